This is an optimization exercise on Yosys and OpenROAD, whose aim is small area, not a production implementation.
RTL that was checked went through simulation tests only; none was proved equivalent to the original.
The runs stand in the order in which they began. Some may have run side by side, so a run need not build on the results above it, and the first need not be the original design.
Not every run is shown, and edits may drop behaviour that the tests do not exercise.
The RTL of runs 4 and 5 was laid out without a check of its function.
No activity file was given, so power comes from the tool's default toggle rates. The flow treats the clock pin as an ideal source, which a real chip does not have.

File: design.v
`timescale 1ns / 1ps
module lte_hw_acc_scrambler #(
    parameter IN_DATA_WIDTH = 1
)
(
    input  logic                         clk,
    input  logic                         ce,
    input  logic                         rstn,
    input  logic [3:0]                   sfn,         
    input [IN_DATA_WIDTH - 1 : 0]        s_data,      
    input                                s_valid,
    output                               s_ready,
    input                                in_sof,      
    input [7:0]                          in_lof,      
    input [4:0]                          cfg_addr,
    input [30:0]                         cfg_data,
    input                                cfg_wr,
    output [IN_DATA_WIDTH - 1 : 0]       m_data,
    output                               m_valid,
    input                                m_ready,
    output                               out_sof,     
    output [7:0]                         out_lof      
);
    logic [30:0]                    x_data_1;
    logic [30:0]                    x_data_2;
    logic [19:0] [30:0]             cfg_reg;         
    logic [7:0]                     counter;
    logic                           processing;      
    logic                           transfer;
    logic [30:0]                    effective_x1;
    logic [30:0]                    effective_x2;
    assign effective_x1 = (transfer && in_sof) ? cfg_reg[2 * sfn] : x_data_1;
    assign effective_x2 = (transfer && in_sof) ? cfg_reg[2 * sfn + 1] : x_data_2;
    always @(posedge clk) begin
        if(!rstn) begin
            for (int i = 0; i < 20; i++) begin
                if (i % 2 == 0) begin
                    cfg_reg[i] <= {30'b0, 1'b1};
                end
                else if (i % 2 == 1) begin
                    cfg_reg[i] <= (i >> 2) << 9;
                end
            end
        end
        if(cfg_wr && !processing) begin
            cfg_reg[cfg_addr] <= cfg_data;
        end
    end
    always_ff @(posedge clk) begin
        if (!rstn) begin
            x_data_1    <= 31'b0;
            x_data_2    <= 31'b0;
            processing  <= 1'b0;
            counter     <= 8'b0;
        end else if(ce) begin
            if (transfer) begin
                if (in_sof) begin
                    x_data_1 <= {effective_x1[0] ^ effective_x1[3], effective_x1[30:1]};
                    x_data_2 <= {effective_x2[0] ^ effective_x2[1] ^ effective_x2[2] ^ effective_x2[3], effective_x2[30:1]};
                    counter <= in_lof - 8'd1;
                    processing <= 1'b1;
                end else if (processing) begin
                    x_data_1 <= {x_data_1[0] ^ x_data_1[3], x_data_1[30:1]};
                    x_data_2 <= {x_data_2[0] ^ x_data_2[1] ^ x_data_2[2] ^ x_data_2[3], x_data_2[30:1]};
                    counter <= counter - 8'd1;
                    if (counter == 8'd1) begin 
                        processing <= 1'b0;
                    end
                end
            end
        end
    end
    assign m_data   = s_data ^ (effective_x1[0] ^ effective_x2[0]);
    assign transfer = s_valid && s_ready;
    assign s_ready  = m_ready;
    assign m_valid  = s_valid;
    assign out_lof  = in_lof;
    assign out_sof  = in_sof;
endmodule
File: run.sh
#!/bin/bash
# synth_recipe.tcl (not shown) runs the flow's synth.tcl, then flattens the netlist and writes it again
# the make line also repeats each setting of config.mk as NAME=value (left out here)
make -C /OpenROAD-flow-scripts/flow DESIGN_CONFIG=/design/flow/config.mk WORK_HOME=/design/flow/orfs CLKGATE_MAP_FILE= SYNTH_SCRIPT=/design/flow/synth_recipe.tcl finish
File: config.mk
export PLATFORM = sky130hd
export DESIGN_NAME = lte_hw_acc_scrambler
export DESIGN_NICKNAME = lte_hw_acc_scrambler
export VERILOG_FILES = /design/flow/design.v
export SDC_FILE = /design/flow/constraint.sdc
export NUM_CORES = 4
export LEC_CHECK = 0
export CAP_MARGIN = 20
export CORE_MARGIN = 2
export CORE_UTILIZATION = 45
export SLEW_MARGIN = 20
File: constraint.sdc
create_clock -name core_clock -period 3.6 [get_ports {clk}]
set_input_delay 0.7200 -clock core_clock [delete_from_list [all_inputs] [get_ports {clk}]]
set_output_delay 0.7200 -clock core_clock [all_outputs]
set_load 0.01 [all_outputs]
==> results.cfg, run 1 <==
[worst_setup_path]
path_max_fanout = 3
cp.depth = 7
slowest_stage = or3b_2
setup.worst_path.class = input pin to output pin
crit_path_end_kind = output pin
critPathTopFamily = simple AND/OR/NAND/NOR gates
cp.arrival_ps = 2480
crit_chain = clkdlybuf4s50_1 > or3b_2 > nor3_1 > a221oi_2 > xor2_1 > xnor2_1 > dlymetal6s2s_1
cpPeakStageDelay_ps = 490
worstSetupStartpointType = input pin
ff2ff_path_depth = 6
critical_path_required_ps = 2880
crit_buf_inv = 2

[yosys]
synth.area.top_cells = dfxtp_1 (48%), nand2_1 (9.5%), mux4_2 (9.0%), a32o_1 (6.4%), o21ai_0 (5.4%)
synthSimpleGateAreaFrac_pct = 12.11
synth_fa_ha_area_share_pct = 0.2598
postSynthCellCount = 3073
synth_compound_area_share_pct = 21.89
yosysTopAreaCellShare_pct = 47.87
ys_types = 54
synth.ff_latch_count = 691
synthMuxAreaShare_pct = 11.95
avgSynthCellArea_um2 = 9.403
synth_top_family_by_area = compound AO/OA/AOI/OAI gates
syn_area_um2 = 28900
synth_edf_count = 0
synth_area_leader_cell = dfxtp_1
synthArstFlopShare_pct = 0
synthesis.yosys.warnings = 1
synth_xor_xnor_area_share_pct = 0.5586
synth.most_common_cell = nand2_1
synth_seq_area_share_pct = 47.87
synth_flop_cell = dfxtp_1
synth_commonest_cells = nand2_1 (732), dfxtp_1 (691), o21ai_0 (313), clkbuf_1 (262), a32o_1 (185)

[clock_tree]
htree_levels = 3
cts.clk_slew.worst_paths_ps = 60
clk-insertion-delay-late_ps = 610
cts_root_buf = clkbuf_16
cts_tree = built
cts_sinks = 691
cts_buffer_depth = 3
cts_made_buffers = 73

[grt]
grt_use_total_pct = 25.30
grt_max_degree = 207
antenna_found_initial = 1
grt_pass1_wl_um = 132700
overflow = 0
first_global_vias = 23010

[pwr]
power.density_nw_per_um2 = 499.6
ir_drop_mv = 0.3627
power.share.sequential_pct = 47.8
comb_power_share_pct = 7.8
p_clk_share_pct = 44.4
p_int_mw = 12.46
p_switching_mw = 3.964
swShare_pct = 24.13
finalPower_mw = 16.43
p_leak_nw = 11.07

[sta]
fmax_mhz = 312.1
finalHoldViolCount = 0
slew_headroom_pct = 21.66
report.final.slew_viol_count = 0
post-route-period-util_pct = 89.01
tightest_slew_ps = 1173
rsz0062_at_grt = no
fin_crit_ps = 3204
hold_ws_ps = 455.0
finalSetupTns_ps = 0
setup_violations = 0
skew_ps = 18.36

[finish]
drive_gt1_share_pct = 12.60
largest_reg_flops = 620
nets = 3023
area_delta_synth_final_pct = 13.79
final_util_pct = 51.94
stdcell_count = 3855

[placement]
hpwlAfterDp_um = 48420
place_inst = 3732
gp_congestion = 0.8223
port_buffers = 67

[die]
rows = 92
die_area_um2 = 66260
ios = 68
start_util_pct = 45.64
die_w_um = 257.4
core_area_um2 = 63310
die_y_um = 257.4

[detailed_routing]
dr_total_vias = 23340
avgRoutedWirePerCell_um = 21.98
drt-total-wl_um = 84720
final_antenna_net_count = 0
drt_iter0_drc = 1890
drt_pass1_iterations = 5
post-route-drc-count = 0
avgViaCountPerCell = 6.055

[hold_path]
hold_path.class = flip-flop to flip-flop
whs_path_depth = 2

[status]
outcome = complete, no violations

[run]
maxCapViolCount = 0
==> layer usage <==
metal / track usage (%) / routed length, um / up-vias
met3: 4.433 / 6030 / 143
met1: 34.59 / 37290 / 11540
li1: - / - / 10830
met4: 7.370 / 2127 / 0
met2: 41.08 / 39270 / 828
met5: 0 / 0 / -
==> layout by cell type (no fill, tap or decap), drive strengths merged, types with 2 or more instances in the layout <==
cell type      netlist  layout
nor2b                4       4
a221oi              10      10
xnor2                7       7
o22ai                4       4
clkdlybuf4s50        0      62
buf                 93     106
nand3b               2       2
xor2                 8       8
a32o               185     185
and3                 4       4
clkinv               1      17
a22oi                5       5
nor3                25      25
diode                0       2
o21bai               2       2
clkbuf             264     103
nand2              732     732
a21oi              129     129
mux2i               83      83
and2                 2       2
mux4               116     116
a22o               118     118
o21ai              314     314
a21bo                4       4
ha                   6       6
o211ai             112     112
nand3               14      14
nor3b                2       2
a31oi               12      12
nor2                92      92
bufinv               0       2
dfxtp              691     691
or3                  2       2
a2bb2oi              2       2
a211oi               4       4
nand2b               4       4
inv                  9       9
o21a                 2       2
==> tightest hold or removal path: cells and delay by family, from the launching register on <==
kind / cells / cell delay [ps]
and+or+nand+nor: 1 / 50
AOI/OAI and AO/OA: 1 / 50
DFF: 1 / 310
==> power by group through the flow <==
stage	logic, mW	registers (mW)	clock network (mW)
6_report	1.28	7.85	7.30
5_1_grt	1.36	7.86	7.74
3_5_place_dp	1.27	8.01	0
2_1_floorplan	0.781	7.99	0
4_1_cts	1.27	7.84	7.43
3_3_place_gp	1.25	8.00	0
==> final cells by class <==
class / count / area [um2]
Sequential cell: 691 / 13830
Timing Repair Buffer: 170 / 1827
Antenna cell: 2 / 5.005
Clock buffer: 102 / 2132
Multi-Input combinational cell: 2015 / 13820
Fill cell: 5650 / 30430
Clock inverter: 19 / 162.7
Inverter: 10 / 40.04
Tap cell: 846 / 1059
==> timing repair <==
| action | 4_1_cts | 5_1_grt |
|---|---|---|
| gates resized for setup | 0 | 3 |
| setup buffers | 0 | 0 |
| setup endpoints to repair | 0 | 1 |
| hold buffers | 0 | 0 |
==> kinds of logic after synthesis <==
group                      Yosys count
AOI/OAI and AO/OA                  907
and+or+nand+nor                    886
DFF                                691
buffers and inverters              367
muxes                              200
xor gates and xnor gates            16
adders and majority gates            6
==> worst paths after layout <==
kind | from | slack (ps) | to
hold / removal | x_data_1[6] | 460 | x_data_1[6]
hold reg to reg | x_data_1[6] | 460 | x_data_1[6]
setup reg to reg | processing | 1050 | cfg_reg[175]
setup / recovery | sfn[3] | 400 | m_data[0]
==> metrics by stage <==
stage,instance area [um2],worst slack (ps)
2_1_floorplan,28900,664.9
3_3_place_gp,30570,-60.65
3_5_place_dp,30570,19.80
4_1_cts,32860,12.50
5_1_grt,32880,312.2
6_report,32880,395.6
==> inputs of run 2 (changes only) <==
==> design.v (replaced) <==
`timescale 1ns / 1ps
module lte_scr_ao22 (
    input  logic a1, b1, a2, b2,
    output logic y
);
    assign y = (a1 & b1) | (a2 & b2);
endmodule
module lte_scr_aoi222 (
    input  logic a1, b1, a2, b2, a3, b3,
    output logic y
);
    assign y = !((a1 & b1) | (a2 & b2) | (a3 & b3));
endmodule
module lte_scr_aoi22 (
    input  logic a1, b1, a2, b2,
    output logic y
);
    assign y = !((a1 & b1) | (a2 & b2));
endmodule
module lte_scr_nand4 (
    input  logic a, b, c, d,
    output logic y
);
    assign y = !(a & b & c & d);
endmodule
module lte_scr_or12 (
    input  logic [11:0] s,
    input  logic [11:0] d,
    output logic        y
);
    logic [3:0] t;
    for (genvar g = 0; g < 4; g++) begin : g_t
        lte_scr_aoi222 u (.a1(s[3*g]), .b1(d[3*g]), .a2(s[3*g+1]), .b2(d[3*g+1]),
                          .a3(s[3*g+2]), .b3(d[3*g+2]), .y(t[g]));
    end
    lte_scr_nand4 u_o (.a(t[0]), .b(t[1]), .c(t[2]), .d(t[3]), .y(y));
endmodule
module lte_scr_or10 (
    input  logic [9:0] s,
    input  logic [9:0] d,
    output logic       y
);
    logic [3:0] t;
    for (genvar g = 0; g < 3; g++) begin : g_t
        lte_scr_aoi222 u (.a1(s[3*g]), .b1(d[3*g]), .a2(s[3*g+1]), .b2(d[3*g+1]),
                          .a3(s[3*g+2]), .b3(d[3*g+2]), .y(t[g]));
    end
    lte_scr_aoi22 u_3 (.a1(s[9]), .b1(d[9]), .a2(1'b0), .b2(1'b0), .y(t[3]));
    lte_scr_nand4 u_o (.a(t[0]), .b(t[1]), .c(t[2]), .d(t[3]), .y(y));
endmodule
module lte_hw_acc_scrambler #(
    parameter IN_DATA_WIDTH = 1
)
(
    input  logic                         clk,
    input  logic                         ce,
    input  logic                         rstn,
    input  logic [3:0]                   sfn,
    input [IN_DATA_WIDTH - 1 : 0]        s_data,
    input                                s_valid,
    output                               s_ready,
    input                                in_sof,
    input [7:0]                          in_lof,
    input [4:0]                          cfg_addr,
    input [30:0]                         cfg_data,
    input                                cfg_wr,
    output [IN_DATA_WIDTH - 1 : 0]       m_data,
    output                               m_valid,
    input                                m_ready,
    output                               out_sof,
    output [7:0]                         out_lof
);
    logic [19:0][30:0] cfg_reg;
    logic [30:0] x_data_1, x_data_2;
    logic [7:0]  counter;
    logic        processing;
    wire transfer = s_valid & m_ready;
    wire load     = transfer & in_sof;
    logic [9:0] dec;
    always_comb begin
        for (int k = 0; k < 8; k++)
            dec[k] = !sfn[3] && (sfn[2:0] == k[2:0]);
        dec[8] = sfn[3] & !sfn[0];
        dec[9] = sfn[3] &  sfn[0];
    end
    function automatic logic [30:0] rst_val(input int i);
        rst_val = (i % 2 == 0) ? 31'd1 : 31'((i >> 2) << 9);
    endfunction
    wire [30:0] dz = cfg_data & {31{rstn}};     
    wire [30:0] d1 = cfg_data | {31{!rstn}};    
    logic [19:0] we, keep;
    logic [19:0][30:0] cfg_nxt;
    always_comb begin
        for (int i = 0; i < 20; i++) begin
            we[i]   = !rstn || (cfg_wr && !processing && cfg_addr == i[4:0]);
            keep[i] = rstn && !(cfg_wr && !processing && cfg_addr == i[4:0]);
        end
    end
    for (genvar i = 0; i < 20; i++) begin : g_cfg
        localparam logic [30:0] RV = rst_val(i);
        for (genvar b = 0; b < 31; b++) begin : g_b
            lte_scr_ao22 u_hold (
                .a1(RV[b] ? d1[b] : dz[b]), .b1(we[i]),
                .a2(cfg_reg[i][b]), .b2(keep[i]),
                .y(cfg_nxt[i][b]));
        end
    end
    always_ff @(posedge clk)
        cfg_reg <= cfg_nxt;
    wire        go    = rstn & ce & transfer;
    wire        sel_a = go & in_sof;
    wire [9:0]  sel_l = dec & {10{sel_a}};
    wire        sel_s = go & !in_sof & processing;
    wire        sel_h = rstn & !(ce & transfer & (in_sof | processing));
    logic [3:0] rd1, rd2;
    for (genvar b = 0; b < 4; b++) begin : g_rd
        logic [9:0] c1, c2;
        for (genvar k = 0; k < 10; k++) begin : g_k
            assign c1[k] = cfg_reg[2*k][b];
            assign c2[k] = cfg_reg[2*k+1][b];
        end
        lte_scr_or10 u_r1 (.s(dec), .d(c1), .y(rd1[b]));
        lte_scr_or10 u_r2 (.s(dec), .d(c2), .y(rd2[b]));
    end
    wire [30:0] nx1, nx2;
    for (genvar b = 0; b < 3; b++) begin : g_lo
        logic t1, t2;
        lte_scr_aoi222 u_1 (.a1(sel_a), .b1(rd1[b+1]), .a2(sel_s), .b2(x_data_1[b+1]),
                            .a3(sel_h), .b3(x_data_1[b]), .y(t1));
        lte_scr_aoi222 u_2 (.a1(sel_a), .b1(rd2[b+1]), .a2(sel_s), .b2(x_data_2[b+1]),
                            .a3(sel_h), .b3(x_data_2[b]), .y(t2));
        assign nx1[b] = !t1;
        assign nx2[b] = !t2;
    end
    for (genvar b = 3; b < 30; b++) begin : g_hi
        logic [11:0] c1, c2;
        for (genvar k = 0; k < 10; k++) begin : g_k
            assign c1[k] = cfg_reg[2*k][b+1];
            assign c2[k] = cfg_reg[2*k+1][b+1];
        end
        assign c1[10] = x_data_1[b+1];
        assign c2[10] = x_data_2[b+1];
        assign c1[11] = x_data_1[b];
        assign c2[11] = x_data_2[b];
        lte_scr_or12 u_1 (.s({sel_h, sel_s, sel_l}), .d(c1), .y(nx1[b]));
        lte_scr_or12 u_2 (.s({sel_h, sel_s, sel_l}), .d(c2), .y(nx2[b]));
    end
    wire fb1_l = rd1[0] ^ rd1[3];
    wire fb2_l = rd2[0] ^ rd2[1] ^ rd2[2] ^ rd2[3];
    wire fb1_s = x_data_1[0] ^ x_data_1[3];
    wire fb2_s = x_data_2[0] ^ x_data_2[1] ^ x_data_2[2] ^ x_data_2[3];
    logic f1, f2;
    lte_scr_aoi222 u_f1 (.a1(sel_a), .b1(fb1_l), .a2(sel_s), .b2(fb1_s),
                         .a3(sel_h), .b3(x_data_1[30]), .y(f1));
    lte_scr_aoi222 u_f2 (.a1(sel_a), .b1(fb2_l), .a2(sel_s), .b2(fb2_s),
                         .a3(sel_h), .b3(x_data_2[30]), .y(f2));
    assign nx1[30] = !f1;
    assign nx2[30] = !f2;
    always_ff @(posedge clk) begin
        x_data_1 <= nx1;
        x_data_2 <= nx2;
    end
    always_ff @(posedge clk) begin
        if (ce && transfer) begin
            if (in_sof)
                counter <= in_lof - 8'd1;
            else if (processing)
                counter <= counter - 8'd1;
        end
    end
    always_ff @(posedge clk) begin
        if (!rstn)
            processing <= 1'b0;
        else if (ce && transfer) begin
            if (in_sof)
                processing <= 1'b1;
            else if (processing && counter == 8'd1)
                processing <= 1'b0;
        end
    end
    wire e0 = load ? (rd1[0] ^ rd2[0]) : (x_data_1[0] ^ x_data_2[0]);
    assign m_data   = s_data ^ e0;
    assign s_ready  = m_ready;
    assign m_valid  = s_valid;
    assign out_lof  = in_lof;
    assign out_sof  = in_sof;
endmodule
--- a/config.mk
+++ b/config.mk
@@ -10,2 +10,4 @@
 export CORE_UTILIZATION = 45
 export SLEW_MARGIN = 20
+export SYNTH_HIERARCHICAL = 1
+export SYNTH_MINIMUM_KEEP_SIZE = 0
==> run 2 against run 1 <==
Against the previous run: maximum frequency fell by 5.8%; via count down 14%; sequential power grew 9.7%; register-to-register slack better by 240 ps; sequential share of layout area increased by 6.3 points; sequential cell count is the same; highest routed layer unchanged; synthesized cell count shrank 40%; setup slack worse by 200 ps; largest power group unchanged; critical path depth up 3; first-iteration DRC count increased by 61%; still clean on timing, DRC and antenna; hold slack improved by 18 ps; non-clock buffer count rose by 25.
==> results.cfg, run 2 <==
[status]
outcome = complete, no violations

[yosys]
synthesis.yosys.warnings = 7
synth_commonest_cells = dfxtp_1 (683), a22o_1 (620), a222oi_1 (248), nand4_1 (62), and2_1 (34)
synth_flop_cell = dfxtp_1
ys_types = 35
syn_area_um2 = 23600
yosysTopAreaCellShare_pct = 57.93
avgSynthCellArea_um2 = 12.78
synth_area_leader_cell = dfxtp_1
synth_seq_area_share_pct = 58.95
synth.ff_latch_count = 691
postSynthCellCount = 1847
synth.most_common_cell = dfxtp_1
synthArstFlopShare_pct = 0
synth.area.top_cells = dfxtp_1 (58%), a22o_1 (23%), a222oi_1 (11%), nand4_1 (1.6%), edfxtp_1 (1.0%)
synth_edf_count = 8

[sta]
layout_setup_ws_ps = 197.3
skew_ps = 15.82
setup_violations = 0
finalSetupTns_ps = 0
tightest_slew_ps = 1058
fmax_mhz = 293.9
fin_crit_ps = 3403
post-route-period-util_pct = 94.52
finalHoldViolCount = 0
rsz0062_at_grt = no
hold_ws_ps = 473.0
report.final.slew_viol_count = 0
slew_headroom_pct = 29.46

[detailed_routing]
drt_pass1_iterations = 9
avgRoutedWirePerCell_um = 29.31
final_antenna_net_count = 0
drt-total-wl_um = 83050
avgViaCountPerCell = 7.091
post-route-drc-count = 0
dr_total_vias = 20090
drt_iter0_drc = 3045

[grt]
antenna_found_initial = 0
first_global_vias = 19860
grt_max_degree = 63
grt_use_total_pct = 30.30
overflow = 0
grt_pass1_wl_um = 125600

[worst_setup_path]
critical_path_required_ps = 2880
ff2ff_path_depth = 6
r2r_slack_ps = 1290
path_max_fanout = 5
reg2reg_from = processing
setup.worst_path.class = input pin to output pin
r2r-end = cfg_reg[247]
crit_path_end_kind = output pin
worstSetupStartpointType = input pin
cp.arrival_ps = 2680

[finish]
num_antenna_cells = 0
nets = 2163
multi_input_area_um2 = 9851
area_delta_synth_final_pct = 21.75
ff_latch_area_um2 = 13910
stdcell_count = 2833
largest_reg_flops = 620
final_cell_mix = dfxtp_1 (683), a22o_1 (620), a222oi_1 (248)
drive_gt1_share_pct = 13.33
final_area_um2 = 28740
fill_cells = 4243
final_util_pct = 55.68
layout_commonest_cell = dfxtp_1

[pwr]
power.density_nw_per_um2 = 597.5
ir_drop_mv = 0.4552
finalPower_mw = 17.17
p_leak_nw = 11.37

[placement]
port_buffers = 67
place_area_um2 = 26440
gp_congestion = 0.8294
dp_worst_setup_slack_ps = -505.9
hpwlAfterDp_um = 44880
place_inst = 2708

[clock_tree]
cts.clk_slew.worst_paths_ps = 60
cts_root_buf = clkbuf_16
htree_levels = 3
cts_hold_buf = 0
cts_made_buffers = 71
clk-insertion-delay-late_ps = 610
cts_sinks = 691
cts_buffer_depth = 3
cts_tree = built

[die]
die_w_um = 233.0
die_area_um2 = 54300
core_area_um2 = 51610
die_y_um = 233.0
ios = 68
rows = 83
start_util_pct = 45.73

[run]
maxCapViolCount = 0

[hold_path]
hold_path.class = flip-flop to flip-flop
hold_start = cfg_reg[423]
min_to = cfg_reg[423]
whs_path_depth = 1
-- run 2: cell count changes in the layout (fill, tap and decap cells not counted), moves of 26 or more --
cell / before / now
and2_1: 2 / 32
buf_4: 73 / 114
mux4_2: 116 / 0
o211ai_1: 112 / 0
a222oi_1: 0 / 248
a21oi_1: 127 / 2
inv_1: 7 / 33
nor2_1: 83 / 11
o21ai_0: 313 / 2
nand2_1: 732 / 11
a22o_1: 118 / 620
mux2i_1: 83 / 5
nand4_1: 0 / 62
a32o_1: 185 / 0
-- run 2: logic make-up (layout without fill, tap and decap cells) --
group / Yosys count / in the layout / synth area share [%]
simple gates: 164 / 164 / 4.198
compound gates: 901 / 901 / 34.48
mux: 5 / 5 / 0.2121
buf+inv: 52 / 350 / 1.023
flops: 691 / 691 / 58.95
xor+xnor: 23 / 23 / 0.8535
other cells: 8 / 16 / 0.1272
fa+ha+maj: 3 / 3 / 0.1591
-- run 2: area by class of cell --
class / instances / share of cell area (%)
well taps: 680 / 2.961
inverters: 33 / 0.4311
repair buffers: 195 / 6.252
multi-input cells: 1112 / 34.28
flip-flops and latches: 691 / 48.42
clock inverters: 15 / 0.4354
clock buffers: 107 / 7.223
-- run 2: what timing repair did --
| item | CTS | global route |
|---|---|---|
| gates cloned | 0 | 0 |
| buffers inserted | 2 | 1 |
| endpoints found under the setup margin | 1 | 1 |
| pin swaps | 6 | 3 |
| gates resized for setup | 16 | 6 |
-- run 2: per-layer routing --
| layer | vias up | track usage [%] | share of wire (%) |
|---|---|---|---|
| met5 | - | 0 | 0 |
| met4 | 0 | 11.66 | 3.8 |
| met3 | 235 | 4.828 | 8.9 |
| met2 | 1178 | 47.50 | 45 |
| met1 | 10120 | 41.91 | 43 |
| li1 | 8558 | - | - |
-- run 2: how the worst max path moves through the flow --
stage | from | endpoint | slack, ps | cells after the start
floorplan | cfg_addr[4] | cfg_reg[248] | -590 | 5
global placement | sfn[0] | m_data[0] | -410 | 10
detailed placement | sfn[0] | m_data[0] | -510 | 10
CTS | sfn[2] | m_data[0] | 0.5 | 10
global route | sfn[1] | m_data[0] | 120 | 10
finish | sfn[1] | m_data[0] | 200 | 10
-- run 2: power breakdown --
group | leakage [nW] | total, mW | internal (mW) | switching [mW]
combinational | 4.55 | 1.49 | 0.663 | 0.825
clock | 1.08 | 7.08 | 4.05 | 3.02
sequential | 5.74 | 8.61 | 8.27 | 0.334
total | 11.4 | 17.2 | 13.0 | 4.18
-- run 2: modules after synthesis, one instance, submodules excluded, excerpt --
module	flip-flops and latches	cell area [um2]
lte_scr_aoi22	0	12.51
lte_scr_aoi222	0	10.01
lte_hw_acc_scrambler	691	15170
lte_scr_nand4	0	6.256
lte_scr_or10	0	3.754
lte_scr_ao22	0	8.758
-- run 2: worst max-delay path, stage by stage --
cell	delay [ps]
dlygate4sd2_1	340
buf_4	200
nor3_2	80
a222oi_1	370
nand4_1	270
xnor2_2	240
nor2_1	70
a21oi_2	120
xnor2_1	120
buf_2	140
==> inputs of run 3 (changes only) <==
--- a/config.mk
+++ b/config.mk
@@ -6,8 +6,8 @@
 export NUM_CORES = 4
 export LEC_CHECK = 0
-export CAP_MARGIN = 20
+export CAP_MARGIN = 0
 export CORE_MARGIN = 2
-export CORE_UTILIZATION = 45
-export SLEW_MARGIN = 20
+export CORE_UTILIZATION = 60
+export SLEW_MARGIN = 0
 export SYNTH_HIERARCHICAL = 1
 export SYNTH_MINIMUM_KEEP_SIZE = 0
==> run 3 against run 2 <==
Against the previous run: still clean; synthesized area unchanged; maximum frequency decreased by 3.3%; clock skew about the same; sequential cell count is the same; critical path type unchanged.
==> results.cfg, run 3 <==
[status]
outcome = complete, no violations

[yosys]
synthesis.yosys.warnings = 7
synth.area.top_cells = dfxtp_1 (58%), a22o_1 (23%), a222oi_1 (11%), nand4_1 (1.6%), edfxtp_1 (1.0%)
ys_types = 35
avgSynthCellArea_um2 = 12.78
synth.ff_latch_count = 691
yosysTopAreaCellShare_pct = 57.93
synth_edf_count = 8
synth_area_leader_cell = dfxtp_1
synth_seq_area_share_pct = 58.95
synth_flop_cell = dfxtp_1
synthArstFlopShare_pct = 0
synth_commonest_cells = dfxtp_1 (683), a22o_1 (620), a222oi_1 (248), nand4_1 (62), and2_1 (34)
syn_area_um2 = 23600
synth.most_common_cell = dfxtp_1
postSynthCellCount = 1847

[die]
die_w_um = 202.3
start_util_pct = 60.93
ios = 68
core_area_um2 = 38740
die_area_um2 = 40940
die_y_um = 202.3
rows = 72

[clock_tree]
cts_sinks = 691
cts_made_buffers = 68
htree_levels = 3
clk-insertion-delay-late_ps = 590
cts_root_buf = clkbuf_16
cts_buffer_depth = 3
cts.clk_slew.worst_paths_ps = 60
cts_hold_buf = 0
cts_tree = built

[grt]
grt.met2_usage_pct = 58.06
grt_pass1_wl_um = 121900
antenna_found_initial = 0
grt_use_total_pct = 38.31
top_usage_layer = met2
overflow = 0
grt_max_degree = 63
first_global_vias = 20100
use_met3_pct = 6.965
grt_use_met1_pct = 53.08

[sta]
layout_setup_ws_ps = 82.73
slew_headroom_pct = 31.36
finalHoldViolCount = 0
tightest_slew_ps = 1030
fin_crit_ps = 3517
finalSetupTns_ps = 0
report.final.slew_viol_count = 0
post-route-period-util_pct = 97.70
skew_ps = 16.08
setup_violations = 0
fmax_mhz = 284.3

[worst_setup_path]
critical_path_required_ps = 2880
ff2ff_path_depth = 6
setup.worst_path.class = input pin to output pin
worstSetupStartpointType = input pin
path_max_fanout = 7
cp.arrival_ps = 2800
crit_path_end_kind = output pin

[placement]
hpwlAfterDp_um = 43330
dp_worst_setup_slack_ps = -469.9
gp_congestion = 0.8701
port_buffers = 67

[run]
maxCapViolCount = 0

[detailed_routing]
drt-total-wl_um = 79860
dr_total_vias = 20360
avgRoutedWirePerCell_um = 29.93
final_antenna_net_count = 0
drt_iter0_drc = 3354
post-route-drc-count = 0
avgViaCountPerCell = 7.632
drt_pass1_iterations = 10

[finish]
largest_reg_flops = 620
layout_commonest_cell = dfxtp_1
drive_gt1_share_pct = 13.54
final_cell_mix = dfxtp_1 (683), a22o_1 (620), a222oi_1 (248)
area_delta_synth_final_pct = 21.80
nets = 2159

[pwr]
ir_drop_mv = 0.4736
power.density_nw_per_um2 = 609.8
p_leak_nw = 11.45

[hold_path]
whs_path_depth = 1
hold_path.class = flip-flop to flip-flop
run 3: cell counts after synthesis:
No cell type changed its count.
run 3: Yosys stat by module (local to each module, per instance), excerpt:
module	cells inside	flip-flops and latches
lte_scr_ao22	1	0
lte_scr_aoi222	1	0
lte_scr_or10	1	0
lte_scr_aoi22	1	0
lte_hw_acc_scrambler	901	691
lte_scr_nand4	1	0
run 3: final timing paths:
| path | slack [ps] | start | end |
|---|---|---|---|
| max | 80 | sfn[3] | m_data[0] |
| min | 470 | cfg_reg[112] | cfg_reg[112] |
| max reg2reg | 1330 | processing | cfg_reg[464] |
| min reg2reg | 470 | cfg_reg[112] | cfg_reg[112] |
run 3: final cells by class:
| class | count | area, um2 |
|---|---|---|
| multi-input combinational | 1112 | 9801 |
| antenna | 1 | 2.502 |
| timing repair buffer | 194 | 1898 |
| inverter | 33 | 123.9 |
| sequential | 691 | 13910 |
| clock buffer | 103 | 2120 |
| clock inverter | 16 | 242.7 |
| fill | 2606 | 9988 |
| tap | 518 | 648.1 |
run 3: through the flow:
stage / power, mW / cell area, um2 / hold slack, ps / util [%] / std cells
floorplan: 9.533 / 23650 / 432.8 / - / 1855
global route: 18.00 / 28750 / 481.0 / 74.21 / 2667
detailed placement: 10.17 / 26320 / 453.2 / 67.94 / 2545
global placement: 10.11 / 26320 / 444.5 / 67.94 / 2545
CTS: 17.50 / 28730 / 473.9 / 74.18 / 2666
finish: 17.53 / 28750 / 472.9 / 74.22 / 2668
run 3: worst max-delay path, stage by stage:
cell and delay (ps):
clkdlybuf4s50_1 440, buf_4 180, nor2b_1 190, a222oi_1 320, nand4_1 230, xnor2_2 240, nor2_1 70, a21oi_2 120
xnor2_1 130, buf_2 150
run 3: timing repair:
item | in CTS | in global routing
pin swaps | 4 | 4
gates resized for setup | 12 | 3
setup endpoints to repair | 1 | 1
setup buffers | 2 | 1
run 3: per-layer routing:
layer / vias up / wire [um]
met5: - / 0
met4: 0 / 3605
met3: 273 / 9236
met2: 1517 / 34930
met1: 10040 / 32090
li1: 8538 / -
run 3: power breakdown:
group / switching, mW / internal, mW / total, mW
Clock: 2.95 / 4.49 / 7.44
Combinational: 0.813 / 0.661 / 1.47
Sequential: 0.343 / 8.27 / 8.61
run 3: cell families (layout without fill, tap and decap cells):
logic type,count (synthesis),in the layout,synth area share (%)
adder cells (fa/ha/maj),3,3,0.1591
buffers and inverters,52,346,1.023
multiplexers,5,5,0.2121
AO/OA/AOI/OAI,901,901,34.48
XOR/XNOR,23,23,0.8535
flip-flops,691,691,58.95
AND/OR/NAND/NOR,164,164,4.198
other,8,17,0.1272
==> inputs of run 4 (changes only) <==
--- a/design.v
+++ b/design.v
@@ -12,9 +12,9 @@
     assign y = !((a1 & b1) | (a2 & b2) | (a3 & b3));
 endmodule
-module lte_scr_aoi22 (
-    input  logic a1, b1, a2, b2,
+module lte_scr_nand2 (
+    input  logic a, b,
     output logic y
 );
-    assign y = !((a1 & b1) | (a2 & b2));
+    assign y = !(a & b);
 endmodule
 module lte_scr_nand4 (
@@ -46,5 +46,5 @@
                           .a3(s[3*g+2]), .b3(d[3*g+2]), .y(t[g]));
     end
-    lte_scr_aoi22 u_3 (.a1(s[9]), .b1(d[9]), .a2(1'b0), .b2(1'b0), .y(t[3]));
+    lte_scr_nand2 u_3 (.a(s[9]), .b(d[9]), .y(t[3]));
     lte_scr_nand4 u_o (.a(t[0]), .b(t[1]), .c(t[2]), .d(t[3]), .y(y));
 endmodule
@@ -164,5 +164,5 @@
         if (ce && transfer) begin
             if (in_sof)
-                counter <= in_lof - 8'd1;
+                counter <= in_lof;
             else if (processing)
                 counter <= counter - 8'd1;
@@ -175,5 +175,5 @@
             if (in_sof)
                 processing <= 1'b1;
-            else if (processing && counter == 8'd1)
+            else if (processing && counter == 8'd2)
                 processing <= 1'b0;
         end
--- a/config.mk
+++ b/config.mk
@@ -6,8 +6,11 @@
 export NUM_CORES = 4
 export LEC_CHECK = 0
-export CAP_MARGIN = 0
+export CAP_MARGIN = 20
 export CORE_MARGIN = 2
-export CORE_UTILIZATION = 60
-export SLEW_MARGIN = 0
+export CORE_UTILIZATION = 45
+export CTS_BUF_LIST = sky130_fd_sc_hd__clkbuf_16
+export CTS_CLUSTER_DIAMETER = 60
+export CTS_CLUSTER_SIZE = 30
+export SLEW_MARGIN = 20
 export SYNTH_HIERARCHICAL = 1
 export SYNTH_MINIMUM_KEEP_SIZE = 0
==> run 4 against run 3 <==
Against the previous run: power down 11%; first-iteration DRC count is 1.1% higher; hold slack improved by 5.4 ps; non-clock buffer count grew 6; final area fell by 1.9%; routed wire length is 4.2% higher; synthesized area is 0.48% lower; setup slack improved by 110 ps; sequential cell count stayed put; critical endpoint unchanged; largest power group unchanged; highest routed layer unchanged.
==> results.cfg, run 4 <==
[sta]
hold_ws_ps = 478.4
report.final.slew_viol_count = 0
layout_setup_ws_ps = 195.2
setup_violations = 0
skew_ps = 39.56
fin_crit_ps = 3405
tightest_slew_ps = 1124
finalHoldViolCount = 0
rsz0062_at_grt = no
slew_headroom_pct = 24.93
post-route-period-util_pct = 94.58
fmax_mhz = 293.7

[yosys]
synth_commonest_cells = dfxtp_1 (683), a22o_1 (620), a222oi_1 (248), nand4_1 (62), and2_1 (32)
yosysTopAreaCellShare_pct = 58.21
synthArstFlopShare_pct = 0
ys_types = 40
synth.most_common_cell = dfxtp_1
synth_edf_count = 8
synth.ff_latch_count = 691
avgSynthCellArea_um2 = 12.79
synth_flop_cell = dfxtp_1
synth_area_leader_cell = dfxtp_1
synth.area.top_cells = dfxtp_1 (58%), a22o_1 (23%), a222oi_1 (11%), nand4_1 (1.7%), edfxtp_1 (1.0%)
synthesis.yosys.warnings = 7
postSynthCellCount = 1836
syn_area_um2 = 23490
synth_seq_area_share_pct = 59.23

[detailed_routing]
final_antenna_net_count = 0
dr_total_vias = 19830
avgViaCountPerCell = 7.159
drt-total-wl_um = 83230
drt_iter0_drc = 3392
post-route-drc-count = 0
avgRoutedWirePerCell_um = 30.05
drt_pass1_iterations = 9

[finish]
final_area_um2 = 28210
final_cell_mix = dfxtp_1 (683), a22o_1 (620), a222oi_1 (248)
final_util_pct = 54.77
layout_commonest_cell = dfxtp_1
stdcell_count = 2770
ff_latch_area_um2 = 13910
fill_cells = 4350
drive_gt1_share_pct = 11.92
nets = 2113
largest_reg_flops = 620
multi_input_area_um2 = 9728
area_delta_synth_final_pct = 20.11

[worst_setup_path]
r2r_slack_ps = 1340
setup.worst_path.class = input pin to output pin
crit_path_end_kind = output pin
cp.arrival_ps = 2680
reg2reg_from = processing
critical_path_required_ps = 2880
crit_chain = dlygate4sd2_1 > buf_4 > nand2_1 > nor3_2 > a222oi_1 > nand4_1 > xor2_1 > mux2i_1 > xnor2_1 > clkdlybuf4s15_2
ff2ff_path_depth = 6
r2r-end = x_data_1[3]
worstSetupStartpointType = input pin
cpPeakStageDelay_ps = 410
slowest_stage = a222oi_1
path_max_fanout = 4

[grt]
antenna_found_initial = 0
grt_use_total_pct = 29.96
grt_max_degree = 70
first_global_vias = 19130
overflow = 0
grt_pass1_wl_um = 123900

[die]
rows = 83
core_area_um2 = 51510
die_area_um2 = 54040
start_util_pct = 45.60
die_y_um = 232.5
die_w_um = 232.5
ios = 68

[pwr]
ir_drop_mv = 0.3561
p_clk_share_pct = 35.2
power.share.sequential_pct = 55.1
swShare_pct = 27.28
p_switching_mw = 4.256
p_int_mw = 11.35
p_leak_nw = 10.97
comb_power_share_pct = 9.7
power.density_nw_per_um2 = 553.0

[clock_tree]
cts.clk_slew.worst_paths_ps = 90
cts_made_buffers = 42
cts_tree = built
htree_levels = 2
clk-insertion-delay-late_ps = 630
cts_sinks = 691
cts_root_buf = clkbuf_16
cts_buffer_depth = 3

[placement]
place_inst = 2685
gp_congestion = 0.8801
hpwlAfterDp_um = 43630
place_area_um2 = 26610
port_buffers = 67
dp_worst_setup_slack_ps = -423.5

[hold_path]
hold_path.class = flip-flop to flip-flop
min_to = x_data_1[0]
whs_path_depth = 2
hold_start = x_data_1[1]

[run]
maxCapViolCount = 0

[status]
outcome = complete, no violations
[run 4: timing repair]
item,4_1_cts,5_1_grt
endpoints found under the setup margin,1,1
pin swaps,2,2
resized for setup,9,4
hold buffers,0,0
setup buffers,6,0
[run 4: cell families (layout without fill, tap and decap cells)]
logic type      after synthesis  count (layout)  synth area share, %
compound gates              920             920                35.05
xor+xnor                     13              13               0.4847
fa+ha+maj                     2               2               0.1065
buf+inv                      36             289               0.7830
flops                       691             691                59.23
mux                           1               1              0.04262
other cells                   0               1                    0
simple gates                173             173                4.304
[run 4: critical path, delay by kind of cell]
family	cells	cell delay, ps
buffers and inverters	3	680
AOI/OAI and AO/OA	1	410
and+or+nand+nor	3	370
xor gates and xnor gates	2	340
muxes	1	170
[run 4: per-layer routing]
layer	global-route usage (%)	wire length [um]	vias up
met5	0	0	-
met4	9.514	2190	0
met3	5.380	8549	151
met2	47.52	37690	1190
met1	41.41	34800	10000
li1	-	-	8487
[run 4: area by class of cell]
type                            count  share of cell area, %
Antenna cell                        1               0.008870
Clock buffer                       42                  3.725
Clock inverter                     36                  1.641
Inverter                           11                 0.1464
Multi-Input combinational cell   1109                  34.48
Sequential cell                   691                  49.32
Tap cell                          680                  3.016
Timing Repair Buffer              200                  7.664
[run 4: Yosys stat by module, one instance, submodules excluded, excerpt]
| module | cells | flip-flops and latches |
|---|---|---|
| lte_scr_nand2 | 1 | 0 |
| lte_scr_aoi222 | 1 | 0 |
| lte_scr_nand4 | 1 | 0 |
| lte_scr_ao22 | 1 | 0 |
| lte_hw_acc_scrambler | 898 | 691 |
[run 4: how the worst max path moves through the flow]
stage            from           end  slack (ps)  cells past startpoint
2_1_floorplan  sfn[0]  x_data_1[10]         0.3                      5
3_3_place_gp   sfn[0]     m_data[0]        -340                      9
3_5_place_dp   sfn[3]     m_data[0]        -420                      9
4_1_cts        sfn[3]     m_data[0]           4                      9
5_1_grt        sfn[2]     m_data[0]          90                     10
6_report       sfn[2]     m_data[0]         200                     10
[run 4: power groups by stage]
stage	registers, mW	clock network [mW]	logic (mW)
finish	8.60	5.50	1.51
global route	8.66	5.84	1.59
CTS	8.58	5.55	1.49
detailed placement	8.74	0	1.47
global placement	8.73	0	1.44
floorplan	8.65	0	0.867
[run 4: metrics by stage]
step,setup TNS (ps),power [mW]
3_3_place_gp,-338.2,10.16
6_report,0,15.60
4_1_cts,0,15.61
3_5_place_dp,-423.5,10.21
5_1_grt,0,16.08
2_1_floorplan,0,9.521
==> inputs of run 5 (changes only) <==
--- a/config.mk
+++ b/config.mk
@@ -9,7 +9,7 @@
 export CORE_MARGIN = 2
 export CORE_UTILIZATION = 45
-export CTS_BUF_LIST = sky130_fd_sc_hd__clkbuf_16
-export CTS_CLUSTER_DIAMETER = 60
-export CTS_CLUSTER_SIZE = 30
+export CTS_BUF_LIST = sky130_fd_sc_hd__clkbuf_8
+export CTS_CLUSTER_DIAMETER = 40
+export CTS_CLUSTER_SIZE = 12
 export SLEW_MARGIN = 20
 export SYNTH_HIERARCHICAL = 1
==> run 5 against run 4 <==
Against the previous run: setup slack got worse by 0.81 ps; die area is the same; combinational power is essentially flat; synthesized area unchanged; register-to-register slack worse by 30 ps; clock power up 27%; critical path depth unchanged; critical path type unchanged; largest power group unchanged; sequential power is essentially flat; cell count is 3.1% higher; clock-buffer cell count up 59; non-clock buffer count is the same; utilization increased by 1.3 points.
==> results.cfg, run 5 <==
[status]
outcome = complete, no violations

[worst_setup_path]
worstSetupStartpointType = input pin
path_max_fanout = 4
crit_path_end_kind = output pin
critical_path_required_ps = 2880
setup.worst_path.class = input pin to output pin
cp.arrival_ps = 2690

[grt]
grt_pass1_wl_um = 125300
grt_use_total_pct = 30.41
first_global_vias = 19520
overflow = 0
antenna_found_initial = 0
grt_max_degree = 70

[pwr]
power.share.sequential_pct = 50.3
comb_power_share_pct = 8.8
p_switching_mw = 4.375
ir_drop_mv = 0.2584
p_leak_nw = 11.34
finalPower_mw = 17.09
swShare_pct = 25.60
power.density_nw_per_um2 = 591.9
p_int_mw = 12.72
p_clk_share_pct = 40.9

[sta]
finalHoldViolCount = 0
finalSetupTns_ps = 0
setup_violations = 0
rsz0062_at_grt = no
skew_ps = 32.59
tightest_slew_ps = 1121
post-route-period-util_pct = 94.60
fmax_mhz = 293.6
fin_crit_ps = 3406
report.final.slew_viol_count = 0
slew_headroom_pct = 25.12

[clock_tree]
cts_made_buffers = 91
clk-insertion-delay-late_ps = 700
cts_tree = built
htree_levels = 3
cts_root_buf = clkbuf_8
cts_sinks = 691
cts.clk_slew.worst_paths_ps = 70
cts_buffer_depth = 3

[detailed_routing]
avgViaCountPerCell = 7.071
post-route-drc-count = 0
drt_pass1_iterations = 10
final_antenna_net_count = 0
avgRoutedWirePerCell_um = 29.55
drt-total-wl_um = 84370
drt_iter0_drc = 3090
dr_total_vias = 20190

[finish]
nets = 2162
largest_reg_flops = 620
final_cell_mix = dfxtp_1 (683), a22o_1 (620), a222oi_1 (248)
num_antenna_cells = 0
fill_cells = 4327
area_delta_synth_final_pct = 22.94
ff_latch_area_um2 = 13910
drive_gt1_share_pct = 15.36
multi_input_area_um2 = 9728
final_util_pct = 56.06
layout_commonest_cell = dfxtp_1

[yosys]
synthesis.yosys.warnings = 7
postSynthCellCount = 1836
synth.area.top_cells = dfxtp_1 (58%), a22o_1 (23%), a222oi_1 (11%), nand4_1 (1.7%), edfxtp_1 (1.0%)
synth_edf_count = 8
avgSynthCellArea_um2 = 12.79
synth_area_leader_cell = dfxtp_1
yosysTopAreaCellShare_pct = 58.21
syn_area_um2 = 23490
synth_flop_cell = dfxtp_1
synth.ff_latch_count = 691
synth_seq_area_share_pct = 59.23
ys_types = 40
synth_commonest_cells = dfxtp_1 (683), a22o_1 (620), a222oi_1 (248), nand4_1 (62), and2_1 (32)
synth.most_common_cell = dfxtp_1
synthArstFlopShare_pct = 0

[die]
rows = 83
ios = 68
core_area_um2 = 51510
die_area_um2 = 54040
die_w_um = 232.5
start_util_pct = 45.60
die_y_um = 232.5

[hold_path]
hold_path.class = flip-flop to flip-flop

[run]
maxCapViolCount = 0

[placement]
port_buffers = 67
gp_congestion = 0.8801
hpwlAfterDp_um = 43630
## run 5: cell counts after synthesis
No cell type changed its count.
## run 5: worst paths after layout
| check | end | from | cells past startpoint | slack [ps] |
|---|---|---|---|---|
| worst max-delay path | m_data[0] | sfn[2] | 10 | 190 |
| worst min-delay path | x_data_1[1] | x_data_1[2] | 2 | 470 |
| worst max register to register | x_data_1[3] | processing | 6 | 1310 |
| worst min register to register | x_data_1[1] | x_data_1[2] | 2 | 470 |
## run 5: power groups by stage
stage | combinational (mW) | sequential (mW) | clock, mW
finish | 1.51 | 8.60 | 6.99
CTS | 1.49 | 8.58 | 7.07
global placement | 1.44 | 8.73 | 0
global route | 1.59 | 8.65 | 7.37
detailed placement | 1.47 | 8.74 | 0
floorplan | 0.867 | 8.65 | 0
## run 5: what timing repair did
item	in CTS	in global routing
hold buffers	0	0
buffers inserted	6	0
gates resized for setup	9	4
pin swaps	2	2
endpoints found under the setup margin	1	1
endpoints found under the hold margin	0	0
## run 5: final cells by class
cell class	instances	share of cell area, %
multi-input combinational	1109	33.69
timing repair buffer	200	7.487
tap	680	2.946
inverter	11	0.1430
clock buffer	101	4.814
sequential	691	48.18
clock inverter	63	2.743
## run 5: critical path: stages
cell,delay (ps)
dlygate4sd2_1,290
buf_4,160
nand2_1,100
nor3_2,70
a222oi_1,400
nand4_1,200
xor2_1,210
mux2i_1,170
xnor2_1,130
clkdlybuf4s15_2,240
## run 5: per-module statistics from Yosys, one instance, submodules excluded, excerpt
module | times used | cells inside
lte_scr_nand2 | 8 | 1
lte_scr_nand4 | 62 | 1
lte_scr_ao22 | 620 | 1
lte_scr_aoi222 | 248 | 1
lte_hw_acc_scrambler | 1 | 898
## run 5: per-layer routing
layer  GRT usage [%]  vias to the layer above  wire length [um]
met5               0                        -                 0
met4           11.62                        0              2486
met3           5.221                      191              8718
met2           47.70                     1259             37870
met1           41.87                    10120             35290
li1                -                     8622                 -
## run 5: through the flow
step	setup slack [ps]	cell area [um2]	std cells	hold WS, ps
detailed placement	-423.5	26610	2685	452.9
global route	88.71	28880	2855	477.0
finish	194.4	28880	2855	470.3
global placement	-338.2	26610	2685	444.7
CTS	4.485	28860	2855	433.8
floorplan	0.2593	23530	1836	432.8
## run 5: cells by family after synthesis
kind of cell    Yosys count  share of synthesized area [%]
compound gates          920                          35.05
fa+ha+maj                 2                         0.1065
simple gates            173                          4.304
mux                       1                        0.04262
xor+xnor                 13                         0.4847
buf+inv                  36                         0.7830
flops                   691                          59.23
==> inputs of run 6 (changes only) <==
--- a/design.v
+++ b/design.v
@@ -120,18 +120,23 @@
             assign c2[k] = cfg_reg[2*k+1][b];
         end
-        lte_scr_or10 u_r1 (.s(dec), .d(c1), .y(rd1[b]));
+        if (b == 0 || b == 3) begin : g_r1
+            lte_scr_or10 u_r1 (.s(dec), .d(c1), .y(rd1[b]));
+        end else begin : g_n1
+            assign rd1[b] = 1'b0;    
+        end
         lte_scr_or10 u_r2 (.s(dec), .d(c2), .y(rd2[b]));
     end
     wire [30:0] nx1, nx2;
     for (genvar b = 0; b < 3; b++) begin : g_lo
-        logic t1, t2;
-        lte_scr_aoi222 u_1 (.a1(sel_a), .b1(rd1[b+1]), .a2(sel_s), .b2(x_data_1[b+1]),
-                            .a3(sel_h), .b3(x_data_1[b]), .y(t1));
+        logic t2;
         lte_scr_aoi222 u_2 (.a1(sel_a), .b1(rd2[b+1]), .a2(sel_s), .b2(x_data_2[b+1]),
                             .a3(sel_h), .b3(x_data_2[b]), .y(t2));
-        assign nx1[b] = !t1;
         assign nx2[b] = !t2;
     end
-    for (genvar b = 3; b < 30; b++) begin : g_hi
+    logic t1;
+    lte_scr_aoi222 u_lo1 (.a1(sel_a), .b1(rd1[3]), .a2(sel_s), .b2(x_data_1[3]),
+                          .a3(sel_h), .b3(x_data_1[2]), .y(t1));
+    assign nx1[2] = !t1;
+    for (genvar b = 0; b < 30; b++) begin : g_hi
         logic [11:0] c1, c2;
         for (genvar k = 0; k < 10; k++) begin : g_k
@@ -143,6 +148,10 @@
         assign c1[11] = x_data_1[b];
         assign c2[11] = x_data_2[b];
-        lte_scr_or12 u_1 (.s({sel_h, sel_s, sel_l}), .d(c1), .y(nx1[b]));
-        lte_scr_or12 u_2 (.s({sel_h, sel_s, sel_l}), .d(c2), .y(nx2[b]));
+        if (b != 2) begin : g_1
+            lte_scr_or12 u_1 (.s({sel_h, sel_s, sel_l}), .d(c1), .y(nx1[b]));
+        end
+        if (b >= 3) begin : g_2
+            lte_scr_or12 u_2 (.s({sel_h, sel_s, sel_l}), .d(c2), .y(nx2[b]));
+        end
     end
     wire fb1_l = rd1[0] ^ rd1[3];
--- a/config.mk
+++ b/config.mk
@@ -9,7 +9,7 @@
 export CORE_MARGIN = 2
 export CORE_UTILIZATION = 45
-export CTS_BUF_LIST = sky130_fd_sc_hd__clkbuf_8
-export CTS_CLUSTER_DIAMETER = 40
-export CTS_CLUSTER_SIZE = 12
+export CTS_BUF_LIST = sky130_fd_sc_hd__clkbuf_16
+export CTS_CLUSTER_DIAMETER = 60
+export CTS_CLUSTER_SIZE = 30
 export SLEW_MARGIN = 20
 export SYNTH_HIERARCHICAL = 1
==> run 6 against run 5 <==
Against the previous run: sequential power is essentially flat; sequential cell count did not move; clock power is 19% lower; global-route usage down 0.37 points; hold slack gained 8.3 ps; synthesized cell count fell by 0.22%; via count is 2.6% lower; largest cell class unchanged; highest routed layer unchanged.
==> results.cfg, run 6 <==
[die]
die_area_um2 = 54010
rows = 83
start_util_pct = 45.66
die_y_um = 232.4
ios = 68
die_w_um = 232.4
core_area_um2 = 51410

[sta]
skew_ps = 23.09
slew_headroom_pct = 27.55
tightest_slew_ps = 1084
layout_setup_ws_ps = 90.89
setup_violations = 0
fmax_mhz = 285.0
finalSetupTns_ps = 0
fin_crit_ps = 3509
rsz0062_at_grt = no
post-route-period-util_pct = 97.48
finalHoldViolCount = 0
report.final.slew_viol_count = 0

[clock_tree]
cts_tree = built
cts_root_buf = clkbuf_16
cts_made_buffers = 43
clk-insertion-delay-late_ps = 620
cts.clk_slew.worst_paths_ps = 90
cts_sinks = 691
cts_hold_buf = 0
cts_buffer_depth = 3
htree_levels = 2

[detailed_routing]
final_antenna_net_count = 0
post-route-drc-count = 0
dr_total_vias = 19660
drt-total-wl_um = 82940
drt_iter0_drc = 3052
drt_pass1_iterations = 8
avgViaCountPerCell = 7.181
avgRoutedWirePerCell_um = 30.29

[worst_setup_path]
reg2reg_from = processing
crit_chain = dlygate4sd2_1 > nand2b_1 > nor2_1 > a222oi_1 > nand4_1 > xor2_1 > mux2i_1 > xnor2_1 > buf_2
setup.worst_path.class = input pin to output pin
crit_path_end_kind = output pin
cpPeakStageDelay_ps = 420
startpoint = sfn[1]
critPathTopFamily = buffers and inverters
critical_path_required_ps = 2880
crit_buf_inv = 2
worstSetupStartpointType = input pin
path_max_fanout = 6
slowest_stage = dlygate4sd2_1
cp.arrival_ps = 2790

[finish]
nets = 2083
drive_gt1_share_pct = 10.88
largest_reg_flops = 620
final_area_um2 = 27880
final_cell_mix = dfxtp_1 (683), a22o_1 (620), a222oi_1 (248)
fill_cells = 4359
area_delta_synth_final_pct = 18.79
num_antenna_cells = 0
stdcell_count = 2738
layout_commonest_cell = dfxtp_1

[yosys]
synth.most_common_cell = dfxtp_1
synthesis.yosys.warnings = 7
synth_commonest_cells = dfxtp_1 (683), a22o_1 (620), a222oi_1 (248), nand4_1 (62), and2_1 (32)
synthArstFlopShare_pct = 0
synth_edf_count = 8
synth_seq_area_share_pct = 59.27
synth_flop_cell = dfxtp_1
synth.area.top_cells = dfxtp_1 (58%), a22o_1 (23%), a222oi_1 (11%), nand4_1 (1.7%), edfxtp_1 (1.0%)
postSynthCellCount = 1832
synth_area_leader_cell = dfxtp_1
yosysTopAreaCellShare_pct = 58.25
avgSynthCellArea_um2 = 12.81
syn_area_um2 = 23470
ys_types = 39
synth.ff_latch_count = 691

[placement]
gp_congestion = 0.8687
place_area_um2 = 26240
hpwlAfterDp_um = 43350
dp_worst_setup_slack_ps = -518.4
port_buffers = 67
place_inst = 2657

[grt]
grt_pass1_wl_um = 123900
overflow = 0
grt_max_degree = 63
antenna_found_initial = 0
first_global_vias = 19180
grt_use_total_pct = 30.04

[pwr]
p_clk_share_pct = 36.0
p_int_mw = 11.54
power.share.sequential_pct = 54.7
comb_power_share_pct = 9.3
swShare_pct = 26.57
p_leak_nw = 10.79
p_switching_mw = 4.177
power.density_nw_per_um2 = 563.6
ir_drop_mv = 0.3176

[status]
outcome = complete, no violations

[hold_path]
hold_path.class = flip-flop to flip-flop
hold_start = cfg_reg[578]

[run]
maxCapViolCount = 0
run 6: cell types whose count changed after synthesis:
| cell | change |
|---|---|
| buf_1 | -1 |
| clkbuf_1 | +1 |
| nand2_1 | -2 |
| inv_1 | -2 |
run 6: logic make-up after synthesis:
group                    count (synthesis)  share of synthesized area, %
XOR/XNOR                                13                        0.4851
AND/OR/NAND/NOR                        171                         4.275
flip-flops                             691                         59.27
adder cells (fa/ha/maj)                  2                        0.1066
multiplexers                             1                       0.04264
buffers and inverters                   34                        0.7516
AO/OA/AOI/OAI                          920                         35.07
run 6: metrics by stage:
step           power [mW]  hold WS (ps)  utilization, %
2_1_floorplan       9.517         441.1               -
3_3_place_gp        10.11         454.3           51.01
3_5_place_dp        10.16         453.4           51.04
4_1_cts             15.73         481.2           54.15
5_1_grt             16.21         488.4           54.24
6_report            15.72         478.6           54.24
run 6: what timing repair did:
item / CTS / global route
gates resized for setup: 9 / 6
buffers inserted: 1 / 0
endpoints found under the setup margin: 1 / 1
pin swaps: 3 / 6
run 6: area by class of cell:
class | instances | area (um2) | area share [%]
clock buffer | 45 | 1126 | 4.038
inverter | 9 | 33.78 | 0.1212
multi-input combinational | 1107 | 9749 | 34.96
tap | 680 | 850.8 | 3.051
timing repair buffer | 173 | 1772 | 6.354
sequential | 691 | 13910 | 49.90
clock inverter | 33 | 439.2 | 1.575
run 6: Yosys stat by module, one instance, submodules excluded, excerpt:
module                copies in the design  cells  cell area [um2]  flops+latches
lte_scr_aoi222                         248      1            10.01              0
lte_scr_nand2                            6      1            3.754              0
lte_hw_acc_scrambler                     1    896            15150            691
lte_scr_nand4                           62      1            6.256              0
lte_scr_ao22                           620      1            8.758              0
run 6: layer usage:
metal	vias up	global-route usage (%)	routed length, um
li1	8416	-	-
met5	-	0	0
met4	0	8.193	1799
met2	1179	47.98	37950
met3	126	5.478	8464
met1	9940	41.68	34720
run 6: path summary, 6_finish.rpt:
kind	end	slack [ps]	cells past startpoint
setup reg to reg	cfg_reg[29]	1180	5
hold reg to reg	cfg_reg[578]	480	1
hold / removal	cfg_reg[578]	480	1
setup / recovery	m_data[0]	90	9
run 6: power groups by stage:
stage	combinational, mW	clock (mW)	sequential, mW
2_1_floorplan	0.863	0	8.65
3_3_place_gp	1.38	0	8.73
3_5_place_dp	1.42	0	8.75
4_1_cts	1.43	5.72	8.58
5_1_grt	1.54	6.02	8.66
6_report	1.46	5.66	8.59
==> inputs of run 7 (changes only) <==
==> flow/run.sh (new file) <==
#!/bin/bash
# Standard layout, with the smallest buffer on the ports.
export BUFFER_PORTS_ARGS="-buffer_cell sky130_fd_sc_hd__buf_1"
cp standard.sh standard_copy.txt
bash standard.sh > standard.log 2>&1
==> standard.sh (new file) <==
#!/bin/bash
# synth_recipe.tcl (not shown) runs the flow's synth.tcl, then flattens the netlist and writes it again
# the make line also repeats each setting of config.mk as NAME=value (left out here)
make -C /OpenROAD-flow-scripts/flow DESIGN_CONFIG=/design/flow/config.mk WORK_HOME=/design/flow/orfs CLKGATE_MAP_FILE= SYNTH_SCRIPT=/design/flow/synth_recipe.tcl "${@:-finish}"
removed: run.sh
==> run 7 against run 6 <==
Against the previous run: die area unchanged; non-clock buffer count shrank 28; cell count decreased by 1.1%; sequential cell count stayed put; routed wire length rose by 0.48%; via count increased by 0.34%; critical path type unchanged.
==> results.cfg, run 7 <==
[status]
outcome = complete, no violations

[run]
maxCapViolCount = 0

[hold_path]
hold_start = in_lof[0]
hold_path.class = input pin to flip-flop

[grt]
first_global_vias = 18950
grt_use_total_pct = 30.30
grt_use_met1_pct = 43.24
grt_max_degree = 63
antenna_found_initial = 0
grt_pass1_wl_um = 124000
top_usage_layer = met2
overflow = 0
grt.met2_usage_pct = 46.05
use_met3_pct = 5.539

[yosys]
postSynthCellCount = 1832
synth_xor_xnor_area_share_pct = 0.4850
synth_fa_ha_area_share_pct = 0.1066
synth.most_common_cell = dfxtp_1
synthesis.yosys.warnings = 7
synth_top_family_by_area = compound AO/OA/AOI/OAI gates
synth_seq_area_share_pct = 59.27
synth_edf_count = 8
synth_flop_cell = dfxtp_1
synth.area.top_cells = dfxtp_1 (58%), a22o_1 (23%), a222oi_1 (11%), nand4_1 (1.7%), edfxtp_1 (1.0%)
synth_compound_area_share_pct = 35.07
synth_commonest_cells = dfxtp_1 (683), a22o_1 (620), a222oi_1 (248), nand4_1 (62), and2_1 (32)
synthSimpleGateAreaFrac_pct = 4.275
synth_area_leader_cell = dfxtp_1
syn_area_um2 = 23470
yosysTopAreaCellShare_pct = 58.25
synth.ff_latch_count = 691
synthArstFlopShare_pct = 0
avgSynthCellArea_um2 = 12.81
ys_types = 39
synthMuxAreaShare_pct = 0.04264

[finish]
largest_reg_flops = 620
num_antenna_cells = 0
final_util_pct = 52.65
final_cell_mix = dfxtp_1 (683), a22o_1 (620), a222oi_1 (248)
layout_commonest_cell = dfxtp_1
drive_gt1_share_pct = 9.517
nets = 2055
area_delta_synth_final_pct = 15.31

[sta]
report.final.slew_viol_count = 0
fin_crit_ps = 3393
tightest_slew_ps = 1198
finalHoldViolCount = 0
fmax_mhz = 294.7
skew_ps = 21.37
rsz0062_at_grt = no
setup_violations = 0
slew_headroom_pct = 19.81
finalSetupTns_ps = 0
post-route-period-util_pct = 94.25

[pwr]
swShare_pct = 26.38
comb_power_share_pct = 8.8
finalPower_mw = 15.58
p_int_mw = 11.47
ir_drop_mv = 0.3310
power.share.sequential_pct = 55.2
power.density_nw_per_um2 = 575.7
p_leak_nw = 10.38
p_switching_mw = 4.110
p_clk_share_pct = 36.0

[worst_setup_path]
cpPeakStageDelay_ps = 400
critical_path_required_ps = 2880
setup.worst_path.class = input pin to output pin
path_max_fanout = 9
crit_path_end_kind = output pin
worstSetupStartpointType = input pin
cp.arrival_ps = 2670
crit_chain = buf_1 > nand2b_1 > nor3_2 > a222oi_1 > nand4_1 > xor2_1 > mux2i_1 > xnor2_1 > buf_1
startpoint = sfn[0]
reg2reg_from = processing
cpMostUsedCell = buf_1
slowest_stage = nor3_2

[die]
ios = 68
die_y_um = 232.4
die_area_um2 = 54010
core_area_um2 = 51410
rows = 83
start_util_pct = 45.66
die_w_um = 232.4

[detailed_routing]
post-route-drc-count = 0
avgViaCountPerCell = 7.285
drt-total-wl_um = 83340
dr_total_vias = 19730
drt_iter0_drc = 3354
avgRoutedWirePerCell_um = 30.78
drt_pass1_iterations = 10
final_antenna_net_count = 0

[clock_tree]
cts_sinks = 691
cts_made_buffers = 43
cts.clk_slew.worst_paths_ps = 90
cts_tree = built
cts_root_buf = clkbuf_16
clk-insertion-delay-late_ps = 610
cts_buffer_depth = 3
cts_hold_buf = 0
htree_levels = 2

[placement]
port_buffers = 67
gp_congestion = 0.9075
hpwlAfterDp_um = 42630
run 7: power by group through the flow:
stage	logic, mW	registers, mW	clock network (mW)
2_1_floorplan	0.863	8.65	0
3_3_place_gp	1.30	8.74	0
3_5_place_dp	1.34	8.75	0
4_1_cts	1.34	8.58	5.67
5_1_grt	1.45	8.66	5.94
6_report	1.38	8.60	5.60
run 7: path summary, 6_finish.rpt:
kind,end,slack (ps),cells past startpoint
worst max register to register,cfg_reg[106],990,4
worst min-delay path,counter[0],450,3
worst min register to register,cfg_reg[160],480,1
worst max-delay path,m_data[0],210,9
run 7: critical path: cells and delay by family:
family / cells / cell delay [ps]
muxes: 1 / 110
and+or+nand+nor: 3 / 820
xor gates and xnor gates: 2 / 300
buffers and inverters: 2 / 550
AOI/OAI and AO/OA: 1 / 150
run 7: Yosys stat by module, one instance, submodules excluded, a selection:
module                cells inside  flops+latches  cell area [um2]
lte_scr_nand4                    1              0            6.256
lte_scr_ao22                     1              0            8.758
lte_scr_aoi222                   1              0            10.01
lte_scr_nand2                    1              0            3.754
lte_hw_acc_scrambler           896            691            15150
run 7: layer usage:
metal / wire, um / share of wire [%]
met4: 2068 / 2.5
met2: 36850 / 44
met1: 35250 / 42
met5: 0 / 0
met3: 9178 / 11
run 7: repair_timing:
item / in CTS / in global routing
gates resized for setup: 0 / 5
endpoints found under the setup margin: 0 / 1
endpoints found under the hold margin: 0 / 0
setup buffers: 0 / 0
run 7: logic make-up after synthesis:
family | Yosys count
XOR/XNOR | 13
flip-flops | 691
adder cells (fa/ha/maj) | 2
AO/OA/AOI/OAI | 920
buffers and inverters | 34
AND/OR/NAND/NOR | 171
multiplexers | 1
run 7: per-stage QoR:
stage / hold WS [ps] / worst slack (ps) / instances / cell area (um2)
2_1_floorplan: 441.1 / 39.44 / 1832 / 23520
3_3_place_gp: 454.3 / 196.7 / 2631 / 25480
3_5_place_dp: 453.7 / 18.67 / 2631 / 25480
4_1_cts: 436.2 / 33.61 / 2707 / 27020
5_1_grt: 469.9 / 6.536 / 2708 / 27070
6_report: 451.2 / 207.0 / 2708 / 27070
run 7: cell type report:
type | count | area, um2
inverter | 9 | 33.78
multi-input combinational | 1107 | 9728
sequential | 691 | 13910
clock buffer | 43 | 1076
clock inverter | 33 | 465.4
timing repair buffer | 145 | 999.7
fill | 4430 | 24340
tap | 680 | 850.8
==> inputs of run 8 (changes only) <==
==> flow/run.sh (replaced) <==
#!/bin/bash
# Standard layout, with the smallest buffer on the ports.
export BUFFER_PORTS_ARGS="-buffer_cell sky130_fd_sc_hd__buf_1"
export RECOVER_POWER=100
cp standard.sh standard_copy.txt
bash standard.sh > standard.log 2>&1
==> run 8 against run 7 <==
Against the previous run: routed wire length hardly changed; critical endpoint unchanged; sequential power hardly changed; power is 0.14% lower; still clean; via count is 0.31% higher; clock skew is 1.1 ps higher.
==> results.cfg, run 8 <==
[status]
outcome = complete, no violations

[yosys]
postSynthCellCount = 1832
synth_commonest_cells = dfxtp_1 (683), a22o_1 (620), a222oi_1 (248), nand4_1 (62), and2_1 (32)
synth_flop_cell = dfxtp_1
synth_area_leader_cell = dfxtp_1
synth_edf_count = 8
synth.ff_latch_count = 691
avgSynthCellArea_um2 = 12.81
syn_area_um2 = 23470
synthArstFlopShare_pct = 0
synth.most_common_cell = dfxtp_1
yosysTopAreaCellShare_pct = 58.25
synthesis.yosys.warnings = 7
ys_types = 39
synth.area.top_cells = dfxtp_1 (58%), a22o_1 (23%), a222oi_1 (11%), nand4_1 (1.7%), edfxtp_1 (1.0%)
synth_seq_area_share_pct = 59.27

[worst_setup_path]
r2r-end = cfg_reg[394]
crit_chain = clkbuf_1 > nand2b_1 > nor3_2 > a222oi_1 > nand4_1 > xor2_1 > mux2i_1 > xnor2_1 > buf_1
worstSetupStartpointType = input pin
startpoint = sfn[0]
ff2ff_path_depth = 5
cp.arrival_ps = 2700
r2r_slack_ps = 620
setup.worst_path.class = input pin to output pin
crit_buf_inv = 2
slowest_stage = nor3_2
crit_path_end_kind = output pin
path_max_fanout = 9
critPathTopFamily = simple AND/OR/NAND/NOR gates
critical_path_required_ps = 2880
reg2reg_from = processing
cpPeakStageDelay_ps = 410

[detailed_routing]
drt_pass1_iterations = 9
drt_iter0_drc = 3227
avgRoutedWirePerCell_um = 30.79
drt-total-wl_um = 83370
avgViaCountPerCell = 7.308
final_antenna_net_count = 0
post-route-drc-count = 0
dr_total_vias = 19790

[grt]
first_global_vias = 18950
overflow = 0
grt_max_degree = 63
grt_pass1_wl_um = 124000
grt_use_total_pct = 30.30
antenna_found_initial = 0

[sta]
post-route-period-util_pct = 94.99
finalSetupTns_ps = 0
fin_crit_ps = 3420
fmax_mhz = 292.4
setup_violations = 0
tightest_slew_ps = 1326
rsz0062_at_grt = no
finalHoldViolCount = 0
report.final.slew_viol_count = 0
slew_headroom_pct = 11.59
skew_ps = 22.49

[pwr]
power.density_nw_per_um2 = 578.0
p_leak_nw = 10.31
finalPower_mw = 15.56
ir_drop_mv = 0.3289

[clock_tree]
cts_resized = 0
cts_made_buffers = 43
htree_levels = 2
cts_tree = built
postCtsSetupBuffers = 0
cts.clk_slew.worst_paths_ps = 90
cts_root_buf = clkbuf_16
cts_sinks = 691
cts_hold_buf = 0
cts_buffer_depth = 3
clk-insertion-delay-late_ps = 610

[die]
ios = 68
die_y_um = 232.4
die_area_um2 = 54010
core_area_um2 = 51410
rows = 83
start_util_pct = 45.66
die_w_um = 232.4

[hold_path]
hold_path.class = input pin to flip-flop
min_to = counter[0]
whs_path_depth = 3
hold_start = in_lof[0]

[run]
maxCapViolCount = 0

[placement]
hpwlAfterDp_um = 42630
gp_congestion = 0.9075
port_buffers = 67

[finish]
drive_gt1_share_pct = 8.974
num_antenna_cells = 0
layout_commonest_cell = dfxtp_1
fill_cells = 4462
final_cell_mix = dfxtp_1 (683), a22o_1 (620), a222oi_1 (248)
area_delta_synth_final_pct = 14.68
largest_reg_flops = 620
nets = 2055
-- run 8: cell count changes in the layout (fill, tap and decap cells not counted), sizes merged --
cell	delta
buf	-35
clkbuf	+35
-- run 8: Yosys stat by module, one instance, submodules excluded, a selection --
module / flip-flops and latches / copies in the design / cell area [um2]
lte_scr_nand2: 0 / 6 / 3.754
lte_hw_acc_scrambler: 691 / 1 / 15150
lte_scr_nand4: 0 / 62 / 6.256
lte_scr_aoi222: 0 / 248 / 10.01
lte_scr_ao22: 0 / 620 / 8.758
-- run 8: cells by family after synthesis --
| kind of cell | after synthesis | share of synthesized area, % |
|---|---|---|
| compound gates | 920 | 35.07 |
| flops | 691 | 59.27 |
| simple gates | 171 | 4.275 |
| buf+inv | 34 | 0.7516 |
| xor+xnor | 13 | 0.4851 |
| fa+ha+maj | 2 | 0.1066 |
| mux | 1 | 0.04264 |
-- run 8: area by class of cell --
type | count | area (um2) | share of cell area, %
clock buffer | 43 | 1076 | 3.997
clock inverter | 33 | 465.4 | 1.729
inverter | 9 | 33.78 | 0.1255
multi-input combinational | 1107 | 9672 | 35.93
sequential | 691 | 13910 | 51.68
tap | 680 | 850.8 | 3.160
timing repair buffer | 145 | 909.6 | 3.379
-- run 8: per-layer routing --
metal	vias up	wire length, um	share of wire [%]	global-route usage (%)
met3	159	9161	11	5.539
met5	-	0	0	0
met2	1276	36700	44	46.05
met4	0	2310	2.8	10.26
met1	9999	35200	42	43.24
li1	8355	-	-	-
-- run 8: stage by stage --
stage                     setup slack [ps]  utilization [%]  hold slack (ps)  cells  instance area, um2
final                                180.5            52.37            454.1   2708               26920
after global routing                 23.29            52.37            469.9   2708               26920
after CTS                            33.61            52.56            436.2   2707               27020
after detailed placement             18.67            49.56            453.7   2631               25480
after global placement               196.7            49.56            454.3   2631               25480
after floorplan                      39.44                -            441.1   1832               23520
-- run 8: report_power, final --
group	internal [mW]	leakage (nW)	switching [mW]
clock network	2.64	0.741	2.96
logic	0.559	3.84	0.802
registers	8.26	5.74	0.340
-- run 8: tightest hold or removal path, delay by kind of cell --
kind,cells,cell delay [ps]
buf+inv,1,90
compound gates,1,70
simple gates,1,60
-- run 8: worst max-delay path by stage --
| stage | to | slack (ps) | cells after the start |
|---|---|---|---|
| finish | m_data[0] | 180 | 9 |
| CTS | m_data[0] | 30 | 8 |
| floorplan | x_data_1[0] | 40 | 6 |
| global route | m_data[0] | 20 | 9 |
| global placement | m_data[0] | 200 | 8 |
| detailed placement | m_data[0] | 20 | 8 |
==> inputs of run 9 (changes only) <==
==> flow/run.sh (replaced) <==
#!/bin/bash
# Standard layout, with the smallest buffer on the ports.
export BUFFER_PORTS_ARGS="-buffer_cell sky130_fd_sc_hd__buf_1"
cp standard.sh standard_copy.txt
bash standard.sh > standard.log 2>&1
--- a/config.mk
+++ b/config.mk
@@ -8,5 +8,5 @@
 export CAP_MARGIN = 20
 export CORE_MARGIN = 2
-export CORE_UTILIZATION = 45
+export CORE_UTILIZATION = 65
 export CTS_BUF_LIST = sky130_fd_sc_hd__clkbuf_16
 export CTS_CLUSTER_DIAMETER = 60
==> run 9 against run 8 <==
Against the previous run: still clean; register-to-register slack better by 400 ps; non-clock buffer count up 10; die area down 30%; cell count down 8.2%; synthesized cell count unchanged; clock skew up 11 ps; combinational power about the same; sequential power about the same; routed wire length down 6.9%; setup slack worse by 34 ps; critical endpoint unchanged.
==> results.cfg, run 9 <==
[worst_setup_path]
crit_path_end_kind = output pin
cp.arrival_ps = 2730
setup.worst_path.class = input pin to output pin
worstSetupStartpointType = input pin
critical_path_required_ps = 2880
path_max_fanout = 9

[die]
die_w_um = 194.0
ios = 68
die_area_um2 = 37650
rows = 69
core_area_um2 = 35570
start_util_pct = 65.99
die_y_um = 194.0

[sta]
fin_crit_ps = 3453
report.final.slew_viol_count = 0
finalHoldViolCount = 0
tightest_slew_ps = 972.6
setup_violations = 0
skew_ps = 33.57
fmax_mhz = 289.6
layout_setup_ws_ps = 146.7
finalSetupTns_ps = 0
slew_headroom_pct = 35.16
post-route-period-util_pct = 95.92

[clock_tree]
cts_tree = built
cts_hold_buf = 0
cts_buffer_depth = 3
cts_root_buf = clkbuf_16
cts_sinks = 691
htree_levels = 2
cts.clk_slew.worst_paths_ps = 80
cts_made_buffers = 37
clk-insertion-delay-late_ps = 590

[grt]
grt_use_total_pct = 39.85
grt_max_degree = 67
grt_pass1_wl_um = 117600
first_global_vias = 19310
antenna_found_initial = 0
overflow = 0

[detailed_routing]
wl_met2_um = 34700
avgRoutedWirePerCell_um = 31.21
met3WireLength_um = 10660
drt_iter0_drc = 3374
final_antenna_net_count = 0
post-route-drc-count = 0
routed.top_layer = met4
dr_total_vias = 19920
drt_pass1_iterations = 8
drt-total-wl_um = 77580
avgViaCountPerCell = 8.011
wl_met1_um = 29560

[finish]
drive_gt1_share_pct = 9.481
final_area_um2 = 26480
area_delta_synth_final_pct = 12.82
largest_reg_flops = 620
nets = 2059
layout_commonest_cell = dfxtp_1
final_util_pct = 74.45
final_cell_mix = dfxtp_1 (683), a22o_1 (620), a222oi_1 (248)
num_antenna_cells = 0

[yosys]
synth_seq_area_share_pct = 59.27
yosysTopAreaCellShare_pct = 58.25
synth_commonest_cells = dfxtp_1 (683), a22o_1 (620), a222oi_1 (248), nand4_1 (62), and2_1 (32)
synth.ff_latch_count = 691
synthArstFlopShare_pct = 0
synth_area_leader_cell = dfxtp_1
synth_edf_count = 8
syn_area_um2 = 23470
postSynthCellCount = 1832
synth.most_common_cell = dfxtp_1
avgSynthCellArea_um2 = 12.81
ys_types = 39
synth.area.top_cells = dfxtp_1 (58%), a22o_1 (23%), a222oi_1 (11%), nand4_1 (1.7%), edfxtp_1 (1.0%)
synth_flop_cell = dfxtp_1
synthesis.yosys.warnings = 7

[placement]
dp_worst_setup_slack_ps = 139.8
hpwlAfterDp_um = 41230
port_buffers = 67
place_area_um2 = 25200
gp_congestion = 0.9728

[status]
outcome = complete, no violations

[hold_path]
hold_path.class = flip-flop to flip-flop

[pwr]
finalPower_mw = 14.85
p_leak_nw = 10.29
ir_drop_mv = 0.6471
power.density_nw_per_um2 = 560.8

[run]
maxCapViolCount = 0
-- run 9: cell type report --
class / instances / area, um2
Clock buffer: 37 / 925.9
Clock inverter: 26 / 320.3
Fill cell: 2457 / 9086
Inverter: 9 / 33.78
Multi-Input combinational cell: 1107 / 9598
Sequential cell: 691 / 13910
Tap cell: 461 / 576.8
Timing Repair Buffer: 155 / 1115
-- run 9: kinds of logic after synthesis --
group / count (synthesis) / share of synthesized area (%)
and+or+nand+nor: 171 / 4.275
AOI/OAI and AO/OA: 920 / 35.07
DFF: 691 / 59.27
adders and majority gates: 2 / 0.1066
muxes: 1 / 0.04264
buffers and inverters: 34 / 0.7516
xor gates and xnor gates: 13 / 0.4851
-- run 9: report_power, final --
group          switching, mW  internal, mW  leakage, nW
sequential             0.352          8.26         5.74
clock                   2.69          2.21        0.614
combinational          0.774         0.566         3.94
total                   3.81          11.0         10.3
-- run 9: what timing repair did --
action	4_1_cts	5_1_grt
gates resized for setup	0	9
setup buffers	0	0
hold endpoints to repair	0	0
setup endpoints to repair	0	1
-- run 9: critical path, stage by stage --
cell and delay [ps]:
buf_1 420, nand2b_1 290, nor2_1 400, a222oi_1 130, nand4_1 180, xor2_1 180, mux2i_1 100, xnor2_1 140
buf_1 170
-- run 9: per-stage QoR --
stage                     instances  hold slack [ps]
final                          2486            477.0
after global routing           2486            491.7
after CTS                      2486            455.7
after detailed placement       2423            453.7
after global placement         2423            454.7
after floorplan                1832            441.1
-- run 9: metal layers --
| metal | vias to the layer above | GRT usage, % |
|---|---|---|
| met1 | 9766 | 54.65 |
| met5 | - | 0 |
| met2 | 1568 | 62.54 |
| li1 | 8351 | - |
| met4 | 0 | 15.21 |
| met3 | 230 | 7.949 |
-- run 9: worst paths after layout --
path / slack [ps] / startpoint / cells past startpoint / endpoint
setup reg to reg: 1020 / processing / 5 / cfg_reg[184]
setup / recovery: 150 / sfn[0] / 9 / m_data[0]
hold / removal: 480 / cfg_reg[470] / 1 / cfg_reg[470]
hold reg to reg: 480 / cfg_reg[470] / 1 / cfg_reg[470]
-- run 9: modules after synthesis, one instance, submodules excluded, a selection --
module                cells  flip-flops and latches
lte_hw_acc_scrambler    896                     691
lte_scr_aoi222            1                       0
lte_scr_nand2             1                       0
lte_scr_ao22              1                       0
lte_scr_nand4             1                       0
==> inputs of run 10 (changes only) <==
--- a/design.v
+++ b/design.v
@@ -5,4 +5,10 @@
 );
     assign y = (a1 & b1) | (a2 & b2);
+endmodule
+module lte_scr_ao221 (
+    input  logic a1, b1, a2, b2, c,
+    output logic y
+);
+    assign y = (a1 & b1) | (a2 & b2) | c;
 endmodule
 module lte_scr_aoi222 (
@@ -87,21 +93,25 @@
         rst_val = (i % 2 == 0) ? 31'd1 : 31'((i >> 2) << 9);
     endfunction
-    wire [30:0] dz = cfg_data & {31{rstn}};     
-    wire [30:0] d1 = cfg_data | {31{!rstn}};    
     logic [19:0] we, keep;
     logic [19:0][30:0] cfg_nxt;
     always_comb begin
         for (int i = 0; i < 20; i++) begin
-            we[i]   = !rstn || (cfg_wr && !processing && cfg_addr == i[4:0]);
+            we[i]   = rstn && cfg_wr && !processing && cfg_addr == i[4:0];
             keep[i] = rstn && !(cfg_wr && !processing && cfg_addr == i[4:0]);
         end
     end
+    wire rst = !rstn;
     for (genvar i = 0; i < 20; i++) begin : g_cfg
         localparam logic [30:0] RV = rst_val(i);
         for (genvar b = 0; b < 31; b++) begin : g_b
-            lte_scr_ao22 u_hold (
-                .a1(RV[b] ? d1[b] : dz[b]), .b1(we[i]),
-                .a2(cfg_reg[i][b]), .b2(keep[i]),
-                .y(cfg_nxt[i][b]));
+            if (RV[b]) begin : g_one
+                lte_scr_ao221 u_hold (
+                    .a1(cfg_data[b]), .b1(we[i]), .a2(cfg_reg[i][b]), .b2(keep[i]),
+                    .c(rst), .y(cfg_nxt[i][b]));
+            end else begin : g_zero
+                lte_scr_ao22 u_hold (
+                    .a1(cfg_data[b]), .b1(we[i]), .a2(cfg_reg[i][b]), .b2(keep[i]),
+                    .y(cfg_nxt[i][b]));
+            end
         end
     end
==> flow/run.sh (replaced) <==
#!/bin/bash
# Standard layout, with the smallest buffer on the ports.
export BUFFER_PORTS_ARGS="-buffer_cell sky130_fd_sc_hd__buf_1"
export RECOVER_POWER=100
cp standard.sh standard_copy.txt
bash standard.sh > standard.log 2>&1
--- a/config.mk
+++ b/config.mk
@@ -8,5 +8,5 @@
 export CAP_MARGIN = 20
 export CORE_MARGIN = 2
-export CORE_UTILIZATION = 65
+export CORE_UTILIZATION = 45
 export CTS_BUF_LIST = sky130_fd_sc_hd__clkbuf_16
 export CTS_CLUSTER_DIAMETER = 60
==> run 10 against run 9 <==
Against the previous run: the layout now fails its checks (max-capacitance violations, max-slew violations); sequential share of layout area shrank 1.1 points; synthesized cell count shrank 1.6%; non-clock buffer count grew 17; critical path type is now flip-flop to flip-flop; largest power group unchanged; highest routed layer is now met5.
==> results.cfg, run 10 <==
[pwr]
p_leak_nw = 9.864
ir_drop_mv = 0.3364
power.density_nw_per_um2 = 522.5

[sta]
post-route-period-util_pct = 95.21
rsz0062_at_grt = no
slew_headroom_pct = -31.83
finalSetupTns_ps = 0
fin_crit_ps = 3427
finalHoldViolCount = 0
layout_setup_ws_ps = 172.5
setup_violations = 0
tightest_slew_ps = 1978
fmax_mhz = 291.8
hold_ws_ps = 448.7
report.final.slew_viol_count = 122
skew_ps = 33.50

[detailed_routing]
drt_pass1_iterations = 9
avgViaCountPerCell = 7.325
avgRoutedWirePerCell_um = 33.17
drt-total-wl_um = 90190
drt_iter0_drc = 3668
final_antenna_net_count = 0
dr_total_vias = 19920
post-route-drc-count = 0

[clock_tree]
cts_buffer_depth = 3
clk-insertion-delay-late_ps = 620
cts_sinks = 691
cts_root_buf = clkbuf_16
cts_tree = built
htree_levels = 2
cts_made_buffers = 44
cts.clk_slew.worst_paths_ps = 110

[worst_setup_path]
cpPeakStageDelay_ps = 1430
worstSetupStartpointType = flip-flop
path_max_fanout = 16
cp.arrival_ps = 3970
r2r_slack_ps = 170
critical_path_required_ps = 4140
critPathTopFamily = simple AND/OR/NAND/NOR gates
setup.worst_path.class = flip-flop to flip-flop
crit_path_end_kind = flip-flop
crit_buf_inv = 2
slowest_stage = nor2_1
crit_chain = nor4b_1 > clkbuf_1 > nand3_1 > nor2_1 > buf_12 > a22o_1

[hold_path]
hold_path.class = input pin to flip-flop

[placement]
dp_worst_setup_slack_ps = 87.78
gp_congestion = 0.9416
port_buffers = 67
hpwlAfterDp_um = 50610

[finish]
area_delta_synth_final_pct = 16.27
layout_commonest_cell = dfxtp_1
nets = 2063
final_cell_mix = dfxtp_1 (683), a22o_1 (600), a222oi_1 (248)
largest_reg_flops = 620
drive_gt1_share_pct = 10.00
fill_cells = 4347
num_antenna_cells = 0

[die]
die_w_um = 231.4
die_area_um2 = 53560
start_util_pct = 45.46
ios = 68
die_y_um = 231.4
rows = 83
core_area_um2 = 51200

[yosys]
synth.area.top_cells = dfxtp_1 (59%), a22o_1 (23%), a222oi_1 (11%), nand4_1 (1.7%), edfxtp_1 (1.0%)
avgSynthCellArea_um2 = 12.91
synthArstFlopShare_pct = 0
ys_types = 42
synth_flop_cell = dfxtp_1
synth_area_leader_cell = dfxtp_1
syn_area_um2 = 23270
synth.ff_latch_count = 691
synth_edf_count = 8
yosysTopAreaCellShare_pct = 58.75
synthesis.yosys.warnings = 7
synth.most_common_cell = dfxtp_1
postSynthCellCount = 1803
synth_commonest_cells = dfxtp_1 (683), a22o_1 (600), a222oi_1 (248), nand4_1 (62), nor2_1 (36)
synth_seq_area_share_pct = 59.78

[status]
failed_checks = max-capacitance violations, max-slew violations
outcome = finished with violations

[grt]
grt_use_total_pct = 33.08
overflow = 0
first_global_vias = 19260
grt_max_degree = 62
grt_pass1_wl_um = 132000
antenna_found_initial = 1

[run]
maxCapViolCount = 7
-- run 10: cell types whose count changed in the layout (fill, tap and decap cells not counted), moves of 14 or more --
cell and change:
o21a_1 -14, o21ai_2 -20, clkbuf_1 +24, and2_1 -31, nor2_1 +14, buf_4 -26, a221o_1 +20, a22o_1 -20
clkbuf_2 +19
-- run 10: where the power goes --
part	internal (mW)	switching, mW
clock network	2.55	3.17
logic	0.131	0.515
registers	7.72	0.0436
-- run 10: Yosys stat by module, one instance, submodules excluded, a selection --
module                cell area, um2  cells
lte_hw_acc_scrambler           14930    867
lte_scr_nand2                  3.754      1
lte_scr_ao221                  10.01      1
lte_scr_nand4                  6.256      1
lte_scr_aoi222                 10.01      1
lte_scr_ao22                   8.758      1
-- run 10: final cells by class --
cell class                 instances  area [um2]  share of cell area [%]
sequential                       691       13910                   51.42
multi-input combinational       1086        9478                   35.03
timing repair buffer             172        1155                   4.268
clock buffer                      45        1126                   4.161
tap                              680       850.8                   3.144
clock inverter                    35       499.2                   1.845
inverter                          10       37.54                  0.1387
-- run 10: kinds of logic after synthesis --
family | after synthesis | share of synthesized area [%]
fa+ha+maj | 2 | 0.1075
simple gates | 170 | 4.037
xor+xnor | 13 | 0.4892
flops | 691 | 59.78
mux | 1 | 0.04301
compound gates | 900 | 34.91
buf+inv | 26 | 0.6290
-- run 10: worst register-to-register path, cell delays in order, from the launching register on --
cell and delay (ps):
dfxtp_1 350, nor4b_1 410, clkbuf_1 410, nand3_1 280, nor2_1 1430, buf_12 280, a22o_1 190
-- run 10: worst paths after layout --
path                                   start            to  cells past startpoint
worst min-delay path               in_lof[1]    counter[1]                      3
worst min register to register  cfg_reg[204]  cfg_reg[204]                      1
worst max-delay path              processing  cfg_reg[606]                      6
worst max register to register    processing  cfg_reg[606]                      6
-- run 10: through the flow --
stage | power, mW | utilization (%) | cell area, um2 | cells
floorplan | 8.157 | - | 23320 | 1803
global placement | 8.574 | 50.26 | 25730 | 2637
detailed placement | 8.586 | 50.26 | 25730 | 2637
CTS | 14.20 | 53.43 | 27360 | 2717
global route | 14.51 | 52.85 | 27060 | 2719
finish | 14.14 | 52.85 | 27060 | 2719
-- run 10: repair_timing --
item,in CTS,in global routing
resized for setup,0,8
hold buffers,0,0
endpoints found under the setup margin,0,1
buffers inserted,0,0
-- run 10: per-layer routing --
metal | vias to the layer above | track usage [%] | routed length (um) | part of all wire (%)
li1 | 8355 | - | - | -
met1 | 9937 | 46.85 | 37550 | 42
met2 | 1380 | 49.99 | 39110 | 43
met3 | 244 | 5.918 | 10020 | 11
met4 | 2 | 13.06 | 3498 | 3.9
met5 | - | 0 | 11 | 0.012
==> inputs of run 11 (changes only) <==
==> flow/run.sh (replaced) <==
#!/bin/bash
# Standard layout, with the smallest buffer on the ports.
export BUFFER_PORTS_ARGS="-buffer_cell sky130_fd_sc_hd__buf_1"
bash standard.sh > standard.log 2>&1
--- a/config.mk
+++ b/config.mk
@@ -8,5 +8,5 @@
 export CAP_MARGIN = 20
 export CORE_MARGIN = 2
-export CORE_UTILIZATION = 45
+export CORE_UTILIZATION = 70
 export CTS_BUF_LIST = sky130_fd_sc_hd__clkbuf_16
 export CTS_CLUSTER_DIAMETER = 60
==> run 11 against run 10 <==
Against the previous run: now clean on timing, DRC and antenna; via count up 2.5%; sequential share of layout area up 1.0 points; routed wire length is 11% lower; non-clock buffer count shrank 18; sequential power about the same; clock skew decreased by 11 ps; critical path type is now input pin to output pin.
==> results.cfg, run 11 <==
[sta]
fin_crit_ps = 3413
setup_violations = 0
fmax_mhz = 293.0
rsz0062_at_grt = no
slew_headroom_pct = 23.08
finalSetupTns_ps = 0
tightest_slew_ps = 1154
post-route-period-util_pct = 94.80
report.final.slew_viol_count = 0
layout_setup_ws_ps = 187.4
finalHoldViolCount = 0
skew_ps = 22.35
hold_ws_ps = 475.6

[die]
die_y_um = 186.3
die_w_um = 186.3
die_area_um2 = 34720
core_area_um2 = 32620
rows = 66
ios = 68
start_util_pct = 71.35

[yosys]
syn_area_um2 = 23270
synth_commonest_cells = dfxtp_1 (683), a22o_1 (600), a222oi_1 (248), nand4_1 (62), nor2_1 (36)
ys_types = 42
synth_area_leader_cell = dfxtp_1
yosysTopAreaCellShare_pct = 58.75
synth.ff_latch_count = 691
synth.area.top_cells = dfxtp_1 (59%), a22o_1 (23%), a222oi_1 (11%), nand4_1 (1.7%), edfxtp_1 (1.0%)
synth.most_common_cell = dfxtp_1
synth_flop_cell = dfxtp_1
postSynthCellCount = 1803
synthesis.yosys.warnings = 7
synthArstFlopShare_pct = 0
avgSynthCellArea_um2 = 12.91
synth_edf_count = 8
synth_seq_area_share_pct = 59.78

[detailed_routing]
final_antenna_net_count = 0
drt_pass1_iterations = 12
avgRoutedWirePerCell_um = 32.85
avgViaCountPerCell = 8.350
drt_iter0_drc = 3967
post-route-drc-count = 0
dr_total_vias = 20420
drt-total-wl_um = 80360

[placement]
place_inst = 2383
gp_congestion = 0.9518
port_buffers = 67
hpwlAfterDp_um = 43830
dp_worst_setup_slack_ps = 106.3

[clock_tree]
clk-insertion-delay-late_ps = 580
cts.clk_slew.worst_paths_ps = 80
cts_root_buf = clkbuf_16
cts_tree = built
cts_sinks = 691
cts_made_buffers = 37
htree_levels = 2
cts_buffer_depth = 3
postCtsSetupBuffers = 0

[worst_setup_path]
critical_path_required_ps = 2880
crit_chain = buf_1 > nand2b_1 > nor3_1 > a222oi_1 > nand4_1 > xor2_1 > mux2i_1 > xnor2_1 > buf_1
critPathTopFamily = simple AND/OR/NAND/NOR gates
crit_buf_inv = 2
path_max_fanout = 6
cpPeakStageDelay_ps = 590
cpMostUsedCell = buf_1
crit_path_end_kind = output pin
slowest_stage = nor3_1
worstSetupStartpointType = input pin
setup.worst_path.class = input pin to output pin
cp.arrival_ps = 2690

[finish]
drive_gt1_share_pct = 10.43
multi_input_area_um2 = 9563
num_antenna_cells = 0
layout_commonest_cell = dfxtp_1
area_delta_synth_final_pct = 13.99
final_cell_mix = dfxtp_1 (683), a22o_1 (600), a222oi_1 (248)
nets = 2038
stdcell_count = 2446
ff_latch_area_um2 = 13910
largest_reg_flops = 620
fill_cells = 1933
final_util_pct = 81.33

[status]
outcome = complete, no violations

[grt]
grt_pass1_wl_um = 122100
grt_max_degree = 63
antenna_found_initial = 0
first_global_vias = 20150
grt_use_total_pct = 45.00
overflow = 0

[pwr]
power.density_nw_per_um2 = 501.7
p_leak_nw = 9.742
ir_drop_mv = 0.4898

[hold_path]
hold_path.class = input pin to flip-flop

[run]
maxCapViolCount = 0
## run 11: changes by cell type in the layout (fill, tap and decap cells not counted), moves of 6 or more
cell / delta
nor2_4: -7
a21oi_4: +8
nor2_1: -11
buf_4: +18
a21oi_1: -6
clkbuf_16: -8
clkbuf_1: -24
clkbuf_2: -16
nor2_2: +18
## run 11: power breakdown
part | leakage [nW] | internal, mW | switching [mW]
combinational | 3.55 | 0.139 | 0.491
sequential | 5.58 | 7.72 | 0.0445
clock | 0.604 | 2.18 | 2.73
total | 9.74 | 10.0 | 3.27
## run 11: final cells by class
class	count	share of cell area, %
inverter	10	0.1415
timing repair buffer	154	4.514
multi-input combinational	1086	36.05
clock inverter	26	1.278
tap	442	2.085
clock buffer	37	3.490
sequential	691	52.45
## run 11: path summary, 6_finish.rpt
kind | startpoint | to | slack [ps] | depth (start not counted)
max | sfn[2] | m_data[0] | 190 | 9
max reg2reg | processing | cfg_reg[485] | 1100 | 5
min reg2reg | cfg_reg[277] | cfg_reg[277] | 480 | 1
min | in_lof[7] | counter[7] | 480 | 3
## run 11: worst min-delay path: cells and delay by family
| family | cells | cell delay (ps) |
|---|---|---|
| simple gates | 2 | 120 |
| buf+inv | 1 | 80 |
## run 11: timing repair
item                       in CTS  in global routing
hold buffers                    0                  0
resized for setup               0                  8
setup endpoints to repair       0                  1
## run 11: logic make-up after synthesis
logic type      after synthesis  synth area share, %
xor+xnor                     13               0.4892
flops                       691                59.78
buf+inv                      26               0.6290
compound gates              900                34.91
fa+ha+maj                     2               0.1075
mux                           1              0.04301
simple gates                170                4.037
## run 11: per-stage QoR
| step | power (mW) | instance area, um2 |
|---|---|---|
| detailed placement | 8.527 | 25230 |
| global route | 13.59 | 26530 |
| global placement | 8.509 | 25230 |
| finish | 13.31 | 26530 |
| floorplan | 8.157 | 23320 |
| CTS | 13.25 | 26500 |
## run 11: modules after synthesis, one instance, submodules excluded, excerpt
module	copies in the design	cells inside
lte_hw_acc_scrambler	1	867
lte_scr_ao221	20	1
lte_scr_aoi222	248	1
lte_scr_ao22	600	1
lte_scr_nand4	62	1
lte_scr_nand2	6	1
## run 11: metal layers
metal | global-route usage (%) | vias up | part of all wire, %
li1 | - | 8302 | -
met1 | 59.22 | 9900 | 36
met2 | 68.99 | 1804 | 44
met3 | 11.04 | 417 | 15
met4 | 23.75 | 0 | 6.0
met5 | 0.5495 | - | 0
==> inputs of run 12 (changes only) <==
--- a/config.mk
+++ b/config.mk
@@ -8,8 +8,9 @@
 export CAP_MARGIN = 20
 export CORE_MARGIN = 2
-export CORE_UTILIZATION = 70
+export CORE_UTILIZATION = 65
 export CTS_BUF_LIST = sky130_fd_sc_hd__clkbuf_16
 export CTS_CLUSTER_DIAMETER = 60
 export CTS_CLUSTER_SIZE = 30
+export GPL_TIMING_DRIVEN = 0
 export SLEW_MARGIN = 20
 export SYNTH_HIERARCHICAL = 1
==> run 12 against run 11 <==
Against the previous run: the layout now fails its checks (negative setup slack); hold slack improved by 4.8 ps; cell count up 1.4%; synthesized cell count did not move; maximum frequency down 8.4%.
==> results.cfg, run 12 <==
[yosys]
synth_area_leader_cell = dfxtp_1
synthesis.yosys.warnings = 7
synth.area.top_cells = dfxtp_1 (59%), a22o_1 (23%), a222oi_1 (11%), nand4_1 (1.7%), edfxtp_1 (1.0%)
synthArstFlopShare_pct = 0
ys_types = 42
synth.most_common_cell = dfxtp_1
synth_flop_cell = dfxtp_1
avgSynthCellArea_um2 = 12.91
yosysTopAreaCellShare_pct = 58.75
synth.ff_latch_count = 691
synth_edf_count = 8
synth_seq_area_share_pct = 59.78
synth_commonest_cells = dfxtp_1 (683), a22o_1 (600), a222oi_1 (248), nand4_1 (62), nor2_1 (36)
postSynthCellCount = 1803
syn_area_um2 = 23270

[finish]
largest_reg_flops = 620
final_cell_mix = dfxtp_1 (683), a22o_1 (600), a222oi_1 (248)
area_delta_synth_final_pct = 18.77
layout_commonest_cell = dfxtp_1
multi_input_area_um2 = 9687
fill_cells = 2114
ff_latch_area_um2 = 13910
drive_gt1_share_pct = 11.69
nets = 2052
final_util_pct = 78.09

[detailed_routing]
dr_total_vias = 20640
drt-total-wl_um = 83900
avgViaCountPerCell = 8.321
routed.top_layer = met4
final_antenna_net_count = 0
wl_met2_um = 36990
drt_iter0_drc = 3593
met3WireLength_um = 11320
wl_met1_um = 30240
post-route-drc-count = 0
avgRoutedWirePerCell_um = 33.83
drt_pass1_iterations = 14

[worst_setup_path]
worstSetupStartpointType = input pin
path_max_fanout = 7
slowest_stage = a222oi_1
setup.worst_path.class = input pin to output pin
crit_path_end_kind = output pin
cp.arrival_ps = 3010
r2r_slack_ps = 410
crit_chain = buf_2 > nand2b_2 > nor2_2 > a222oi_1 > nand4_1 > xor2_1 > mux2i_1 > xnor2_1 > clkbuf_2
cpPeakStageDelay_ps = 470
critical_path_required_ps = 2880
crit_buf_inv = 2
critPathTopFamily = simple AND/OR/NAND/NOR gates

[clock_tree]
cts_buffer_depth = 3
cts.clk_slew.worst_paths_ps = 70
clk-insertion-delay-late_ps = 580
cts_hold_buf = 0
cts_made_buffers = 37
htree_levels = 2
cts_root_buf = clkbuf_16
cts_sinks = 691
cts_tree = built

[die]
rows = 69
core_area_um2 = 35400
die_area_um2 = 37340
start_util_pct = 65.75
die_y_um = 193.2
die_w_um = 193.2
ios = 68

[grt]
grt_pass1_wl_um = 125400
first_global_vias = 20760
grt_max_degree = 31
grt_use_total_pct = 42.81
antenna_found_initial = 1
overflow = 0

[sta]
post-route-period-util_pct = 103.5
slew_headroom_pct = 15.47
hold_ws_ps = 480.4
fin_crit_ps = 3726
tightest_slew_ps = 1263
finalHoldViolCount = 0
skew_ps = 26.10
finalSetupTns_ps = -125.7
setup_violations = 1
report.final.slew_viol_count = 0
layout_setup_ws_ps = -125.7
fmax_mhz = 268.4

[pwr]
ir_drop_mv = 0.5720
p_leak_nw = 10.14
finalPower_mw = 13.41
power.density_nw_per_um2 = 485.2

[status]
failed_checks = negative setup slack
outcome = finished with violations

[placement]
port_buffers = 66
gp_congestion = 0.8547
hpwlAfterDp_um = 51810

[hold_path]
hold_path.class = input pin to flip-flop

[run]
maxCapViolCount = 0
-- run 12: cell types whose count changed in the layout (fill, tap and decap cells not counted), sizes merged --
| cell | previous run | this run |
|---|---|---|
| buf | 150 | 160 |
| clkbuf | 41 | 45 |
| clkinv | 7 | 8 |
| clkinvlp | 5 | 2 |
| diode | 0 | 1 |
| inv | 22 | 24 |
-- run 12: power breakdown --
part | total (mW) | internal (mW) | switching, mW
clock | 4.90 | 2.17 | 2.73
combinational | 0.743 | 0.208 | 0.535
sequential | 7.77 | 7.72 | 0.0459
-- run 12: kinds of logic after synthesis --
family | share of synthesized area (%)
DFF | 59.78
xor gates and xnor gates | 0.4892
and+or+nand+nor | 4.037
adders and majority gates | 0.1075
buffers and inverters | 0.6290
AOI/OAI and AO/OA | 34.91
muxes | 0.04301
-- run 12: final cells by class --
| type | instances | area share [%] |
|---|---|---|
| Clock inverter | 26 | 1.132 |
| Antenna cell | 1 | 0.009053 |
| Timing Repair Buffer | 152 | 7.500 |
| Inverter | 10 | 0.1358 |
| Multi-Input combinational cell | 1086 | 35.04 |
| Clock buffer | 37 | 3.349 |
| Buffer | 16 | 0.4119 |
| Sequential cell | 691 | 50.33 |
| Tap cell | 461 | 2.087 |
-- run 12: worst paths after layout --
kind / from / cells after the start / endpoint
setup / recovery: sfn[1] / 9 / m_data[0]
hold / removal: in_lof[7] / 3 / counter[7]
setup reg to reg: processing / 6 / cfg_reg[518]
hold reg to reg: cfg_reg[245] / 1 / cfg_reg[245]
-- run 12: what timing repair did --
item                                    CTS  global route
endpoints found under the setup margin    1             1
pin swaps                                 0             4
setup buffers                             0             3
resized for setup                        10            12
-- run 12: worst reg2reg max path: cells and delay by family (launching register included) --
family                 cells  cell delay (ps)
AO/OA/AOI/OAI              1              150
buffers and inverters      2              600
flip-flops                 1              420
AND/OR/NAND/NOR            3             1970
-- run 12: layer usage --
metal  vias to the layer above  global-route usage [%]
met5                         -                       0
met4                         0                   25.19
met3                       467                   11.11
met2                      1725                   66.39
met1                     10110                   54.20
li1                       8339                       -
-- run 12: through the flow --
stage	cell area, um2	worst slack, ps	cells
after floorplan	23320	39.44	1803
after global placement	24140	-2785	2330
after detailed placement	26280	-364.3	2411
after CTS	27550	22.67	2474
after global routing	27640	-170.8	2480
final	27640	-125.7	2480
-- run 12: Yosys stat by module (local to each module, per instance), excerpt --
| module | flops+latches | cells |
|---|---|---|
| lte_scr_nand4 | 0 | 1 |
| lte_scr_ao22 | 0 | 1 |
| lte_scr_ao221 | 0 | 1 |
| lte_scr_aoi222 | 0 | 1 |
| lte_scr_nand2 | 0 | 1 |
| lte_hw_acc_scrambler | 691 | 867 |
==> inputs of run 13 (changes only) <==
--- a/config.mk
+++ b/config.mk
@@ -11,6 +11,5 @@
 export CTS_BUF_LIST = sky130_fd_sc_hd__clkbuf_16
 export CTS_CLUSTER_DIAMETER = 60
-export CTS_CLUSTER_SIZE = 30
-export GPL_TIMING_DRIVEN = 0
+export CTS_CLUSTER_SIZE = 36
 export SLEW_MARGIN = 20
 export SYNTH_HIERARCHICAL = 1
==> run 13 against run 12 <==
Against the previous run: the run now finishes clean; register-to-register slack better by 670 ps; maximum frequency increased by 6.8%; via count down 3.1%; synthesized area did not move; critical path type unchanged.
==> results.cfg, run 13 <==
[worst_setup_path]
crit_path_end_kind = output pin
cp.arrival_ps = 2770
ff2ff_path_depth = 6
r2r_slack_ps = 1080
worstSetupStartpointType = input pin
r2r-end = cfg_reg[368]
critical_path_required_ps = 2880
reg2reg_from = processing
path_max_fanout = 6
setup.worst_path.class = input pin to output pin

[finish]
final_area_um2 = 26440
final_util_pct = 74.69
layout_commonest_cell = dfxtp_1
num_antenna_cells = 0
nets = 2027
area_delta_synth_final_pct = 13.59
drive_gt1_share_pct = 9.774
final_cell_mix = dfxtp_1 (683), a22o_1 (600), a222oi_1 (248)
largest_reg_flops = 620

[yosys]
synthArstFlopShare_pct = 0
syn_area_um2 = 23270
synth_area_leader_cell = dfxtp_1
synth.ff_latch_count = 691
yosysTopAreaCellShare_pct = 58.75
avgSynthCellArea_um2 = 12.91
synthesis.yosys.warnings = 7
synth.area.top_cells = dfxtp_1 (59%), a22o_1 (23%), a222oi_1 (11%), nand4_1 (1.7%), edfxtp_1 (1.0%)
synth_edf_count = 8
synth_flop_cell = dfxtp_1
synth_commonest_cells = dfxtp_1 (683), a22o_1 (600), a222oi_1 (248), nand4_1 (62), nor2_1 (36)
postSynthCellCount = 1803
synth.most_common_cell = dfxtp_1
ys_types = 42
synth_seq_area_share_pct = 59.78

[grt]
grt_use_total_pct = 40.84
antenna_found_initial = 1
grt_pass1_wl_um = 119200
overflow = 0
grt_max_degree = 57
first_global_vias = 19470

[sta]
setup_violations = 0
slew_headroom_pct = 15.52
fmax_mhz = 286.6
finalSetupTns_ps = 0
rsz0062_at_grt = no
layout_setup_ws_ps = 110.5
finalHoldViolCount = 0
hold_ws_ps = 460.1
skew_ps = 32.81
fin_crit_ps = 3489
post-route-period-util_pct = 96.93
tightest_slew_ps = 1267
report.final.slew_viol_count = 0

[clock_tree]
postCtsSetupBuffers = 0
htree_levels = 2
cts_root_buf = clkbuf_16
clk-insertion-delay-late_ps = 580
cts_made_buffers = 37
cts.clk_slew.worst_paths_ps = 90
cts_sinks = 691
cts_buffer_depth = 3
cts_tree = built

[placement]
hpwlAfterDp_um = 44800
gp_congestion = 0.9267
dp_worst_setup_slack_ps = -92.42
port_buffers = 67
place_area_um2 = 25100

[pwr]
power.density_nw_per_um2 = 505.3
ir_drop_mv = 0.6481
p_leak_nw = 9.688

[die]
die_y_um = 193.2
rows = 69
die_area_um2 = 37340
die_w_um = 193.2
ios = 68
start_util_pct = 65.75
core_area_um2 = 35400

[detailed_routing]
drt_pass1_iterations = 9
final_antenna_net_count = 0
dr_total_vias = 19990
drt-total-wl_um = 79330
avgRoutedWirePerCell_um = 32.30
drt_iter0_drc = 3953
avgViaCountPerCell = 8.138
post-route-drc-count = 0

[hold_path]
whs_path_depth = 3
hold_start = in_lof[5]
min_to = counter[5]
hold_path.class = input pin to flip-flop

[status]
outcome = complete, no violations

[run]
maxCapViolCount = 0
run 13: cells by family (layout without fill, tap and decap cells):
| family | after synthesis | count (layout) | share of synthesized area (%) |
|---|---|---|---|
| multiplexers | 1 | 1 | 0.04301 |
| buffers and inverters | 26 | 218 | 0.6290 |
| AO/OA/AOI/OAI | 900 | 900 | 34.91 |
| flip-flops | 691 | 691 | 59.78 |
| adder cells (fa/ha/maj) | 2 | 2 | 0.1075 |
| XOR/XNOR | 13 | 13 | 0.4892 |
| AND/OR/NAND/NOR | 170 | 170 | 4.037 |
run 13: power by group:
part	total, mW	internal [mW]	leakage, nW	switching [mW]
combinational	0.625	0.136	3.47	0.489
sequential	7.77	7.72	5.58	0.0432
clock	4.97	2.20	0.634	2.77
total	13.4	10.1	9.69	3.30
run 13: how the worst max path moves through the flow:
| stage | start | to | slack, ps | cells after the start |
|---|---|---|---|---|
| 2_1_floorplan | sfn[0] | x_data_1[0] | 40 | 6 |
| 3_3_place_gp | sfn[0] | m_data[0] | 170 | 8 |
| 3_5_place_dp | sfn[0] | m_data[0] | -90 | 8 |
| 4_1_cts | sfn[0] | m_data[0] | 40 | 9 |
| 5_1_grt | sfn[2] | m_data[0] | 30 | 9 |
| 6_report | sfn[2] | m_data[0] | 110 | 9 |
run 13: modules after synthesis, one instance, submodules excluded, excerpt:
| module | area [um2] | flip-flops and latches |
|---|---|---|
| lte_hw_acc_scrambler | 14930 | 691 |
| lte_scr_ao221 | 10.01 | 0 |
| lte_scr_aoi222 | 10.01 | 0 |
| lte_scr_ao22 | 8.758 | 0 |
| lte_scr_nand4 | 6.256 | 0 |
| lte_scr_nand2 | 3.754 | 0 |
run 13: stage by stage:
stage               cells  total power [mW]
floorplan            1803             8.157
global placement     2388             8.506
detailed placement   2389             8.523
CTS                  2454             13.33
global route         2456             13.68
finish               2456             13.36
run 13: cell type report:
type | count | area, um2
sequential | 691 | 13910
multi-input combinational | 1086 | 9608
fill | 2392 | 8960
timing repair buffer | 143 | 1020
clock buffer | 37 | 925.9
tap | 461 | 576.8
clock inverter | 28 | 355.3
inverter | 10 | 37.54
run 13: worst max-delay path: stages:
cell and delay [ps]:
buf_1 200, nand2_1 230, nor3_1 570, a222oi_1 270, nand4_1 200, xor2_1 180
mux2i_1 110, xnor2_1 130, buf_1 170
run 13: routing by layer:
layer	global-route usage [%]	share of wire (%)	vias up
met4	20.98	5.5	2
met3	8.525	14	346
met1	55.08	37	9759
met5	0	0.011	-
met2	62.41	43	1588
li1	-	-	8292
run 13: what timing repair did:
item,4_1_cts,5_1_grt
resized for setup,1,1
setup endpoints to repair,1,1
hold buffers,0,0
==> inputs of run 14 (changes only) <==
--- a/config.mk
+++ b/config.mk
@@ -11,5 +11,5 @@
 export CTS_BUF_LIST = sky130_fd_sc_hd__clkbuf_16
 export CTS_CLUSTER_DIAMETER = 60
-export CTS_CLUSTER_SIZE = 36
+export CTS_CLUSTER_SIZE = 30
 export SLEW_MARGIN = 20
 export SYNTH_HIERARCHICAL = 1
==> run 14 against run 13 <==
Against the previous run: critical endpoint unchanged; largest cell class unchanged; power is 0.60% lower; register-to-register slack hardly changed; synthesized area stayed put; still clean on timing, DRC and antenna; cell count stayed put; first-iteration DRC count is 0.83% lower; critical path type unchanged.
==> results.cfg, run 14 <==
[status]
outcome = complete, no violations

[yosys]
synth_commonest_cells = dfxtp_1 (683), a22o_1 (600), a222oi_1 (248), nand4_1 (62), nor2_1 (36)
synth_edf_count = 8
synth_seq_area_share_pct = 59.78
synth.area.top_cells = dfxtp_1 (59%), a22o_1 (23%), a222oi_1 (11%), nand4_1 (1.7%), edfxtp_1 (1.0%)
synth_flop_cell = dfxtp_1
postSynthCellCount = 1803
syn_area_um2 = 23270
yosysTopAreaCellShare_pct = 58.75
synth.ff_latch_count = 691
synthArstFlopShare_pct = 0
avgSynthCellArea_um2 = 12.91
synthesis.yosys.warnings = 7
synth_area_leader_cell = dfxtp_1
ys_types = 42
synth.most_common_cell = dfxtp_1

[sta]
report.final.slew_viol_count = 0
slew_headroom_pct = 15.78
skew_ps = 35.33
rsz0062_at_grt = no
fin_crit_ps = 3498
setup_violations = 0
tightest_slew_ps = 1263
fmax_mhz = 285.9
post-route-period-util_pct = 97.16
finalHoldViolCount = 0

[die]
start_util_pct = 65.75
die_y_um = 193.2
ios = 68
core_area_um2 = 35400
die_w_um = 193.2
die_area_um2 = 37340
rows = 69

[placement]
place_area_um2 = 25100
hpwlAfterDp_um = 44800
port_buffers = 67
gp_congestion = 0.9267
place_inst = 2389

[pwr]
comb_power_share_pct = 4.7
p_leak_nw = 9.669
swShare_pct = 24.86
p_clk_share_pct = 36.8
power.share.sequential_pct = 58.5
ir_drop_mv = 0.6510
p_switching_mw = 3.300
p_int_mw = 9.977
power.density_nw_per_um2 = 502.8

[grt]
first_global_vias = 19450
grt_use_total_pct = 40.81
antenna_found_initial = 1
grt_pass1_wl_um = 119100
grt_max_degree = 57
overflow = 0

[finish]
final_cell_mix = dfxtp_1 (683), a22o_1 (600), a222oi_1 (248)
stdcell_count = 2456
final_area_um2 = 26410
nets = 2027
largest_reg_flops = 620
drive_gt1_share_pct = 9.674
layout_commonest_cell = dfxtp_1
area_delta_synth_final_pct = 13.47
num_antenna_cells = 0

[clock_tree]
clk-insertion-delay-late_ps = 590
cts_root_buf = clkbuf_16
cts_hold_buf = 0
htree_levels = 2
cts_made_buffers = 37
cts_sinks = 691
cts_tree = built
cts_buffer_depth = 3
cts_resized = 1
cts.clk_slew.worst_paths_ps = 90
postCtsSetupBuffers = 0

[detailed_routing]
final_antenna_net_count = 0
dr_total_vias = 20070
drt_iter0_drc = 3920
post-route-drc-count = 0
avgViaCountPerCell = 8.170
drt_pass1_iterations = 10
avgRoutedWirePerCell_um = 32.37
drt-total-wl_um = 79510

[worst_setup_path]
cp.arrival_ps = 2780
path_max_fanout = 6
worstSetupStartpointType = input pin
setup.worst_path.class = input pin to output pin
crit_path_end_kind = output pin
critical_path_required_ps = 2880

[run]
maxCapViolCount = 0

[hold_path]
hold_path.class = input pin to flip-flop
-- run 14: path summary, 6_finish.rpt --
kind / cells past startpoint / endpoint / slack (ps) / start
max: 10 / m_data[0] / 100 / sfn[1]
min: 3 / counter[5] / 460 / in_lof[5]
max reg2reg: 6 / cfg_reg[356] / 1070 / processing
min reg2reg: 1 / cfg_reg[443] / 480 / cfg_reg[443]
-- run 14: cell type report --
class	instances	area [um2]
Inverter	10	37.54
Clock buffer	37	925.9
Sequential cell	691	13910
Clock inverter	28	326.6
Timing Repair Buffer	143	1020
Fill cell	2398	8989
Tap cell	461	576.8
Multi-Input combinational cell	1086	9608
-- run 14: critical path: stages --
cell and delay [ps]:
buf_1 120, buf_4 190, nand2b_1 110, nor3_1 610, a222oi_1 230, nand4_1 200, xor2_1 190, mux2i_1 110
xnor2_1 130, buf_1 170
-- run 14: kinds of logic (layout without fill, tap and decap cells) --
group / count (synthesis) / count (layout) / synth area share, %
xor+xnor: 13 / 13 / 0.4892
mux: 1 / 1 / 0.04301
simple gates: 170 / 170 / 4.037
buf+inv: 26 / 218 / 0.6290
compound gates: 900 / 900 / 34.91
fa+ha+maj: 2 / 2 / 0.1075
flops: 691 / 691 / 59.78
-- run 14: layer usage --
layer,part of all wire [%],up-vias,global-route usage [%]
met5,0,-,0
met4,5.2,0,20.78
met3,14,341,8.351
met2,43,1612,62.30
met1,37,9831,55.30
li1,-,8281,-
-- run 14: stage by stage --
step	TNS, ps	setup slack [ps]	utilization [%]	hold slack (ps)	total power, mW
finish	0	102.2	74.61	462.6	13.28
global placement	0	174.3	70.86	454.1	8.506
detailed placement	-92.42	-92.42	70.90	453.7	8.523
CTS	0	42.59	74.46	455.8	13.24
global route	0	32.07	74.61	490.0	13.59
floorplan	0	39.44	-	441.1	8.157
-- run 14: power groups by stage --
stage	Combinational [mW]	Sequential, mW	Clock, mW
3_3_place_gp	0.569	7.94	0
5_1_grt	0.637	7.77	5.18
6_report	0.626	7.77	4.89
4_1_cts	0.588	7.76	4.89
3_5_place_dp	0.584	7.94	0
2_1_floorplan	0.231	7.93	0
-- run 14: modules after synthesis (local to each module, per instance), excerpt --
module / flops+latches / times used
lte_hw_acc_scrambler: 691 / 1
lte_scr_aoi222: 0 / 248
lte_scr_nand4: 0 / 62
lte_scr_ao22: 0 / 600
lte_scr_ao221: 0 / 20
lte_scr_nand2: 0 / 6
==> inputs of run 15 (changes only) <==
--- a/config.mk
+++ b/config.mk
@@ -6,5 +6,5 @@
 export NUM_CORES = 4
 export LEC_CHECK = 0
-export CAP_MARGIN = 20
+export CAP_MARGIN = 0
 export CORE_MARGIN = 2
 export CORE_UTILIZATION = 65
@@ -12,5 +12,5 @@
 export CTS_CLUSTER_DIAMETER = 60
 export CTS_CLUSTER_SIZE = 30
-export SLEW_MARGIN = 20
+export SLEW_MARGIN = 0
 export SYNTH_HIERARCHICAL = 1
 export SYNTH_MINIMUM_KEEP_SIZE = 0
==> run 15 against run 14 <==
Against the previous run: maximum frequency hardly changed; via count shrank 0.14%; setup slack barely moved; largest cell class unchanged; highest routed layer unchanged.
==> results.cfg, run 15 <==
[die]
die_y_um = 193.2
die_w_um = 193.2
ios = 68
core_area_um2 = 35400
rows = 69
die_area_um2 = 37340
start_util_pct = 65.75

[grt]
grt_max_degree = 57
grt_pass1_wl_um = 120100
antenna_found_initial = 0
first_global_vias = 19480
overflow = 0
grt_use_total_pct = 41.23

[clock_tree]
cts_hold_buf = 0
htree_levels = 2
cts_sinks = 691
cts_resized = 1
postCtsSetupBuffers = 0
cts_root_buf = clkbuf_16
cts_tree = built
cts_buffer_depth = 3
cts.clk_slew.worst_paths_ps = 100
clk-insertion-delay-late_ps = 600
cts_made_buffers = 37

[yosys]
synthArstFlopShare_pct = 0
synthesis.yosys.warnings = 7
synth.area.top_cells = dfxtp_1 (59%), a22o_1 (23%), a222oi_1 (11%), nand4_1 (1.7%), edfxtp_1 (1.0%)
syn_area_um2 = 23270
synth_edf_count = 8
ys_types = 42
synth_commonest_cells = dfxtp_1 (683), a22o_1 (600), a222oi_1 (248), nand4_1 (62), nor2_1 (36)
synth.most_common_cell = dfxtp_1
postSynthCellCount = 1803
avgSynthCellArea_um2 = 12.91
synth_seq_area_share_pct = 59.78
synth_area_leader_cell = dfxtp_1
synth_flop_cell = dfxtp_1
yosysTopAreaCellShare_pct = 58.75
synth.ff_latch_count = 691

[placement]
gp_congestion = 0.9267
hpwlAfterDp_um = 44680
place_inst = 2388
port_buffers = 67
dp_worst_setup_slack_ps = -103.8

[detailed_routing]
post-route-drc-count = 0
dr_total_vias = 20040
drt_pass1_iterations = 10
avgViaCountPerCell = 8.161
final_antenna_net_count = 0
avgRoutedWirePerCell_um = 32.42
drt_iter0_drc = 3799
drt-total-wl_um = 79590

[worst_setup_path]
reg2reg_from = processing
path_max_fanout = 6
worstSetupStartpointType = input pin
cp.arrival_ps = 2780
crit_path_end_kind = output pin
setup.worst_path.class = input pin to output pin
startpoint = sfn[2]
critical_path_required_ps = 2880

[pwr]
p_leak_nw = 9.662
comb_power_share_pct = 4.6
ir_drop_mv = 0.6116
power.share.sequential_pct = 57.7
p_int_mw = 10.13
finalPower_mw = 13.45
p_switching_mw = 3.323
p_clk_share_pct = 37.7
power.density_nw_per_um2 = 509.1
swShare_pct = 24.71

[finish]
area_delta_synth_final_pct = 13.52
final_cell_mix = dfxtp_1 (683), a22o_1 (600), a222oi_1 (248)
stdcell_count = 2455
num_antenna_cells = 0
drive_gt1_share_pct = 9.529
layout_commonest_cell = dfxtp_1
fill_cells = 2385
nets = 2024
largest_reg_flops = 620

[hold_path]
hold_start = in_lof[5]
hold_path.class = input pin to flip-flop

[sta]
tightest_slew_ps = 1296
rsz0062_at_grt = no
layout_setup_ws_ps = 102.0
slew_headroom_pct = 13.59
report.final.slew_viol_count = 0
skew_ps = 31.28
finalHoldViolCount = 0
hold_ws_ps = 434.9
setup_violations = 0
fmax_mhz = 285.9
fin_crit_ps = 3498
post-route-period-util_pct = 97.17

[status]
outcome = complete, no violations

[run]
maxCapViolCount = 0
## run 15: cell counts after synthesis
No cell type changed its count.
## run 15: worst paths after layout
kind	slack, ps	cells after the start	to
worst min register to register	480	2	x_data_2[23]
worst min-delay path	430	3	counter[5]
worst max register to register	1060	5	cfg_reg[425]
worst max-delay path	100	9	m_data[0]
## run 15: per-stage QoR
stage	TNS, ps	instance area (um2)	util (%)
floorplan	0	23320	-
global placement	0	25080	70.86
detailed placement	-103.8	25080	70.86
CTS	0	26410	74.61
global route	0	26420	74.64
finish	0	26420	74.64
## run 15: cell families (layout without fill, tap and decap cells)
family                     Yosys count  in the layout  share of synthesized area [%]
AOI/OAI and AO/OA                  900            900                          34.91
DFF                                691            691                          59.78
and+or+nand+nor                    170            170                          4.037
buffers and inverters               26            217                         0.6290
xor gates and xnor gates            13             13                         0.4892
adders and majority gates            2              2                         0.1075
muxes                                1              1                        0.04301
## run 15: final cells by class
class	instances	area [um2]	share of cell area, %
clock buffers	39	975.9	3.694
well taps	461	576.8	2.183
inverters	10	37.54	0.1421
multi-input cells	1086	9608	36.37
repair buffers	140	962.2	3.642
flip-flops and latches	691	13910	52.66
clock inverters	28	345.3	1.307
## run 15: power by group through the flow
stage / combinational [mW] / clock (mW) / sequential [mW]
global route: 0.632 / 5.34 / 7.77
global placement: 0.569 / 0 / 7.94
detailed placement: 0.584 / 0 / 7.94
CTS: 0.586 / 5.06 / 7.76
finish: 0.617 / 5.07 / 7.77
floorplan: 0.231 / 0 / 7.93
## run 15: worst max-delay path, stage by stage
cell and delay, ps:
buf_1 190, nand2_1 210, nor3_1 600, a222oi_1 260
nand4_1 200, xor2_1 190, mux2i_1 110, xnor2_1 130
buf_1 170
## run 15: metal layers
layer | part of all wire [%] | track usage [%] | vias up
met4 | 5.6 | 21.85 | 0
met3 | 14 | 8.909 | 353
met5 | 0 | 0 | -
met1 | 37 | 55.54 | 9787
met2 | 43 | 62.55 | 1614
li1 | - | - | 8282
## run 15: per-module statistics from Yosys (local to each module, per instance), excerpt
module,cells inside,copies in the design,flip-flops and latches,cell area [um2]
lte_scr_ao221,1,20,0,10.01
lte_scr_nand4,1,62,0,6.256
lte_scr_aoi222,1,248,0,10.01
lte_scr_ao22,1,600,0,8.758
lte_scr_nand2,1,6,0,3.754
lte_hw_acc_scrambler,867,1,691,14930
==> inputs of run 16 (changes only) <==
--- a/config.mk
+++ b/config.mk
@@ -6,11 +6,11 @@
 export NUM_CORES = 4
 export LEC_CHECK = 0
-export CAP_MARGIN = 0
+export CAP_MARGIN = 20
 export CORE_MARGIN = 2
 export CORE_UTILIZATION = 65
-export CTS_BUF_LIST = sky130_fd_sc_hd__clkbuf_16
+export CTS_BUF_LIST = sky130_fd_sc_hd__clkbuf_8 sky130_fd_sc_hd__clkbuf_16
 export CTS_CLUSTER_DIAMETER = 60
 export CTS_CLUSTER_SIZE = 30
-export SLEW_MARGIN = 0
+export SLEW_MARGIN = 20
 export SYNTH_HIERARCHICAL = 1
 export SYNTH_MINIMUM_KEEP_SIZE = 0
==> run 16 against run 15 <==
Against the previous run: still clean; power is 0.98% lower; die area stayed put; via count is 0.15% lower; synthesized area stayed put; global-route usage is 0.42 points lower; largest power group unchanged.
==> results.cfg, run 16 <==
[finish]
drive_gt1_share_pct = 9.774
layout_commonest_cell = dfxtp_1
final_util_pct = 74.66
largest_reg_flops = 620
final_cell_mix = dfxtp_1 (683), a22o_1 (600), a222oi_1 (248)
area_delta_synth_final_pct = 13.55
num_antenna_cells = 0
nets = 2027
final_area_um2 = 26430

[sta]
fin_crit_ps = 3487
fmax_mhz = 286.8
layout_setup_ws_ps = 112.8
report.final.slew_viol_count = 0
slew_headroom_pct = 16.45
post-route-period-util_pct = 96.87
rsz0062_at_grt = no
tightest_slew_ps = 1253
skew_ps = 35.94
finalHoldViolCount = 0
setup_violations = 0

[grt]
grt_max_degree = 57
grt_use_total_pct = 40.81
antenna_found_initial = 1
first_global_vias = 19440
overflow = 0
grt_pass1_wl_um = 119200

[yosys]
avgSynthCellArea_um2 = 12.91
postSynthCellCount = 1803
synth.most_common_cell = dfxtp_1
synth.ff_latch_count = 691
synth.area.top_cells = dfxtp_1 (59%), a22o_1 (23%), a222oi_1 (11%), nand4_1 (1.7%), edfxtp_1 (1.0%)
ys_types = 42
synthArstFlopShare_pct = 0
synth_edf_count = 8
syn_area_um2 = 23270
synth_flop_cell = dfxtp_1
synth_area_leader_cell = dfxtp_1
synthesis.yosys.warnings = 7
yosysTopAreaCellShare_pct = 58.75
synth_seq_area_share_pct = 59.78
synth_commonest_cells = dfxtp_1 (683), a22o_1 (600), a222oi_1 (248), nand4_1 (62), nor2_1 (36)

[die]
die_area_um2 = 37340
die_y_um = 193.2
rows = 69
die_w_um = 193.2
start_util_pct = 65.75
ios = 68
core_area_um2 = 35400

[detailed_routing]
drt-total-wl_um = 79300
post-route-drc-count = 0
drt_iter0_drc = 3963
avgViaCountPerCell = 8.145
dr_total_vias = 20010
drt_pass1_iterations = 10
final_antenna_net_count = 0
avgRoutedWirePerCell_um = 32.29

[worst_setup_path]
r2r_slack_ps = 1090
critical_path_required_ps = 2880
r2r-end = cfg_reg[356]
path_max_fanout = 6
critPathTopFamily = simple AND/OR/NAND/NOR gates
cpPeakStageDelay_ps = 600
slowest_stage = nor3_1
worstSetupStartpointType = input pin
reg2reg_from = processing
crit_buf_inv = 3
crit_path_end_kind = output pin
crit_chain = buf_1 > buf_4 > nand2b_1 > nor3_1 > a222oi_1 > nand4_1 > xor2_1 > mux2i_1 > xnor2_1 > buf_1
setup.worst_path.class = input pin to output pin
cpMostUsedCell = buf_1
cp.arrival_ps = 2770
ff2ff_path_depth = 6

[placement]
place_area_um2 = 25100
hpwlAfterDp_um = 44800
gp_congestion = 0.9267
dp_worst_setup_slack_ps = -92.42
port_buffers = 67

[clock_tree]
cts_hold_buf = 0
htree_levels = 2
cts_root_buf = clkbuf_16
cts_resized = 1
cts_tree = built
cts_made_buffers = 37
cts.clk_slew.worst_paths_ps = 90
cts_sinks = 691
postCtsSetupBuffers = 0
clk-insertion-delay-late_ps = 580
cts_buffer_depth = 3

[hold_path]
hold_path.class = input pin to flip-flop
min_to = counter[5]
whs_path_depth = 3
hold_start = in_lof[5]

[pwr]
p_leak_nw = 9.680
power.density_nw_per_um2 = 503.9
ir_drop_mv = 0.6535

[run]
maxCapViolCount = 0

[status]
outcome = complete, no violations
## run 16: cell count changes in the layout (fill, tap and decap cells not counted), sizes merged
cell / change
clkinvlp: -1
bufinv: -1
clkbuf: +3
## run 16: how the worst max path moves through the flow
stage	from	endpoint	slack (ps)	cells past startpoint
5_1_grt	sfn[2]	m_data[0]	30	9
4_1_cts	sfn[0]	m_data[0]	40	9
6_report	sfn[1]	m_data[0]	110	10
3_3_place_gp	sfn[0]	m_data[0]	170	8
3_5_place_dp	sfn[0]	m_data[0]	-90	8
2_1_floorplan	sfn[0]	x_data_1[0]	40	6
## run 16: logic make-up (layout without fill, tap and decap cells)
group                      after synthesis  in the layout  share of synthesized area, %
AOI/OAI and AO/OA                      900            900                         34.91
xor gates and xnor gates                13             13                        0.4892
DFF                                    691            691                         59.78
and+or+nand+nor                        170            170                         4.037
buffers and inverters                   26            218                        0.6290
adders and majority gates                2              2                        0.1075
muxes                                    1              1                       0.04301
## run 16: Yosys stat by module (local to each module, per instance), a selection
| module | copies in the design | cells |
|---|---|---|
| lte_scr_ao221 | 20 | 1 |
| lte_scr_ao22 | 600 | 1 |
| lte_scr_nand4 | 62 | 1 |
| lte_scr_nand2 | 6 | 1 |
| lte_scr_aoi222 | 248 | 1 |
| lte_hw_acc_scrambler | 1 | 867 |
## run 16: final cells by class
class                   instances  area (um2)
clock buffers                  39       953.4
clock inverters                26       319.1
fillers                      2395        8969
inverters                      10       37.54
multi-input cells            1086        9608
flip-flops and latches        691       13910
well taps                     461       576.8
repair buffers                143        1020
## run 16: per-layer routing
metal | vias to the layer above | part of all wire (%) | track usage [%]
met3 | 327 | 14 | 8.543
met2 | 1611 | 43 | 62.30
met4 | 2 | 5.1 | 20.87
met1 | 9772 | 38 | 55.13
met5 | - | 0.016 | 0
li1 | 8293 | - | -
## run 16: through the flow
step / hold WS [ps] / instances / TNS (ps) / power (mW)
2_1_floorplan: 441.1 / 1803 / 0 / 8.157
3_3_place_gp: 454.1 / 2388 / 0 / 8.506
3_5_place_dp: 453.7 / 2389 / -92.42 / 8.523
4_1_cts: 455.8 / 2454 / 0 / 13.29
5_1_grt: 490.0 / 2456 / 0 / 13.63
6_report: 461.9 / 2456 / 0 / 13.32
## run 16: worst reg2reg max path, stage by stage (launching register included)
cell and delay (ps):
dfxtp_1 460, nor2b_1 160, nand3b_1 120, buf_4 190, o21a_1 980, buf_4 410
a22o_1 160
## run 16: where the power goes
group	total [mW]	leakage (nW)	internal (mW)	switching (mW)
sequential	7.77	5.58	7.72	0.0431
clock	4.93	0.626	2.16	2.76
combinational	0.625	3.47	0.136	0.489
==> inputs of run 17 (changes only) <==
--- a/design.v
+++ b/design.v
@@ -54,4 +54,27 @@
     lte_scr_nand2 u_3 (.a(s[9]), .b(d[9]), .y(t[3]));
     lte_scr_nand4 u_o (.a(t[0]), .b(t[1]), .c(t[2]), .d(t[3]), .y(y));
+endmodule
+module lte_scr_rowsel (
+    input  logic a,       
+    input  logic b,       
+    input  logic r,       
+    output logic we,
+    output logic keep
+);
+    assign we   = a & b;
+    assign keep = r & !(a & b);
+endmodule
+module lte_scr_xsel (
+    input  logic [9:0]  dec,
+    input  logic        r,        
+    input  logic        ct,       
+    input  logic        sof,
+    input  logic        proc_,
+    output logic [11:0] sel       
+);
+    wire go = r & ct;
+    assign sel[9:0] = dec & {10{go & sof}};
+    assign sel[10]  = go & !sof & proc_;
+    assign sel[11]  = r & !(ct & (sof | proc_));
 endmodule
 module lte_hw_acc_scrambler #(
@@ -93,10 +116,17 @@
         rst_val = (i % 2 == 0) ? 31'd1 : 31'((i >> 2) << 9);
     endfunction
-    logic [19:0] we, keep;
+    wire       wen = rstn & cfg_wr & !processing;
+    logic [4:0] wa;
+    logic [3:0] wb;
+    always_comb begin
+        for (int j = 0; j < 5; j++) wa[j] = wen && cfg_addr[4:2] == j[2:0];
+        for (int m = 0; m < 4; m++) wb[m] = cfg_addr[1:0] == m[1:0];
+    end
+    logic [19:0][1:0] we, keep;
     logic [19:0][30:0] cfg_nxt;
-    always_comb begin
-        for (int i = 0; i < 20; i++) begin
-            we[i]   = rstn && cfg_wr && !processing && cfg_addr == i[4:0];
-            keep[i] = rstn && !(cfg_wr && !processing && cfg_addr == i[4:0]);
+    for (genvar i = 0; i < 20; i++) begin : g_row
+        for (genvar h = 0; h < 2; h++) begin : g_h
+            lte_scr_rowsel u_rs (.a(wa[i/4]), .b(wb[i%4]), .r(rstn),
+                                 .we(we[i][h]), .keep(keep[i][h]));
         end
     end
@@ -107,10 +137,10 @@
             if (RV[b]) begin : g_one
                 lte_scr_ao221 u_hold (
-                    .a1(cfg_data[b]), .b1(we[i]), .a2(cfg_reg[i][b]), .b2(keep[i]),
-                    .c(rst), .y(cfg_nxt[i][b]));
+                    .a1(cfg_data[b]), .b1(we[i][b/16]), .a2(cfg_reg[i][b]),
+                    .b2(keep[i][b/16]), .c(rst), .y(cfg_nxt[i][b]));
             end else begin : g_zero
                 lte_scr_ao22 u_hold (
-                    .a1(cfg_data[b]), .b1(we[i]), .a2(cfg_reg[i][b]), .b2(keep[i]),
-                    .y(cfg_nxt[i][b]));
+                    .a1(cfg_data[b]), .b1(we[i][b/16]), .a2(cfg_reg[i][b]),
+                    .b2(keep[i][b/16]), .y(cfg_nxt[i][b]));
             end
         end
@@ -118,62 +148,42 @@
     always_ff @(posedge clk)
         cfg_reg <= cfg_nxt;
-    wire        go    = rstn & ce & transfer;
-    wire        sel_a = go & in_sof;
-    wire [9:0]  sel_l = dec & {10{sel_a}};
-    wire        sel_s = go & !in_sof & processing;
-    wire        sel_h = rstn & !(ce & transfer & (in_sof | processing));
-    logic [3:0] rd1, rd2;
-    for (genvar b = 0; b < 4; b++) begin : g_rd
-        logic [9:0] c1, c2;
+    wire ct = ce & transfer;
+    logic [1:0][11:0] sel;     
+    for (genvar l = 0; l < 2; l++) begin : g_sel
+        lte_scr_xsel u_xs (.dec(dec), .r(rstn), .ct(ct), .sof(in_sof),
+                           .proc_(processing), .sel(sel[l]));
+    end
+    wire sel_a1 = rstn & ct & in_sof;
+    logic rd1, rd2;
+    logic [9:0] c10, c20;
+    for (genvar k = 0; k < 10; k++) begin : g_rd
+        assign c10[k] = cfg_reg[2*k][0];
+        assign c20[k] = cfg_reg[2*k+1][0];
+    end
+    lte_scr_or10 u_r1 (.s(dec), .d(c10), .y(rd1));
+    lte_scr_or10 u_r2 (.s(dec), .d(c20), .y(rd2));
+    wire [30:0] nx1, nx2;
+    logic t1, t2;
+    lte_scr_aoi222 u_lo1 (.a1(sel_a1), .b1(rd1), .a2(sel[0][10]), .b2(x_data_1[1]),
+                          .a3(sel[0][11]), .b3(x_data_1[0]), .y(t1));
+    lte_scr_aoi222 u_lo2 (.a1(sel_a1), .b1(rd2), .a2(sel[1][10]), .b2(x_data_2[1]),
+                          .a3(sel[1][11]), .b3(x_data_2[0]), .y(t2));
+    assign nx1[0] = !t1;
+    assign nx2[0] = !t2;
+    wire [31:1] st1 = {x_data_1[0] ^ x_data_1[3], x_data_1[30:1]};
+    wire [31:1] st2 = {x_data_2[0] ^ x_data_2[1] ^ x_data_2[2] ^ x_data_2[3], x_data_2[30:1]};
+    for (genvar b = 1; b < 31; b++) begin : g_hi
+        logic [11:0] c1, c2;
         for (genvar k = 0; k < 10; k++) begin : g_k
             assign c1[k] = cfg_reg[2*k][b];
             assign c2[k] = cfg_reg[2*k+1][b];
         end
-        if (b == 0 || b == 3) begin : g_r1
-            lte_scr_or10 u_r1 (.s(dec), .d(c1), .y(rd1[b]));
-        end else begin : g_n1
-            assign rd1[b] = 1'b0;    
-        end
-        lte_scr_or10 u_r2 (.s(dec), .d(c2), .y(rd2[b]));
-    end
-    wire [30:0] nx1, nx2;
-    for (genvar b = 0; b < 3; b++) begin : g_lo
-        logic t2;
-        lte_scr_aoi222 u_2 (.a1(sel_a), .b1(rd2[b+1]), .a2(sel_s), .b2(x_data_2[b+1]),
-                            .a3(sel_h), .b3(x_data_2[b]), .y(t2));
-        assign nx2[b] = !t2;
-    end
-    logic t1;
-    lte_scr_aoi222 u_lo1 (.a1(sel_a), .b1(rd1[3]), .a2(sel_s), .b2(x_data_1[3]),
-                          .a3(sel_h), .b3(x_data_1[2]), .y(t1));
-    assign nx1[2] = !t1;
-    for (genvar b = 0; b < 30; b++) begin : g_hi
-        logic [11:0] c1, c2;
-        for (genvar k = 0; k < 10; k++) begin : g_k
-            assign c1[k] = cfg_reg[2*k][b+1];
-            assign c2[k] = cfg_reg[2*k+1][b+1];
-        end
-        assign c1[10] = x_data_1[b+1];
-        assign c2[10] = x_data_2[b+1];
+        assign c1[10] = st1[b+1];
+        assign c2[10] = st2[b+1];
         assign c1[11] = x_data_1[b];
         assign c2[11] = x_data_2[b];
-        if (b != 2) begin : g_1
-            lte_scr_or12 u_1 (.s({sel_h, sel_s, sel_l}), .d(c1), .y(nx1[b]));
-        end
-        if (b >= 3) begin : g_2
-            lte_scr_or12 u_2 (.s({sel_h, sel_s, sel_l}), .d(c2), .y(nx2[b]));
-        end
-    end
-    wire fb1_l = rd1[0] ^ rd1[3];
-    wire fb2_l = rd2[0] ^ rd2[1] ^ rd2[2] ^ rd2[3];
-    wire fb1_s = x_data_1[0] ^ x_data_1[3];
-    wire fb2_s = x_data_2[0] ^ x_data_2[1] ^ x_data_2[2] ^ x_data_2[3];
-    logic f1, f2;
-    lte_scr_aoi222 u_f1 (.a1(sel_a), .b1(fb1_l), .a2(sel_s), .b2(fb1_s),
-                         .a3(sel_h), .b3(x_data_1[30]), .y(f1));
-    lte_scr_aoi222 u_f2 (.a1(sel_a), .b1(fb2_l), .a2(sel_s), .b2(fb2_s),
-                         .a3(sel_h), .b3(x_data_2[30]), .y(f2));
-    assign nx1[30] = !f1;
-    assign nx2[30] = !f2;
+        lte_scr_or12 u_1 (.s(sel[0]), .d(c1), .y(nx1[b]));
+        lte_scr_or12 u_2 (.s(sel[1]), .d(c2), .y(nx2[b]));
+    end
     always_ff @(posedge clk) begin
         x_data_1 <= nx1;
@@ -198,5 +208,5 @@
         end
     end
-    wire e0 = load ? (rd1[0] ^ rd2[0]) : (x_data_1[0] ^ x_data_2[0]);
+    wire e0 = load ? (rd1 ^ rd2) : (x_data_1[1] ^ x_data_2[1]);
     assign m_data   = s_data ^ e0;
     assign s_ready  = m_ready;
--- a/config.mk
+++ b/config.mk
@@ -9,5 +9,5 @@
 export CORE_MARGIN = 2
 export CORE_UTILIZATION = 65
-export CTS_BUF_LIST = sky130_fd_sc_hd__clkbuf_8 sky130_fd_sc_hd__clkbuf_16
+export CTS_BUF_LIST = sky130_fd_sc_hd__clkbuf_16
 export CTS_CLUSTER_DIAMETER = 60
 export CTS_CLUSTER_SIZE = 30
==> run 17 against run 16 <==
Against the previous run: still clean on timing, DRC and antenna; clock power shrank 2%; sequential power hardly changed; sequential share of layout area up 0.58 points; register-to-register slack got worse by 220 ps; power down 0.93%; synthesized cell count grew 1.5%.
==> results.cfg, run 17 <==
[status]
outcome = complete, no violations

[yosys]
synth_xor_xnor_area_share_pct = 0.3331
synth.area.top_cells = dfxtp_1 (58%), a22o_1 (22%), a222oi_1 (10%), nand4_1 (1.7%), a21boi_1 (1.3%)
synth.most_common_cell = dfxtp_1
avgSynthCellArea_um2 = 12.93
synth_compound_area_share_pct = 35.18
postSynthCellCount = 1830
synthMuxAreaShare_pct = 0.04230
synthSimpleGateAreaFrac_pct = 4.965
synth.ff_latch_count = 691
synthArstFlopShare_pct = 0
synth_seq_area_share_pct = 58.80
synth_edf_count = 8
synth_flop_cell = dfxtp_1
ys_types = 43
syn_area_um2 = 23660
synthesis.yosys.warnings = 7
synth_top_family_by_area = compound AO/OA/AOI/OAI gates
synth_fa_ha_area_share_pct = 0.1058
yosysTopAreaCellShare_pct = 57.79
synth_commonest_cells = dfxtp_1 (683), a22o_1 (600), a222oi_1 (248), nand4_1 (63), and2_1 (45)
synth_area_leader_cell = dfxtp_1

[die]
die_w_um = 194.8
rows = 69
start_util_pct = 66.20
die_y_um = 194.8
ios = 68
core_area_um2 = 35740
die_area_um2 = 37950

[pwr]
ir_drop_mv = 0.3508
power.density_nw_per_um2 = 504.7
finalPower_mw = 13.19
p_leak_nw = 9.721

[sta]
rsz0062_at_grt = no
fin_crit_ps = 3227
finalHoldViolCount = 0
tightest_slew_ps = 1170
skew_ps = 30.27
report.final.slew_viol_count = 0
finalSetupTns_ps = 0
setup_violations = 0
post-route-period-util_pct = 89.63
fmax_mhz = 309.9
slew_headroom_pct = 22.02

[worst_setup_path]
cpMostUsedCell = buf_1
startpoint = sfn[3]
critical_path_required_ps = 2880
ff2ff_path_depth = 5
crit_path_end_kind = output pin
slowest_stage = a222oi_1
setup.worst_path.class = input pin to output pin
cpPeakStageDelay_ps = 380
crit_chain = buf_1 > nand2b_1 > nor2_1 > a222oi_1 > nand4_1 > xor2_1 > mux2i_1 > xnor2_1 > buf_1
critPathCapture = m_data[0]
r2r_slack_ps = 870
reg2reg_from = processing
path_max_fanout = 7
r2r-end = cfg_reg[454]
worstSetupStartpointType = input pin
cp.arrival_ps = 2510

[clock_tree]
clk-insertion-delay-late_ps = 580
cts_root_buf = clkbuf_16
htree_levels = 2
cts_resized = 0
cts_made_buffers = 37
cts_sinks = 691
cts_hold_buf = 0
cts.clk_slew.worst_paths_ps = 90
postCtsSetupBuffers = 0
cts_buffer_depth = 3
cts_tree = built

[grt]
grt_max_degree = 42
grt_pass1_wl_um = 112400
antenna_found_initial = 0
grt_use_total_pct = 37.61
overflow = 0
first_global_vias = 19230

[run]
maxCapViolCount = 0

[finish]
area_delta_synth_final_pct = 10.46
final_cell_mix = dfxtp_1 (683), a22o_1 (600), a222oi_1 (248)
nets = 2042
stdcell_count = 2470
largest_reg_flops = 620
drive_gt1_share_pct = 8.362
layout_commonest_cell = dfxtp_1
num_antenna_cells = 0
final_util_pct = 73.13

[detailed_routing]
final_antenna_net_count = 0
drt_iter0_drc = 3403
dr_total_vias = 19580
drt-total-wl_um = 73210
avgViaCountPerCell = 7.927
avgRoutedWirePerCell_um = 29.64
drt_pass1_iterations = 9
post-route-drc-count = 0

[hold_path]
hold_path.class = input pin to flip-flop
hold_start = in_lof[6]

[placement]
place_inst = 2404
gp_congestion = 0.8728
port_buffers = 67
hpwlAfterDp_um = 41850
## run 17: cell count changes in the layout (fill, tap and decap cells not counted), moves of 5 or more
cell,delta
and2_1,+44
a21boi_1,+35
nor2_4,-21
and2_4,+20
buf_12,-13
a21oi_4,-12
nand2_1,-9
buf_1,-8
clkbuf_2,+7
o21a_1,-6
a21boi_2,+5
nor2_2,-5
## run 17: stage by stage
step	hold slack (ps)	instance area, um2	worst slack, ps
detailed placement	454.4	24860	403.0
global route	480.7	26140	181.0
CTS	453.6	26100	379.7
floorplan	441.1	23660	894.4
finish	467.3	26140	373.4
global placement	454.1	24850	446.1
## run 17: layout make-up
cell class,instances,area [um2]
clock buffers,37,925.9
clock inverters,27,312.8
fillers,2519,9604
inverters,6,22.52
multi-input cells,1118,9641
flip-flops and latches,691,13910
well taps,461,576.8
repair buffers,130,745.7
## run 17: power breakdown
part           switching, mW  internal, mW
combinational          0.437         0.142
clock                   2.68          2.17
sequential            0.0417          7.72
total                   3.16          10.0
## run 17: kinds of logic (layout without fill, tap and decap cells)
logic type	after synthesis	count (layout)
compound gates	922	922
fa+ha+maj	2	2
xor+xnor	9	9
flops	691	691
buf+inv	21	200
mux	1	1
simple gates	184	184
## run 17: routing by layer
metal  track usage [%]  vias to the layer above  share of wire (%)
li1                  -                     8353                  -
met3             7.288                      233                 12
met5                 0                        -                  0
met2             58.16                     1368                 44
met4             16.03                        0                4.0
met1             51.84                     9625                 40
## run 17: per-module statistics from Yosys, one instance, submodules excluded, a selection
module	area (um2)	copies in the design	cells
lte_hw_acc_scrambler	14520	1	788
lte_scr_xsel	127.6	2	15
lte_scr_rowsel	13.76	40	2
lte_scr_ao221	10.01	20	1
lte_scr_aoi222	10.01	248	1
lte_scr_ao22	8.758	600	1
lte_scr_nand4	6.256	62	1
lte_scr_nand2	3.754	2	1
## run 17: how the worst min path moves through the flow
| stage | endpoint | cells after the start |
|---|---|---|
| 2_1_floorplan | cfg_reg[10] | 1 |
| 3_3_place_gp | cfg_reg[47] | 1 |
| 3_5_place_dp | cfg_reg[287] | 1 |
| 4_1_cts | counter[6] | 3 |
| 5_1_grt | counter[5] | 3 |
| 6_report | counter[6] | 3 |
## run 17: critical path, delay by kind of cell
family | cells | cell delay (ps)
AND/OR/NAND/NOR | 3 | 530
XOR/XNOR | 2 | 350
AO/OA/AOI/OAI | 1 | 380
buffers and inverters | 2 | 370
multiplexers | 1 | 170
==> inputs of run 18 (changes only) <==
--- a/config.mk
+++ b/config.mk
@@ -10,6 +10,6 @@
 export CORE_UTILIZATION = 65
 export CTS_BUF_LIST = sky130_fd_sc_hd__clkbuf_16
-export CTS_CLUSTER_DIAMETER = 60
-export CTS_CLUSTER_SIZE = 30
+export CTS_CLUSTER_DIAMETER = 70
+export CTS_CLUSTER_SIZE = 32
 export SLEW_MARGIN = 20
 export SYNTH_HIERARCHICAL = 1
==> run 18 against run 17 <==
Against the previous run: still clean on timing, DRC and antenna; first-iteration DRC count decreased by 9.6%; cell count about the same; utilization decreased by 0.25 points; critical path depth unchanged; via count decreased by 0.21%.
==> results.cfg, run 18 <==
[status]
outcome = complete, no violations

[clock_tree]
cts_hold_buf = 0
cts_made_buffers = 35
htree_levels = 2
postCtsSetupBuffers = 0
cts_buffer_depth = 3
cts.clk_slew.worst_paths_ps = 100
cts_tree = built
cts_sinks = 691
clk-insertion-delay-late_ps = 560
cts_root_buf = clkbuf_16
cts_resized = 0

[yosys]
avgSynthCellArea_um2 = 12.93
synthesis.yosys.warnings = 7
synth.area.top_cells = dfxtp_1 (58%), a22o_1 (22%), a222oi_1 (10%), nand4_1 (1.7%), a21boi_1 (1.3%)
postSynthCellCount = 1830
synthArstFlopShare_pct = 0
synth_flop_cell = dfxtp_1
synth_seq_area_share_pct = 58.80
synth.ff_latch_count = 691
synth_edf_count = 8
yosysTopAreaCellShare_pct = 57.79
synth_area_leader_cell = dfxtp_1
ys_types = 43
syn_area_um2 = 23660
synth_commonest_cells = dfxtp_1 (683), a22o_1 (600), a222oi_1 (248), nand4_1 (63), and2_1 (45)
synth.most_common_cell = dfxtp_1

[grt]
overflow = 0
grt_max_degree = 42
first_global_vias = 19100
antenna_found_initial = 0
grt_use_total_pct = 37.38
grt_pass1_wl_um = 112000

[detailed_routing]
drt-total-wl_um = 73160
post-route-drc-count = 0
avgViaCountPerCell = 7.917
drt_pass1_iterations = 9
avgRoutedWirePerCell_um = 29.64
drt_iter0_drc = 3075
final_antenna_net_count = 0
dr_total_vias = 19540

[die]
ios = 68
start_util_pct = 66.20
die_y_um = 194.8
rows = 69
die_area_um2 = 37950
die_w_um = 194.8
core_area_um2 = 35740

[finish]
nets = 2040
ff_latch_area_um2 = 13910
area_delta_synth_final_pct = 10.09
num_antenna_cells = 0
layout_commonest_cell = dfxtp_1
final_cell_mix = dfxtp_1 (683), a22o_1 (600), a222oi_1 (248)
final_util_pct = 72.88
multi_input_area_um2 = 9641
drive_gt1_share_pct = 8.171
largest_reg_flops = 620
fill_cells = 2509

[sta]
finalSetupTns_ps = 0
finalHoldViolCount = 0
fin_crit_ps = 3243
layout_setup_ws_ps = 357.1
slew_headroom_pct = 21.48
report.final.slew_viol_count = 0
fmax_mhz = 308.4
tightest_slew_ps = 1178
rsz0062_at_grt = no
skew_ps = 17.99
post-route-period-util_pct = 90.08
setup_violations = 0

[worst_setup_path]
slowest_stage = a222oi_1
startpoint = sfn[3]
reg2reg_from = processing
critical_path_required_ps = 2880
cpPeakStageDelay_ps = 390
worstSetupStartpointType = input pin
crit_path_end_kind = output pin
cpMostUsedCell = buf_1
cp.arrival_ps = 2520
crit_chain = buf_1 > nand2b_1 > nor2_1 > a222oi_1 > nand4_1 > xor2_1 > mux2i_1 > xnor2_1 > buf_1
path_max_fanout = 7
setup.worst_path.class = input pin to output pin

[placement]
hpwlAfterDp_um = 41850
dp_worst_setup_slack_ps = 403.0
gp_congestion = 0.8728
port_buffers = 67

[pwr]
comb_power_share_pct = 4.5
finalPower_mw = 12.96
ir_drop_mv = 0.3917
power.share.sequential_pct = 59.9
swShare_pct = 23.44
p_clk_share_pct = 35.6
power.density_nw_per_um2 = 497.5
p_int_mw = 9.922
p_switching_mw = 3.038
p_leak_nw = 9.659

[run]
maxCapViolCount = 0

[hold_path]
hold_path.class = input pin to flip-flop
hold_start = in_lof[1]
[run 18: cell counts after synthesis]
No cell type changed its count.
[run 18: power groups by stage]
stage	combinational [mW]	sequential, mW	clock [mW]
after global placement	0.535	7.94	0
after CTS	0.551	7.76	4.65
after detailed placement	0.548	7.94	0
after floorplan	0.229	7.93	0
final	0.581	7.76	4.61
after global routing	0.600	7.77	4.91
[run 18: cells by family (layout without fill, tap and decap cells)]
| kind of cell | after synthesis | after routing | synth area share, % |
|---|---|---|---|
| xor gates and xnor gates | 9 | 9 | 0.3331 |
| buffers and inverters | 21 | 198 | 0.5763 |
| AOI/OAI and AO/OA | 922 | 922 | 35.18 |
| adders and majority gates | 2 | 2 | 0.1057 |
| and+or+nand+nor | 184 | 184 | 4.965 |
| muxes | 1 | 1 | 0.04231 |
| DFF | 691 | 691 | 58.80 |
[run 18: final cells by class]
cell class | count | share of cell area (%)
sequential | 691 | 53.41
multi-input combinational | 1118 | 37.01
clock buffer | 36 | 3.458
timing repair buffer | 130 | 2.867
tap | 461 | 2.214
clock inverter | 26 | 0.9558
inverter | 6 | 0.08646
[run 18: through the flow]
step / instance area (um2) / instances / hold slack (ps)
after detailed placement: 24860 / 2404 / 454.4
after floorplan: 23660 / 1830 / 441.1
after CTS: 26010 / 2466 / 450.8
after global routing: 26050 / 2468 / 469.7
after global placement: 24850 / 2404 / 454.1
final: 26050 / 2468 / 461.6
[run 18: path summary, 6_finish.rpt]
path                        to  slack (ps)  cells after the start
setup / recovery     m_data[0]         360                      9
hold / removal      counter[1]         460                      3
setup reg to reg  cfg_reg[458]         860                      5
hold reg to reg   cfg_reg[441]         480                      1
[run 18: per-module statistics from Yosys (local to each module, per instance), excerpt]
| module | cells inside | times used | area [um2] | flops+latches |
|---|---|---|---|---|
| lte_hw_acc_scrambler | 788 | 1 | 14520 | 691 |
| lte_scr_ao22 | 1 | 600 | 8.758 | 0 |
| lte_scr_aoi222 | 1 | 248 | 10.01 | 0 |
| lte_scr_nand2 | 1 | 2 | 3.754 | 0 |
| lte_scr_nand4 | 1 | 62 | 6.256 | 0 |
| lte_scr_rowsel | 2 | 40 | 13.76 | 0 |
| lte_scr_xsel | 15 | 2 | 127.6 | 0 |
[run 18: critical path: cells and delay by family]
family / cells / cell delay, ps
and+or+nand+nor: 3 / 530
AOI/OAI and AO/OA: 1 / 390
buffers and inverters: 2 / 370
xor gates and xnor gates: 2 / 350
muxes: 1 / 170
[run 18: metal layers]
layer,global-route usage [%],vias up,wire length (um)
met5,0,-,0
met4,14.84,0,2696
met3,7.062,220,9043
met2,58.41,1426,32460
met1,51.53,9545,28960
li1,-,8347,-
==> inputs of run 19 (changes only) <==
--- a/config.mk
+++ b/config.mk
@@ -8,5 +8,5 @@
 export CAP_MARGIN = 20
 export CORE_MARGIN = 2
-export CORE_UTILIZATION = 65
+export CORE_UTILIZATION = 70
 export CTS_BUF_LIST = sky130_fd_sc_hd__clkbuf_16
 export CTS_CLUSTER_DIAMETER = 70
==> run 19 against run 18 <==
Against the previous run: sequential power about the same; die area down 7.0%; non-clock buffer count down 5; first-iteration DRC count up 20%; cell count down 0.93%.
==> results.cfg, run 19 <==
[yosys]
synth.ff_latch_count = 691
synth_seq_area_share_pct = 58.80
avgSynthCellArea_um2 = 12.93
synth_flop_cell = dfxtp_1
synthArstFlopShare_pct = 0
yosysTopAreaCellShare_pct = 57.79
synth_commonest_cells = dfxtp_1 (683), a22o_1 (600), a222oi_1 (248), nand4_1 (63), and2_1 (45)
synthesis.yosys.warnings = 7
synth.area.top_cells = dfxtp_1 (58%), a22o_1 (22%), a222oi_1 (10%), nand4_1 (1.7%), a21boi_1 (1.3%)
ys_types = 43
synth_area_leader_cell = dfxtp_1
postSynthCellCount = 1830
synth.most_common_cell = dfxtp_1
syn_area_um2 = 23660
synth_edf_count = 8

[grt]
first_global_vias = 18930
grt_pass1_wl_um = 110100
grt_max_degree = 36
overflow = 0
grt_use_total_pct = 39.32
antenna_found_initial = 3

[sta]
fin_crit_ps = 3294
post-route-period-util_pct = 91.50
finalHoldViolCount = 0
tightest_slew_ps = 1219
skew_ps = 22.63
fmax_mhz = 303.6
setup_violations = 0
report.final.slew_viol_count = 0
layout_setup_ws_ps = 306.0
slew_headroom_pct = 18.75
rsz0062_at_grt = no
finalSetupTns_ps = 0

[detailed_routing]
drt_pass1_iterations = 9
drt-total-wl_um = 72000
dr_total_vias = 19690
avgRoutedWirePerCell_um = 29.45
post-route-drc-count = 0
drt_iter0_drc = 3688
avgViaCountPerCell = 8.052
final_antenna_net_count = 0

[die]
rows = 67
ios = 68
core_area_um2 = 33450
start_util_pct = 70.74
die_y_um = 187.9
die_w_um = 187.9
die_area_um2 = 35290

[worst_setup_path]
cp.arrival_ps = 2570
path_max_fanout = 7
crit_path_end_kind = output pin
setup.worst_path.class = input pin to output pin
worstSetupStartpointType = input pin
critical_path_required_ps = 2880
r2r_slack_ps = 860

[clock_tree]
cts_hold_buf = 0
cts_root_buf = clkbuf_16
postCtsSetupBuffers = 0
cts_tree = built
htree_levels = 1
cts_resized = 0
cts.clk_slew.worst_paths_ps = 90
clk-insertion-delay-late_ps = 620
cts_buffer_depth = 3
cts_sinks = 691
cts_made_buffers = 31

[pwr]
p_clk_share_pct = 34.5
ir_drop_mv = 0.4668
comb_power_share_pct = 4.5
p_int_mw = 9.653
power.density_nw_per_um2 = 491.8
power.share.sequential_pct = 61.0
p_leak_nw = 9.605
p_switching_mw = 3.086
swShare_pct = 24.23

[run]
maxCapViolCount = 0

[finish]
drive_gt1_share_pct = 7.318
ff_latch_area_um2 = 13910
multi_input_area_um2 = 9617
nets = 2031
final_cell_mix = dfxtp_1 (683), a22o_1 (600), a222oi_1 (248)
largest_reg_flops = 620
fill_cells = 2146
area_delta_synth_final_pct = 9.460
layout_commonest_cell = dfxtp_1

[placement]
port_buffers = 67
dp_worst_setup_slack_ps = 359.1
hpwlAfterDp_um = 40460
gp_congestion = 0.8868

[status]
outcome = complete, no violations

[hold_path]
hold_path.class = input pin to flip-flop
==> run 19: changes by cell type in the layout (fill, tap and decap cells not counted), moves of 2 or more <==
cell | before | now
inv_1 | 6 | 8
inv_8 | 1 | 3
clkinvlp_4 | 6 | 0
a21boi_2 | 5 | 0
a21boi_1 | 35 | 40
diode_2 | 0 | 2
clkinv_1 | 4 | 1
clkinv_2 | 3 | 1
clkbuf_16 | 36 | 31
buf_4 | 61 | 56
clkinv_8 | 1 | 5
==> run 19: power by group through the flow <==
stage / sequential [mW] / clock, mW / combinational (mW)
final: 7.77 / 4.39 / 0.577
after global routing: 7.78 / 4.65 / 0.594
after CTS: 7.76 / 4.40 / 0.547
after detailed placement: 7.94 / 0 / 0.544
after global placement: 7.94 / 0 / 0.527
after floorplan: 7.93 / 0 / 0.229
==> run 19: per-stage QoR <==
step	util [%]	cell area [um2]	hold slack (ps)	cells	power [mW]
floorplan	-	23660	441.1	1830	8.154
global placement	74.10	24790	453.9	2386	8.464
detailed placement	74.10	24790	453.0	2386	8.482
CTS	77.31	25860	402.2	2441	12.71
global route	77.43	25900	418.5	2445	13.02
finish	77.43	25900	411.3	2445	12.74
==> run 19: kinds of logic after synthesis <==
group                    after synthesis  share of synthesized area, %
AO/OA/AOI/OAI                        922                         35.18
flip-flops                           691                         58.80
XOR/XNOR                               9                        0.3331
AND/OR/NAND/NOR                      184                         4.965
buffers and inverters                 21                        0.5763
multiplexers                           1                       0.04231
adder cells (fa/ha/maj)                2                        0.1057
==> run 19: Yosys stat by module (local to each module, per instance), a selection <==
module / flip-flops and latches / cell area, um2 / copies in the design / cells inside
lte_scr_xsel: 0 / 127.6 / 2 / 15
lte_scr_ao22: 0 / 8.758 / 600 / 1
lte_scr_nand4: 0 / 6.256 / 62 / 1
lte_scr_aoi222: 0 / 10.01 / 248 / 1
lte_scr_rowsel: 0 / 13.76 / 40 / 2
lte_scr_ao221: 0 / 10.01 / 20 / 1
lte_scr_nand2: 0 / 3.754 / 2 / 1
lte_hw_acc_scrambler: 691 / 14520 / 1 / 788
==> run 19: per-layer routing <==
layer | track usage [%] | part of all wire, %
met1 | 55.36 | 38
met2 | 60.94 | 44
met3 | 7.561 | 14
met4 | 13.93 | 3.6
met5 | 0 | 0
==> run 19: cell type report <==
cell class                 instances  share of cell area (%)
multi-input combinational       1118                   37.13
clock buffer                      31                   2.995
timing repair buffer             125                   2.734
antenna                            2                 0.01932
inverter                           6                 0.08696
sequential                       691                   53.72
clock inverter                    24                   1.150
tap                              448                   2.164
==> run 19: worst max-delay path, cell delays in order <==
cell	delay, ps
buf_1	220
nand2b_1	230
nor2_1	120
a222oi_1	380
nand4_1	210
xor2_1	210
mux2i_1	180
xnor2_1	150
buf_1	170
==> run 19: path summary, 6_finish.rpt <==
check             cells past startpoint    startpoint            to
hold / removal                        2     in_lof[3]    counter[3]
setup / recovery                      9        sfn[3]     m_data[0]
hold reg to reg                       1  cfg_reg[472]  cfg_reg[472]
setup reg to reg                      6    processing  cfg_reg[320]
==> inputs of run 20 (changes only) <==
--- a/config.mk
+++ b/config.mk
@@ -12,4 +12,5 @@
 export CTS_CLUSTER_DIAMETER = 70
 export CTS_CLUSTER_SIZE = 32
+export GPL_ROUTABILITY_DRIVEN = 0
 export SLEW_MARGIN = 20
 export SYNTH_HIERARCHICAL = 1
==> run 20 against run 19 <==
Against the previous run: sequential cell count is the same; still clean on timing, DRC and antenna; critical endpoint unchanged; global-route usage is the same; final area is the same; sequential power is essentially flat.
==> results.cfg, run 20 <==
[yosys]
avgSynthCellArea_um2 = 12.93
synth_flop_cell = dfxtp_1
synth.area.top_cells = dfxtp_1 (58%), a22o_1 (22%), a222oi_1 (10%), nand4_1 (1.7%), a21boi_1 (1.3%)
syn_area_um2 = 23660
synth.ff_latch_count = 691
synth_fa_ha_area_share_pct = 0.1058
synth_commonest_cells = dfxtp_1 (683), a22o_1 (600), a222oi_1 (248), nand4_1 (63), and2_1 (45)
synth_compound_area_share_pct = 35.18
synth_area_leader_cell = dfxtp_1
ys_types = 43
synth.most_common_cell = dfxtp_1
synthesis.yosys.warnings = 7
synth_seq_area_share_pct = 58.80
yosysTopAreaCellShare_pct = 57.79
synthSimpleGateAreaFrac_pct = 4.965
synth_top_family_by_area = compound AO/OA/AOI/OAI gates
synth_xor_xnor_area_share_pct = 0.3331
synthMuxAreaShare_pct = 0.04230
postSynthCellCount = 1830
synthArstFlopShare_pct = 0
synth_edf_count = 8

[sta]
fmax_mhz = 303.6
finalSetupTns_ps = 0
slew_headroom_pct = 18.75
rsz0062_at_grt = no
post-route-period-util_pct = 91.50
skew_ps = 22.63
tightest_slew_ps = 1219
finalHoldViolCount = 0
fin_crit_ps = 3294
report.final.slew_viol_count = 0
setup_violations = 0

[die]
die_area_um2 = 35290
start_util_pct = 70.74
die_y_um = 187.9
die_w_um = 187.9
rows = 67
ios = 68
core_area_um2 = 33450

[finish]
nets = 2031
layout_commonest_cell = dfxtp_1
stdcell_count = 2445
final_cell_mix = dfxtp_1 (683), a22o_1 (600), a222oi_1 (248)
area_delta_synth_final_pct = 9.460
fill_cells = 2146
largest_reg_flops = 620
drive_gt1_share_pct = 7.318

[clock_tree]
cts_buffer_depth = 3
cts_hold_buf = 0
cts_tree = built
clk-insertion-delay-late_ps = 620
cts_sinks = 691
cts_root_buf = clkbuf_16
cts_resized = 0
cts_made_buffers = 31
htree_levels = 1
postCtsSetupBuffers = 0
cts.clk_slew.worst_paths_ps = 90

[worst_setup_path]
cpPeakStageDelay_ps = 380
critical_path_required_ps = 2880
slowest_stage = a222oi_1
cpMostUsedCell = buf_1
reg2reg_from = processing
r2r_slack_ps = 860
cp.arrival_ps = 2570
startpoint = sfn[3]
setup.worst_path.class = input pin to output pin
crit_chain = buf_1 > nand2b_1 > nor2_1 > a222oi_1 > nand4_1 > xor2_1 > mux2i_1 > xnor2_1 > buf_1
crit_path_end_kind = output pin
worstSetupStartpointType = input pin
path_max_fanout = 7

[grt]
grt_pass1_wl_um = 110100
antenna_found_initial = 3
overflow = 0
grt_max_degree = 36
first_global_vias = 18930
grt_use_total_pct = 39.32

[detailed_routing]
dr_total_vias = 19690
drt-total-wl_um = 72000
avgViaCountPerCell = 8.052
drt_pass1_iterations = 9
avgRoutedWirePerCell_um = 29.45
drt_iter0_drc = 3688
post-route-drc-count = 0
final_antenna_net_count = 0

[run]
maxCapViolCount = 0

[hold_path]
hold_start = in_lof[3]
hold_path.class = input pin to flip-flop

[placement]
port_buffers = 67
hpwlAfterDp_um = 40460
place_inst = 2386

[status]
outcome = complete, no violations

[pwr]
ir_drop_mv = 0.4668
power.density_nw_per_um2 = 491.8
p_leak_nw = 9.605
## run 20: cells by family (layout without fill, tap and decap cells)
kind of cell / Yosys count / in the layout
buffers and inverters: 21 / 186
and+or+nand+nor: 184 / 184
AOI/OAI and AO/OA: 922 / 922
DFF: 691 / 691
adders and majority gates: 2 / 2
muxes: 1 / 1
xor gates and xnor gates: 9 / 9
other: 0 / 2
## run 20: final cells by class
class	count	area (um2)	area share, %
flip-flops and latches	691	13910	53.72
multi-input cells	1118	9617	37.13
clock buffers	31	775.7	2.995
repair buffers	125	708.2	2.734
well taps	448	560.5	2.164
clock inverters	24	297.8	1.150
inverters	6	22.52	0.08696
diodes	2	5.005	0.01932
## run 20: worst max-delay path: cells and delay by family
kind	cells	cell delay, ps
compound gates	1	380
xor+xnor	2	360
buf+inv	2	390
mux	1	180
simple gates	3	560
## run 20: path summary, 6_finish.rpt
| path | to | depth (start not counted) |
|---|---|---|
| worst min-delay path | counter[3] | 2 |
| worst min register to register | cfg_reg[472] | 1 |
| worst max-delay path | m_data[0] | 9 |
| worst max register to register | cfg_reg[320] | 6 |
## run 20: through the flow
stage	utilization, %	power (mW)	cell area [um2]	setup slack [ps]	hold WS (ps)
6_report	77.43	12.74	25900	306.0	411.3
5_1_grt	77.43	13.02	25900	188.4	418.5
4_1_cts	77.31	12.71	25860	347.6	402.2
3_5_place_dp	74.10	8.482	24790	359.1	453.0
3_3_place_gp	74.10	8.464	24790	494.4	453.9
2_1_floorplan	-	8.154	23660	894.4	441.1
## run 20: routing by layer
| metal | vias to the layer above | routed length, um | GRT usage (%) | part of all wire, % |
|---|---|---|---|---|
| li1 | 8319 | - | - | - |
| met2 | 1575 | 32000 | 60.94 | 44 |
| met4 | 0 | 2556 | 13.93 | 3.6 |
| met1 | 9582 | 27590 | 55.36 | 38 |
| met3 | 210 | 9842 | 7.561 | 14 |
| met5 | - | 0 | 0 | 0 |
## run 20: where the power goes
group / total [mW] / internal (mW) / switching [mW] / leakage, nW
logic: 0.577 / 0.143 / 0.435 / 3.49
registers: 7.77 / 7.72 / 0.0423 / 5.58
clock network: 4.39 / 1.79 / 2.61 / 0.529
total: 12.7 / 9.65 / 3.09 / 9.61
## run 20: per-module statistics from Yosys, one instance, submodules excluded, a selection
module	cells	times used
lte_scr_ao22	1	600
lte_hw_acc_scrambler	788	1
lte_scr_nand4	1	62
lte_scr_rowsel	2	40
lte_scr_xsel	15	2
lte_scr_ao221	1	20
lte_scr_nand2	1	2
lte_scr_aoi222	1	248
==> inputs of run 21 (changes only) <==
--- a/design.v
+++ b/design.v
@@ -54,4 +54,16 @@
     lte_scr_nand2 u_3 (.a(s[9]), .b(d[9]), .y(t[3]));
     lte_scr_nand4 u_o (.a(t[0]), .b(t[1]), .c(t[2]), .d(t[3]), .y(y));
+endmodule
+module lte_scr_inv (
+    input  logic a,
+    output logic y
+);
+    assign y = !a;
+endmodule
+module lte_scr_and2 (
+    input  logic a, b,
+    output logic y
+);
+    assign y = a & b;
 endmodule
 module lte_scr_rowsel (
@@ -62,6 +74,8 @@
     output logic keep
 );
-    assign we   = a & b;
-    assign keep = r & !(a & b);
+    logic nab;
+    lte_scr_nand2 u_n (.a(a), .b(b), .y(nab));
+    lte_scr_inv   u_w (.a(nab), .y(we));
+    lte_scr_and2  u_k (.a(r), .b(nab), .y(keep));
 endmodule
 module lte_scr_xsel (
--- a/config.mk
+++ b/config.mk
@@ -12,5 +12,4 @@
 export CTS_CLUSTER_DIAMETER = 70
 export CTS_CLUSTER_SIZE = 32
-export GPL_ROUTABILITY_DRIVEN = 0
 export SLEW_MARGIN = 20
 export SYNTH_HIERARCHICAL = 1
==> run 21 against run 20 <==
Against the previous run: non-clock buffer count shrank 43; largest cell class unchanged; combinational power fell by 8.1%; sequential cell count unchanged; critical endpoint unchanged; synthesized cell count increased by 2.2%; register-to-register slack gained 240 ps; synthesized area unchanged; sequential share of layout area is 0.42 points higher; routed wire length decreased by 2.2%.
==> results.cfg, run 21 <==
[clock_tree]
cts_sinks = 691
cts_made_buffers = 34
cts_tree = built
htree_levels = 2
cts_buffer_depth = 3
cts_hold_buf = 0
cts_resized = 0
clk-insertion-delay-late_ps = 560
cts_root_buf = clkbuf_16
cts.clk_slew.worst_paths_ps = 110
postCtsSetupBuffers = 0

[sta]
tightest_slew_ps = 1197
rsz0062_at_grt = no
report.final.slew_viol_count = 0
fmax_mhz = 305.0
finalSetupTns_ps = 0
layout_setup_ws_ps = 320.9
post-route-period-util_pct = 91.09
skew_ps = 27.25
hold_ws_ps = 442.9
setup_violations = 0
slew_headroom_pct = 20.20
finalHoldViolCount = 0
fin_crit_ps = 3279

[die]
die_y_um = 187.9
die_w_um = 187.9
die_area_um2 = 35290
core_area_um2 = 33450
rows = 67
ios = 68
start_util_pct = 70.74

[finish]
layout_commonest_cell = dfxtp_1
final_area_um2 = 25700
final_util_pct = 76.83
multi_input_area_um2 = 9462
drive_gt1_share_pct = 5.558
largest_reg_flops = 620
stdcell_count = 2446
fill_cells = 2206
area_delta_synth_final_pct = 8.603
final_cell_mix = dfxtp_1 (683), a22o_1 (600), a222oi_1 (248)
ff_latch_area_um2 = 13910
nets = 2031

[yosys]
yosysTopAreaCellShare_pct = 57.79
synthesis.yosys.warnings = 7
synth.area.top_cells = dfxtp_1 (58%), a22o_1 (22%), a222oi_1 (10%), nand4_1 (1.7%), and2_1 (1.2%)
ys_types = 42
synth_seq_area_share_pct = 58.80
synth_flop_cell = dfxtp_1
synthArstFlopShare_pct = 0
synth.ff_latch_count = 691
postSynthCellCount = 1870
syn_area_um2 = 23660
synth_area_leader_cell = dfxtp_1
synth.most_common_cell = dfxtp_1
avgSynthCellArea_um2 = 12.65
synth_edf_count = 8
synth_commonest_cells = dfxtp_1 (683), a22o_1 (600), a222oi_1 (248), nand4_1 (63), nand2_1 (50)

[detailed_routing]
drt_pass1_iterations = 9
avgRoutedWirePerCell_um = 28.80
avgViaCountPerCell = 7.961
dr_total_vias = 19470
drt-total-wl_um = 70440
post-route-drc-count = 0
final_antenna_net_count = 0
drt_iter0_drc = 3152

[hold_path]
min_to = counter[6]
hold_start = in_lof[6]
whs_path_depth = 3
hold_path.class = input pin to flip-flop

[grt]
grt.met2_usage_pct = 58.25
grt_max_degree = 45
first_global_vias = 18690
top_usage_layer = met2
grt_pass1_wl_um = 108200
grt_use_total_pct = 38.62
antenna_found_initial = 3
use_met3_pct = 9.789
grt_use_met1_pct = 54.22
overflow = 0

[worst_setup_path]
critical_path_required_ps = 2880
setup.worst_path.class = input pin to output pin
ff2ff_path_depth = 6
cp.arrival_ps = 2560
r2r-end = cfg_reg[289]
r2r_slack_ps = 1100
crit_path_end_kind = output pin
worstSetupStartpointType = input pin
reg2reg_from = processing
path_max_fanout = 7

[placement]
place_area_um2 = 24470
place_inst = 2383
dp_worst_setup_slack_ps = 389.3
hpwlAfterDp_um = 41230
port_buffers = 67
gp_congestion = 0.9255

[pwr]
p_leak_nw = 9.747
power.density_nw_per_um2 = 506.2
finalPower_mw = 13.01
ir_drop_mv = 0.6667

[run]
maxCapViolCount = 0

[status]
outcome = complete, no violations
## run 21: cell count changes in the layout (fill, tap and decap cells not counted), sizes merged
| cell | change |
|---|---|
| clkinv | +1 |
| nand2 | +40 |
| diode | -1 |
| clkbuf | +9 |
| a21boi | -40 |
| bufinv | +2 |
| inv | +38 |
| buf | -48 |
## run 21: Yosys stat by module (local to each module, per instance), a selection
module                cells inside  times used  cell area [um2]
lte_scr_nand2                    1          42            3.754
lte_scr_ao221                    1          20            10.01
lte_scr_aoi222                   1         248            10.01
lte_scr_inv                      1          40            3.754
lte_scr_xsel                    15           2            127.6
lte_scr_nand4                    1          62            6.256
lte_scr_ao22                     1         600            8.758
lte_scr_and2                     1          40            6.256
lte_hw_acc_scrambler           788           1            14520
## run 21: layout make-up
cell class	instances	share of cell area, %
antenna	1	0.009738
clock buffer	35	3.408
clock inverter	25	1.208
inverter	46	0.6719
multi-input combinational	1118	36.82
sequential	691	54.14
tap	448	2.181
timing repair buffer	82	1.558
## run 21: worst max path at each step
stage	cells past startpoint	slack (ps)	endpoint	from
floorplan	6	930	m_data[0]	sfn[3]
global placement	9	440	m_data[0]	sfn[3]
detailed placement	9	390	m_data[0]	sfn[3]
CTS	8	370	m_data[0]	sfn[3]
global route	9	190	m_data[0]	sfn[3]
finish	8	320	m_data[0]	sfn[0]
## run 21: cell families after synthesis
family | count (synthesis) | share of synthesized area (%)
XOR/XNOR | 9 | 0.3331
AO/OA/AOI/OAI | 882 | 33.91
buffers and inverters | 61 | 1.211
AND/OR/NAND/NOR | 224 | 5.600
multiplexers | 1 | 0.04231
adder cells (fa/ha/maj) | 2 | 0.1057
flip-flops | 691 | 58.80
## run 21: routing by layer
| layer | routed length (um) | vias up |
|---|---|---|
| li1 | - | 8290 |
| met1 | 27660 | 9551 |
| met2 | 30880 | 1479 |
| met3 | 9929 | 146 |
| met4 | 1921 | 6 |
| met5 | 42 | - |
## run 21: worst max-delay path: stages
cell and delay (ps):
buf_1 150, nor4_1 620, a222oi_1 270, nand4_1 210, xor2_1 160, mux2i_1 100
xnor2_1 150, buf_1 170
## run 21: power by group
| group | switching (mW) | internal [mW] |
|---|---|---|
| combinational | 0.415 | 0.115 |
| clock | 2.60 | 2.11 |
| sequential | 0.0448 | 7.72 |
==> inputs of run 22 (changes only) <==
--- a/config.mk
+++ b/config.mk
@@ -8,5 +8,5 @@
 export CAP_MARGIN = 20
 export CORE_MARGIN = 2
-export CORE_UTILIZATION = 70
+export CORE_UTILIZATION = 75
 export CTS_BUF_LIST = sky130_fd_sc_hd__clkbuf_16
 export CTS_CLUSTER_DIAMETER = 70
==> run 22 against run 21 <==
Against the previous run: combinational power fell by 0.8%; still clean on timing, DRC and antenna; sequential power barely moved; synthesized area did not move; highest routed layer unchanged; critical endpoint unchanged; final area fell by 0.16%; utilization rose by 5.1 points.
==> results.cfg, run 22 <==
[pwr]
comb_power_share_pct = 4.0
p_clk_share_pct = 36.8
swShare_pct = 23.84
p_leak_nw = 9.737
p_switching_mw = 3.130
finalPower_mw = 13.13
p_int_mw = 10.00
power.density_nw_per_um2 = 511.8
ir_drop_mv = 0.4855
power.share.sequential_pct = 59.2

[worst_setup_path]
worstSetupStartpointType = input pin
crit_chain = buf_1 > nor4_1 > a222oi_1 > nand4_1 > xor2_1 > mux2i_1 > xnor2_1 > buf_1
cpMostUsedCell = buf_1
critical_path_required_ps = 2880
setup.worst_path.class = input pin to output pin
crit_path_end_kind = output pin
cpPeakStageDelay_ps = 650
slowest_stage = nor4_1
startpoint = sfn[3]
reg2reg_from = processing
cp.arrival_ps = 2540
path_max_fanout = 7

[yosys]
synth.area.top_cells = dfxtp_1 (58%), a22o_1 (22%), a222oi_1 (10%), nand4_1 (1.7%), and2_1 (1.2%)
synthArstFlopShare_pct = 0
ys_types = 42
synth_flop_cell = dfxtp_1
synth.ff_latch_count = 691
postSynthCellCount = 1870
synth_seq_area_share_pct = 58.80
synthesis.yosys.warnings = 7
avgSynthCellArea_um2 = 12.65
synth_area_leader_cell = dfxtp_1
synth_edf_count = 8
synth.most_common_cell = dfxtp_1
syn_area_um2 = 23660
synth_commonest_cells = dfxtp_1 (683), a22o_1 (600), a222oi_1 (248), nand4_1 (63), nand2_1 (50)
yosysTopAreaCellShare_pct = 57.79

[run]
maxCapViolCount = 0

[detailed_routing]
final_antenna_net_count = 0
avgRoutedWirePerCell_um = 29.69
dr_total_vias = 19640
drt_iter0_drc = 3630
post-route-drc-count = 0
avgViaCountPerCell = 8.192
drt_pass1_iterations = 10
drt-total-wl_um = 71190

[finish]
multi_input_area_um2 = 9462
largest_reg_flops = 620
fill_cells = 1830
final_cell_mix = dfxtp_1 (683), a22o_1 (600), a222oi_1 (248)
nets = 2027
drive_gt1_share_pct = 5.569
ff_latch_area_um2 = 13910
area_delta_synth_final_pct = 8.429
layout_commonest_cell = dfxtp_1

[sta]
finalHoldViolCount = 0
post-route-period-util_pct = 90.62
setup_violations = 0
fin_crit_ps = 3262
fmax_mhz = 306.5
skew_ps = 28.43
slew_headroom_pct = 20.02
rsz0062_at_grt = no
tightest_slew_ps = 1200
finalSetupTns_ps = 0
report.final.slew_viol_count = 0

[die]
die_y_um = 181.6
rows = 65
core_area_um2 = 31310
die_w_um = 181.6
die_area_um2 = 32990
ios = 68
start_util_pct = 75.57

[clock_tree]
cts_resized = 0
cts_root_buf = clkbuf_16
cts_made_buffers = 34
cts_hold_buf = 0
cts_sinks = 691
postCtsSetupBuffers = 0
cts_tree = built
clk-insertion-delay-late_ps = 560
cts_buffer_depth = 3
cts.clk_slew.worst_paths_ps = 110
htree_levels = 2

[grt]
grt_pass1_wl_um = 109700
antenna_found_initial = 6
overflow = 0
first_global_vias = 18850
grt_max_degree = 34
grt_use_total_pct = 41.92

[status]
outcome = complete, no violations

[hold_path]
hold_path.class = input pin to flip-flop
hold_start = in_lof[6]

[placement]
gp_congestion = 0.8699
port_buffers = 67
hpwlAfterDp_um = 40940
-- run 22: routing by layer --
layer / share of wire, % / routed length (um) / vias up / track usage [%]
li1: - / - / 8277 / -
met1: 38 / 26920 / 9559 / 58.09
met2: 45 / 32240 / 1578 / 65.50
met3: 13 / 9365 / 224 / 8.404
met4: 3.7 / 2619 / 6 / 15.71
met5: 0.052 / 37 / - / 0
-- run 22: cell families (layout without fill, tap and decap cells) --
kind of cell    after synthesis  in the layout  share of synthesized area (%)
simple gates                224            224                          5.600
fa+ha+maj                     2              2                         0.1057
flops                       691            691                          58.80
other cells                   0              3                              0
mux                           1              1                        0.04231
compound gates              882            882                          33.91
buf+inv                      61            184                          1.211
xor+xnor                      9              9                         0.3331
-- run 22: final cells by class --
cell class / instances / area share, %
tap: 402 / 1.960
timing repair buffer: 78 / 1.400
clock inverter: 23 / 1.219
antenna: 3 / 0.02926
sequential: 691 / 54.23
inverter: 46 / 0.6730
multi-input combinational: 1118 / 36.88
clock buffer: 37 / 3.609
-- run 22: worst paths after layout --
path	to	slack, ps	cells past startpoint
worst max register to register	cfg_reg[248]	960	6
worst min-delay path	counter[6]	450	3
worst max-delay path	m_data[0]	340	8
worst min register to register	cfg_reg[443]	480	1
-- run 22: power groups by stage --
stage | Clock, mW | Sequential [mW] | Combinational, mW
after detailed placement | 0 | 7.94 | 0.493
after global placement | 0 | 7.94 | 0.478
after CTS | 4.83 | 7.77 | 0.497
final | 4.84 | 7.77 | 0.526
after global routing | 5.13 | 7.78 | 0.544
after floorplan | 0 | 7.93 | 0.224
-- run 22: Yosys stat by module (local to each module, per instance), a selection --
module | area (um2) | flops+latches
lte_scr_xsel | 127.6 | 0
lte_scr_nand4 | 6.256 | 0
lte_scr_and2 | 6.256 | 0
lte_hw_acc_scrambler | 14520 | 691
lte_scr_ao221 | 10.01 | 0
lte_scr_inv | 3.754 | 0
-- run 22: worst max-delay path, delay by kind of cell --
family                 cells  cell delay [ps]
XOR/XNOR                   2              330
AO/OA/AOI/OAI              1              240
multiplexers               1              110
buffers and inverters      2              310
AND/OR/NAND/NOR            2              830
-- run 22: per-stage QoR --
stage          hold slack (ps)  cell area, um2  utilization (%)  worst slack (ps)  instances
3_3_place_gp             454.1           24380            77.86             458.0       2334
5_1_grt                  487.2           25650            81.93             240.3       2397
6_report                 447.4           25660            81.94             337.6       2398
2_1_floorplan            441.1           23660                -             929.2       1870
3_5_place_dp             453.2           24380            77.86             444.0       2334
4_1_cts                  443.3           25620            81.81             424.0       2394
==> inputs of run 23 (changes only) <==
--- a/config.mk
+++ b/config.mk
@@ -8,8 +8,8 @@
 export CAP_MARGIN = 20
 export CORE_MARGIN = 2
-export CORE_UTILIZATION = 75
+export CORE_UTILIZATION = 70
 export CTS_BUF_LIST = sky130_fd_sc_hd__clkbuf_16
 export CTS_CLUSTER_DIAMETER = 70
-export CTS_CLUSTER_SIZE = 32
+export CTS_CLUSTER_SIZE = 34
 export SLEW_MARGIN = 20
 export SYNTH_HIERARCHICAL = 1
==> run 23 against run 22 <==
Against the previous run: die area up 7.0%; critical path depth unchanged; setup slack worse by 56 ps; power down 3.0%; cell count rose by 1.8%; clock power is 8.3% lower; synthesized area is the same; critical path type unchanged.
==> results.cfg, run 23 <==
[yosys]
synth_edf_count = 8
synth_commonest_cells = dfxtp_1 (683), a22o_1 (600), a222oi_1 (248), nand4_1 (63), nand2_1 (50)
synthArstFlopShare_pct = 0
synth_area_leader_cell = dfxtp_1
synth_seq_area_share_pct = 58.80
postSynthCellCount = 1870
ys_types = 42
synth.area.top_cells = dfxtp_1 (58%), a22o_1 (22%), a222oi_1 (10%), nand4_1 (1.7%), and2_1 (1.2%)
synth_fa_ha_area_share_pct = 0.1058
synth.most_common_cell = dfxtp_1
synth_top_family_by_area = compound AO/OA/AOI/OAI gates
synth_flop_cell = dfxtp_1
synthSimpleGateAreaFrac_pct = 5.600
synth.ff_latch_count = 691
synthMuxAreaShare_pct = 0.04230
synth_xor_xnor_area_share_pct = 0.3331
synth_compound_area_share_pct = 33.91
yosysTopAreaCellShare_pct = 57.79
avgSynthCellArea_um2 = 12.65
synthesis.yosys.warnings = 7
syn_area_um2 = 23660

[detailed_routing]
drt-total-wl_um = 69980
post-route-drc-count = 0
drt_iter0_drc = 3333
dr_total_vias = 19480
drt_pass1_iterations = 7
avgRoutedWirePerCell_um = 28.65
final_antenna_net_count = 0
avgViaCountPerCell = 7.975

[placement]
gp_congestion = 0.9255
port_buffers = 67
hpwlAfterDp_um = 41230
place_inst = 2383
place_area_um2 = 24470

[worst_setup_path]
critical_path_required_ps = 2880
crit_path_end_kind = output pin
path_max_fanout = 7
worstSetupStartpointType = input pin
setup.worst_path.class = input pin to output pin
cp.arrival_ps = 2600
startpoint = sfn[3]
reg2reg_from = processing

[die]
start_util_pct = 70.74
die_y_um = 187.9
rows = 67
core_area_um2 = 33450
die_w_um = 187.9
die_area_um2 = 35290
ios = 68

[clock_tree]
clk-insertion-delay-late_ps = 620
cts_tree = built
cts_root_buf = clkbuf_16
cts_made_buffers = 31
cts_buffer_depth = 3
cts_sinks = 691
cts.clk_slew.worst_paths_ps = 100
cts_resized = 0
postCtsSetupBuffers = 0
cts_hold_buf = 0
htree_levels = 1

[sta]
slew_headroom_pct = 21.53
finalHoldViolCount = 0
post-route-period-util_pct = 92.17
fin_crit_ps = 3318
skew_ps = 20.86
finalSetupTns_ps = 0
report.final.slew_viol_count = 0
tightest_slew_ps = 1177
hold_ws_ps = 406.2
setup_violations = 0
fmax_mhz = 301.4
rsz0062_at_grt = no

[grt]
grt_max_degree = 45
antenna_found_initial = 3
grt_use_total_pct = 38.38
first_global_vias = 18540
overflow = 0
grt_pass1_wl_um = 107900

[finish]
area_delta_synth_final_pct = 8.244
final_util_pct = 76.57
final_cell_mix = dfxtp_1 (683), a22o_1 (600), a222oi_1 (248)
final_area_um2 = 25610
layout_commonest_cell = dfxtp_1
largest_reg_flops = 620
stdcell_count = 2442
nets = 2029
drive_gt1_share_pct = 5.569

[hold_path]
hold_path.class = input pin to flip-flop
hold_start = in_lof[6]

[run]
maxCapViolCount = 0

[pwr]
power.density_nw_per_um2 = 497.5
p_leak_nw = 9.690
ir_drop_mv = 0.5372

[status]
outcome = complete, no violations
==> run 23: power breakdown <==
part / switching (mW) / internal, mW / total [mW]
Combinational: 0.415 / 0.116 / 0.531
Sequential: 0.0446 / 7.73 / 7.77
Clock: 2.68 / 1.76 / 4.44
==> run 23: final timing paths <==
kind | end | slack [ps] | cells past startpoint
setup / recovery | m_data[0] | 280 | 8
hold / removal | counter[6] | 410 | 3
setup reg to reg | cfg_reg[289] | 1080 | 6
hold reg to reg | cfg_reg[468] | 480 | 1
==> run 23: modules after synthesis, one instance, submodules excluded, excerpt <==
| module | flops+latches | area (um2) |
|---|---|---|
| lte_scr_ao22 | 0 | 8.758 |
| lte_scr_and2 | 0 | 6.256 |
| lte_scr_nand4 | 0 | 6.256 |
| lte_scr_xsel | 0 | 127.6 |
| lte_scr_nand2 | 0 | 3.754 |
| lte_scr_inv | 0 | 3.754 |
| lte_scr_aoi222 | 0 | 10.01 |
| lte_hw_acc_scrambler | 691 | 14520 |
| lte_scr_ao221 | 0 | 10.01 |
==> run 23: layout make-up <==
| class | instances | area, um2 |
|---|---|---|
| Fill cell | 2238 | 7836 |
| Sequential cell | 691 | 13910 |
| Inverter | 46 | 172.7 |
| Clock inverter | 24 | 315.3 |
| Clock buffer | 31 | 775.7 |
| Antenna cell | 1 | 2.502 |
| Tap cell | 448 | 560.5 |
| Timing Repair Buffer | 83 | 410.4 |
| Multi-Input combinational cell | 1118 | 9462 |
==> run 23: stage by stage <==
step	setup slack (ps)	power, mW
2_1_floorplan	929.2	8.151
3_5_place_dp	389.3	8.441
4_1_cts	373.4	12.72
6_report	282.0	12.74
3_3_place_gp	441.9	8.424
5_1_grt	186.8	13.04
==> run 23: logic make-up after synthesis <==
family,Yosys count
adder cells (fa/ha/maj),2
AO/OA/AOI/OAI,882
XOR/XNOR,9
flip-flops,691
multiplexers,1
AND/OR/NAND/NOR,224
buffers and inverters,61
==> run 23: per-layer routing <==
metal  vias up  global-route usage, %  share of wire, %
li1       8287                      -                 -
met3       173                  8.834                14
met5         -                      0             0.064
met4         6                  12.90               3.1
met2      1449                  58.03                44
met1      9561                  54.58                39
==> run 23: worst max-delay path: stages <==
cell and delay [ps]:
buf_1 150, nor4_1 660, a222oi_1 280, nand4_1 210, xor2_1 160, mux2i_1 100
xnor2_1 150, buf_1 170
==> inputs of run 24 (changes only) <==
--- a/config.mk
+++ b/config.mk
@@ -10,6 +10,6 @@
 export CORE_UTILIZATION = 70
 export CTS_BUF_LIST = sky130_fd_sc_hd__clkbuf_16
-export CTS_CLUSTER_DIAMETER = 70
-export CTS_CLUSTER_SIZE = 34
+export CTS_CLUSTER_DIAMETER = 85
+export CTS_CLUSTER_SIZE = 32
 export SLEW_MARGIN = 20
 export SYNTH_HIERARCHICAL = 1
==> run 24 against run 23 <==
Against the previous run: still clean; power is 7.5% lower; die area did not move; hold slack better by 25 ps; sequential cell count did not move; clock power fell by 22%; clock skew is 1.2 ps lower; register-to-register slack about the same; cell count fell by 1.0%; sequential share of layout area increased by 0.92 points; maximum frequency grew 1.0%; global-route usage decreased by 0.21 points; routed wire length decreased by 0.69%; highest routed layer unchanged.
==> results.cfg, run 24 <==
[yosys]
synth_commonest_cells = dfxtp_1 (683), a22o_1 (600), a222oi_1 (248), nand4_1 (63), nand2_1 (50)
postSynthCellCount = 1870
syn_area_um2 = 23660
synth_top_family_by_area = compound AO/OA/AOI/OAI gates
synth_xor_xnor_area_share_pct = 0.3331
synth.most_common_cell = dfxtp_1
synth.area.top_cells = dfxtp_1 (58%), a22o_1 (22%), a222oi_1 (10%), nand4_1 (1.7%), and2_1 (1.2%)
yosysTopAreaCellShare_pct = 57.79
synth_area_leader_cell = dfxtp_1
synth_fa_ha_area_share_pct = 0.1058
synth_flop_cell = dfxtp_1
synthMuxAreaShare_pct = 0.04230
ys_types = 42
synth_seq_area_share_pct = 58.80
synth.ff_latch_count = 691
synth_compound_area_share_pct = 33.91
avgSynthCellArea_um2 = 12.65
synth_edf_count = 8
synthArstFlopShare_pct = 0
synthSimpleGateAreaFrac_pct = 5.600
synthesis.yosys.warnings = 7

[sta]
report.final.slew_viol_count = 0
post-route-period-util_pct = 91.26
fin_crit_ps = 3285
hold_ws_ps = 431.1
finalSetupTns_ps = 0
setup_violations = 0
finalHoldViolCount = 0
skew_ps = 19.65
tightest_slew_ps = 1176
rsz0062_at_grt = no
layout_setup_ws_ps = 314.8
slew_headroom_pct = 21.60
fmax_mhz = 304.4

[die]
die_area_um2 = 35290
core_area_um2 = 33450
die_y_um = 187.9
rows = 67
start_util_pct = 70.74
die_w_um = 187.9
ios = 68

[finish]
nets = 2024
fill_cells = 2293
largest_reg_flops = 620
final_area_um2 = 25190
area_delta_synth_final_pct = 6.441
stdcell_count = 2417
num_antenna_cells = 0
final_cell_mix = dfxtp_1 (683), a22o_1 (600), a222oi_1 (248)
layout_commonest_cell = dfxtp_1
final_util_pct = 75.30
drive_gt1_share_pct = 4.368

[placement]
place_area_um2 = 24470
hpwlAfterDp_um = 41230
dp_worst_setup_slack_ps = 389.3
place_inst = 2383
gp_congestion = 0.9255
port_buffers = 67

[worst_setup_path]
cp.arrival_ps = 2570
path_max_fanout = 7
worstSetupStartpointType = input pin
crit_chain = buf_1 > nand2b_1 > nor3_1 > a222oi_1 > nand4_1 > xor2_1 > mux2i_1 > xnor2_1 > buf_1
setup.worst_path.class = input pin to output pin
slowest_stage = a222oi_1
crit_path_end_kind = output pin
critical_path_required_ps = 2880
cpPeakStageDelay_ps = 340
cpMostUsedCell = buf_1

[pwr]
power.density_nw_per_um2 = 467.8
comb_power_share_pct = 4.5
swShare_pct = 22.60
p_int_mw = 9.119
p_clk_share_pct = 29.5
ir_drop_mv = 0.4800
power.share.sequential_pct = 66.0
p_switching_mw = 2.662
p_leak_nw = 9.496
finalPower_mw = 11.78

[hold_path]
hold_path.class = input pin to flip-flop

[run]
maxCapViolCount = 0

[detailed_routing]
final_antenna_net_count = 0
drt_iter0_drc = 3379
post-route-drc-count = 0
drt_pass1_iterations = 11
avgRoutedWirePerCell_um = 28.75
avgViaCountPerCell = 7.998
drt-total-wl_um = 69490
dr_total_vias = 19330

[grt]
grt_pass1_wl_um = 107400
overflow = 0
first_global_vias = 18560
grt_max_degree = 45
antenna_found_initial = 3
grt_use_total_pct = 38.17

[clock_tree]
cts.clk_slew.worst_paths_ps = 110
cts_hold_buf = 0
clk-insertion-delay-late_ps = 590
cts_made_buffers = 25
postCtsSetupBuffers = 0
cts_root_buf = clkbuf_16
cts_sinks = 691
cts_resized = 0
cts_buffer_depth = 3
htree_levels = 1
cts_tree = built

[status]
outcome = complete, no violations
==> run 24: cell count changes in the layout (fill, tap and decap cells not counted) <==
cell | before | now
inv_12 | 7 | 0
clkbuf_16 | 31 | 25
inv_6 | 2 | 1
inv_8 | 5 | 0
clkinv_8 | 6 | 0
buf_6 | 3 | 4
inv_2 | 0 | 1
clkinvlp_4 | 1 | 0
clkinv_4 | 2 | 1
diode_2 | 1 | 0
clkinv_1 | 0 | 1
==> run 24: Yosys stat by module (local to each module, per instance), a selection <==
module | flops+latches | cells inside
lte_scr_nand2 | 0 | 1
lte_scr_ao22 | 0 | 1
lte_hw_acc_scrambler | 691 | 788
lte_scr_inv | 0 | 1
lte_scr_aoi222 | 0 | 1
lte_scr_and2 | 0 | 1
lte_scr_nand4 | 0 | 1
lte_scr_ao221 | 0 | 1
lte_scr_xsel | 0 | 15
==> run 24: cells by family (layout without fill, tap and decap cells) <==
| kind of cell | Yosys count | in the layout |
|---|---|---|
| compound gates | 882 | 882 |
| simple gates | 224 | 224 |
| flops | 691 | 691 |
| buf+inv | 61 | 160 |
| xor+xnor | 9 | 9 |
| fa+ha+maj | 2 | 2 |
| mux | 1 | 1 |
==> run 24: worst max-delay path, delay by kind of cell <==
family | cells | cell delay, ps
simple gates | 3 | 590
mux | 1 | 160
buf+inv | 2 | 390
compound gates | 1 | 340
xor+xnor | 2 | 360
==> run 24: layout make-up <==
type | instances | area, um2 | area share, %
multi-input combinational | 1118 | 9462 | 37.57
clock inverter | 5 | 30.03 | 0.1192
inverter | 46 | 172.7 | 0.6856
clock buffer | 25 | 625.6 | 2.484
tap | 448 | 560.5 | 2.226
timing repair buffer | 84 | 421.7 | 1.674
sequential | 691 | 13910 | 55.24
==> run 24: power by group through the flow <==
stage / sequential, mW / clock (mW) / combinational [mW]
floorplan: 7.93 / 0 / 0.224
detailed placement: 7.94 / 0 / 0.501
CTS: 7.77 / 3.50 / 0.503
global route: 7.78 / 3.73 / 0.551
finish: 7.77 / 3.48 / 0.532
global placement: 7.94 / 0 / 0.485
==> run 24: final timing paths <==
| check | slack [ps] | from | cells past startpoint | to |
|---|---|---|---|---|
| hold reg to reg | 490 | cfg_reg[392] | 1 | cfg_reg[392] |
| setup / recovery | 310 | sfn[3] | 9 | m_data[0] |
| hold / removal | 430 | in_lof[6] | 3 | counter[6] |
| setup reg to reg | 1080 | processing | 6 | cfg_reg[289] |
==> run 24: routing by layer <==
metal	GRT usage, %	part of all wire (%)
met1	54.28	40
met3	8.666	14
met5	0	0.066
met4	12.51	3.5
met2	57.96	43
==> inputs of run 25 (changes only) <==
--- a/config.mk
+++ b/config.mk
@@ -10,5 +10,5 @@
 export CORE_UTILIZATION = 70
 export CTS_BUF_LIST = sky130_fd_sc_hd__clkbuf_16
-export CTS_CLUSTER_DIAMETER = 85
+export CTS_CLUSTER_DIAMETER = 100
 export CTS_CLUSTER_SIZE = 32
 export SLEW_MARGIN = 20
==> run 25 against run 24 <==
Against the previous run: clock power hardly changed; power grew 0.11%; via count about the same; setup slack got worse by 45 ps; cell count down 0.17%; clock-buffer cell count unchanged; sequential share of layout area about the same; first-iteration DRC count fell by 2.6%; hold slack better by 4.0 ps; non-clock buffer count shrank 1; routed wire length is 0.27% higher; critical path type unchanged; critical endpoint unchanged; highest routed layer unchanged.
==> results.cfg, run 25 <==
[status]
outcome = complete, no violations

[worst_setup_path]
critical_path_required_ps = 2880
setup.worst_path.class = input pin to output pin
crit_path_end_kind = output pin
worstSetupStartpointType = input pin
path_max_fanout = 7
cp.arrival_ps = 2610

[grt]
grt_max_degree = 45
antenna_found_initial = 3
grt_pass1_wl_um = 107800
grt_use_total_pct = 38.36
first_global_vias = 18620
overflow = 0

[finish]
nets = 2023
layout_commonest_cell = dfxtp_1
stdcell_count = 2413
final_cell_mix = dfxtp_1 (683), a22o_1 (600), a222oi_1 (248)
largest_reg_flops = 620
multi_input_area_um2 = 9462
final_area_um2 = 25160
fill_cells = 2295
num_antenna_cells = 0
ff_latch_area_um2 = 13910
drive_gt1_share_pct = 4.173
area_delta_synth_final_pct = 6.351

[hold_path]
hold_path.class = input pin to flip-flop

[yosys]
synthMuxAreaShare_pct = 0.04230
synth.most_common_cell = dfxtp_1
synth.area.top_cells = dfxtp_1 (58%), a22o_1 (22%), a222oi_1 (10%), nand4_1 (1.7%), and2_1 (1.2%)
postSynthCellCount = 1870
synth_edf_count = 8
synth_compound_area_share_pct = 33.91
avgSynthCellArea_um2 = 12.65
synth_top_family_by_area = compound AO/OA/AOI/OAI gates
synth_flop_cell = dfxtp_1
synth_seq_area_share_pct = 58.80
synth_xor_xnor_area_share_pct = 0.3331
synthArstFlopShare_pct = 0
syn_area_um2 = 23660
synthesis.yosys.warnings = 7
synth_fa_ha_area_share_pct = 0.1058
ys_types = 42
yosysTopAreaCellShare_pct = 57.79
synth_area_leader_cell = dfxtp_1
synth_commonest_cells = dfxtp_1 (683), a22o_1 (600), a222oi_1 (248), nand4_1 (63), nand2_1 (50)
synthSimpleGateAreaFrac_pct = 5.600
synth.ff_latch_count = 691

[placement]
dp_worst_setup_slack_ps = 389.3
place_area_um2 = 24470
port_buffers = 67
hpwlAfterDp_um = 41230
gp_congestion = 0.9255
place_inst = 2383

[clock_tree]
cts_made_buffers = 25
cts.clk_slew.worst_paths_ps = 100
cts_resized = 0
cts_hold_buf = 0
clk-insertion-delay-late_ps = 600
cts_tree = built
cts_sinks = 691
cts_buffer_depth = 3
htree_levels = 1
cts_root_buf = clkbuf_16
postCtsSetupBuffers = 0

[detailed_routing]
dr_total_vias = 19340
drt_pass1_iterations = 10
drt_iter0_drc = 3290
post-route-drc-count = 0
avgRoutedWirePerCell_um = 28.88
drt-total-wl_um = 69680
final_antenna_net_count = 0
avgViaCountPerCell = 8.016

[die]
die_area_um2 = 35290
rows = 67
ios = 68
core_area_um2 = 33450
start_util_pct = 70.74
die_y_um = 187.9
die_w_um = 187.9

[sta]
fmax_mhz = 300.3
fin_crit_ps = 3330
tightest_slew_ps = 1214
finalSetupTns_ps = 0
slew_headroom_pct = 19.05
post-route-period-util_pct = 92.51
report.final.slew_viol_count = 0
layout_setup_ws_ps = 269.5
setup_violations = 0
rsz0062_at_grt = no
skew_ps = 14.86
finalHoldViolCount = 0

[pwr]
power.density_nw_per_um2 = 468.7
finalPower_mw = 11.79
ir_drop_mv = 0.4843
p_leak_nw = 9.485

[run]
maxCapViolCount = 0
-- run 25: metal layers --
layer	vias up	share of wire [%]	global-route usage, %
met4	6	3.1	12.87
met3	168	13	8.609
met2	1398	44	58.16
li1	8245	-	-
met1	9525	40	54.58
met5	-	0.066	0
-- run 25: layout make-up --
type | instances | share of cell area [%]
flip-flops and latches | 691 | 55.29
clock inverters | 2 | 0.07955
repair buffers | 83 | 1.631
well taps | 448 | 2.228
inverters | 46 | 0.6862
multi-input cells | 1118 | 37.60
clock buffers | 25 | 2.486
-- run 25: kinds of logic after synthesis --
family | count (synthesis)
adder cells (fa/ha/maj) | 2
buffers and inverters | 61
multiplexers | 1
AND/OR/NAND/NOR | 224
XOR/XNOR | 9
flip-flops | 691
AO/OA/AOI/OAI | 882
-- run 25: final timing paths --
check / start / endpoint / slack [ps] / cells past startpoint
worst max-delay path: sfn[3] / m_data[0] / 270 / 9
worst min-delay path: in_lof[6] / counter[6] / 440 / 3
worst max register to register: processing / cfg_reg[289] / 1060 / 6
worst min register to register: cfg_reg[553] / cfg_reg[553] / 480 / 1
-- run 25: where the power goes --
| part | total, mW | internal (mW) | leakage (nW) | switching [mW] |
|---|---|---|---|---|
| logic | 0.531 | 0.116 | 3.58 | 0.415 |
| clock network | 3.49 | 1.27 | 0.321 | 2.22 |
| registers | 7.77 | 7.73 | 5.58 | 0.0447 |
| total | 11.8 | 9.12 | 9.48 | 2.68 |
-- run 25: Yosys stat by module (local to each module, per instance), a selection --
module / copies in the design / cell area (um2) / cells inside / flops+latches
lte_scr_ao22: 600 / 8.758 / 1 / 0
lte_scr_and2: 40 / 6.256 / 1 / 0
lte_scr_nand2: 42 / 3.754 / 1 / 0
lte_scr_aoi222: 248 / 10.01 / 1 / 0
lte_hw_acc_scrambler: 1 / 14520 / 788 / 691
lte_scr_ao221: 20 / 10.01 / 1 / 0
lte_scr_nand4: 62 / 6.256 / 1 / 0
lte_scr_xsel: 2 / 127.6 / 15 / 0
lte_scr_inv: 40 / 3.754 / 1 / 0
-- run 25: stage by stage --
stage | hold WS [ps] | utilization [%]
after floorplan | 441.1 | -
after global placement | 454.4 | 73.10
after detailed placement | 453.4 | 73.15
after CTS | 422.6 | 75.08
after global routing | 459.2 | 75.23
final | 435.1 | 75.23
-- run 25: critical path, cell delays in order --
cell,delay (ps)
buf_1,220
nand2b_1,220
nor2_1,110
a222oi_1,410
nand4_1,240
xor2_1,220
mux2i_1,160
xnor2_1,140
buf_1,170

port drivers added, routing unchanged:
The results above use ideal ports. As a check the final layouts listed here were re-extracted and re-timed, cells and wires unchanged.
Step 1: set_driving_cell puts a clkbuf_16 on clk and a buf_2 on each other input, an assumption about the parent block.
Step 2 times the ports against the registers' clock, not the clock port: input delays grow and output delays shrink by t, the midpoint of the rising clock arrivals with the driver on.
a / b / c = ideal / step 1 / step 2; a / b = the first two.
run | t, ns | setup WS [ns] | clock arrival spread, ns
run 1 | 0.664 | 0.396 / 0.364 / 0.111 | 0.022 / 0.022
run 2 | 0.666 | 0.197 / 0.178 / 0.178 | 0.016 / 0.016
run 3 | 0.637 | 0.083 / 0.061 / 0.061 | 0.021 / 0.021
run 4 | 0.665 | 0.195 / 0.170 / 0.170 | 0.047 / 0.047
run 5 | 0.744 | 0.194 / 0.169 / 0.169 | 0.037 / 0.037
run 6 | 0.659 | 0.091 / 0.062 / 0.062 | 0.034 / 0.034
run 7 | 0.655 | 0.207 / 0.175 / 0.175 | 0.030 / 0.029
run 8 | 0.654 | 0.180 / 0.149 / -0.419 | 0.032 / 0.032
run 9 | 0.629 | 0.147 / 0.121 / 0.121 | 0.033 / 0.033
run 10 | 0.672 | 0.173 / 0.173 / -0.428 | 0.039 / 0.038
run 11 | 0.619 | 0.187 / 0.162 / 0.162 | 0.030 / 0.029
run 12 | 0.619 | -0.126 / -0.175 / -0.228 | 0.040 / 0.040
run 13 | 0.623 | 0.111 / 0.079 / 0.079 | 0.033 / 0.034
run 14 | 0.626 | 0.102 / 0.076 / 0.076 | 0.036 / 0.036
run 15 | 0.639 | 0.102 / 0.071 / 0.071 | 0.034 / 0.033
run 16 | 0.623 | 0.113 / 0.086 / 0.086 | 0.037 / 0.036
run 17 | 0.619 | 0.373 / 0.350 / 0.350 | 0.033 / 0.033
run 18 | 0.617 | 0.357 / 0.334 / 0.334 | 0.022 / 0.022
run 19 | 0.675 | 0.306 / 0.283 / 0.283 | 0.033 / 0.032
run 20 | 0.675 | 0.306 / 0.283 / 0.283 | 0.033 / 0.032
run 21 | 0.606 | 0.321 / 0.300 / 0.300 | 0.032 / 0.032
run 22 | 0.605 | 0.338 / 0.316 / 0.316 | 0.031 / 0.030
run 23 | 0.670 | 0.282 / 0.263 / 0.263 | 0.026 / 0.026
run 24 | 0.637 | 0.315 / 0.294 / 0.294 | 0.025 / 0.026
run 25 | 0.639 | 0.270 / 0.249 / 0.249 | 0.025 / 0.024
For run 10, which loses most, drivers alone change the setup slack by 0.000 ns; drivers and shift together by -0.601 ns.
